This is an optimization exercise on Yosys and OpenROAD, whose aim is small area, not a production implementation.
The RTL was checked by simulation tests, not by an equivalence proof against the original design.
Runs are listed by start time; runs that overlapped did not see each other's results, and the first one shown may already differ from the original design.
Some runs may be left out. An edit can pass the tests and still lose a function that they never use.

$ cat run.sh
#!/bin/bash
# synth_recipe.tcl (not shown) runs the flow's synth.tcl, then flattens the netlist and writes it again
# the make line also repeats each setting of config.mk as NAME=value (left out here)
make -C /OpenROAD-flow-scripts/flow DESIGN_CONFIG=/design/flow/config.mk WORK_HOME=/design/flow/orfs CLKGATE_MAP_FILE= SYNTH_SCRIPT=/design/flow/synth_recipe.tcl finish
$ cat config.mk
export PLATFORM = sky130hd
export DESIGN_NAME = ov2640_cfg_top
export DESIGN_NICKNAME = ov2640_cfg_top
export VERILOG_FILES = /design/flow/design.v
export SDC_FILE = /design/flow/constraint.sdc
export NUM_CORES = 4
export LEC_CHECK = 0
export CAP_MARGIN = 20
export CORE_MARGIN = 2
export CORE_UTILIZATION = 25
export SLEW_MARGIN = 20
$ cat constraint.sdc
create_clock -name core_clock -period 10.0 [get_ports {clk}]
set_input_delay 2.0000 -clock core_clock [delete_from_list [all_inputs] [get_ports {clk}]]
set_output_delay 2.0000 -clock core_clock [all_outputs]
set_load 0.01 [all_outputs]
$ cat design.v
module OV2640_Registers (
    input clk, 
    input rst_n,
    input resend, 
    input advance, 
    input [7:0] zoom,
    output [15:0] command, 
    output finished
);
    reg [15:0] sreg;
    reg finished_temp;
    reg [8:0] address;
    assign command = sreg; 
    assign finished = finished_temp;
    always @ (sreg) begin
        if(sreg == 16'hFFFF) begin
            finished_temp <= 1;
        end
        else begin
            finished_temp <= 0;
        end
    end
    always @ (posedge clk) begin
        if(rst_n == 0) begin             
            address <= {9{1'b0}};
        end
        else if(resend == 1) begin       
            address <= {8{1'b0}};
        end
        else if(advance == 1) begin      
            address <= address+1;
        end
        if(rst_n == 0) begin
            sreg <= 16'h0000;
        end
        else
        case (address) 
          000 : sreg <= 16'hFF_05;
          001 : sreg <= 16'h12_80;
          002 : sreg <= 16'hFF_00;
          003 : sreg <= 16'h2c_ff;
          004 : sreg <= 16'h2e_df;
          005 : sreg <= 16'hFF_01;
          006 : sreg <= 16'h3c_32;
          007 : sreg <= 16'h11_80; 
          008 : sreg <= 16'h09_02; 
          009 : sreg <= 16'h04_28;
          010 : sreg <= 16'h13_E5;
          011 : sreg <= 16'h14_48;
          012 : sreg <= 16'h15_00; 
          013 : sreg <= 16'h2c_0c;
          014 : sreg <= 16'h33_78;
          015 : sreg <= 16'h3a_33;
          016 : sreg <= 16'h3b_fb;
          017 : sreg <= 16'h3e_00;
          018 : sreg <= 16'h43_11;
          019 : sreg <= 16'h16_10;
          020 : sreg <= 16'h39_02;
          021 : sreg <= 16'h35_88;
          022 : sreg <= 16'h22_0a;
          023 : sreg <= 16'h37_40;
          024 : sreg <= 16'h23_00;
          025 : sreg <= 16'h34_a0;
          026 : sreg <= 16'h06_02;
          027 : sreg <= 16'h06_88;
          028 : sreg <= 16'h07_c0;
          029 : sreg <= 16'h0d_b7;
          030 : sreg <= 16'h0e_01;
          031 : sreg <= 16'h4c_00;
          032 : sreg <= 16'h4a_81;
          033 : sreg <= 16'h21_99;
          034 : sreg <= 16'h24_40;
          035 : sreg <= 16'h25_38;
          036 : sreg <= 16'h26_82; 	
          037 : sreg <= 16'h48_FF; 
          038 : sreg <= {8'h49_,zoom}; 
          039 : sreg <= 16'h5c_00;
          040 : sreg <= 16'h63_00;
          041 : sreg <= 16'h46_00;
          042 : sreg <= 16'h47_00;
          043 : sreg <= 16'h0C_3A; 
          044 : sreg <= 16'h5D_55;
          045 : sreg <= 16'h5E_7d;
          046 : sreg <= 16'h5F_7d;
          047 : sreg <= 16'h60_55;
          048 : sreg <= 16'h61_70;
          049 : sreg <= 16'h62_80;
          050 : sreg <= 16'h7c_05;
          051 : sreg <= 16'h20_80;
          052 : sreg <= 16'h28_30;
          053 : sreg <= 16'h6c_00;
          054 : sreg <= 16'h6d_80;
          055 : sreg <= 16'h6e_00;
          056 : sreg <= 16'h70_02;
          057 : sreg <= 16'h71_94;
          058 : sreg <= 16'h73_c1;
          059 : sreg <= 16'h3d_34;
          060 : sreg <= 16'h5a_57;
          061 : sreg <= 16'h4F_bb;
          062 : sreg <= 16'h50_9c;
          063 : sreg <= 16'hFF_00;
          064 : sreg <= 16'he5_7f;
          065 : sreg <= 16'hF9_C0;
          066 : sreg <= 16'h41_24;
          067 : sreg <= 16'hE0_14;
          068 : sreg <= 16'h76_ff;
          069 : sreg <= 16'h33_a0;
          070 : sreg <= 16'h42_20;
          071 : sreg <= 16'h43_18;
          072 : sreg <= 16'h4c_00;
          073 : sreg <= 16'h87_D0;
          074 : sreg <= 16'h88_3f;
          075 : sreg <= 16'hd7_03;
          076 : sreg <= 16'hd9_10;
          077 : sreg <= 16'hD3_82;
          078 : sreg <= 16'hc8_08;
          079 : sreg <= 16'hc9_80;
          080 : sreg <= 16'h7C_00;
          081 : sreg <= 16'h7D_00;
          082 : sreg <= 16'h7C_03;
          083 : sreg <= 16'h7D_48;
          084 : sreg <= 16'h7D_48;
          085 : sreg <= 16'h7C_08;
          086 : sreg <= 16'h7D_20;
          087 : sreg <= 16'h7D_10;
          088 : sreg <= 16'h7D_0e;
          089 : sreg <= 16'h90_00;
          090 : sreg <= 16'h91_0e;
          091 : sreg <= 16'h91_1a;
          092 : sreg <= 16'h91_31;
          093 : sreg <= 16'h91_5a;
          094 : sreg <= 16'h91_69;
          095 : sreg <= 16'h91_75;
          096 : sreg <= 16'h91_7e;
          097 : sreg <= 16'h91_88;
          098 : sreg <= 16'h91_8f;
          099 : sreg <= 16'h91_96;
          100 : sreg <= 16'h91_a3;
          101 : sreg <= 16'h91_af;
          102 : sreg <= 16'h91_c4;
          103 : sreg <= 16'h91_d7;
          104 : sreg <= 16'h91_e8;
          105 : sreg <= 16'h91_20;
          106 : sreg <= 16'h92_00;
          107 : sreg <= 16'h93_06;
          108 : sreg <= 16'h93_e3;
          109 : sreg <= 16'h93_03;
          110 : sreg <= 16'h93_03;
          111 : sreg <= 16'h93_00;
          112 : sreg <= 16'h93_02;
          113 : sreg <= 16'h93_00;
          114 : sreg <= 16'h93_00;
          115 : sreg <= 16'h93_00;
          116 : sreg <= 16'h93_00;
          117 : sreg <= 16'h93_00;
          118 : sreg <= 16'h93_00;
          119 : sreg <= 16'h93_00;
          120 : sreg <= 16'h96_00;
          121 : sreg <= 16'h97_08;
          122 : sreg <= 16'h97_19;
          123 : sreg <= 16'h97_02;
          124 : sreg <= 16'h97_0c;
          125 : sreg <= 16'h97_24;
          126 : sreg <= 16'h97_30;
          127 : sreg <= 16'h97_28;
          128 : sreg <= 16'h97_26;
          129 : sreg <= 16'h97_02;
          130 : sreg <= 16'h97_98;
          131 : sreg <= 16'h97_80;
          132 : sreg <= 16'h97_00;
          133 : sreg <= 16'h97_00;
          134 : sreg <= 16'ha4_00;
          135 : sreg <= 16'ha8_00;
          136 : sreg <= 16'hc5_11;
          137 : sreg <= 16'hc6_51;
          138 : sreg <= 16'hbf_80;
          139 : sreg <= 16'hc7_10;
          140 : sreg <= 16'hb6_66;
          141 : sreg <= 16'hb8_A5;
          142 : sreg <= 16'hb7_64;
          143 : sreg <= 16'hb9_7C;
          144 : sreg <= 16'hb3_af;
          145 : sreg <= 16'hb4_97;
          146 : sreg <= 16'hb5_FF;
          147 : sreg <= 16'hb0_C5;
          148 : sreg <= 16'hb1_94;
          149 : sreg <= 16'hb2_0f;
          150 : sreg <= 16'hc4_5c;
          151 : sreg <= 16'ha6_00;
          152 : sreg <= 16'ha7_20;
          153 : sreg <= 16'ha7_d8;
          154 : sreg <= 16'ha7_1b;
          155 : sreg <= 16'ha7_31;
          156 : sreg <= 16'ha7_00;
          157 : sreg <= 16'ha7_18;
          158 : sreg <= 16'ha7_20;
          159 : sreg <= 16'ha7_d8;
          160 : sreg <= 16'ha7_19;
          161 : sreg <= 16'ha7_31;
          162 : sreg <= 16'ha7_00;
          163 : sreg <= 16'ha7_18;
          164 : sreg <= 16'ha7_20;
          165 : sreg <= 16'ha7_d8;
          166 : sreg <= 16'ha7_19;
          167 : sreg <= 16'ha7_31;
          168 : sreg <= 16'ha7_00;
          169 : sreg <= 16'ha7_18;
          170 : sreg <= 16'h7f_00;
          171 : sreg <= 16'he5_1f;
          172 : sreg <= 16'he1_77;
          173 : sreg <= 16'hdd_7f;
          174 : sreg <= 16'hC2_0E;
          175 : sreg <= 16'hFF_01;
          176 : sreg <= 16'hFF_00;
          177 : sreg <= 16'hE0_04;
          178 : sreg <= 16'hDA_04; 
          179 : sreg <= 16'hD7_03;
          180 : sreg <= 16'hE1_77;
          181 : sreg <= 16'hE0_00;
          182 : sreg <= 16'hFF_00;
          183 : sreg <= 16'h05_01;
          184 : sreg <= 16'h5A_A0; 
          185 : sreg <= 16'h5B_78; 
          186 : sreg <= 16'h5C_00; 
          187 : sreg <= 16'hFF_01;
          188 : sreg <= 16'h11_80; 
          189 : sreg <= 16'hFF_01;
          190 : sreg <= 16'h12_40; 
          191 : sreg <= 16'h03_0A; 
          192 : sreg <= 16'h32_09; 
          193 : sreg <= 16'h17_11; 
          194 : sreg <= 16'h18_43; 
          195 : sreg <= 16'h19_00; 
          196 : sreg <= 16'h1A_4b; 
          197 : sreg <= 16'h3d_38; 
          198 : sreg <= 16'h35_da;
          199 : sreg <= 16'h22_1a;
          200 : sreg <= 16'h37_c3;
          201 : sreg <= 16'h34_c0;
          202 : sreg <= 16'h06_88;
          203 : sreg <= 16'h0d_87;
          204 : sreg <= 16'h0e_41;
          205 : sreg <= 16'h42_03;
          206 : sreg <= 16'hFF_00; 
          207 : sreg <= 16'h05_01;
          208 : sreg <= 16'hE0_04;
          209 : sreg <= 16'hC0_64;    
          210 : sreg <= 16'hC1_4B;      
          211 : sreg <= 16'h8C_00; 
          212 : sreg <= 16'h53_00; 
          213 : sreg <= 16'h54_00; 
          214 : sreg <= 16'h51_C8;   
          215 : sreg <= 16'h52_96;   
          216 : sreg <= 16'h55_00; 
          217 : sreg <= 16'h57_00; 
          218 : sreg <= 16'h86_3D;
          219 : sreg <= 16'h50_80;         
          220 : sreg <= 16'hD3_80; 
          221 : sreg <= 16'h05_00;
          222 : sreg <= 16'hE0_00;
          223 : sreg <= 16'hFF_00;
          224 : sreg <= 16'h05_00;
          225 : sreg <= 16'hFF_00;
          226 : sreg <= 16'hE0_04;
          227 : sreg <= 16'hDA_04; 
          228 : sreg <= 16'hD7_03;
          229 : sreg <= 16'hE1_77;
          230 : sreg <= 16'hE0_00;            
          default : sreg <= 16'hFF_FF;     
        endcase  
    end 
endmodule               
module I2C_Interface #(parameter SID = 8'h42) ( 
    input clk,                                   
    input rst_n,                                 
    output siod,                                 
    output siod_oe,                              
    output sioc,                                 
    output taken,                                
    input send,                                  
    input [7:0] rega,                            
    input [7:0] value);                          
    reg [7:0] divider;
    reg [31:0] busy_sr;
    reg [31:0] data_sr;
    reg sioc_temp;
    reg taken_temp;
    reg siod_temp;
    reg siod_oe_temp;
    localparam id = SID; 
    assign siod = siod_temp;
    assign siod_oe = siod_oe_temp;
    assign sioc = sioc_temp;
    assign taken = taken_temp;
    always @ (busy_sr or data_sr[31]) begin
        if(busy_sr[11:10] == 2'b10 || busy_sr[20:19] == 2'b10 || busy_sr[29:28] == 2'b10) begin
            siod_temp <= 1'b0;
            siod_oe_temp <= 1'b0;
        end
        else begin
            siod_temp <= data_sr[31];
            siod_oe_temp <= 1'b1;
        end
    end
    always @ (posedge clk) begin
        taken_temp <= 1'b0;
        if(rst_n == 0) begin
            divider <= 8'b00000001;
            busy_sr <= {32{1'b0}};
            data_sr <= {32{1'b1}};
            sioc_temp <= 1'b1;
        end
        else if(busy_sr[31] == 0) begin
            sioc_temp <= 1;
            if(send == 1) begin
                if(divider == 8'b00000000) begin
                    data_sr <= {3'b100, id, 1'b0, rega, 1'b0, value, 1'b0, 2'b01};
                    busy_sr <= {3'b111, 9'b111111111, 9'b111111111, 9'b111111111, 2'b11};
                    taken_temp <= 1'b1;
                end
                else begin
                    divider <= divider + 1;
                end
            end
        end
        else begin
            case ({busy_sr[31:29],busy_sr[2:0]})         
                6'b111_111: begin                        
                    case (divider[7:6])                  
                        2'b00: sioc_temp <= 1;          
                        2'b01: sioc_temp <= 1;          
                        2'b10: sioc_temp <= 1;          
                        default: sioc_temp <= 1;
                    endcase
                end
                6'b111_110: begin                        
                    case (divider[7:6])                  
                        2'b00: sioc_temp <= 1;           
                        2'b01: sioc_temp <= 1;
                        2'b10: sioc_temp <= 1;
                        default: sioc_temp <= 1;
                    endcase
                end
                6'b111_100: begin                        
                    case (divider[7:6])                  
                        2'b00: sioc_temp <= 0;           
                        2'b01: sioc_temp <= 0;           
                        2'b10: sioc_temp <= 0;
                        default: sioc_temp <= 0;
                    endcase
                end
                6'b110_000: begin                        
                    case (divider[7:6])                  
                        2'b00: sioc_temp <= 0;
                        2'b01: sioc_temp <= 1;
                        2'b10: sioc_temp <= 1;
                        default: sioc_temp <= 1;
                    endcase
                end
                6'b100_000: begin                        
                    case (divider[7:6])                  
                        2'b00: sioc_temp <= 1;           
                        2'b01: sioc_temp <= 1;
                        2'b10: sioc_temp <= 1;
                        default: sioc_temp <= 1;
                    endcase
                end
                6'b000_000: begin                        
                    case (divider[7:6])                  
                        2'b00: sioc_temp <= 1;           
                        2'b01: sioc_temp <= 1;           
                        2'b10: sioc_temp <= 1;
                        default: sioc_temp <= 1;
                    endcase
                end
                default: begin                          
                    case (divider[7:6])
                        2'b00: sioc_temp <= 0;          
                        2'b01: sioc_temp <= 1;          
                        2'b10: sioc_temp <= 1;
                        default: sioc_temp <= 0;
                    endcase
                end
            endcase
            if(divider == 8'b11111111) begin
                busy_sr <= {busy_sr[30:0], 1'b0};         
                data_sr <= {data_sr[30:0], 1'b1};         
                divider <= {8{1'b0}};                    
            end
            else begin
                divider <= divider + 1;
            end
        end
    end
endmodule
module OV2640_Controller (
    input clk,                               
    input rst_n,                             
    input resend,                            
    output config_finished,                  
    output sioc,                             
    output siod,                             
    output siod_oe,                          
    output reset,                            
    output pwdn,                             
    input [7:0]zoom
);
    wire [15:0] command;
    wire finished;
    wire taken;
    reg send;
    assign config_finished = finished;
    assign reset = 1;
    assign pwdn = 0;
    always @ (finished) begin
        send = ~finished;
    end
    OV2640_Registers LUT(
        .clk(clk),                           
        .rst_n(rst_n),
        .advance(taken),                     
        .command(command),                   
        .finished(finished),                 
        .resend(resend),                     
        .zoom(zoom)
    );
    I2C_Interface #(
        .SID (8'h60) 
    ) I2C (
        .clk(clk),                           
        .rst_n(rst_n),
        .taken(taken),                       
        .siod(siod),                         
        .siod_oe(siod_oe),
        .sioc(sioc),                         
        .send(send),                         
        .rega(command[15:8]),                
        .value(command[7:0])                 
    );
endmodule
module ov2640_cfg_top (
    input        clk,                
    input        rst_n,              
    input        zoom_in,            
    input        zoom_out,           
    input        resend,             
    output       config_finished,    
    output       sioc,               
    output       siod_o,             
    output       siod_oe,            
    output       cam_reset,          
    output       cam_pwdn            
);
reg [7:0] zoom_counter;
always @(posedge clk) begin
    if (!rst_n) begin
        zoom_counter <= 8'b0;
    end
    else if (zoom_in) begin
        zoom_counter <= zoom_counter + 8'b1;
    end
    else if (zoom_out) begin
        zoom_counter <= zoom_counter - 8'b1;
    end
end
OV2640_Controller u_OV2640_Controller
(
    .clk             (clk),
    .rst_n           (rst_n),
    .resend          (resend),
    .config_finished (config_finished),
    .sioc            (sioc),
    .siod            (siod_o),
    .siod_oe         (siod_oe),
    .reset           (cam_reset),
    .pwdn            (cam_pwdn),
    .zoom            (zoom_counter)
);
endmodule
==> results of run 1 <==
[worst register-to-register path, stage by stage, from the launching register on]
cell and delay, ns:
dfxtp_1 0.43, inv_1 0.10, ha_1 0.21, buf_4 0.27
nand2b_1 0.45, a21oi_1 0.20, a22oi_1 0.77, o221ai_1 0.27
nor4b_1 0.54, nand4_1 0.44, or4_1 0.69, o31a_1 0.27
[metrics by stage]
| step | setup WS, ns | hold slack [ns] | cells |
|---|---|---|---|
| after detailed placement | 5.43 | 0.466 | 1562 |
| after floorplan | 6.21 | 0.447 | 1164 |
| after global placement | 5.41 | 0.463 | 1562 |
| after global routing | 5.29 | 0.502 | 1578 |
| final | 5.25 | 0.476 | 1578 |
| after CTS | 5.59 | 0.478 | 1578 |
[flip-flops by register name, indices dropped and copies added, names as in the netlist]
signal	flops
u_OV2640_Controller.I2C.sioc_temp	1
u_OV2640_Controller.I2C.busy_sr	32
u_OV2640_Controller.LUT.address	9
u_OV2640_Controller.LUT.sreg	16
u_OV2640_Controller.I2C.data_sr	31
u_OV2640_Controller.I2C.taken_temp	1
zoom_counter	8
u_OV2640_Controller.I2C.divider	8
[layout make-up]
class                           instances  area, µm²  area share (%)
Timing Repair Buffer                   52        410            4.51
Clock inverter                          7       80.1           0.880
Sequential cell                       106       2120            23.3
Multi-Input combinational cell        947       5650            62.1
Tap cell                              442        553            6.08
Inverter                               15       56.3           0.619
Clock buffer                            9        225            2.47
[layer usage]
layer | vias to the layer above | track usage (%) | routed length, µm
met2 | 764 | 42.9 | 20500
met1 | 4817 | 36.1 | 19400
met3 | 241 | 8.36 | 5610
li1 | 4277 | - | -
met4 | 2 | 19.9 | 4270
met5 | - | 0 | 13
[Yosys cell counts, types with 18 or more instances]
cell | number | area share, %
nand2_1 | 190 | 8.7
nor2_1 | 113 | 5.2
dfxtp_1 | 106 | 26
a21oi_1 | 71 | 4.3
clkbuf_1 | 69 | 3.2
o21ai_0 | 67 | 4.1
nor3_1 | 43 | 2.6
a31oi_1 | 42 | 3.2
nand3_1 | 34 | 2.1
nand4_1 | 26 | 2.0
o22ai_1 | 21 | 1.6
mux2i_1 | 18 | 2.2
nand2b_1 | 18 | 1.4
nor4_1 | 18 | 1.4
[cells by family after synthesis]
logic type,synth area share (%)
xor gates and xnor gates,2.02
other,0.0914
muxes,2.33
adders and majority gates,2.38
AOI/OAI and AO/OA,27.4
buffers and inverters,5.72
DFF,25.8
and+or+nand+nor,34.3
[placed cells by master (no fill, tap or decap), types with 8 or more instances in the layout]
cell,instances
a21oi_1,71
a2111oi_0,12
xnor2_1,11
buf_4,44
o31a_1,11
clkbuf_16,9
a221o_1,13
a31oi_1,42
nand4_1,26
a211oi_1,8
mux2i_1,18
nand2_1,190
dfxtp_1,105
o22ai_1,21
nor4_1,17
nor2b_1,14
nand3_1,34
or4_1,11
nor2_1,113
ha_1,11
clkdlybuf4s50_1,8
nand3b_1,11
xor2_1,8
nor3_1,42
inv_1,14
and2_1,9
o21ai_0,66
a22oi_1,12
or3_1,10
o211ai_1,10
nand2b_1,18
[worst max-delay path by stage]
stage                                                    startpoint                                         end  slack, ns  cells past startpoint
floorplan                                                   zoom_in                zoom_counter[7]$_SDFFE_PN0P_       6.21                     10
global placement                                            zoom_in                zoom_counter[7]$_SDFFE_PN0P_       5.41                     11
detailed placement                                          zoom_in                zoom_counter[7]$_SDFFE_PN0P_       5.43                     11
CTS                 u_OV2640_Controller.LUT.address[3]$_SDFFE_PP0P_  u_OV2640_Controller.LUT.sreg[8]$_SDFF_PN0_       5.59                      9
global route        u_OV2640_Controller.LUT.address[0]$_SDFFE_PP0P_  u_OV2640_Controller.LUT.sreg[4]$_SDFF_PN0_       5.29                     11
finish              u_OV2640_Controller.LUT.address[0]$_SDFFE_PP0P_  u_OV2640_Controller.LUT.sreg[4]$_SDFF_PN0_       5.25                     11
==> key figures, run 1 <==
Timing
  – Max-slew violations: 0
  – RSZ-0062 raised after global routing: no
  – Fin crit share: 47.5%
  – Worst slew margin: 23.5%
  – Hold Fails Final Rpt: 0
  – Final Setup Violations: 0
  – Actual slew at the worst max-slew pin: 1.14 ns
  – Min Tclk post-route: 4.75 ns
  – Max Fclk: 210 MHz
  – Setup TNS: 0 ns
  – Final Skew: 0.0122 ns

Setup path
  – Crit Path Max Fanout: 34
  – Buf/Inv on CP: 2
  – Crit-path cells: inv_1 > ha_1 > buf_4 > nand2b_1 > a21oi_1 > a22oi_1 > o221ai_1 > nor4b_1 > nand4_1 > or4_1 > o31a_1
  – CP top delay family: simple AND/OR/NAND/NOR gates
  – R2r endpoint: u_OV2640_Controller.LUT.sreg[4]$_SDFF_PN0_
  – R2r setup slk: 5.25 ns
  – Worst R2R Start: u_OV2640_Controller.LUT.address[0]$_SDFFE_PP0P_
  – Nature of the critical path startpoint: register
  – Worst path required time: 10.25 ns
  – CP Class: register to register
  – Max stage delay on crit path: 0.77 ns
  – Reg2reg path depth: 11
  – Crit-path slowest cell: a22oi_1
  – CP Data Arrival Time: 5.00 ns
  – CP Capture Type: register

Place
  – Cell Area, Placed: 8790 µm²
  – Final GP Congestion: 1.11
  – Hpwl dp: 35.9 mm
  – Buffers added on ports: 8

Logic synthesis
  – Syn Area/Cell: 7.06 µm²
  – Main flop type after synthesis: dfxtp_1
  – Synthesized area: 8220 µm²
  – Seq/Total Area, Yosys: 25.8%
  – Unique masters post-synth: 79
  – Post-synth EDFFs: 0
  – Syn Inst Count: 1164
  – Post-synth ARST share: 0%
  – Yosys warns: 4
  – Flops & latches, synth: 106
  – Syn nets: 1184

Global route
  – Initial antenna violation count: 3
  – Global route overflow: 0
  – Pin count of the biggest net entering global routing: 56
  – Vias in the first global route: 9609
  – First-pass GRT wire length: 70.7 mm
  – GRT Util Overall: 29.0%

Layout
  – Filler cell count: 3628
  – # diodes: 0
  – Final Util: 28.0%
  – Share of layout cells above drive strength 1: 7.75%
  – Nets: 1151
  – Syn-to-layout area delta: 10.7%
  – Finished Cell Area: 9100 µm²

Hold path
  – Hold endpoint: u_OV2640_Controller.I2C.busy_sr[24]$_SDFFE_PN0P_
  – Hold Crit Depth: 2
  – Hold Crit Class: register to register
  – HP Start: u_OV2640_Controller.I2C.busy_sr[23]$_SDFFE_PN0P_

Floorplan
  – Die span in y: 185 µm
  – Initial core utilization: 25.3%
  – DIE AREA: 34300 µm²
  – I/O pin count: 11
  – Die Wd: 185 µm
  – Core area: 32500 µm²
  – Num rows: 66

Clocking
  – Clock slew at reported path FFs: 0.08 ns
  – Hold buffer count at CTS: 0
  – # H-tree levels: 3
  – CTS Root Cell: clkbuf_16
  – Post-cts sizing count: 0
  – CTS tree: built
  – Skew-Pair Late Insertion Delay: 0.36 ns
  – Clock Tree Buf Depth: 2
  – # clock sinks: 106
  – Num CTS Buffers: 9
  – Setup bufs post-CTS: 0

Routing
  – Antenna viol nets, final: 0
  – Avg WL per Cell: 31.5 µm
  – DRC: 0
  – Post-Route WL: 49.8 mm
  – DR pass1 iterations: 8
  – Via-to-Cell Ratio: 6.40
  – Initial DRC count: 1711
  – Via count: 10100

Run
  – Max-cap check violation count: 0

Status
  – Status: timing/DRC/antenna clean
Power of run 1 is not shown: the default activity estimate is doubtful for this run.
==> run 2, diff against run 1 <==
==> design.v (replaced) <==
module OV2640_Registers (
    input      [7:0]  idx,
    output reg [15:0] cmd
);
    always @(*) begin
        case (idx)
            8'd1: cmd = 16'hFF_05;
            8'd2: cmd = 16'h12_80;
            8'd3: cmd = 16'hFF_00;
            8'd4: cmd = 16'h2c_ff;
            8'd5: cmd = 16'h2e_df;
            8'd6: cmd = 16'hFF_01;
            8'd7: cmd = 16'h3c_32;
            8'd8: cmd = 16'h11_80;
            8'd9: cmd = 16'h09_02;
            8'd10: cmd = 16'h04_28;
            8'd11: cmd = 16'h13_E5;
            8'd12: cmd = 16'h14_48;
            8'd13: cmd = 16'h15_00;
            8'd14: cmd = 16'h2c_0c;
            8'd15: cmd = 16'h33_78;
            8'd16: cmd = 16'h3a_33;
            8'd17: cmd = 16'h3b_fb;
            8'd18: cmd = 16'h3e_00;
            8'd19: cmd = 16'h43_11;
            8'd20: cmd = 16'h16_10;
            8'd21: cmd = 16'h39_02;
            8'd22: cmd = 16'h35_88;
            8'd23: cmd = 16'h22_0a;
            8'd24: cmd = 16'h37_40;
            8'd25: cmd = 16'h23_00;
            8'd26: cmd = 16'h34_a0;
            8'd27: cmd = 16'h06_02;
            8'd28: cmd = 16'h06_88;
            8'd29: cmd = 16'h07_c0;
            8'd30: cmd = 16'h0d_b7;
            8'd31: cmd = 16'h0e_01;
            8'd32: cmd = 16'h4c_00;
            8'd33: cmd = 16'h4a_81;
            8'd34: cmd = 16'h21_99;
            8'd35: cmd = 16'h24_40;
            8'd36: cmd = 16'h25_38;
            8'd37: cmd = 16'h26_82;
            8'd38: cmd = 16'h48_FF;
            8'd39: cmd = 16'h49_xx;
            8'd40: cmd = 16'h5c_00;
            8'd41: cmd = 16'h63_00;
            8'd42: cmd = 16'h46_00;
            8'd43: cmd = 16'h47_00;
            8'd44: cmd = 16'h0C_3A;
            8'd45: cmd = 16'h5D_55;
            8'd46: cmd = 16'h5E_7d;
            8'd47: cmd = 16'h5F_7d;
            8'd48: cmd = 16'h60_55;
            8'd49: cmd = 16'h61_70;
            8'd50: cmd = 16'h62_80;
            8'd51: cmd = 16'h7c_05;
            8'd52: cmd = 16'h20_80;
            8'd53: cmd = 16'h28_30;
            8'd54: cmd = 16'h6c_00;
            8'd55: cmd = 16'h6d_80;
            8'd56: cmd = 16'h6e_00;
            8'd57: cmd = 16'h70_02;
            8'd58: cmd = 16'h71_94;
            8'd59: cmd = 16'h73_c1;
            8'd60: cmd = 16'h3d_34;
            8'd61: cmd = 16'h5a_57;
            8'd62: cmd = 16'h4F_bb;
            8'd63: cmd = 16'h50_9c;
            8'd64: cmd = 16'hFF_00;
            8'd65: cmd = 16'he5_7f;
            8'd66: cmd = 16'hF9_C0;
            8'd67: cmd = 16'h41_24;
            8'd68: cmd = 16'hE0_14;
            8'd69: cmd = 16'h76_ff;
            8'd70: cmd = 16'h33_a0;
            8'd71: cmd = 16'h42_20;
            8'd72: cmd = 16'h43_18;
            8'd73: cmd = 16'h4c_00;
            8'd74: cmd = 16'h87_D0;
            8'd75: cmd = 16'h88_3f;
            8'd76: cmd = 16'hd7_03;
            8'd77: cmd = 16'hd9_10;
            8'd78: cmd = 16'hD3_82;
            8'd79: cmd = 16'hc8_08;
            8'd80: cmd = 16'hc9_80;
            8'd81: cmd = 16'h7C_00;
            8'd82: cmd = 16'h7D_00;
            8'd83: cmd = 16'h7C_03;
            8'd84: cmd = 16'h7D_48;
            8'd85: cmd = 16'h7D_48;
            8'd86: cmd = 16'h7C_08;
            8'd87: cmd = 16'h7D_20;
            8'd88: cmd = 16'h7D_10;
            8'd89: cmd = 16'h7D_0e;
            8'd90: cmd = 16'h90_00;
            8'd91: cmd = 16'h91_0e;
            8'd92: cmd = 16'h91_1a;
            8'd93: cmd = 16'h91_31;
            8'd94: cmd = 16'h91_5a;
            8'd95: cmd = 16'h91_69;
            8'd96: cmd = 16'h91_75;
            8'd97: cmd = 16'h91_7e;
            8'd98: cmd = 16'h91_88;
            8'd99: cmd = 16'h91_8f;
            8'd100: cmd = 16'h91_96;
            8'd101: cmd = 16'h91_a3;
            8'd102: cmd = 16'h91_af;
            8'd103: cmd = 16'h91_c4;
            8'd104: cmd = 16'h91_d7;
            8'd105: cmd = 16'h91_e8;
            8'd106: cmd = 16'h91_20;
            8'd107: cmd = 16'h92_00;
            8'd108: cmd = 16'h93_06;
            8'd109: cmd = 16'h93_e3;
            8'd110: cmd = 16'h93_03;
            8'd111: cmd = 16'h93_03;
            8'd112: cmd = 16'h93_00;
            8'd113: cmd = 16'h93_02;
            8'd114: cmd = 16'h93_00;
            8'd115: cmd = 16'h93_00;
            8'd116: cmd = 16'h93_00;
            8'd117: cmd = 16'h93_00;
            8'd118: cmd = 16'h93_00;
            8'd119: cmd = 16'h93_00;
            8'd120: cmd = 16'h93_00;
            8'd121: cmd = 16'h96_00;
            8'd122: cmd = 16'h97_08;
            8'd123: cmd = 16'h97_19;
            8'd124: cmd = 16'h97_02;
            8'd125: cmd = 16'h97_0c;
            8'd126: cmd = 16'h97_24;
            8'd127: cmd = 16'h97_30;
            8'd128: cmd = 16'h97_28;
            8'd129: cmd = 16'h97_26;
            8'd130: cmd = 16'h97_02;
            8'd131: cmd = 16'h97_98;
            8'd132: cmd = 16'h97_80;
            8'd133: cmd = 16'h97_00;
            8'd134: cmd = 16'h97_00;
            8'd135: cmd = 16'ha4_00;
            8'd136: cmd = 16'ha8_00;
            8'd137: cmd = 16'hc5_11;
            8'd138: cmd = 16'hc6_51;
            8'd139: cmd = 16'hbf_80;
            8'd140: cmd = 16'hc7_10;
            8'd141: cmd = 16'hb6_66;
            8'd142: cmd = 16'hb8_A5;
            8'd143: cmd = 16'hb7_64;
            8'd144: cmd = 16'hb9_7C;
            8'd145: cmd = 16'hb3_af;
            8'd146: cmd = 16'hb4_97;
            8'd147: cmd = 16'hb5_FF;
            8'd148: cmd = 16'hb0_C5;
            8'd149: cmd = 16'hb1_94;
            8'd150: cmd = 16'hb2_0f;
            8'd151: cmd = 16'hc4_5c;
            8'd152: cmd = 16'ha6_00;
            8'd153: cmd = 16'ha7_20;
            8'd154: cmd = 16'ha7_d8;
            8'd155: cmd = 16'ha7_1b;
            8'd156: cmd = 16'ha7_31;
            8'd157: cmd = 16'ha7_00;
            8'd158: cmd = 16'ha7_18;
            8'd159: cmd = 16'ha7_20;
            8'd160: cmd = 16'ha7_d8;
            8'd161: cmd = 16'ha7_19;
            8'd162: cmd = 16'ha7_31;
            8'd163: cmd = 16'ha7_00;
            8'd164: cmd = 16'ha7_18;
            8'd165: cmd = 16'ha7_20;
            8'd166: cmd = 16'ha7_d8;
            8'd167: cmd = 16'ha7_19;
            8'd168: cmd = 16'ha7_31;
            8'd169: cmd = 16'ha7_00;
            8'd170: cmd = 16'ha7_18;
            8'd171: cmd = 16'h7f_00;
            8'd172: cmd = 16'he5_1f;
            8'd173: cmd = 16'he1_77;
            8'd174: cmd = 16'hdd_7f;
            8'd175: cmd = 16'hC2_0E;
            8'd176: cmd = 16'hFF_01;
            8'd177: cmd = 16'hFF_00;
            8'd178: cmd = 16'hE0_04;
            8'd179: cmd = 16'hDA_04;
            8'd180: cmd = 16'hD7_03;
            8'd181: cmd = 16'hE1_77;
            8'd182: cmd = 16'hE0_00;
            8'd183: cmd = 16'hFF_00;
            8'd184: cmd = 16'h05_01;
            8'd185: cmd = 16'h5A_A0;
            8'd186: cmd = 16'h5B_78;
            8'd187: cmd = 16'h5C_00;
            8'd188: cmd = 16'hFF_01;
            8'd189: cmd = 16'h11_80;
            8'd190: cmd = 16'hFF_01;
            8'd191: cmd = 16'h12_40;
            8'd192: cmd = 16'h03_0A;
            8'd193: cmd = 16'h32_09;
            8'd194: cmd = 16'h17_11;
            8'd195: cmd = 16'h18_43;
            8'd196: cmd = 16'h19_00;
            8'd197: cmd = 16'h1A_4b;
            8'd198: cmd = 16'h3d_38;
            8'd199: cmd = 16'h35_da;
            8'd200: cmd = 16'h22_1a;
            8'd201: cmd = 16'h37_c3;
            8'd202: cmd = 16'h34_c0;
            8'd203: cmd = 16'h06_88;
            8'd204: cmd = 16'h0d_87;
            8'd205: cmd = 16'h0e_41;
            8'd206: cmd = 16'h42_03;
            8'd207: cmd = 16'hFF_00;
            8'd208: cmd = 16'h05_01;
            8'd209: cmd = 16'hE0_04;
            8'd210: cmd = 16'hC0_64;
            8'd211: cmd = 16'hC1_4B;
            8'd212: cmd = 16'h8C_00;
            8'd213: cmd = 16'h53_00;
            8'd214: cmd = 16'h54_00;
            8'd215: cmd = 16'h51_C8;
            8'd216: cmd = 16'h52_96;
            8'd217: cmd = 16'h55_00;
            8'd218: cmd = 16'h57_00;
            8'd219: cmd = 16'h86_3D;
            8'd220: cmd = 16'h50_80;
            8'd221: cmd = 16'hD3_80;
            8'd222: cmd = 16'h05_00;
            8'd223: cmd = 16'hE0_00;
            8'd224: cmd = 16'hFF_00;
            8'd225: cmd = 16'h05_00;
            8'd226: cmd = 16'hFF_00;
            8'd227: cmd = 16'hE0_04;
            8'd228: cmd = 16'hDA_04;
            8'd229: cmd = 16'hD7_03;
            8'd230: cmd = 16'hE1_77;
            8'd231: cmd = 16'hE0_00;
            default: cmd = 16'hxxxx;
        endcase
    end
endmodule
module ov2640_cfg_top (
    input        clk,                
    input        rst_n,              
    input        zoom_in,            
    input        zoom_out,           
    input        resend,             
    output       config_finished,    
    output       sioc,               
    output       siod_o,             
    output       siod_oe,            
    output       cam_reset,          
    output       cam_pwdn            
);
assign cam_reset = 1'b1;
assign cam_pwdn  = 1'b0;
reg [7:0] zoom_counter;
always @(posedge clk) begin
    if (!rst_n)
        zoom_counter <= 8'b0;
    else if (zoom_in)
        zoom_counter <= zoom_counter + 8'b1;
    else if (zoom_out)
        zoom_counter <= zoom_counter - 8'b1;
end
reg  [13:0] c;
reg  [7:0]  cur;
reg         z, o, rs_d;
reg  [7:0]  zsnap;
reg         sioc_r;
wire       idle = c[13];
wire [4:0] k    = c[12:8];
wire [7:0] ptr  = z ? {7'b0, o} : cur;            
wire       fin  = ~z & (cur == 8'd231);           
wire       load = idle & ~fin;
wire       step = (c == 14'd1);                   
always @(posedge clk) begin
    rs_d <= resend;
    if (!rst_n) begin
        c <= 14'd7937;                           
        z <= 1'b1;
        o <= 1'b0;
    end else begin
        if (load) begin
            c   <= 14'd0;
            cur <= ptr;
            z   <= rs_d;
            o   <= 1'b0;
        end else begin
            if (!idle)
                c <= c + 14'd1;
            if (step)
                cur <= cur + 8'd1;
            z <= z | rs_d;
            o <= rs_d ? 1'b0 : (step ? 1'b1 : o);
        end
    end
    if (c == 14'd8191)
        zsnap <= zoom_counter;
end
always @(posedge clk) begin
    if (!rst_n)
        sioc_r <= 1'b1;
    else case (k)
        5'd0, 5'd1, 5'd31: sioc_r <= 1'b1;
        5'd2:              sioc_r <= 1'b0;
        5'd30:             sioc_r <= c[7:6] != 2'b00;
        default:           sioc_r <= c[7] ^ c[6];
    endcase
end
wire [15:0] cmd;
OV2640_Registers u_rom (.idx(cur), .cmd(cmd));
wire [7:0] value = (cur == 8'd39) ? zsnap : cmd[7:0];
reg sd;
always @(*) begin
    case (k)
        5'd0:  sd = 1'b1;                          
        5'd4, 5'd5: sd = 1'b1;                     
        5'd12: sd = cmd[15];
        5'd13: sd = cmd[14];
        5'd14: sd = cmd[13];
        5'd15: sd = cmd[12];
        5'd16: sd = cmd[11];
        5'd17: sd = cmd[10];
        5'd18: sd = cmd[9];
        5'd19: sd = cmd[8];
        5'd21: sd = value[7];
        5'd22: sd = value[6];
        5'd23: sd = value[5];
        5'd24: sd = value[4];
        5'd25: sd = value[3];
        5'd26: sd = value[2];
        5'd27: sd = value[1];
        5'd28: sd = value[0];
        5'd31: sd = 1'b1;                          
        default: sd = 1'b0;
    endcase
end
assign config_finished = fin;
assign sioc    = sioc_r;
assign siod_o  = sd;
assign siod_oe = ~((k == 5'd11) | (k == 5'd20) | (k == 5'd29));
endmodule
==> run 2 against run 1 <==
Critical path depth up 3; global-route usage down 4.4 points; cell area down 15%.
==> key figures, run 2 <==
Status
  – Status: timing/DRC/antenna clean (unchanged)

Clocking
  – Clock slew at reported path FFs: 0.07 ns (was 0.08 ns)
  – CTS tree: built (unchanged)
  – CTS Root Cell: clkbuf_16 (unchanged)
  – Hold buffer count at CTS: 0 (unchanged)
  – Setup bufs post-CTS: 0 (unchanged)
  – Skew-Pair Late Insertion Delay: 0.36 ns (about the same)
  – # clock sinks: 58 (was 106)
  – # H-tree levels: 3 (unchanged)
  – Num CTS Buffers: 9 (unchanged)
  – Clock Tree Buf Depth: 2 (unchanged)
  – Post-cts sizing count: 0 (unchanged)

Logic synthesis
  – Largest family of logic cells by synthesized area: compound AO/OA/AOI/OAI gates (was simple AND/OR/NAND/NOR gates)
  – Post-synthesis mux area share: 3.02% (was 2.33%)
  – Synth Area in XOR/XNOR: 2.25% (was 2.02%)
  – Top-area cell type share of the netlist area: 12.0% (was 25.8%)
  – Unique masters post-synth: 85 (was 79)
  – Main flop type after synthesis: dfxtp_1 (unchanged)
  – Leading cell types by count after synthesis: nand2_1, o21ai_0, nor2_1 (was nand2_1, nor2_1, dfxtp_1)
  – Syn Inst Count: 1011 (was 1164)
  – Seq/Total Area, Yosys: 18.9% (was 25.8%)
  – Synthesized area: 7010 µm² (was 8220 µm²)
  – Yosys warns: 2 (was 4)
  – Post-synth EDFFs: 16 (was 0)
  – Synth Area in Compound Gates: 38.7% (was 27.4%)
  – Count leader, synth: nand2_1 (unchanged)
  – Post-Synth Simple-Gate Area: 23.7% (was 34.3%)
  – Syn Area/Cell: 6.93 µm² (was 7.06 µm²)
  – Post-synth ARST share: 0% (unchanged)
  – Largest cells by area after synthesis: dfxtp_1, o21ai_0, edfxtp_1, nand2_1, a21oi_1 (was dfxtp_1, nand2_1, nor2_1, a21oi_1, o21ai_0)
  – Flops & latches, synth: 58 (was 106)
  – Synth area leader: dfxtp_1 (unchanged)
  – Synth Area in Adders: 5.82% (was 2.38%)
  – Syn nets: 1048 (was 1184)

Timing
  – Hold Fails Final Rpt: 0 (unchanged)
  – RSZ-0062 raised after global routing: no (unchanged)
  – Final Setup Violations: 0 (unchanged)
  – Max-slew violations: 0 (unchanged)
  – Max Fclk: 147 MHz (was 210 MHz)
  – Fin crit share: 67.9% (was 47.5%)
  – Actual slew at the worst max-slew pin: 1.24 ns (was 1.14 ns)
  – Worst slew margin: 16.2% (was 23.5%)
  – Min Tclk post-route: 6.79 ns (was 4.75 ns)
  – Setup TNS: 0 ns (unchanged)
  – Final Skew: 0.0202 ns (was 0.0122 ns)

Layout
  – Finished Cell Area: 7690 µm² (was 9100 µm²)
  – Nets: 1001 (was 1151)
  – Filler cell count: 3069 (was 3628)
  – # diodes: 0 (unchanged)
  – Commonest non-fill, non-tap cell in the layout: nand2_1 (unchanged)
  – Syn-to-layout area delta: 9.73% (was 10.7%)
  – Most frequent cells in the layout: nand2_1, o21ai_0, nor2_1 (was nand2_1, nor2_1, dfxtp_1)
  – Final Util: 27.8% (was 28.0%)
  – Finished Layout Cells: 1347 (was 1578)
  – Number of flip-flops in the largest register: 16 (was 32)
  – Share of layout cells above drive strength 1: 7.22% (was 7.75%)

Setup path
  – CP top delay family: buffers and inverters (was simple AND/OR/NAND/NOR gates)
  – Worst R2R Start: cur[0]$_DFFE_PN_ (was u_OV2640_Controller.LUT.address[0]$_SDFFE_PP0P_)
  – CP Capture Type: register (unchanged)
  – Max stage delay on crit path: 1.02 ns (was 0.77 ns)
  – Crit-path slowest cell: clkdlybuf4s50_1 (was a22oi_1)
  – Crit-path cells: clkdlybuf4s50_1 > o211ai_2 > buf_4 > inv_4 > o21a_1 > ha_1 > buf_4 > clkinv_1 > nand2_1 > a21oi_1 > nor3_1 > nor3_1 > a2111oi_0 > a211oi_1 (was inv_1 > ha_1 > buf_4 > nand2b_1 > a21oi_1 > a22oi_1 > o221ai_1 > nor4b_1 > nand4_1 > or4_1 > o31a_1)
  – Worst path required time: 10.22 ns (was 10.25 ns)
  – Crit Path Max Fanout: 29 (was 34)
  – Nature of the critical path startpoint: primary input (was register)
  – Buf/Inv on CP: 5 (was 2)
  – R2r setup slk: 4.37 ns (was 5.25 ns)
  – CP Data Arrival Time: 7.02 ns (was 5.00 ns)
  – CP Class: primary input to register (was register to register)
  – R2r endpoint: cmd[7]$_DFF_P_ (was u_OV2640_Controller.LUT.sreg[4]$_SDFF_PN0_)
  – Reg2reg path depth: 16 (was 11)

Global route
  – Pin count of the biggest net entering global routing: 74 (was 56)
  – Global route overflow: 0 (unchanged)
  – Initial antenna violation count: 1 (was 3)
  – Vias in the first global route: 8079 (was 9609)
  – First-pass GRT wire length: 53.8 mm (was 70.7 mm)
  – GRT Util Overall: 24.6% (was 29.0%)

Floorplan
  – Core area: 27700 µm² (was 32500 µm²)
  – DIE AREA: 29400 µm² (was 34300 µm²)
  – Num rows: 61 (was 66)
  – Die Wd: 171 µm (was 185 µm)
  – I/O pin count: 11 (unchanged)
  – Die span in y: 171 µm (was 185 µm)
  – Initial core utilization: 25.3% (about the same)

Routing
  – Avg WL per Cell: 27.2 µm (was 31.5 µm)
  – Antenna viol nets, final: 0 (unchanged)
  – Initial DRC count: 1855 (was 1711)
  – DRC: 0 (unchanged)
  – DR pass1 iterations: 7 (was 8)
  – Via-to-Cell Ratio: 6.61 (was 6.40)
  – Via count: 8906 (was 10100)
  – Post-Route WL: 36.6 mm (was 49.8 mm)

Hold path
  – Hold endpoint: o$_SDFFE_PP0N_ (was u_OV2640_Controller.I2C.busy_sr[24]$_SDFFE_PN0P_)
  – Hold Crit Depth: 1 (was 2)
  – HP Start: rs_d$_DFF_P_ (was u_OV2640_Controller.I2C.busy_sr[23]$_SDFFE_PN0P_)
  – Hold Crit Class: register to register (unchanged)

Place
  – Cell Area, Placed: 7380 µm² (was 8790 µm²)
  – Placed cell count: 1331 (was 1562)
  – Hpwl dp: 24.2 mm (was 35.9 mm)
  – Buffers added on ports: 8 (unchanged)
  – Final GP Congestion: 1.06 (was 1.11)

Run
  – Max-cap check violation count: 0 (unchanged)
==> run 2: cell types whose count changed after synthesis, moves of 18 or more <==
cell      before  now
nand4_1       26    5
dfxtp_1      106   42
nand2_1      190  117
buf_2         13   40
o21ai_0       67  102
clkbuf_1      69   39
o211ai_1      10   28
a31oi_1       42   19
==> run 2: kinds of logic after synthesis <==
family | Yosys count
multiplexers | 17
adder cells (fa/ha/maj) | 32
XOR/XNOR | 18
AO/OA/AOI/OAI | 407
other | 2
buffers and inverters | 120
flip-flops | 58
AND/OR/NAND/NOR | 357
==> run 2: worst reg2reg max path: stages, from the launching register on <==
cell,delay [ns]
edfxtp_1,0.54
ha_1,0.31
nand3_1,0.21
o31a_1,0.40
o211ai_2,0.17
buf_4,0.37
inv_4,0.19
o21a_1,0.44
ha_1,0.68
buf_4,0.35
clkinv_1,0.40
nand2_1,0.35
a21oi_1,0.13
nor3_1,0.19
nor3_1,0.08
a2111oi_0,0.62
a211oi_1,0.08
==> run 2: worst max-delay path by stage <==
stage	start	endpoint	cells after the start
after floorplan	cur[0]$_DFFE_PN_	siod_o	9
after global placement	rst_n	cmd[7]$_DFF_P_	14
after detailed placement	rst_n	cmd[7]$_DFF_P_	14
after CTS	rst_n	cmd[7]$_DFF_P_	14
after global routing	rst_n	cmd[7]$_DFF_P_	14
final	rst_n	cmd[7]$_DFF_P_	14
==> run 2: cell type report <==
class | count | area (µm²) | share of cell area, %
clock inverters | 6 | 81.3 | 1.06
flip-flops and latches | 58 | 1320 | 17.2
repair buffers | 36 | 290 | 3.77
inverters | 26 | 100 | 1.30
well taps | 378 | 473 | 6.15
multi-input cells | 833 | 5200 | 67.6
clock buffers | 10 | 229 | 2.98
==> run 2: routing by layer <==
layer / vias to the layer above / track usage, % / share of wire [%]
li1: 3734 / - / -
met1: 4088 / 31.6 / 38
met2: 850 / 33.6 / 39
met3: 234 / 9.71 / 16
met4: 0 / 16.1 / 7.6
met5: - / 0 / 0
==> run 2: metrics by stage <==
| step | hold slack [ns] | setup slack, ns |
|---|---|---|
| final | 0.433 | 3.21 |
| after global routing | 0.453 | 3.08 |
| after CTS | 0.441 | 3.49 |
| after detailed placement | 0.430 | 3.15 |
| after global placement | 0.424 | 3.03 |
| after floorplan | 0.400 | 5.51 |
Power of run 2 is not shown: the default activity estimate is doubtful for this run.
==> run 3, diff against run 2 <==
==> design.v (replaced) <==
module OV2640_Registers (
    input  [7:0]  idx,
    output [15:0] cmd
);
    OV2640_Registers_logic u (.x0(idx[7]), .x1(idx[6]), .x2(idx[5]), .x3(idx[4]), .x4(idx[3]), .x5(idx[2]), .x6(idx[1]), .x7(idx[0]), .z00(cmd[15]), .z01(cmd[14]), .z02(cmd[13]), .z03(cmd[12]), .z04(cmd[11]), .z05(cmd[10]), .z06(cmd[9]), .z07(cmd[8]), .z08(cmd[7]), .z09(cmd[6]), .z10(cmd[5]), .z11(cmd[4]), .z12(cmd[3]), .z13(cmd[2]), .z14(cmd[1]), .z15(cmd[0]));
endmodule
module OV2640_Registers_logic ( 
    x0, x1, x2, x3, x4, x5, x6, x7,
    z00, z01, z02, z03, z04, z05, z06, z07, z08, z09, z10, z11, z12, z13,
    z14, z15  );
  input  x0, x1, x2, x3, x4, x5, x6, x7;
  output z00, z01, z02, z03, z04, z05, z06, z07, z08, z09, z10, z11, z12, z13,
    z14, z15;
  wire new_n25, new_n26, new_n27, new_n28, new_n29, new_n30, new_n31,
    new_n32, new_n33, new_n34, new_n35, new_n36, new_n37, new_n38, new_n39,
    new_n40, new_n41, new_n42, new_n43, new_n44, new_n45, new_n46, new_n47,
    new_n48, new_n49, new_n50, new_n51, new_n52, new_n53, new_n54, new_n55,
    new_n56, new_n57, new_n58, new_n59, new_n60, new_n61, new_n62, new_n63,
    new_n64, new_n65, new_n66, new_n67, new_n68, new_n69, new_n70, new_n71,
    new_n72, new_n73, new_n74, new_n75, new_n76, new_n77, new_n78, new_n79,
    new_n80, new_n81, new_n82, new_n83, new_n84, new_n85, new_n86, new_n87,
    new_n88, new_n89, new_n91, new_n92, new_n93, new_n94, new_n95, new_n96,
    new_n97, new_n98, new_n99, new_n100, new_n101, new_n102, new_n103,
    new_n104, new_n105, new_n106, new_n107, new_n108, new_n109, new_n110,
    new_n111, new_n112, new_n113, new_n114, new_n115, new_n116, new_n117,
    new_n118, new_n119, new_n120, new_n121, new_n122, new_n123, new_n124,
    new_n125, new_n126, new_n127, new_n128, new_n129, new_n130, new_n131,
    new_n132, new_n133, new_n134, new_n135, new_n136, new_n137, new_n138,
    new_n139, new_n140, new_n141, new_n142, new_n143, new_n144, new_n145,
    new_n146, new_n147, new_n148, new_n149, new_n150, new_n151, new_n152,
    new_n153, new_n154, new_n155, new_n156, new_n157, new_n158, new_n159,
    new_n160, new_n161, new_n162, new_n163, new_n164, new_n165, new_n166,
    new_n167, new_n168, new_n169, new_n170, new_n171, new_n172, new_n173,
    new_n174, new_n175, new_n176, new_n177, new_n178, new_n179, new_n180,
    new_n181, new_n182, new_n183, new_n184, new_n185, new_n186, new_n187,
    new_n188, new_n189, new_n190, new_n191, new_n192, new_n193, new_n194,
    new_n195, new_n196, new_n197, new_n198, new_n199, new_n200, new_n201,
    new_n202, new_n203, new_n204, new_n205, new_n206, new_n207, new_n208,
    new_n209, new_n210, new_n211, new_n212, new_n213, new_n214, new_n215,
    new_n216, new_n217, new_n219, new_n220, new_n221, new_n222, new_n223,
    new_n224, new_n225, new_n226, new_n227, new_n228, new_n229, new_n230,
    new_n231, new_n232, new_n233, new_n234, new_n235, new_n236, new_n237,
    new_n238, new_n239, new_n240, new_n241, new_n242, new_n243, new_n244,
    new_n245, new_n246, new_n247, new_n248, new_n249, new_n250, new_n251,
    new_n252, new_n253, new_n254, new_n256, new_n257, new_n258, new_n259,
    new_n260, new_n261, new_n262, new_n263, new_n264, new_n265, new_n266,
    new_n267, new_n268, new_n269, new_n270, new_n271, new_n272, new_n273,
    new_n274, new_n275, new_n276, new_n277, new_n278, new_n279, new_n280,
    new_n281, new_n282, new_n283, new_n284, new_n285, new_n286, new_n287,
    new_n288, new_n289, new_n290, new_n291, new_n292, new_n293, new_n294,
    new_n295, new_n296, new_n297, new_n298, new_n299, new_n300, new_n301,
    new_n302, new_n303, new_n304, new_n305, new_n306, new_n307, new_n308,
    new_n309, new_n310, new_n311, new_n312, new_n313, new_n314, new_n315,
    new_n316, new_n317, new_n318, new_n319, new_n320, new_n321, new_n322,
    new_n323, new_n324, new_n325, new_n326, new_n327, new_n328, new_n329,
    new_n330, new_n331, new_n333, new_n334, new_n335, new_n336, new_n337,
    new_n338, new_n339, new_n340, new_n341, new_n343, new_n344, new_n345,
    new_n346, new_n347, new_n348, new_n349, new_n350, new_n351, new_n352,
    new_n353, new_n354, new_n355, new_n356, new_n357, new_n358, new_n359,
    new_n360, new_n361, new_n362, new_n363, new_n364, new_n365, new_n366,
    new_n367, new_n368, new_n369, new_n370, new_n371, new_n372, new_n373,
    new_n374, new_n375, new_n376, new_n377, new_n378, new_n379, new_n380,
    new_n381, new_n382, new_n383, new_n384, new_n385, new_n386, new_n387,
    new_n388, new_n389, new_n390, new_n391, new_n392, new_n393, new_n394,
    new_n395, new_n396, new_n397, new_n399, new_n400, new_n401, new_n402,
    new_n403, new_n404, new_n405, new_n406, new_n407, new_n408, new_n409,
    new_n410, new_n411, new_n412, new_n413, new_n414, new_n415, new_n416,
    new_n417, new_n418, new_n419, new_n420, new_n421, new_n422, new_n423,
    new_n424, new_n425, new_n426, new_n427, new_n428, new_n429, new_n430,
    new_n431, new_n432, new_n433, new_n434, new_n435, new_n436, new_n437,
    new_n438, new_n439, new_n440, new_n441, new_n442, new_n443, new_n444,
    new_n445, new_n446, new_n447, new_n448, new_n449, new_n450, new_n451,
    new_n452, new_n453, new_n454, new_n455, new_n456, new_n457, new_n458,
    new_n459, new_n460, new_n461, new_n462, new_n463, new_n464, new_n465,
    new_n466, new_n467, new_n468, new_n469, new_n470, new_n471, new_n472,
    new_n473, new_n474, new_n475, new_n476, new_n478, new_n479, new_n480,
    new_n481, new_n482, new_n483, new_n484, new_n485, new_n486, new_n487,
    new_n488, new_n489, new_n490, new_n491, new_n492, new_n493, new_n494,
    new_n495, new_n496, new_n497, new_n498, new_n499, new_n500, new_n501,
    new_n502, new_n503, new_n504, new_n505, new_n506, new_n507, new_n508,
    new_n509, new_n510, new_n511, new_n512, new_n513, new_n514, new_n515,
    new_n516, new_n517, new_n518, new_n519, new_n520, new_n521, new_n522,
    new_n523, new_n524, new_n525, new_n526, new_n527, new_n528, new_n529,
    new_n530, new_n531, new_n532, new_n533, new_n534, new_n535, new_n536,
    new_n537, new_n538, new_n540, new_n541, new_n542, new_n543, new_n544,
    new_n545, new_n546, new_n547, new_n548, new_n549, new_n550, new_n551,
    new_n552, new_n553, new_n554, new_n555, new_n556, new_n557, new_n558,
    new_n559, new_n560, new_n561, new_n562, new_n563, new_n564, new_n565,
    new_n566, new_n567, new_n568, new_n569, new_n570, new_n571, new_n572,
    new_n573, new_n574, new_n575, new_n576, new_n577, new_n578, new_n579,
    new_n580, new_n581, new_n582, new_n583, new_n584, new_n585, new_n586,
    new_n587, new_n588, new_n589, new_n590, new_n591, new_n592, new_n593,
    new_n594, new_n595, new_n596, new_n597, new_n598, new_n600, new_n601,
    new_n602, new_n603, new_n604, new_n605, new_n606, new_n607, new_n608,
    new_n609, new_n610, new_n611, new_n612, new_n613, new_n614, new_n615,
    new_n616, new_n617, new_n618, new_n619, new_n620, new_n621, new_n622,
    new_n623, new_n624, new_n625, new_n626, new_n627, new_n628, new_n629,
    new_n630, new_n631, new_n632, new_n633, new_n634, new_n635, new_n636,
    new_n637, new_n638, new_n639, new_n640, new_n641, new_n642, new_n643,
    new_n644, new_n645, new_n646, new_n647, new_n648, new_n649, new_n650,
    new_n651, new_n652, new_n653, new_n654, new_n655, new_n656, new_n658,
    new_n659, new_n660, new_n661, new_n662, new_n663, new_n664, new_n665,
    new_n666, new_n667, new_n668, new_n669, new_n670, new_n671, new_n672,
    new_n673, new_n674, new_n675, new_n676, new_n677, new_n678, new_n679,
    new_n680, new_n681, new_n682, new_n683, new_n684, new_n685, new_n686,
    new_n687, new_n688, new_n689, new_n690, new_n691, new_n692, new_n693,
    new_n694, new_n695, new_n696, new_n697, new_n698, new_n699, new_n700,
    new_n701, new_n702, new_n703, new_n704, new_n705, new_n706, new_n707,
    new_n708, new_n709, new_n710, new_n711, new_n712, new_n713, new_n714,
    new_n715, new_n716, new_n718, new_n719, new_n720, new_n721, new_n722,
    new_n723, new_n724, new_n725, new_n726, new_n727, new_n728, new_n729,
    new_n730, new_n731, new_n732, new_n733, new_n734, new_n735, new_n736,
    new_n737, new_n738, new_n739, new_n740, new_n741, new_n742, new_n743,
    new_n744, new_n745, new_n746, new_n747, new_n748, new_n749, new_n750,
    new_n751, new_n752, new_n753, new_n754, new_n755, new_n756, new_n757,
    new_n758, new_n759, new_n760, new_n761, new_n762, new_n763, new_n764,
    new_n765, new_n766, new_n767, new_n768, new_n769, new_n770, new_n771,
    new_n772, new_n773, new_n774, new_n775, new_n776, new_n777, new_n778,
    new_n779, new_n780, new_n781, new_n783, new_n784, new_n785, new_n786,
    new_n787, new_n788, new_n789, new_n790, new_n791, new_n792, new_n793,
    new_n794, new_n795, new_n796, new_n797, new_n798, new_n799, new_n800,
    new_n801, new_n802, new_n803, new_n804, new_n805, new_n806, new_n807,
    new_n808, new_n809, new_n810, new_n811, new_n812, new_n813, new_n814,
    new_n815, new_n816, new_n817, new_n818, new_n819, new_n820, new_n821,
    new_n822, new_n823, new_n825, new_n826, new_n827, new_n828, new_n829,
    new_n830, new_n831, new_n832, new_n833, new_n834, new_n835, new_n836,
    new_n837, new_n838, new_n839, new_n840, new_n841, new_n842, new_n843,
    new_n844, new_n845, new_n846, new_n847, new_n848, new_n849, new_n850,
    new_n851, new_n852, new_n853, new_n854, new_n855, new_n856, new_n857,
    new_n858, new_n859, new_n860, new_n861, new_n862, new_n863, new_n864,
    new_n865, new_n866, new_n867, new_n868, new_n869, new_n870, new_n871,
    new_n872, new_n873, new_n874, new_n876, new_n877, new_n878, new_n879,
    new_n880, new_n881, new_n882, new_n883, new_n884, new_n885, new_n886,
    new_n887, new_n888, new_n889, new_n890, new_n891, new_n892, new_n893,
    new_n894, new_n895, new_n896, new_n897, new_n898, new_n899, new_n900,
    new_n901, new_n902, new_n903, new_n904, new_n905, new_n906, new_n907,
    new_n908, new_n909, new_n910, new_n911, new_n912, new_n913, new_n914,
    new_n915, new_n916, new_n917, new_n918, new_n919, new_n920, new_n921,
    new_n922, new_n923, new_n924, new_n925, new_n927, new_n928, new_n929,
    new_n930, new_n931, new_n932, new_n933, new_n934, new_n935, new_n936,
    new_n937, new_n938, new_n939, new_n940, new_n941, new_n942, new_n943,
    new_n944, new_n945, new_n946, new_n947, new_n948, new_n949, new_n950,
    new_n951, new_n952, new_n953, new_n954, new_n955, new_n956, new_n957,
    new_n958, new_n959, new_n960, new_n961, new_n962, new_n963, new_n964,
    new_n965, new_n966;
  assign new_n25 = x5 & ~x7;
  assign new_n26 = x3 & x4;
  assign new_n27 = ~new_n25 & new_n26;
  assign new_n28 = ~x5 & x7;
  assign new_n29 = x4 & x6;
  assign new_n30 = new_n28 & new_n29;
  assign new_n31 = ~new_n27 & ~new_n30;
  assign new_n32 = x2 & ~new_n31;
  assign new_n33 = ~x6 & ~x7;
  assign new_n34 = x3 & new_n33;
  assign new_n35 = x3 & ~x5;
  assign new_n36 = ~new_n34 & ~new_n35;
  assign new_n37 = ~x2 & ~x4;
  assign new_n38 = ~x5 & ~x6;
  assign new_n39 = ~x7 & new_n38;
  assign new_n40 = x3 & new_n39;
  assign new_n41 = new_n37 & ~new_n40;
  assign new_n42 = ~x4 & x6;
  assign new_n43 = x1 & ~x3;
  assign new_n44 = x7 & new_n43;
  assign new_n45 = new_n42 & new_n44;
  assign new_n46 = ~x5 & ~x7;
  assign new_n47 = ~x3 & ~new_n46;
  assign new_n48 = ~x1 & ~new_n47;
  assign new_n49 = ~new_n45 & ~new_n48;
  assign new_n50 = new_n41 & new_n49;
  assign new_n51 = ~new_n36 & new_n50;
  assign new_n52 = ~x2 & x4;
  assign new_n53 = x7 & new_n52;
  assign new_n54 = x5 & x6;
  assign new_n55 = new_n53 & new_n54;
  assign new_n56 = x1 & ~new_n55;
  assign new_n57 = ~new_n51 & new_n56;
  assign new_n58 = ~new_n32 & ~new_n57;
  assign new_n59 = x3 & new_n53;
  assign new_n60 = x0 & ~new_n59;
  assign new_n61 = new_n38 & new_n52;
  assign new_n62 = ~new_n60 & ~new_n61;
  assign new_n63 = ~x3 & ~x4;
  assign new_n64 = x2 & new_n63;
  assign new_n65 = ~x6 & new_n28;
  assign new_n66 = new_n64 & ~new_n65;
  assign new_n67 = ~new_n62 & ~new_n66;
  assign new_n68 = ~new_n58 & new_n67;
  assign new_n69 = ~x2 & ~x3;
  assign new_n70 = ~new_n25 & ~new_n28;
  assign new_n71 = ~x4 & ~new_n70;
  assign new_n72 = ~x2 & ~new_n71;
  assign new_n73 = ~x0 & ~x1;
  assign new_n74 = x4 & x7;
  assign new_n75 = x5 & ~x6;
  assign new_n76 = ~new_n74 & new_n75;
  assign new_n77 = new_n73 & ~new_n76;
  assign new_n78 = ~new_n72 & new_n77;
  assign new_n79 = new_n69 & new_n78;
  assign new_n80 = x3 & x7;
  assign new_n81 = new_n38 & ~new_n80;
  assign new_n82 = new_n37 & ~new_n81;
  assign new_n83 = x1 & ~new_n82;
  assign new_n84 = x1 & ~x7;
  assign new_n85 = ~x3 & ~new_n54;
  assign new_n86 = new_n84 & new_n85;
  assign new_n87 = ~x0 & ~new_n86;
  assign new_n88 = ~new_n83 & new_n87;
  assign new_n89 = ~new_n79 & new_n88;
  assign z00 = ~new_n68 & ~new_n89;
  assign new_n91 = ~x3 & x7;
  assign new_n92 = new_n54 & ~new_n91;
  assign new_n93 = ~x0 & ~x2;
  assign new_n94 = x0 & ~x3;
  assign new_n95 = x5 & new_n94;
  assign new_n96 = ~new_n93 & ~new_n95;
  assign new_n97 = ~new_n92 & ~new_n96;
  assign new_n98 = ~x1 & ~new_n97;
  assign new_n99 = ~x1 & x3;
  assign new_n100 = ~x3 & ~x7;
  assign new_n101 = ~x5 & ~new_n100;
  assign new_n102 = ~new_n99 & new_n101;
  assign new_n103 = ~new_n98 & ~new_n102;
  assign new_n104 = ~x1 & ~new_n65;
  assign new_n105 = x2 & ~new_n104;
  assign new_n106 = ~x5 & x6;
  assign new_n107 = x0 & ~new_n100;
  assign new_n108 = new_n106 & ~new_n107;
  assign new_n109 = x0 & ~x6;
  assign new_n110 = ~x2 & ~x7;
  assign new_n111 = ~new_n25 & ~new_n110;
  assign new_n112 = new_n109 & new_n111;
  assign new_n113 = x0 & x1;
  assign new_n114 = x2 & x6;
  assign new_n115 = new_n80 & new_n114;
  assign new_n116 = ~new_n113 & ~new_n115;
  assign new_n117 = ~new_n112 & new_n116;
  assign new_n118 = ~new_n108 & new_n117;
  assign new_n119 = ~new_n105 & new_n118;
  assign new_n120 = ~new_n103 & new_n119;
  assign new_n121 = x0 & ~x2;
  assign new_n122 = x3 & new_n121;
  assign new_n123 = x4 & ~new_n122;
  assign new_n124 = new_n120 & new_n123;
  assign new_n125 = x0 & ~x5;
  assign new_n126 = ~new_n42 & ~new_n125;
  assign new_n127 = ~x1 & x2;
  assign new_n128 = ~x0 & x5;
  assign new_n129 = ~new_n80 & ~new_n128;
  assign new_n130 = new_n127 & ~new_n129;
  assign new_n131 = ~new_n126 & new_n130;
  assign new_n132 = x6 & x7;
  assign new_n133 = ~x3 & ~new_n132;
  assign new_n134 = ~x5 & new_n132;
  assign new_n135 = x3 & new_n54;
  assign new_n136 = ~new_n134 & ~new_n135;
  assign new_n137 = ~new_n133 & new_n136;
  assign new_n138 = ~new_n33 & ~new_n132;
  assign new_n139 = ~x5 & new_n138;
  assign new_n140 = x1 & ~new_n139;
  assign new_n141 = ~new_n137 & new_n140;
  assign new_n142 = new_n42 & new_n69;
  assign new_n143 = ~new_n75 & ~new_n142;
  assign new_n144 = new_n121 & ~new_n143;
  assign new_n145 = new_n141 & new_n144;
  assign new_n146 = ~new_n131 & ~new_n145;
  assign new_n147 = ~new_n124 & new_n146;
  assign new_n148 = new_n26 & new_n147;
  assign new_n149 = ~x3 & x4;
  assign new_n150 = x1 & x5;
  assign new_n151 = new_n63 & new_n150;
  assign new_n152 = ~new_n149 & ~new_n151;
  assign new_n153 = new_n33 & ~new_n152;
  assign new_n154 = new_n43 & new_n139;
  assign new_n155 = x1 & ~x5;
  assign new_n156 = new_n132 & ~new_n155;
  assign new_n157 = ~new_n99 & ~new_n156;
  assign new_n158 = new_n42 & new_n43;
  assign new_n159 = x4 & x5;
  assign new_n160 = ~x1 & new_n159;
  assign new_n161 = ~new_n158 & ~new_n160;
  assign new_n162 = new_n157 & new_n161;
  assign new_n163 = ~new_n154 & new_n162;
  assign new_n164 = ~new_n153 & new_n163;
  assign new_n165 = ~x3 & x5;
  assign new_n166 = ~new_n35 & ~new_n165;
  assign new_n167 = new_n42 & new_n166;
  assign new_n168 = new_n75 & new_n100;
  assign new_n169 = ~x2 & ~new_n168;
  assign new_n170 = ~new_n167 & new_n169;
  assign new_n171 = ~new_n164 & new_n170;
  assign new_n172 = x2 & x3;
  assign new_n173 = ~new_n69 & ~new_n172;
  assign new_n174 = ~new_n132 & ~new_n165;
  assign new_n175 = new_n173 & new_n174;
  assign new_n176 = x0 & ~x1;
  assign new_n177 = ~new_n63 & new_n176;
  assign new_n178 = ~new_n175 & new_n177;
  assign new_n179 = ~new_n171 & new_n178;
  assign new_n180 = ~new_n148 & new_n179;
  assign new_n181 = ~x2 & x3;
  assign new_n182 = new_n34 & new_n37;
  assign new_n183 = ~new_n29 & ~new_n182;
  assign new_n184 = x6 & new_n46;
  assign new_n185 = ~new_n183 & ~new_n184;
  assign new_n186 = new_n181 & ~new_n185;
  assign new_n187 = ~new_n55 & ~new_n66;
  assign new_n188 = ~new_n186 & new_n187;
  assign new_n189 = x1 & x2;
  assign new_n190 = ~new_n75 & ~new_n106;
  assign new_n191 = x2 & ~new_n190;
  assign new_n192 = new_n26 & ~new_n190;
  assign new_n193 = ~new_n26 & new_n190;
  assign new_n194 = ~new_n192 & ~new_n193;
  assign new_n195 = x1 & ~new_n194;
  assign new_n196 = ~new_n70 & ~new_n190;
  assign new_n197 = ~new_n63 & ~new_n196;
  assign new_n198 = ~new_n195 & new_n197;
  assign new_n199 = ~new_n191 & ~new_n198;
  assign new_n200 = ~new_n189 & ~new_n199;
  assign new_n201 = ~new_n188 & new_n200;
  assign new_n202 = new_n78 & ~new_n201;
  assign new_n203 = new_n113 & ~new_n188;
  assign new_n204 = x6 & ~x7;
  assign new_n205 = x5 & new_n63;
  assign new_n206 = new_n204 & new_n205;
  assign new_n207 = x4 & ~new_n165;
  assign new_n208 = ~new_n38 & new_n207;
  assign new_n209 = x4 & ~x7;
  assign new_n210 = x6 & new_n209;
  assign new_n211 = x0 & ~new_n210;
  assign new_n212 = ~new_n208 & ~new_n211;
  assign new_n213 = ~new_n206 & new_n212;
  assign new_n214 = x1 & ~x2;
  assign new_n215 = new_n213 & new_n214;
  assign new_n216 = ~new_n203 & ~new_n215;
  assign new_n217 = ~new_n202 & new_n216;
  assign z01 = new_n180 | ~new_n217;
  assign new_n219 = ~new_n28 & ~new_n190;
  assign new_n220 = ~x2 & new_n28;
  assign new_n221 = x2 & ~x7;
  assign new_n222 = ~x6 & new_n221;
  assign new_n223 = ~new_n220 & ~new_n222;
  assign new_n224 = ~new_n219 & new_n223;
  assign new_n225 = x3 & x5;
  assign new_n226 = ~x2 & ~x6;
  assign new_n227 = ~new_n114 & ~new_n226;
  assign new_n228 = ~new_n225 & new_n227;
  assign new_n229 = new_n224 & new_n228;
  assign new_n230 = x4 & new_n36;
  assign new_n231 = ~new_n229 & new_n230;
  assign new_n232 = new_n200 & ~new_n231;
  assign new_n233 = ~new_n50 & ~new_n232;
  assign new_n234 = x3 & ~x4;
  assign new_n235 = new_n38 & new_n234;
  assign new_n236 = x0 & ~new_n235;
  assign new_n237 = ~new_n233 & ~new_n236;
  assign new_n238 = new_n85 & new_n127;
  assign new_n239 = x2 & ~x4;
  assign new_n240 = ~new_n225 & ~new_n239;
  assign new_n241 = x1 & x3;
  assign new_n242 = ~new_n240 & ~new_n241;
  assign new_n243 = new_n75 & new_n239;
  assign new_n244 = ~x3 & x6;
  assign new_n245 = x7 & ~new_n244;
  assign new_n246 = ~new_n243 & ~new_n245;
  assign new_n247 = new_n242 & new_n246;
  assign new_n248 = ~new_n238 & ~new_n247;
  assign new_n249 = ~x4 & x7;
  assign new_n250 = new_n127 & new_n249;
  assign new_n251 = x5 & new_n250;
  assign new_n252 = new_n248 & ~new_n251;
  assign new_n253 = ~new_n171 & new_n252;
  assign new_n254 = x0 & ~new_n253;
  assign z02 = new_n237 | new_n254;
  assign new_n256 = x1 & x7;
  assign new_n257 = ~new_n125 & new_n256;
  assign new_n258 = new_n52 & new_n91;
  assign new_n259 = new_n257 & new_n258;
  assign new_n260 = new_n147 & ~new_n259;
  assign new_n261 = x0 & ~new_n86;
  assign new_n262 = ~x1 & new_n34;
  assign new_n263 = new_n75 & new_n181;
  assign new_n264 = ~x7 & new_n263;
  assign new_n265 = ~new_n262 & ~new_n264;
  assign new_n266 = new_n261 & new_n265;
  assign new_n267 = ~x0 & x2;
  assign new_n268 = ~x1 & ~x6;
  assign new_n269 = new_n166 & new_n268;
  assign new_n270 = new_n267 & ~new_n269;
  assign new_n271 = ~x4 & ~new_n270;
  assign new_n272 = ~new_n266 & new_n271;
  assign new_n273 = ~x1 & new_n272;
  assign new_n274 = ~x2 & ~new_n179;
  assign new_n275 = ~new_n272 & new_n274;
  assign new_n276 = ~new_n273 & ~new_n275;
  assign new_n277 = new_n260 & new_n276;
  assign new_n278 = new_n52 & new_n141;
  assign new_n279 = new_n132 & new_n165;
  assign new_n280 = new_n52 & ~new_n165;
  assign new_n281 = ~new_n279 & ~new_n280;
  assign new_n282 = ~x1 & ~new_n281;
  assign new_n283 = new_n155 & new_n281;
  assign new_n284 = x0 & ~new_n283;
  assign new_n285 = ~new_n282 & new_n284;
  assign new_n286 = ~new_n278 & new_n285;
  assign new_n287 = ~new_n277 & new_n286;
  assign new_n288 = ~x7 & new_n149;
  assign new_n289 = new_n268 & new_n288;
  assign new_n290 = ~x2 & ~new_n80;
  assign new_n291 = ~x1 & ~x2;
  assign new_n292 = ~new_n290 & ~new_n291;
  assign new_n293 = new_n75 & new_n234;
  assign new_n294 = ~x1 & x6;
  assign new_n295 = new_n91 & new_n294;
  assign new_n296 = ~new_n293 & ~new_n295;
  assign new_n297 = ~new_n292 & new_n296;
  assign new_n298 = ~x7 & new_n63;
  assign new_n299 = new_n155 & new_n298;
  assign new_n300 = ~x6 & x7;
  assign new_n301 = ~new_n209 & ~new_n300;
  assign new_n302 = new_n150 & ~new_n301;
  assign new_n303 = ~new_n299 & ~new_n302;
  assign new_n304 = new_n297 & new_n303;
  assign new_n305 = ~x4 & new_n28;
  assign new_n306 = ~new_n234 & ~new_n305;
  assign new_n307 = new_n268 & ~new_n306;
  assign new_n308 = ~new_n27 & ~new_n42;
  assign new_n309 = ~x7 & ~new_n308;
  assign new_n310 = ~new_n307 & ~new_n309;
  assign new_n311 = new_n304 & new_n310;
  assign new_n312 = ~new_n289 & new_n311;
  assign new_n313 = new_n190 & new_n288;
  assign new_n314 = x3 & x6;
  assign new_n315 = new_n28 & new_n314;
  assign new_n316 = new_n127 & ~new_n315;
  assign new_n317 = ~new_n192 & new_n316;
  assign new_n318 = ~new_n313 & new_n317;
  assign new_n319 = ~x0 & ~new_n318;
  assign new_n320 = ~new_n312 & new_n319;
  assign new_n321 = x0 & ~x4;
  assign new_n322 = new_n43 & new_n321;
  assign new_n323 = ~new_n224 & new_n322;
  assign new_n324 = ~x1 & new_n74;
  assign new_n325 = ~new_n226 & new_n324;
  assign new_n326 = ~new_n173 & new_n325;
  assign new_n327 = ~new_n323 & ~new_n326;
  assign new_n328 = ~new_n320 & new_n327;
  assign new_n329 = ~new_n287 & new_n328;
  assign new_n330 = new_n73 & new_n91;
  assign new_n331 = new_n159 & new_n330;
  assign z03 = ~new_n329 | new_n331;
  assign new_n333 = new_n99 & ~new_n300;
  assign new_n334 = ~x0 & new_n43;
  assign new_n335 = ~new_n333 & ~new_n334;
  assign new_n336 = ~new_n46 & ~new_n335;
  assign new_n337 = ~x0 & x1;
  assign new_n338 = new_n46 & new_n69;
  assign new_n339 = ~new_n337 & new_n338;
  assign new_n340 = ~new_n336 & ~new_n339;
  assign new_n341 = new_n272 & new_n340;
  assign z04 = ~new_n260 | new_n341;
  assign new_n343 = x1 & x4;
  assign new_n344 = ~new_n39 & new_n172;
  assign new_n345 = ~new_n120 & ~new_n344;
  assign new_n346 = new_n343 & ~new_n345;
  assign new_n347 = ~x2 & ~new_n26;
  assign new_n348 = x4 & ~new_n38;
  assign new_n349 = ~new_n347 & ~new_n348;
  assign new_n350 = ~new_n172 & ~new_n347;
  assign new_n351 = ~new_n25 & ~new_n350;
  assign new_n352 = ~new_n349 & new_n351;
  assign new_n353 = ~x4 & new_n137;
  assign new_n354 = new_n114 & new_n298;
  assign new_n355 = new_n104 & ~new_n354;
  assign new_n356 = ~new_n353 & new_n355;
  assign new_n357 = ~new_n352 & new_n356;
  assign new_n358 = x1 & x6;
  assign new_n359 = ~new_n80 & ~new_n358;
  assign new_n360 = ~new_n241 & ~new_n359;
  assign new_n361 = new_n100 & ~new_n155;
  assign new_n362 = ~new_n360 & ~new_n361;
  assign new_n363 = new_n41 & new_n362;
  assign new_n364 = ~x0 & ~new_n363;
  assign new_n365 = new_n26 & new_n39;
  assign new_n366 = ~new_n364 & ~new_n365;
  assign new_n367 = ~new_n357 & ~new_n366;
  assign new_n368 = ~new_n346 & new_n367;
  assign new_n369 = ~x5 & new_n45;
  assign new_n370 = ~new_n30 & ~new_n64;
  assign new_n371 = ~x2 & new_n26;
  assign new_n372 = new_n54 & new_n249;
  assign new_n373 = ~new_n371 & ~new_n372;
  assign new_n374 = new_n370 & new_n373;
  assign new_n375 = ~x4 & ~x5;
  assign new_n376 = new_n227 & new_n375;
  assign new_n377 = x6 & ~new_n159;
  assign new_n378 = new_n221 & ~new_n377;
  assign new_n379 = ~new_n376 & ~new_n378;
  assign new_n380 = new_n374 & new_n379;
  assign new_n381 = ~new_n150 & ~new_n380;
  assign new_n382 = ~new_n164 & ~new_n381;
  assign new_n383 = new_n37 & new_n225;
  assign new_n384 = ~new_n280 & ~new_n383;
  assign new_n385 = ~new_n75 & ~new_n384;
  assign new_n386 = x1 & ~new_n64;
  assign new_n387 = ~new_n182 & new_n386;
  assign new_n388 = ~new_n385 & new_n387;
  assign new_n389 = ~new_n382 & ~new_n388;
  assign new_n390 = x0 & ~new_n142;
  assign new_n391 = ~new_n258 & new_n390;
  assign new_n392 = ~new_n389 & new_n391;
  assign new_n393 = ~new_n369 & ~new_n392;
  assign new_n394 = ~new_n368 & new_n393;
  assign new_n395 = x1 & ~new_n100;
  assign new_n396 = new_n52 & ~new_n395;
  assign new_n397 = new_n219 & new_n396;
  assign z05 = new_n394 | new_n397;
  assign new_n399 = ~new_n53 & new_n294;
  assign new_n400 = x0 & x3;
  assign new_n401 = new_n209 & new_n400;
  assign new_n402 = x0 & x2;
  assign new_n403 = new_n249 & new_n402;
  assign new_n404 = new_n149 & new_n267;
  assign new_n405 = ~new_n403 & ~new_n404;
  assign new_n406 = ~new_n401 & new_n405;
  assign new_n407 = new_n399 & new_n406;
  assign new_n408 = ~new_n28 & ~new_n125;
  assign new_n409 = ~new_n248 & ~new_n408;
  assign new_n410 = new_n80 & new_n125;
  assign new_n411 = new_n268 & ~new_n371;
  assign new_n412 = ~new_n410 & new_n411;
  assign new_n413 = ~new_n409 & new_n412;
  assign new_n414 = ~new_n407 & ~new_n413;
  assign new_n415 = new_n94 & new_n106;
  assign new_n416 = ~x7 & new_n244;
  assign new_n417 = new_n101 & ~new_n400;
  assign new_n418 = ~new_n416 & ~new_n417;
  assign new_n419 = new_n37 & ~new_n418;
  assign new_n420 = ~new_n415 & ~new_n419;
  assign new_n421 = ~new_n414 & new_n420;
  assign new_n422 = new_n93 & new_n288;
  assign new_n423 = ~x2 & new_n38;
  assign new_n424 = ~x0 & x7;
  assign new_n425 = ~x3 & ~new_n424;
  assign new_n426 = new_n423 & new_n425;
  assign new_n427 = ~new_n422 & ~new_n426;
  assign new_n428 = ~x0 & new_n172;
  assign new_n429 = x1 & ~new_n428;
  assign new_n430 = new_n427 & new_n429;
  assign new_n431 = ~new_n421 & ~new_n430;
  assign new_n432 = x2 & new_n132;
  assign new_n433 = x6 & new_n110;
  assign new_n434 = ~new_n432 & ~new_n433;
  assign new_n435 = x5 & ~new_n434;
  assign new_n436 = new_n176 & new_n435;
  assign new_n437 = x4 & ~x5;
  assign new_n438 = ~new_n138 & new_n437;
  assign new_n439 = new_n42 & new_n46;
  assign new_n440 = new_n138 & new_n159;
  assign new_n441 = ~new_n439 & ~new_n440;
  assign new_n442 = ~new_n438 & new_n441;
  assign new_n443 = new_n267 & ~new_n442;
  assign new_n444 = ~new_n436 & ~new_n443;
  assign new_n445 = ~new_n133 & ~new_n444;
  assign new_n446 = ~new_n93 & ~new_n402;
  assign new_n447 = ~new_n73 & ~new_n113;
  assign new_n448 = x2 & new_n447;
  assign new_n449 = ~new_n114 & ~new_n448;
  assign new_n450 = ~new_n446 & new_n449;
  assign new_n451 = ~x3 & new_n226;
  assign new_n452 = ~new_n402 & ~new_n451;
  assign new_n453 = new_n176 & ~new_n452;
  assign new_n454 = ~new_n109 & new_n149;
  assign new_n455 = x7 & new_n226;
  assign new_n456 = ~new_n454 & ~new_n455;
  assign new_n457 = x1 & ~new_n456;
  assign new_n458 = ~new_n453 & ~new_n457;
  assign new_n459 = ~new_n450 & new_n458;
  assign new_n460 = new_n99 & ~new_n138;
  assign new_n461 = ~new_n64 & ~new_n158;
  assign new_n462 = ~new_n446 & new_n461;
  assign new_n463 = ~new_n460 & new_n462;
  assign new_n464 = x5 & ~new_n463;
  assign new_n465 = ~new_n459 & new_n464;
  assign new_n466 = x5 & ~new_n189;
  assign new_n467 = ~x4 & ~x6;
  assign new_n468 = new_n91 & new_n467;
  assign new_n469 = new_n466 & new_n468;
  assign new_n470 = new_n52 & ~new_n100;
  assign new_n471 = ~new_n298 & ~new_n470;
  assign new_n472 = new_n125 & ~new_n300;
  assign new_n473 = ~new_n471 & new_n472;
  assign new_n474 = ~new_n469 & ~new_n473;
  assign new_n475 = ~new_n465 & new_n474;
  assign new_n476 = ~new_n445 & new_n475;
  assign z06 = new_n431 | ~new_n476;
  assign new_n478 = new_n100 & new_n191;
  assign new_n479 = new_n38 & new_n80;
  assign new_n480 = new_n73 & ~new_n220;
  assign new_n481 = ~new_n479 & new_n480;
  assign new_n482 = ~new_n435 & new_n481;
  assign new_n483 = ~new_n478 & new_n482;
  assign new_n484 = ~x3 & new_n138;
  assign new_n485 = ~new_n122 & ~new_n484;
  assign new_n486 = ~new_n226 & ~new_n485;
  assign new_n487 = ~x5 & ~new_n400;
  assign new_n488 = ~new_n121 & ~new_n487;
  assign new_n489 = x7 & ~new_n267;
  assign new_n490 = ~new_n334 & new_n489;
  assign new_n491 = ~new_n488 & ~new_n490;
  assign new_n492 = x1 & ~new_n491;
  assign new_n493 = ~new_n486 & new_n492;
  assign new_n494 = x0 & x6;
  assign new_n495 = x7 & new_n291;
  assign new_n496 = x3 & ~x7;
  assign new_n497 = ~x1 & new_n35;
  assign new_n498 = ~new_n496 & ~new_n497;
  assign new_n499 = ~new_n495 & new_n498;
  assign new_n500 = new_n494 & ~new_n499;
  assign new_n501 = ~x4 & ~new_n263;
  assign new_n502 = ~new_n500 & new_n501;
  assign new_n503 = ~new_n493 & new_n502;
  assign new_n504 = ~new_n483 & new_n503;
  assign new_n505 = new_n134 & ~new_n291;
  assign new_n506 = ~new_n423 & ~new_n505;
  assign new_n507 = ~new_n334 & ~new_n506;
  assign new_n508 = ~new_n73 & new_n226;
  assign new_n509 = ~new_n101 & new_n508;
  assign new_n510 = ~new_n107 & new_n509;
  assign new_n511 = ~x2 & new_n138;
  assign new_n512 = new_n176 & ~new_n432;
  assign new_n513 = ~new_n511 & new_n512;
  assign new_n514 = x5 & new_n496;
  assign new_n515 = ~x0 & ~new_n226;
  assign new_n516 = new_n514 & new_n515;
  assign new_n517 = ~new_n330 & ~new_n516;
  assign new_n518 = ~new_n513 & new_n517;
  assign new_n519 = ~new_n510 & new_n518;
  assign new_n520 = ~new_n507 & new_n519;
  assign new_n521 = new_n127 & new_n410;
  assign new_n522 = ~new_n127 & new_n472;
  assign new_n523 = x4 & ~new_n522;
  assign new_n524 = ~new_n521 & new_n523;
  assign new_n525 = ~new_n520 & new_n524;
  assign new_n526 = ~new_n91 & ~new_n309;
  assign new_n527 = new_n93 & ~new_n526;
  assign new_n528 = ~new_n337 & ~new_n455;
  assign new_n529 = ~new_n28 & ~new_n528;
  assign new_n530 = new_n44 & new_n190;
  assign new_n531 = new_n28 & new_n176;
  assign new_n532 = new_n209 & new_n314;
  assign new_n533 = ~new_n531 & ~new_n532;
  assign new_n534 = ~new_n530 & new_n533;
  assign new_n535 = ~new_n529 & new_n534;
  assign new_n536 = new_n452 & ~new_n535;
  assign new_n537 = ~new_n527 & new_n536;
  assign new_n538 = ~new_n525 & ~new_n537;
  assign z07 = new_n504 | ~new_n538;
  assign new_n540 = new_n121 & new_n257;
  assign new_n541 = new_n100 & new_n267;
  assign new_n542 = ~new_n540 & ~new_n541;
  assign new_n543 = new_n42 & ~new_n542;
  assign new_n544 = ~x4 & new_n38;
  assign new_n545 = ~new_n348 & ~new_n544;
  assign new_n546 = ~new_n329 & new_n545;
  assign new_n547 = new_n75 & new_n256;
  assign new_n548 = x2 & new_n547;
  assign new_n549 = new_n334 & ~new_n433;
  assign new_n550 = ~new_n548 & new_n549;
  assign new_n551 = ~new_n546 & new_n550;
  assign new_n552 = x3 & new_n435;
  assign new_n553 = ~x2 & new_n234;
  assign new_n554 = new_n439 & ~new_n553;
  assign new_n555 = ~x0 & ~new_n554;
  assign new_n556 = new_n38 & new_n100;
  assign new_n557 = new_n52 & new_n556;
  assign new_n558 = new_n221 & new_n293;
  assign new_n559 = ~new_n557 & ~new_n558;
  assign new_n560 = new_n555 & new_n559;
  assign new_n561 = ~new_n263 & ~new_n468;
  assign new_n562 = ~new_n37 & ~new_n561;
  assign new_n563 = x6 & new_n26;
  assign new_n564 = ~new_n63 & ~new_n563;
  assign new_n565 = new_n63 & ~new_n75;
  assign new_n566 = ~new_n173 & ~new_n565;
  assign new_n567 = ~new_n564 & new_n566;
  assign new_n568 = ~new_n562 & ~new_n567;
  assign new_n569 = new_n560 & new_n568;
  assign new_n570 = ~new_n552 & new_n569;
  assign new_n571 = ~x4 & ~new_n190;
  assign new_n572 = ~new_n484 & new_n571;
  assign new_n573 = new_n121 & ~new_n572;
  assign new_n574 = ~new_n213 & new_n573;
  assign new_n575 = ~new_n570 & ~new_n574;
  assign new_n576 = ~new_n29 & ~new_n467;
  assign new_n577 = new_n220 & ~new_n576;
  assign new_n578 = new_n564 & new_n577;
  assign new_n579 = new_n35 & new_n210;
  assign new_n580 = ~x1 & ~new_n579;
  assign new_n581 = ~new_n578 & new_n580;
  assign new_n582 = ~new_n575 & new_n581;
  assign new_n583 = x3 & new_n337;
  assign new_n584 = ~new_n311 & new_n583;
  assign new_n585 = x7 & ~new_n166;
  assign new_n586 = new_n52 & ~new_n54;
  assign new_n587 = ~new_n314 & new_n586;
  assign new_n588 = ~new_n556 & new_n587;
  assign new_n589 = ~new_n585 & new_n588;
  assign new_n590 = new_n113 & ~new_n589;
  assign new_n591 = new_n190 & new_n298;
  assign new_n592 = new_n402 & ~new_n591;
  assign new_n593 = new_n26 & new_n300;
  assign new_n594 = new_n592 & ~new_n593;
  assign new_n595 = ~new_n590 & ~new_n594;
  assign new_n596 = ~new_n584 & new_n595;
  assign new_n597 = ~new_n582 & new_n596;
  assign new_n598 = ~new_n551 & new_n597;
  assign z08 = new_n543 | new_n598;
  assign new_n600 = x5 & x7;
  assign new_n601 = ~new_n576 & new_n600;
  assign new_n602 = new_n100 & new_n467;
  assign new_n603 = ~new_n579 & ~new_n602;
  assign new_n604 = ~new_n601 & new_n603;
  assign new_n605 = new_n402 & ~new_n604;
  assign new_n606 = new_n64 & new_n134;
  assign new_n607 = new_n159 & new_n300;
  assign new_n608 = ~new_n235 & ~new_n607;
  assign new_n609 = ~new_n606 & new_n608;
  assign new_n610 = ~x0 & ~new_n110;
  assign new_n611 = ~new_n609 & new_n610;
  assign new_n612 = ~x0 & new_n26;
  assign new_n613 = ~new_n227 & new_n612;
  assign new_n614 = new_n438 & new_n613;
  assign new_n615 = ~new_n165 & ~new_n614;
  assign new_n616 = ~new_n611 & new_n615;
  assign new_n617 = ~new_n605 & new_n616;
  assign new_n618 = ~new_n109 & ~new_n446;
  assign new_n619 = new_n74 & ~new_n618;
  assign new_n620 = ~x2 & ~new_n467;
  assign new_n621 = ~new_n93 & ~new_n204;
  assign new_n622 = ~new_n620 & ~new_n621;
  assign new_n623 = new_n33 & new_n93;
  assign new_n624 = new_n165 & ~new_n623;
  assign new_n625 = ~new_n622 & new_n624;
  assign new_n626 = ~new_n619 & new_n625;
  assign new_n627 = ~x1 & ~new_n626;
  assign new_n628 = ~new_n617 & new_n627;
  assign new_n629 = x0 & new_n234;
  assign new_n630 = ~x7 & ~new_n155;
  assign new_n631 = new_n629 & ~new_n630;
  assign new_n632 = x4 & new_n330;
  assign new_n633 = ~new_n631 & ~new_n632;
  assign new_n634 = x6 & ~new_n633;
  assign new_n635 = ~new_n34 & ~new_n184;
  assign new_n636 = new_n176 & ~new_n635;
  assign new_n637 = new_n225 & new_n337;
  assign new_n638 = ~new_n636 & ~new_n637;
  assign new_n639 = ~new_n576 & ~new_n638;
  assign new_n640 = ~new_n634 & ~new_n639;
  assign new_n641 = ~x2 & ~new_n640;
  assign new_n642 = ~x7 & new_n226;
  assign new_n643 = new_n43 & ~new_n642;
  assign new_n644 = new_n25 & ~new_n321;
  assign new_n645 = x7 & new_n29;
  assign new_n646 = ~new_n644 & ~new_n645;
  assign new_n647 = new_n643 & new_n646;
  assign new_n648 = new_n424 & new_n620;
  assign new_n649 = ~new_n38 & ~new_n110;
  assign new_n650 = new_n321 & ~new_n649;
  assign new_n651 = ~new_n648 & ~new_n650;
  assign new_n652 = new_n647 & new_n651;
  assign new_n653 = ~new_n159 & new_n191;
  assign new_n654 = ~new_n592 & ~new_n653;
  assign new_n655 = new_n652 & new_n654;
  assign new_n656 = ~new_n641 & ~new_n655;
  assign z09 = new_n628 | ~new_n656;
  assign new_n658 = new_n91 & ~new_n159;
  assign new_n659 = new_n294 & ~new_n330;
  assign new_n660 = ~new_n658 & ~new_n659;
  assign new_n661 = ~new_n55 & new_n494;
  assign new_n662 = new_n181 & new_n305;
  assign new_n663 = x5 & new_n288;
  assign new_n664 = ~new_n26 & ~new_n63;
  assign new_n665 = x2 & new_n46;
  assign new_n666 = ~new_n664 & new_n665;
  assign new_n667 = ~new_n663 & ~new_n666;
  assign new_n668 = ~new_n662 & new_n667;
  assign new_n669 = new_n661 & new_n668;
  assign new_n670 = ~new_n281 & new_n290;
  assign new_n671 = new_n165 & new_n221;
  assign new_n672 = ~x0 & ~new_n671;
  assign new_n673 = ~new_n670 & new_n672;
  assign new_n674 = ~new_n669 & ~new_n673;
  assign new_n675 = ~new_n660 & ~new_n674;
  assign new_n676 = ~new_n125 & new_n250;
  assign new_n677 = x4 & new_n220;
  assign new_n678 = new_n37 & new_n424;
  assign new_n679 = ~new_n205 & ~new_n678;
  assign new_n680 = ~new_n677 & new_n679;
  assign new_n681 = new_n46 & new_n553;
  assign new_n682 = new_n207 & new_n267;
  assign new_n683 = ~new_n681 & ~new_n682;
  assign new_n684 = new_n680 & new_n683;
  assign new_n685 = x6 & ~new_n684;
  assign new_n686 = x1 & ~new_n685;
  assign new_n687 = ~x2 & new_n401;
  assign new_n688 = new_n74 & new_n94;
  assign new_n689 = ~x0 & new_n63;
  assign new_n690 = new_n75 & ~new_n689;
  assign new_n691 = ~new_n688 & new_n690;
  assign new_n692 = ~new_n687 & new_n691;
  assign new_n693 = new_n35 & new_n337;
  assign new_n694 = new_n37 & ~new_n689;
  assign new_n695 = new_n288 & new_n402;
  assign new_n696 = new_n74 & new_n400;
  assign new_n697 = new_n38 & ~new_n696;
  assign new_n698 = ~new_n695 & new_n697;
  assign new_n699 = ~new_n694 & new_n698;
  assign new_n700 = ~new_n693 & ~new_n699;
  assign new_n701 = ~new_n692 & new_n700;
  assign new_n702 = ~new_n686 & new_n701;
  assign new_n703 = ~new_n676 & ~new_n702;
  assign new_n704 = ~new_n675 & ~new_n703;
  assign new_n705 = ~x2 & new_n249;
  assign new_n706 = x2 & ~x6;
  assign new_n707 = ~x7 & ~new_n375;
  assign new_n708 = new_n706 & ~new_n707;
  assign new_n709 = ~new_n705 & ~new_n708;
  assign new_n710 = new_n334 & ~new_n709;
  assign new_n711 = new_n53 & new_n637;
  assign new_n712 = ~new_n84 & new_n128;
  assign new_n713 = x2 & new_n209;
  assign new_n714 = new_n712 & new_n713;
  assign new_n715 = ~new_n711 & ~new_n714;
  assign new_n716 = ~new_n710 & new_n715;
  assign z10 = new_n704 | ~new_n716;
  assign new_n718 = ~new_n204 & ~new_n514;
  assign new_n719 = new_n176 & ~new_n718;
  assign new_n720 = ~new_n637 & ~new_n719;
  assign new_n721 = new_n496 & ~new_n720;
  assign new_n722 = x1 & new_n39;
  assign new_n723 = ~x0 & new_n547;
  assign new_n724 = x4 & ~new_n723;
  assign new_n725 = ~new_n722 & new_n724;
  assign new_n726 = new_n54 & new_n330;
  assign new_n727 = new_n106 & new_n334;
  assign new_n728 = new_n134 & new_n400;
  assign new_n729 = ~new_n727 & ~new_n728;
  assign new_n730 = ~new_n726 & new_n729;
  assign new_n731 = new_n725 & new_n730;
  assign new_n732 = ~new_n721 & new_n731;
  assign new_n733 = new_n274 & new_n732;
  assign new_n734 = x7 & ~new_n544;
  assign new_n735 = new_n94 & ~new_n734;
  assign new_n736 = ~x3 & ~new_n29;
  assign new_n737 = ~new_n159 & ~new_n204;
  assign new_n738 = new_n736 & ~new_n737;
  assign new_n739 = ~x0 & new_n159;
  assign new_n740 = ~new_n579 & ~new_n739;
  assign new_n741 = ~new_n738 & new_n740;
  assign new_n742 = ~new_n735 & new_n741;
  assign new_n743 = ~x1 & ~new_n742;
  assign new_n744 = new_n205 & new_n494;
  assign new_n745 = ~new_n256 & new_n744;
  assign new_n746 = new_n300 & new_n689;
  assign new_n747 = new_n155 & new_n746;
  assign new_n748 = ~new_n745 & ~new_n747;
  assign new_n749 = ~x1 & ~x4;
  assign new_n750 = new_n75 & new_n749;
  assign new_n751 = new_n29 & new_n337;
  assign new_n752 = ~new_n750 & ~new_n751;
  assign new_n753 = new_n80 & ~new_n752;
  assign new_n754 = new_n337 & new_n556;
  assign new_n755 = x2 & ~new_n754;
  assign new_n756 = ~new_n753 & new_n755;
  assign new_n757 = new_n748 & new_n756;
  assign new_n758 = ~new_n743 & new_n757;
  assign new_n759 = ~new_n25 & new_n177;
  assign new_n760 = new_n43 & new_n494;
  assign new_n761 = ~new_n759 & ~new_n760;
  assign new_n762 = ~new_n28 & ~new_n761;
  assign new_n763 = ~new_n34 & ~new_n585;
  assign new_n764 = new_n73 & ~new_n763;
  assign new_n765 = ~x3 & new_n300;
  assign new_n766 = new_n337 & new_n765;
  assign new_n767 = new_n134 & new_n176;
  assign new_n768 = new_n37 & ~new_n767;
  assign new_n769 = ~new_n766 & new_n768;
  assign new_n770 = ~new_n764 & new_n769;
  assign new_n771 = ~new_n762 & new_n770;
  assign new_n772 = ~new_n758 & ~new_n771;
  assign new_n773 = ~new_n733 & new_n772;
  assign new_n774 = new_n73 & new_n235;
  assign new_n775 = new_n26 & ~new_n268;
  assign new_n776 = ~new_n298 & ~new_n775;
  assign new_n777 = new_n712 & ~new_n776;
  assign new_n778 = ~new_n689 & ~new_n777;
  assign new_n779 = ~x7 & ~new_n565;
  assign new_n780 = ~new_n778 & new_n779;
  assign new_n781 = ~new_n774 & ~new_n780;
  assign z11 = new_n773 | ~new_n781;
  assign new_n783 = x0 & ~new_n556;
  assign new_n784 = ~new_n36 & new_n74;
  assign new_n785 = new_n93 & ~new_n514;
  assign new_n786 = ~new_n601 & new_n785;
  assign new_n787 = ~new_n784 & new_n786;
  assign new_n788 = ~new_n783 & ~new_n787;
  assign new_n789 = new_n438 & ~new_n496;
  assign new_n790 = ~new_n468 & ~new_n744;
  assign new_n791 = ~new_n789 & new_n790;
  assign new_n792 = ~x2 & ~new_n791;
  assign new_n793 = ~new_n788 & ~new_n792;
  assign new_n794 = ~new_n25 & new_n192;
  assign new_n795 = new_n28 & new_n736;
  assign new_n796 = x2 & ~new_n795;
  assign new_n797 = ~new_n794 & new_n796;
  assign new_n798 = ~new_n793 & ~new_n797;
  assign new_n799 = x1 & ~new_n798;
  assign new_n800 = new_n165 & new_n402;
  assign new_n801 = new_n294 & ~new_n383;
  assign new_n802 = ~new_n800 & new_n801;
  assign new_n803 = ~new_n181 & new_n739;
  assign new_n804 = ~new_n687 & ~new_n803;
  assign new_n805 = new_n802 & new_n804;
  assign new_n806 = ~new_n705 & ~new_n713;
  assign new_n807 = new_n125 & ~new_n806;
  assign new_n808 = new_n427 & ~new_n807;
  assign new_n809 = new_n805 & new_n808;
  assign new_n810 = ~new_n799 & ~new_n809;
  assign new_n811 = ~x2 & new_n728;
  assign new_n812 = ~new_n810 & ~new_n811;
  assign new_n813 = ~x5 & new_n321;
  assign new_n814 = ~new_n739 & ~new_n813;
  assign new_n815 = new_n110 & ~new_n814;
  assign new_n816 = ~new_n125 & ~new_n128;
  assign new_n817 = new_n63 & ~new_n446;
  assign new_n818 = ~new_n816 & new_n817;
  assign new_n819 = new_n268 & ~new_n671;
  assign new_n820 = ~new_n662 & new_n819;
  assign new_n821 = ~new_n818 & new_n820;
  assign new_n822 = ~new_n815 & new_n821;
  assign new_n823 = ~new_n812 & ~new_n822;
  assign z12 = new_n543 | new_n823;
  assign new_n825 = new_n496 & new_n544;
  assign new_n826 = ~new_n28 & new_n192;
  assign new_n827 = ~new_n825 & ~new_n826;
  assign new_n828 = ~x0 & ~new_n827;
  assign new_n829 = ~new_n209 & ~new_n293;
  assign new_n830 = new_n109 & ~new_n829;
  assign new_n831 = new_n106 & new_n234;
  assign new_n832 = ~new_n739 & ~new_n831;
  assign new_n833 = ~new_n830 & new_n832;
  assign new_n834 = x7 & ~new_n833;
  assign new_n835 = new_n94 & new_n159;
  assign new_n836 = new_n128 & new_n416;
  assign new_n837 = ~new_n835 & ~new_n836;
  assign new_n838 = ~new_n834 & new_n837;
  assign new_n839 = ~new_n828 & new_n838;
  assign new_n840 = x2 & ~new_n839;
  assign new_n841 = x2 & ~new_n106;
  assign new_n842 = new_n629 & ~new_n841;
  assign new_n843 = new_n190 & new_n511;
  assign new_n844 = ~new_n814 & new_n843;
  assign new_n845 = ~new_n842 & ~new_n844;
  assign new_n846 = ~new_n840 & new_n845;
  assign new_n847 = ~x1 & ~new_n846;
  assign new_n848 = ~new_n223 & new_n350;
  assign new_n849 = new_n64 & new_n190;
  assign new_n850 = new_n172 & new_n440;
  assign new_n851 = ~new_n849 & ~new_n850;
  assign new_n852 = ~new_n848 & new_n851;
  assign new_n853 = new_n337 & ~new_n852;
  assign new_n854 = x1 & new_n221;
  assign new_n855 = ~new_n226 & ~new_n854;
  assign new_n856 = ~x4 & new_n47;
  assign new_n857 = ~new_n855 & new_n856;
  assign new_n858 = new_n30 & new_n69;
  assign new_n859 = ~new_n121 & ~new_n858;
  assign new_n860 = ~new_n369 & new_n859;
  assign new_n861 = ~new_n857 & new_n860;
  assign new_n862 = new_n139 & new_n234;
  assign new_n863 = new_n33 & new_n150;
  assign new_n864 = new_n149 & new_n863;
  assign new_n865 = new_n121 & ~new_n864;
  assign new_n866 = ~new_n862 & new_n865;
  assign new_n867 = ~x3 & new_n159;
  assign new_n868 = ~new_n33 & new_n867;
  assign new_n869 = ~x1 & new_n868;
  assign new_n870 = new_n241 & new_n438;
  assign new_n871 = ~new_n869 & ~new_n870;
  assign new_n872 = new_n866 & new_n871;
  assign new_n873 = ~new_n861 & ~new_n872;
  assign new_n874 = ~new_n853 & ~new_n873;
  assign z13 = new_n847 | ~new_n874;
  assign new_n876 = new_n139 & new_n749;
  assign new_n877 = ~new_n45 & ~new_n876;
  assign new_n878 = ~x3 & new_n722;
  assign new_n879 = new_n314 & ~new_n343;
  assign new_n880 = x0 & ~new_n879;
  assign new_n881 = ~new_n84 & ~new_n209;
  assign new_n882 = ~new_n600 & new_n881;
  assign new_n883 = ~new_n880 & new_n882;
  assign new_n884 = ~new_n878 & ~new_n883;
  assign new_n885 = new_n877 & new_n884;
  assign new_n886 = ~new_n63 & new_n358;
  assign new_n887 = ~x0 & ~new_n775;
  assign new_n888 = ~new_n886 & new_n887;
  assign new_n889 = ~new_n885 & ~new_n888;
  assign new_n890 = ~new_n774 & ~new_n889;
  assign new_n891 = ~x2 & ~new_n890;
  assign new_n892 = new_n100 & ~new_n176;
  assign new_n893 = ~new_n449 & new_n892;
  assign new_n894 = x3 & new_n176;
  assign new_n895 = new_n706 & new_n894;
  assign new_n896 = ~new_n451 & ~new_n495;
  assign new_n897 = ~new_n765 & new_n896;
  assign new_n898 = new_n73 & ~new_n897;
  assign new_n899 = ~new_n895 & ~new_n898;
  assign new_n900 = ~new_n893 & new_n899;
  assign new_n901 = ~new_n375 & ~new_n725;
  assign new_n902 = ~new_n900 & new_n901;
  assign new_n903 = new_n268 & ~new_n424;
  assign new_n904 = ~new_n642 & new_n903;
  assign new_n905 = x1 & new_n110;
  assign new_n906 = ~new_n448 & ~new_n905;
  assign new_n907 = ~new_n904 & new_n906;
  assign new_n908 = new_n867 & ~new_n907;
  assign new_n909 = ~x0 & ~new_n314;
  assign new_n910 = new_n305 & new_n909;
  assign new_n911 = new_n83 & new_n910;
  assign new_n912 = new_n204 & new_n466;
  assign new_n913 = new_n127 & new_n300;
  assign new_n914 = ~new_n863 & ~new_n913;
  assign new_n915 = ~new_n912 & new_n914;
  assign new_n916 = new_n612 & ~new_n915;
  assign new_n917 = new_n63 & new_n547;
  assign new_n918 = ~new_n84 & ~new_n91;
  assign new_n919 = new_n61 & ~new_n447;
  assign new_n920 = ~new_n918 & new_n919;
  assign new_n921 = ~new_n917 & ~new_n920;
  assign new_n922 = ~new_n916 & new_n921;
  assign new_n923 = ~new_n911 & new_n922;
  assign new_n924 = ~new_n908 & new_n923;
  assign new_n925 = ~new_n902 & new_n924;
  assign z14 = new_n891 | ~new_n925;
  assign new_n927 = ~new_n400 & new_n607;
  assign new_n928 = ~new_n825 & ~new_n927;
  assign new_n929 = ~new_n830 & new_n928;
  assign new_n930 = new_n63 & new_n139;
  assign new_n931 = new_n94 & new_n249;
  assign new_n932 = ~new_n209 & ~new_n931;
  assign new_n933 = new_n54 & ~new_n932;
  assign new_n934 = ~new_n930 & ~new_n933;
  assign new_n935 = new_n929 & new_n934;
  assign new_n936 = ~x1 & ~new_n935;
  assign new_n937 = x1 & ~x4;
  assign new_n938 = new_n315 & ~new_n937;
  assign new_n939 = ~new_n206 & ~new_n868;
  assign new_n940 = ~new_n938 & new_n939;
  assign new_n941 = ~new_n369 & new_n940;
  assign new_n942 = ~x0 & ~new_n941;
  assign new_n943 = new_n138 & new_n151;
  assign new_n944 = new_n755 & ~new_n943;
  assign new_n945 = ~new_n942 & new_n944;
  assign new_n946 = ~new_n936 & new_n945;
  assign new_n947 = new_n63 & new_n106;
  assign new_n948 = ~new_n765 & ~new_n947;
  assign new_n949 = ~new_n825 & new_n948;
  assign new_n950 = x1 & ~new_n949;
  assign new_n951 = ~new_n213 & ~new_n950;
  assign new_n952 = x0 & ~new_n951;
  assign new_n953 = ~x0 & new_n134;
  assign new_n954 = ~new_n719 & ~new_n953;
  assign new_n955 = new_n564 & ~new_n954;
  assign new_n956 = new_n234 & new_n531;
  assign new_n957 = new_n65 & new_n688;
  assign new_n958 = ~new_n864 & ~new_n957;
  assign new_n959 = ~new_n956 & new_n958;
  assign new_n960 = ~x2 & ~new_n774;
  assign new_n961 = ~new_n728 & ~new_n746;
  assign new_n962 = new_n960 & new_n961;
  assign new_n963 = ~new_n777 & new_n962;
  assign new_n964 = new_n959 & new_n963;
  assign new_n965 = ~new_n955 & new_n964;
  assign new_n966 = ~new_n952 & new_n965;
  assign z15 = ~new_n946 & ~new_n966;
endmodule
module ov2640_cfg_top (
    input        clk,                
    input        rst_n,              
    input        zoom_in,            
    input        zoom_out,           
    input        resend,             
    output       config_finished,    
    output       sioc,               
    output       siod_o,             
    output       siod_oe,            
    output       cam_reset,          
    output       cam_pwdn            
);
assign cam_reset = 1'b1;
assign cam_pwdn  = 1'b0;
reg [7:0] zoom_counter;
always @(posedge clk) begin
    if (!rst_n)
        zoom_counter <= 8'b0;
    else if (zoom_in)
        zoom_counter <= zoom_counter + 8'b1;
    else if (zoom_out)
        zoom_counter <= zoom_counter - 8'b1;
end
reg  [13:0] c;
reg  [7:0]  cur;
reg         z, o, rs_d;
reg  [7:0]  zsnap;
reg         sioc_r;
wire       idle = c[13];
wire [4:0] k    = c[12:8];
wire [7:0] ptr  = z ? {7'b0, o} : cur;            
wire       fin  = ~z & (cur == 8'd231);           
wire       load = idle & ~fin;
wire       step = (c == 14'd1);                   
always @(posedge clk) begin
    rs_d <= resend;
    if (!rst_n) begin
        c <= 14'd7937;                           
        z <= 1'b1;
        o <= 1'b0;
    end else begin
        if (load) begin
            c   <= 14'd0;
            cur <= ptr;
            z   <= rs_d;
            o   <= 1'b0;
        end else begin
            if (!idle)
                c <= c + 14'd1;
            if (step)
                cur <= cur + 8'd1;
            z <= z | rs_d;
            o <= rs_d ? 1'b0 : (step ? 1'b1 : o);
        end
    end
    if (c == 14'd8191)
        zsnap <= zoom_counter;
end
always @(posedge clk) begin
    if (!rst_n)
        sioc_r <= 1'b1;
    else case (k)
        5'd0, 5'd1, 5'd31: sioc_r <= 1'b1;
        5'd2:              sioc_r <= 1'b0;
        5'd30:             sioc_r <= c[7:6] != 2'b00;
        default:           sioc_r <= c[7] ^ c[6];
    endcase
end
wire [15:0] cmd;
OV2640_Registers u_rom (.idx(cur), .cmd(cmd));
wire [7:0] value = (cur == 8'd39) ? zsnap : cmd[7:0];
reg sd;
always @(*) begin
    case (k)
        5'd0:  sd = 1'b1;                          
        5'd4, 5'd5: sd = 1'b1;                     
        5'd12: sd = cmd[15];
        5'd13: sd = cmd[14];
        5'd14: sd = cmd[13];
        5'd15: sd = cmd[12];
        5'd16: sd = cmd[11];
        5'd17: sd = cmd[10];
        5'd18: sd = cmd[9];
        5'd19: sd = cmd[8];
        5'd21: sd = value[7];
        5'd22: sd = value[6];
        5'd23: sd = value[5];
        5'd24: sd = value[4];
        5'd25: sd = value[3];
        5'd26: sd = value[2];
        5'd27: sd = value[1];
        5'd28: sd = value[0];
        5'd31: sd = 1'b1;                          
        default: sd = 1'b0;
    endcase
end
assign config_finished = fin;
assign sioc    = sioc_r;
assign siod_o  = sd;
assign siod_oe = ~((k == 5'd11) | (k == 5'd20) | (k == 5'd29));
endmodule
--- a/config.mk
+++ b/config.mk
@@ -5,7 +5,8 @@
 export SDC_FILE = /design/flow/constraint.sdc
 export NUM_CORES = 4
 export LEC_CHECK = 0
+export ABC_AREA = 1
 export CAP_MARGIN = 20
 export CORE_MARGIN = 2
-export CORE_UTILIZATION = 25
+export CORE_UTILIZATION = 50
 export SLEW_MARGIN = 20
==> run 3 against run 2 <==
Cell area is 15% lower; via count is 3.2% lower; synthesized cell count is 10% higher; critical path depth is 3 higher; non-clock buffer count is 17 lower; worst setup slack worse by 0.22 ns; cell count is 5.7% lower; first-iteration DRC count is 14% higher; area after synthesis is 11% lower.
==> key figures, run 3 <==
Logic synthesis
  – Largest cells by area after synthesis: nand2_1, ha_1, nor2_1, dfxtp_1, edfxtp_1 (was dfxtp_1, o21ai_0, edfxtp_1, nand2_1, a21oi_1)
  – Syn Inst Count: 1115 (was 1011)
  – Count leader, synth: nand2_1 (unchanged)
  – Synthesized area: 6250 µm² (was 7010 µm²)
  – Unique masters post-synth: 43 (was 85)
  – Top-area cell type share of the netlist area: 20.4% (was 12.0%)
  – Leading cell types by count after synthesis: nand2_1, nor2_1, inv_1 (was nand2_1, o21ai_0, nor2_1)
  – Post-synth ARST share: 0% (unchanged)
  – Flops & latches, synth: 42 (was 58)
  – Seq/Total Area, Yosys: 16.0% (was 18.9%)
  – Post-synth EDFFs: 16 (unchanged)
  – Synth area leader: nand2_1 (was dfxtp_1)
  – Syn nets: 1174 (was 1048)
  – Main flop type after synthesis: dfxtp_1 (unchanged)
  – Yosys warns: 1 (was 2)
  – Syn Area/Cell: 5.60 µm² (was 6.93 µm²)

Run
  – Max-cap check violation count: 0 (unchanged)

Floorplan
  – Num rows: 40 (was 61)
  – Die span in y: 116 µm (was 171 µm)
  – Initial core utilization: 51.6% (was 25.3%)
  – Die Wd: 116 µm (was 171 µm)
  – I/O pin count: 11 (unchanged)
  – DIE AREA: 13400 µm² (was 29400 µm²)
  – Core area: 12100 µm² (was 27700 µm²)

Timing
  – Actual slew at the worst max-slew pin: 1.32 ns (was 1.24 ns)
  – Setup TNS: 0 ns (unchanged)
  – Hold Fails Final Rpt: 0 (unchanged)
  – Worst slew margin: 10.8% (was 16.2%)
  – Max Fclk: 143 MHz (was 147 MHz)
  – RSZ-0062 raised after global routing: no (unchanged)
  – Final Setup Violations: 0 (unchanged)
  – Fin crit share: 70.1% (was 67.9%)
  – Max-slew violations: 0 (unchanged)
  – Min Tclk post-route: 7.01 ns (was 6.79 ns)
  – Final Skew: 0.00948 ns (was 0.0202 ns)

Clocking
  – Clock slew at reported path FFs: 0.06 ns (was 0.07 ns)
  – # H-tree levels: 2 (was 3)
  – Post-cts sizing count: 0 (unchanged)
  – Hold buffer count at CTS: 0 (unchanged)
  – CTS tree: built (unchanged)
  – Skew-Pair Late Insertion Delay: 0.29 ns (was 0.36 ns)
  – CTS Root Cell: clkbuf_16 (unchanged)
  – Setup bufs post-CTS: 0 (unchanged)
  – Num CTS Buffers: 5 (was 9)
  – Clock Tree Buf Depth: 2 (unchanged)
  – # clock sinks: 42 (was 58)

Global route
  – Global route overflow: 0 (unchanged)
  – Vias in the first global route: 8043 (was 8079)
  – Pin count of the biggest net entering global routing: 35 (was 74)
  – First-pass GRT wire length: 50.3 mm (was 53.8 mm)
  – GRT Util Overall: 51.7% (was 24.6%)
  – Initial antenna violation count: 1 (unchanged)

Hold path
  – Hold Crit Class: register to register (unchanged)
  – Hold Crit Depth: 1 (unchanged)

Routing
  – Initial DRC count: 2117 (was 1855)
  – Via count: 8620 (was 8906)
  – Avg WL per Cell: 26.9 µm (was 27.2 µm)
  – DRC: 0 (unchanged)
  – Post-Route WL: 34.2 mm (was 36.6 mm)
  – Antenna viol nets, final: 0 (unchanged)
  – Via-to-Cell Ratio: 6.79 (was 6.61)
  – DR pass1 iterations: 12 (was 7)

Place
  – Final GP Congestion: 1.19 (was 1.06)
  – Hpwl dp: 23.9 mm (was 24.2 mm)
  – Buffers added on ports: 8 (unchanged)

Setup path
  – Nature of the critical path startpoint: register (was primary input)
  – CP Data Arrival Time: 5.01 ns (was 7.02 ns)
  – Reg2reg path depth: 10 (was 16)
  – Crit Path Max Fanout: 26 (was 29)
  – CP Class: register to output port (was primary input to register)
  – CP Capture Type: output port (was register)
  – Worst path required time: 8.00 ns (was 10.22 ns)

Layout
  – Total area of sequential cells: 1000 µm² (was 1320 µm²)
  – Number of flip-flops in the largest register: 14 (was 16)
  – Nets: 1158 (was 1001)
  – Most frequent cells in the layout: nand2_1, nor2_1, inv_1 (was nand2_1, o21ai_0, nor2_1)
  – Commonest non-fill, non-tap cell in the layout: nand2_1 (unchanged)
  – Share of layout cells above drive strength 1: 3.00% (was 7.22%)
  – Area of the multi-input gates: 4510 µm² (was 5200 µm²)
  – Filler cell count: 1264 (was 3069)
  – Syn-to-layout area delta: 4.61% (was 9.73%)

Status
  – Status: timing/DRC/antenna clean (unchanged)
==> run 3: cell type report <==
class / instances / share of cell area, %
flip-flops and latches: 42 / 15.3
inverters: 134 / 7.70
repair buffers: 19 / 2.49
diodes: 2 / 0.0766
clock buffers: 5 / 1.91
multi-input cells: 897 / 69.0
clock inverters: 3 / 0.325
well taps: 168 / 3.22
==> run 3: layer usage <==
layer  GRT usage, %  up-vias  wire, µm
li1               -     3626         -
met1           57.6     3716     11000
met2           74.2      934     13500
met3           28.4      340      6120
met4           36.9        4      3460
met5           5.93        -        54
==> run 3: final timing paths <==
path | start | end | slack (ns)
min reg2reg | rs_d$_DFF_P_ | o$_SDFFE_PP0N_ | 0.44
min | rs_d$_DFF_P_ | o$_SDFFE_PP0N_ | 0.44
max reg2reg | cur[0]$_DFFE_PP_ | cur[6]$_SDFFCE_PP0P_ | 6.57
max | cur[7]$_SDFFCE_PP0P_ | siod_o | 2.99
==> run 3: worst max-delay path, stage by stage (launching register included) <==
cell             delay (ns)
edfxtp_1               0.38
buf_4                  0.27
inv_1                  0.41
buf_4                  0.38
ha_1                   0.41
inv_1                  0.20
o21ai_0                1.07
a31oi_1                0.31
nand3_1                0.18
nand2_1                0.12
nand2_1                0.09
nand2_1                0.05
nand2_1                0.05
nor2_1                 0.04
nand3_1                0.07
nor2_1                 0.05
nand2_1                0.08
clkdlybuf4s50_1        0.54
==> run 3: metrics by stage <==
step | cell area, µm² | worst slack, ns | util, % | hold WS, ns | cells
2_1_floorplan | 6250 | 5.39 | - | 0.400 | 1115
3_3_place_gp | 6380 | 4.23 | 52.7 | 0.420 | 1260
3_5_place_dp | 6380 | 4.33 | 52.7 | 0.434 | 1260
4_1_cts | 6530 | 4.00 | 53.9 | 0.444 | 1268
5_1_grt | 6530 | 3.20 | 53.9 | 0.475 | 1268
6_report | 6540 | 2.99 | 54.0 | 0.439 | 1270
==> run 3: logic make-up (layout without fill, tap and decap cells) <==
family / after synthesis / after routing / synth area share (%)
and+or+nand+nor: 619 / 619 / 40.9
xor gates and xnor gates: 7 / 7 / 0.981
DFF: 42 / 42 / 16.0
buffers and inverters: 176 / 161 / 11.9
AOI/OAI and AO/OA: 215 / 215 / 19.1
adders and majority gates: 54 / 54 / 10.9
other: 2 / 4 / 0.120
Power of run 3 is not shown: the default activity estimate is doubtful for this run.
==> run 4, diff against run 3 <==
==> design.v (replaced) <==
module OV2640_Registers (
    input  [7:0]  idx,
    output [15:0] cmd
);
    OV2640_Registers_logic u (.x0(idx[7]), .x1(idx[6]), .x2(idx[5]), .x3(idx[4]), .x4(idx[3]), .x5(idx[2]), .x6(idx[1]), .x7(idx[0]), .z00(cmd[15]), .z01(cmd[14]), .z02(cmd[13]), .z03(cmd[12]), .z04(cmd[11]), .z05(cmd[10]), .z06(cmd[9]), .z07(cmd[8]), .z08(cmd[7]), .z09(cmd[6]), .z10(cmd[5]), .z11(cmd[4]), .z12(cmd[3]), .z13(cmd[2]), .z14(cmd[1]), .z15(cmd[0]));
endmodule
module OV2640_Registers_logic  ( 
    x0, x1, x2, x3, x4, x5, x6, x7,
    z00, z01, z02, z03, z04, z05, z06, z07, z08, z09, z10, z11, z12, z13,
    z14, z15  );
  input  x0, x1, x2, x3, x4, x5, x6, x7;
  output z00, z01, z02, z03, z04, z05, z06, z07, z08, z09, z10, z11, z12, z13,
    z14, z15;
  wire new_n25, new_n26, new_n27, new_n28, new_n29, new_n30, new_n31,
    new_n32, new_n33, new_n34, new_n35, new_n36, new_n37, new_n38, new_n39,
    new_n40, new_n41, new_n42, new_n43, new_n44, new_n45, new_n46, new_n47,
    new_n48, new_n49, new_n50, new_n51, new_n52, new_n53, new_n54, new_n55,
    new_n56, new_n57, new_n58, new_n59, new_n60, new_n61, new_n62, new_n63,
    new_n64, new_n65, new_n66, new_n67, new_n68, new_n69, new_n70, new_n71,
    new_n72, new_n73, new_n74, new_n75, new_n76, new_n77, new_n78, new_n79,
    new_n80, new_n81, new_n82, new_n83, new_n84, new_n85, new_n86, new_n87,
    new_n88, new_n89, new_n90, new_n91, new_n92, new_n93, new_n94, new_n95,
    new_n96, new_n97, new_n98, new_n99, new_n100, new_n101, new_n102,
    new_n103, new_n104, new_n105, new_n106, new_n107, new_n108, new_n109,
    new_n110, new_n111, new_n112, new_n113, new_n114, new_n115, new_n116,
    new_n117, new_n118, new_n119, new_n120, new_n121, new_n122, new_n123,
    new_n124, new_n125, new_n126, new_n127, new_n128, new_n129, new_n130,
    new_n131, new_n132, new_n133, new_n134, new_n135, new_n136, new_n137,
    new_n138, new_n139, new_n140, new_n141, new_n142, new_n143, new_n144,
    new_n145, new_n146, new_n147, new_n148, new_n149, new_n150, new_n151,
    new_n152, new_n153, new_n154, new_n155, new_n156, new_n157, new_n158,
    new_n159, new_n160, new_n161, new_n162, new_n163, new_n164, new_n165,
    new_n166, new_n167, new_n168, new_n169, new_n170, new_n172, new_n173,
    new_n174, new_n175, new_n176, new_n177, new_n178, new_n179, new_n180,
    new_n181, new_n182, new_n183, new_n184, new_n185, new_n186, new_n187,
    new_n188, new_n189, new_n190, new_n191, new_n192, new_n193, new_n195,
    new_n196, new_n197, new_n198, new_n199, new_n200, new_n201, new_n202,
    new_n203, new_n204, new_n205, new_n206, new_n207, new_n208, new_n209,
    new_n210, new_n211, new_n212, new_n213, new_n214, new_n215, new_n216,
    new_n217, new_n218, new_n219, new_n220, new_n221, new_n222, new_n223,
    new_n224, new_n225, new_n226, new_n227, new_n228, new_n229, new_n230,
    new_n231, new_n232, new_n233, new_n234, new_n235, new_n236, new_n237,
    new_n238, new_n239, new_n240, new_n241, new_n242, new_n243, new_n244,
    new_n245, new_n246, new_n247, new_n248, new_n249, new_n250, new_n251,
    new_n252, new_n253, new_n254, new_n255, new_n256, new_n258, new_n259,
    new_n260, new_n261, new_n262, new_n263, new_n264, new_n265, new_n266,
    new_n267, new_n268, new_n269, new_n270, new_n271, new_n272, new_n273,
    new_n274, new_n275, new_n276, new_n277, new_n278, new_n279, new_n280,
    new_n281, new_n282, new_n283, new_n284, new_n285, new_n286, new_n287,
    new_n288, new_n289, new_n290, new_n291, new_n292, new_n293, new_n294,
    new_n295, new_n296, new_n297, new_n298, new_n299, new_n300, new_n301,
    new_n302, new_n303, new_n304, new_n305, new_n306, new_n307, new_n308,
    new_n309, new_n310, new_n311, new_n312, new_n313, new_n314, new_n315,
    new_n316, new_n317, new_n318, new_n319, new_n320, new_n321, new_n322,
    new_n323, new_n324, new_n325, new_n326, new_n327, new_n328, new_n329,
    new_n330, new_n331, new_n332, new_n333, new_n334, new_n335, new_n336,
    new_n337, new_n339, new_n340, new_n341, new_n342, new_n343, new_n344,
    new_n345, new_n346, new_n347, new_n348, new_n349, new_n350, new_n351,
    new_n352, new_n353, new_n354, new_n355, new_n356, new_n357, new_n358,
    new_n359, new_n360, new_n361, new_n362, new_n363, new_n364, new_n365,
    new_n366, new_n367, new_n368, new_n369, new_n370, new_n371, new_n372,
    new_n373, new_n374, new_n375, new_n376, new_n377, new_n378, new_n379,
    new_n380, new_n381, new_n382, new_n383, new_n384, new_n385, new_n386,
    new_n387, new_n388, new_n389, new_n390, new_n391, new_n392, new_n393,
    new_n394, new_n395, new_n397, new_n398, new_n399, new_n400, new_n401,
    new_n402, new_n403, new_n404, new_n405, new_n406, new_n407, new_n408,
    new_n409, new_n410, new_n411, new_n412, new_n413, new_n414, new_n415,
    new_n416, new_n417, new_n418, new_n419, new_n420, new_n421, new_n422,
    new_n423, new_n424, new_n425, new_n426, new_n427, new_n428, new_n429,
    new_n430, new_n431, new_n432, new_n433, new_n434, new_n435, new_n436,
    new_n437, new_n438, new_n439, new_n440, new_n441, new_n442, new_n443,
    new_n444, new_n445, new_n447, new_n448, new_n449, new_n450, new_n451,
    new_n452, new_n453, new_n454, new_n455, new_n456, new_n457, new_n458,
    new_n459, new_n460, new_n461, new_n462, new_n463, new_n464, new_n465,
    new_n466, new_n467, new_n468, new_n469, new_n470, new_n471, new_n472,
    new_n473, new_n474, new_n475, new_n476, new_n477, new_n478, new_n479,
    new_n480, new_n481, new_n482, new_n483, new_n484, new_n485, new_n486,
    new_n487, new_n488, new_n489, new_n490, new_n491, new_n492, new_n493,
    new_n494, new_n495, new_n496, new_n497, new_n498, new_n499, new_n500,
    new_n501, new_n502, new_n503, new_n504, new_n505, new_n507, new_n508,
    new_n509, new_n510, new_n511, new_n512, new_n513, new_n514, new_n515,
    new_n516, new_n517, new_n518, new_n519, new_n520, new_n521, new_n522,
    new_n523, new_n524, new_n525, new_n526, new_n527, new_n528, new_n529,
    new_n530, new_n531, new_n532, new_n533, new_n534, new_n535, new_n536,
    new_n537, new_n538, new_n539, new_n540, new_n541, new_n542, new_n543,
    new_n544, new_n545, new_n546, new_n547, new_n548, new_n549, new_n550,
    new_n551, new_n552, new_n553, new_n554, new_n555, new_n556, new_n557,
    new_n558, new_n559, new_n560, new_n561, new_n562, new_n563, new_n564,
    new_n565, new_n566, new_n567, new_n568, new_n570, new_n571, new_n572,
    new_n573, new_n574, new_n575, new_n576, new_n577, new_n578, new_n579,
    new_n580, new_n581, new_n582, new_n583, new_n584, new_n585, new_n586,
    new_n587, new_n588, new_n589, new_n590, new_n591, new_n592, new_n593,
    new_n594, new_n595, new_n596, new_n597, new_n598, new_n599, new_n600,
    new_n601, new_n602, new_n603, new_n604, new_n605, new_n606, new_n607,
    new_n608, new_n609, new_n610, new_n611, new_n612, new_n613, new_n614,
    new_n615, new_n616, new_n618, new_n619, new_n620, new_n621, new_n622,
    new_n623, new_n624, new_n625, new_n626, new_n627, new_n628, new_n629,
    new_n630, new_n631, new_n632, new_n633, new_n634, new_n635, new_n636,
    new_n637, new_n638, new_n639, new_n640, new_n641, new_n642, new_n643,
    new_n644, new_n645, new_n646, new_n647, new_n648, new_n649, new_n650,
    new_n651, new_n652, new_n653, new_n654, new_n655, new_n656, new_n657,
    new_n658, new_n659, new_n660, new_n661, new_n662, new_n663, new_n664,
    new_n665, new_n666, new_n667, new_n668, new_n669, new_n670, new_n671,
    new_n672, new_n673, new_n674, new_n675, new_n676, new_n677, new_n679,
    new_n680, new_n681, new_n682, new_n683, new_n684, new_n685, new_n686,
    new_n687, new_n688, new_n689, new_n690, new_n691, new_n692, new_n693,
    new_n694, new_n695, new_n696, new_n697, new_n698, new_n699, new_n700,
    new_n701, new_n702, new_n703, new_n704, new_n705, new_n706, new_n707,
    new_n708, new_n709, new_n710, new_n711, new_n712, new_n713, new_n714,
    new_n715, new_n716, new_n717, new_n718, new_n719, new_n720, new_n721,
    new_n722, new_n723, new_n724, new_n725, new_n726, new_n727, new_n728,
    new_n729, new_n730, new_n731, new_n732, new_n734, new_n735, new_n736,
    new_n737, new_n738, new_n739, new_n740, new_n741, new_n742, new_n743,
    new_n744, new_n745, new_n746, new_n747, new_n748, new_n749, new_n750,
    new_n751, new_n752, new_n753, new_n754, new_n755, new_n756, new_n757,
    new_n758, new_n759, new_n760, new_n761, new_n762, new_n763, new_n764,
    new_n765, new_n766, new_n767, new_n768, new_n769, new_n770, new_n771,
    new_n772, new_n773, new_n774, new_n775, new_n776, new_n777, new_n778,
    new_n779, new_n780, new_n781, new_n782, new_n783, new_n784, new_n785,
    new_n787, new_n788, new_n789, new_n790, new_n791, new_n792, new_n793,
    new_n794, new_n795, new_n796, new_n797, new_n798, new_n799, new_n800,
    new_n801, new_n802, new_n803, new_n804, new_n805, new_n806, new_n807,
    new_n808, new_n809, new_n810, new_n811, new_n812, new_n813, new_n814,
    new_n815, new_n816, new_n817, new_n818, new_n819, new_n820, new_n821,
    new_n822, new_n823, new_n824, new_n825, new_n826, new_n827, new_n828,
    new_n829, new_n830, new_n831, new_n832, new_n833, new_n834, new_n835,
    new_n836, new_n838, new_n839, new_n840, new_n841, new_n842, new_n843,
    new_n844, new_n845, new_n846, new_n847, new_n848, new_n849, new_n850,
    new_n851, new_n852, new_n853, new_n854, new_n855, new_n856, new_n857,
    new_n858, new_n859, new_n860, new_n861, new_n862, new_n863, new_n864,
    new_n865, new_n866, new_n867, new_n868, new_n869, new_n871, new_n872,
    new_n873, new_n874, new_n875, new_n876, new_n877, new_n878, new_n879,
    new_n880, new_n881, new_n882, new_n883, new_n884, new_n885, new_n886,
    new_n887, new_n888, new_n889, new_n890, new_n891, new_n892, new_n893,
    new_n894, new_n895, new_n896, new_n897, new_n898, new_n899, new_n900,
    new_n901, new_n902, new_n903, new_n904, new_n905, new_n906, new_n907,
    new_n908, new_n909, new_n910, new_n911, new_n912, new_n913, new_n914,
    new_n915, new_n916, new_n917, new_n918, new_n919, new_n920, new_n921,
    new_n922, new_n923, new_n924, new_n925, new_n926, new_n927, new_n928,
    new_n929, new_n931, new_n932, new_n933, new_n934, new_n935, new_n936,
    new_n937, new_n938, new_n939, new_n940, new_n941, new_n942, new_n943,
    new_n944, new_n945, new_n946, new_n947, new_n948, new_n949, new_n950,
    new_n951, new_n952, new_n953, new_n954, new_n955, new_n956, new_n957,
    new_n958, new_n959, new_n960, new_n961, new_n962, new_n963, new_n964,
    new_n965, new_n966, new_n967, new_n968, new_n969, new_n970, new_n971,
    new_n972, new_n973, new_n974, new_n975, new_n976, new_n977, new_n978,
    new_n979;
  assign new_n25 = x4 & x5;
  assign new_n26 = x6 & ~x7;
  assign new_n27 = ~x6 & x7;
  assign new_n28 = ~new_n26 & ~new_n27;
  assign new_n29 = ~x0 & x2;
  assign new_n30 = ~x1 & new_n29;
  assign new_n31 = x1 & ~x2;
  assign new_n32 = ~x6 & new_n31;
  assign new_n33 = ~new_n30 & ~new_n32;
  assign new_n34 = ~new_n28 & ~new_n33;
  assign new_n35 = x1 & ~new_n27;
  assign new_n36 = ~x2 & x6;
  assign new_n37 = ~x0 & ~new_n36;
  assign new_n38 = new_n35 & new_n37;
  assign new_n39 = ~new_n34 & ~new_n38;
  assign new_n40 = new_n25 & ~new_n39;
  assign new_n41 = ~x3 & ~x4;
  assign new_n42 = x3 & x5;
  assign new_n43 = ~new_n26 & new_n42;
  assign new_n44 = ~x0 & x1;
  assign new_n45 = x5 & ~x6;
  assign new_n46 = ~x4 & ~x7;
  assign new_n47 = new_n45 & ~new_n46;
  assign new_n48 = new_n44 & ~new_n47;
  assign new_n49 = ~new_n43 & new_n48;
  assign new_n50 = x5 & ~x7;
  assign new_n51 = ~x6 & ~x7;
  assign new_n52 = ~x3 & ~new_n51;
  assign new_n53 = new_n50 & new_n52;
  assign new_n54 = x6 & x7;
  assign new_n55 = ~x4 & ~x5;
  assign new_n56 = ~new_n25 & ~new_n55;
  assign new_n57 = new_n54 & new_n56;
  assign new_n58 = ~x5 & new_n51;
  assign new_n59 = new_n41 & new_n58;
  assign new_n60 = ~new_n57 & ~new_n59;
  assign new_n61 = ~new_n53 & new_n60;
  assign new_n62 = new_n49 & new_n61;
  assign new_n63 = ~x0 & ~new_n62;
  assign new_n64 = new_n41 & ~new_n63;
  assign new_n65 = x0 & ~x3;
  assign new_n66 = x4 & ~x6;
  assign new_n67 = ~x5 & new_n66;
  assign new_n68 = ~new_n51 & ~new_n67;
  assign new_n69 = new_n65 & ~new_n68;
  assign new_n70 = x3 & x4;
  assign new_n71 = x0 & x5;
  assign new_n72 = ~new_n51 & new_n71;
  assign new_n73 = new_n70 & new_n72;
  assign new_n74 = x5 & new_n41;
  assign new_n75 = new_n27 & new_n74;
  assign new_n76 = ~new_n73 & ~new_n75;
  assign new_n77 = ~new_n69 & new_n76;
  assign new_n78 = ~new_n45 & ~new_n77;
  assign new_n79 = x5 & new_n54;
  assign new_n80 = new_n41 & ~new_n58;
  assign new_n81 = ~new_n79 & new_n80;
  assign new_n82 = ~x1 & ~new_n81;
  assign new_n83 = ~x0 & ~x7;
  assign new_n84 = ~x4 & ~new_n83;
  assign new_n85 = x3 & ~new_n84;
  assign new_n86 = new_n45 & new_n85;
  assign new_n87 = ~x5 & new_n54;
  assign new_n88 = new_n44 & new_n87;
  assign new_n89 = x0 & x3;
  assign new_n90 = new_n79 & new_n89;
  assign new_n91 = ~new_n88 & ~new_n90;
  assign new_n92 = ~new_n86 & new_n91;
  assign new_n93 = ~new_n82 & new_n92;
  assign new_n94 = ~new_n78 & new_n93;
  assign new_n95 = ~new_n64 & new_n94;
  assign new_n96 = ~new_n40 & ~new_n95;
  assign new_n97 = ~x2 & ~new_n96;
  assign new_n98 = x2 & ~x3;
  assign new_n99 = ~x5 & new_n46;
  assign new_n100 = ~x1 & x7;
  assign new_n101 = ~x5 & x6;
  assign new_n102 = x4 & ~x7;
  assign new_n103 = new_n101 & new_n102;
  assign new_n104 = ~new_n100 & ~new_n103;
  assign new_n105 = x7 & new_n55;
  assign new_n106 = ~new_n35 & ~new_n105;
  assign new_n107 = new_n104 & ~new_n106;
  assign new_n108 = ~new_n99 & ~new_n107;
  assign new_n109 = ~x0 & ~new_n108;
  assign new_n110 = ~x4 & x7;
  assign new_n111 = ~x6 & new_n110;
  assign new_n112 = ~x0 & x5;
  assign new_n113 = new_n111 & new_n112;
  assign new_n114 = ~x1 & new_n113;
  assign new_n115 = x4 & ~x5;
  assign new_n116 = x0 & ~x1;
  assign new_n117 = new_n115 & new_n116;
  assign new_n118 = ~new_n26 & new_n117;
  assign new_n119 = x1 & x4;
  assign new_n120 = ~new_n28 & new_n119;
  assign new_n121 = x5 & new_n120;
  assign new_n122 = ~new_n118 & ~new_n121;
  assign new_n123 = ~new_n114 & new_n122;
  assign new_n124 = ~new_n109 & new_n123;
  assign new_n125 = new_n98 & ~new_n124;
  assign new_n126 = ~new_n97 & ~new_n125;
  assign new_n127 = x0 & new_n50;
  assign new_n128 = x1 & ~new_n127;
  assign new_n129 = ~new_n126 & ~new_n128;
  assign new_n130 = x3 & ~x4;
  assign new_n131 = x2 & ~new_n58;
  assign new_n132 = ~new_n130 & new_n131;
  assign new_n133 = new_n25 & new_n27;
  assign new_n134 = ~x2 & ~new_n133;
  assign new_n135 = ~new_n57 & new_n134;
  assign new_n136 = ~new_n132 & ~new_n135;
  assign new_n137 = ~x7 & new_n74;
  assign new_n138 = ~x6 & new_n137;
  assign new_n139 = new_n44 & ~new_n138;
  assign new_n140 = ~new_n136 & new_n139;
  assign new_n141 = ~x0 & ~new_n140;
  assign new_n142 = x0 & new_n45;
  assign new_n143 = x0 & ~x5;
  assign new_n144 = new_n54 & new_n143;
  assign new_n145 = ~new_n142 & ~new_n144;
  assign new_n146 = x7 & ~new_n145;
  assign new_n147 = ~new_n65 & ~new_n146;
  assign new_n148 = x2 & ~new_n147;
  assign new_n149 = ~new_n26 & ~new_n147;
  assign new_n150 = ~x6 & new_n143;
  assign new_n151 = x2 & x4;
  assign new_n152 = ~new_n150 & new_n151;
  assign new_n153 = ~x0 & x3;
  assign new_n154 = new_n79 & new_n153;
  assign new_n155 = ~new_n152 & ~new_n154;
  assign new_n156 = ~new_n149 & new_n155;
  assign new_n157 = ~new_n148 & ~new_n156;
  assign new_n158 = x1 & ~new_n157;
  assign new_n159 = ~new_n141 & ~new_n158;
  assign new_n160 = x1 & ~x3;
  assign new_n161 = new_n26 & new_n160;
  assign new_n162 = new_n29 & ~new_n161;
  assign new_n163 = ~new_n56 & new_n160;
  assign new_n164 = new_n162 & new_n163;
  assign new_n165 = x0 & ~x2;
  assign new_n166 = new_n41 & new_n165;
  assign new_n167 = new_n55 & new_n89;
  assign new_n168 = ~new_n166 & ~new_n167;
  assign new_n169 = ~new_n164 & new_n168;
  assign new_n170 = ~new_n159 & new_n169;
  assign z00 = new_n129 | ~new_n170;
  assign new_n172 = x2 & x3;
  assign new_n173 = ~x5 & x7;
  assign new_n174 = x4 & ~new_n58;
  assign new_n175 = ~new_n173 & ~new_n174;
  assign new_n176 = ~new_n127 & ~new_n150;
  assign new_n177 = ~new_n175 & new_n176;
  assign new_n178 = x1 & ~new_n177;
  assign new_n179 = new_n54 & new_n119;
  assign new_n180 = ~x4 & x5;
  assign new_n181 = new_n26 & new_n180;
  assign new_n182 = ~new_n179 & ~new_n181;
  assign new_n183 = x0 & ~new_n182;
  assign new_n184 = new_n25 & new_n100;
  assign new_n185 = x6 & new_n184;
  assign new_n186 = new_n26 & new_n55;
  assign new_n187 = x1 & ~x4;
  assign new_n188 = ~new_n186 & ~new_n187;
  assign new_n189 = ~new_n185 & new_n188;
  assign new_n190 = ~x0 & ~new_n189;
  assign new_n191 = ~new_n183 & ~new_n190;
  assign new_n192 = ~new_n178 & new_n191;
  assign new_n193 = new_n172 & ~new_n192;
  assign z01 = ~new_n126 | new_n193;
  assign new_n195 = ~x3 & new_n28;
  assign new_n196 = ~x1 & x3;
  assign new_n197 = ~new_n160 & ~new_n196;
  assign new_n198 = ~new_n195 & new_n197;
  assign new_n199 = ~new_n62 & ~new_n198;
  assign new_n200 = x3 & ~x5;
  assign new_n201 = ~new_n54 & ~new_n200;
  assign new_n202 = new_n174 & new_n201;
  assign new_n203 = ~x0 & ~x2;
  assign new_n204 = ~new_n202 & new_n203;
  assign new_n205 = ~new_n199 & new_n204;
  assign new_n206 = x5 & x6;
  assign new_n207 = new_n110 & new_n206;
  assign new_n208 = ~new_n115 & ~new_n207;
  assign new_n209 = ~x3 & ~new_n208;
  assign new_n210 = new_n101 & new_n196;
  assign new_n211 = new_n162 & ~new_n210;
  assign new_n212 = ~x1 & ~x3;
  assign new_n213 = ~x6 & new_n173;
  assign new_n214 = new_n212 & new_n213;
  assign new_n215 = new_n25 & ~new_n52;
  assign new_n216 = ~new_n214 & ~new_n215;
  assign new_n217 = new_n211 & new_n216;
  assign new_n218 = ~new_n209 & new_n217;
  assign new_n219 = ~new_n159 & new_n218;
  assign new_n220 = ~new_n205 & ~new_n219;
  assign new_n221 = ~new_n103 & ~new_n133;
  assign new_n222 = ~x4 & ~x6;
  assign new_n223 = ~x3 & ~x5;
  assign new_n224 = ~new_n222 & ~new_n223;
  assign new_n225 = ~x3 & ~new_n224;
  assign new_n226 = new_n221 & new_n225;
  assign new_n227 = new_n26 & new_n130;
  assign new_n228 = x5 & new_n227;
  assign new_n229 = ~x1 & x2;
  assign new_n230 = ~new_n228 & new_n229;
  assign new_n231 = ~new_n226 & new_n230;
  assign new_n232 = x4 & x7;
  assign new_n233 = new_n101 & new_n232;
  assign new_n234 = new_n224 & ~new_n233;
  assign new_n235 = ~new_n195 & new_n234;
  assign new_n236 = ~x2 & ~new_n235;
  assign new_n237 = ~x2 & x7;
  assign new_n238 = new_n42 & new_n237;
  assign new_n239 = new_n25 & new_n26;
  assign new_n240 = ~new_n238 & ~new_n239;
  assign new_n241 = ~new_n36 & ~new_n240;
  assign new_n242 = ~x2 & ~x7;
  assign new_n243 = ~new_n52 & ~new_n242;
  assign new_n244 = new_n180 & ~new_n243;
  assign new_n245 = x6 & new_n25;
  assign new_n246 = new_n172 & new_n245;
  assign new_n247 = new_n66 & new_n223;
  assign new_n248 = new_n51 & new_n55;
  assign new_n249 = ~new_n247 & ~new_n248;
  assign new_n250 = ~new_n246 & new_n249;
  assign new_n251 = ~new_n244 & new_n250;
  assign new_n252 = ~new_n241 & new_n251;
  assign new_n253 = ~new_n236 & new_n252;
  assign new_n254 = x1 & ~new_n253;
  assign new_n255 = ~new_n231 & ~new_n254;
  assign new_n256 = x0 & ~new_n255;
  assign z02 = ~new_n220 | new_n256;
  assign new_n258 = ~x0 & ~x6;
  assign new_n259 = x3 & new_n173;
  assign new_n260 = ~new_n130 & ~new_n259;
  assign new_n261 = new_n258 & ~new_n260;
  assign new_n262 = ~new_n25 & ~new_n105;
  assign new_n263 = ~x6 & ~new_n262;
  assign new_n264 = x6 & new_n232;
  assign new_n265 = ~x0 & ~x3;
  assign new_n266 = ~new_n45 & new_n265;
  assign new_n267 = ~new_n264 & new_n266;
  assign new_n268 = ~new_n263 & new_n267;
  assign new_n269 = x1 & ~new_n268;
  assign new_n270 = ~new_n261 & ~new_n269;
  assign new_n271 = ~x3 & new_n79;
  assign new_n272 = new_n66 & new_n71;
  assign new_n273 = ~new_n271 & ~new_n272;
  assign new_n274 = x6 & new_n143;
  assign new_n275 = new_n102 & new_n274;
  assign new_n276 = new_n65 & new_n264;
  assign new_n277 = ~new_n26 & ~new_n55;
  assign new_n278 = new_n89 & ~new_n277;
  assign new_n279 = ~new_n276 & ~new_n278;
  assign new_n280 = ~new_n275 & new_n279;
  assign new_n281 = new_n273 & new_n280;
  assign new_n282 = ~new_n270 & new_n281;
  assign new_n283 = new_n41 & new_n87;
  assign new_n284 = ~x0 & new_n283;
  assign new_n285 = ~x1 & ~new_n284;
  assign new_n286 = x7 & new_n115;
  assign new_n287 = ~x4 & new_n206;
  assign new_n288 = ~new_n286 & ~new_n287;
  assign new_n289 = x0 & ~new_n288;
  assign new_n290 = new_n50 & new_n222;
  assign new_n291 = ~x0 & new_n290;
  assign new_n292 = new_n232 & new_n258;
  assign new_n293 = ~new_n247 & ~new_n292;
  assign new_n294 = ~new_n85 & new_n293;
  assign new_n295 = ~new_n291 & new_n294;
  assign new_n296 = ~new_n289 & new_n295;
  assign new_n297 = new_n285 & new_n296;
  assign new_n298 = x2 & ~new_n297;
  assign new_n299 = ~new_n282 & new_n298;
  assign new_n300 = ~x3 & x7;
  assign new_n301 = new_n25 & new_n300;
  assign new_n302 = ~new_n110 & new_n200;
  assign new_n303 = x0 & ~new_n302;
  assign new_n304 = ~new_n301 & new_n303;
  assign new_n305 = new_n221 & new_n304;
  assign new_n306 = ~new_n62 & ~new_n305;
  assign new_n307 = ~new_n227 & ~new_n306;
  assign new_n308 = new_n110 & new_n223;
  assign new_n309 = ~x1 & ~new_n308;
  assign new_n310 = ~x2 & ~new_n309;
  assign new_n311 = ~new_n307 & new_n310;
  assign new_n312 = ~x5 & new_n26;
  assign new_n313 = x7 & ~new_n101;
  assign new_n314 = new_n268 & new_n313;
  assign new_n315 = ~new_n312 & ~new_n314;
  assign new_n316 = new_n311 & ~new_n315;
  assign new_n317 = new_n203 & ~new_n308;
  assign new_n318 = ~new_n138 & new_n317;
  assign new_n319 = ~new_n31 & ~new_n318;
  assign new_n320 = new_n54 & ~new_n153;
  assign new_n321 = new_n147 & new_n320;
  assign new_n322 = ~new_n45 & ~new_n173;
  assign new_n323 = ~new_n176 & new_n322;
  assign new_n324 = ~new_n119 & ~new_n274;
  assign new_n325 = ~new_n323 & new_n324;
  assign new_n326 = new_n45 & new_n153;
  assign new_n327 = ~x7 & new_n65;
  assign new_n328 = ~new_n223 & ~new_n327;
  assign new_n329 = ~new_n326 & new_n328;
  assign new_n330 = ~new_n325 & new_n329;
  assign new_n331 = ~new_n321 & new_n330;
  assign new_n332 = ~new_n319 & ~new_n331;
  assign new_n333 = ~new_n316 & new_n332;
  assign new_n334 = ~new_n299 & ~new_n333;
  assign new_n335 = x1 & x3;
  assign new_n336 = new_n50 & new_n335;
  assign new_n337 = new_n255 & new_n336;
  assign z03 = new_n334 | new_n337;
  assign new_n339 = ~new_n54 & ~new_n180;
  assign new_n340 = ~x0 & ~new_n99;
  assign new_n341 = ~new_n277 & new_n340;
  assign new_n342 = new_n339 & new_n341;
  assign new_n343 = ~x0 & x7;
  assign new_n344 = x7 & new_n25;
  assign new_n345 = ~x0 & new_n115;
  assign new_n346 = ~new_n344 & ~new_n345;
  assign new_n347 = ~new_n343 & ~new_n346;
  assign new_n348 = ~new_n79 & new_n98;
  assign new_n349 = ~new_n347 & new_n348;
  assign new_n350 = ~new_n342 & new_n349;
  assign new_n351 = x1 & ~new_n350;
  assign new_n352 = ~new_n220 & new_n351;
  assign new_n353 = ~x4 & new_n212;
  assign new_n354 = new_n101 & new_n353;
  assign new_n355 = ~new_n184 & ~new_n354;
  assign new_n356 = new_n196 & new_n245;
  assign new_n357 = new_n51 & new_n223;
  assign new_n358 = x4 & new_n357;
  assign new_n359 = ~new_n356 & ~new_n358;
  assign new_n360 = new_n355 & new_n359;
  assign new_n361 = ~x4 & new_n51;
  assign new_n362 = ~x5 & new_n222;
  assign new_n363 = ~new_n361 & ~new_n362;
  assign new_n364 = x3 & ~new_n363;
  assign new_n365 = x5 & new_n27;
  assign new_n366 = ~new_n46 & ~new_n365;
  assign new_n367 = new_n212 & ~new_n366;
  assign new_n368 = ~new_n364 & ~new_n367;
  assign new_n369 = new_n360 & new_n368;
  assign new_n370 = ~new_n352 & new_n369;
  assign new_n371 = new_n29 & ~new_n370;
  assign new_n372 = ~new_n102 & ~new_n245;
  assign new_n373 = new_n44 & ~new_n372;
  assign new_n374 = new_n142 & new_n187;
  assign new_n375 = new_n50 & new_n119;
  assign new_n376 = ~new_n374 & ~new_n375;
  assign new_n377 = new_n71 & ~new_n222;
  assign new_n378 = new_n100 & new_n377;
  assign new_n379 = ~x1 & new_n143;
  assign new_n380 = x4 & new_n26;
  assign new_n381 = new_n379 & new_n380;
  assign new_n382 = ~new_n378 & ~new_n381;
  assign new_n383 = new_n376 & new_n382;
  assign new_n384 = ~new_n373 & new_n383;
  assign new_n385 = new_n98 & ~new_n384;
  assign new_n386 = x3 & new_n344;
  assign new_n387 = ~x5 & ~new_n102;
  assign new_n388 = ~new_n302 & new_n387;
  assign new_n389 = ~new_n386 & ~new_n388;
  assign new_n390 = x0 & x2;
  assign new_n391 = x6 & new_n390;
  assign new_n392 = x1 & new_n391;
  assign new_n393 = ~new_n389 & new_n392;
  assign new_n394 = ~new_n385 & ~new_n393;
  assign new_n395 = ~new_n311 & new_n394;
  assign z04 = new_n371 | ~new_n395;
  assign new_n397 = ~new_n36 & ~new_n232;
  assign new_n398 = new_n223 & ~new_n397;
  assign new_n399 = x0 & x1;
  assign new_n400 = ~x2 & new_n115;
  assign new_n401 = ~new_n42 & ~new_n400;
  assign new_n402 = ~x3 & x4;
  assign new_n403 = new_n51 & ~new_n402;
  assign new_n404 = ~new_n401 & new_n403;
  assign new_n405 = x2 & ~new_n55;
  assign new_n406 = new_n27 & ~new_n405;
  assign new_n407 = ~new_n260 & new_n406;
  assign new_n408 = ~x2 & new_n25;
  assign new_n409 = ~new_n172 & ~new_n408;
  assign new_n410 = new_n50 & ~new_n409;
  assign new_n411 = ~new_n407 & ~new_n410;
  assign new_n412 = ~new_n404 & new_n411;
  assign new_n413 = ~new_n57 & ~new_n361;
  assign new_n414 = x2 & ~new_n413;
  assign new_n415 = ~x6 & new_n232;
  assign new_n416 = new_n98 & new_n415;
  assign new_n417 = x6 & new_n55;
  assign new_n418 = ~new_n259 & new_n417;
  assign new_n419 = ~x2 & x5;
  assign new_n420 = x6 & new_n70;
  assign new_n421 = new_n419 & new_n420;
  assign new_n422 = ~new_n418 & ~new_n421;
  assign new_n423 = ~new_n416 & new_n422;
  assign new_n424 = ~new_n414 & new_n423;
  assign new_n425 = new_n412 & new_n424;
  assign new_n426 = new_n399 & ~new_n425;
  assign new_n427 = ~new_n79 & new_n402;
  assign new_n428 = new_n419 & new_n427;
  assign new_n429 = ~new_n227 & ~new_n238;
  assign new_n430 = ~new_n428 & new_n429;
  assign new_n431 = new_n140 & new_n430;
  assign new_n432 = ~new_n426 & ~new_n431;
  assign new_n433 = ~new_n398 & ~new_n432;
  assign new_n434 = ~new_n75 & new_n203;
  assign new_n435 = new_n41 & new_n258;
  assign new_n436 = new_n434 & new_n435;
  assign new_n437 = ~x0 & new_n46;
  assign new_n438 = x3 & ~new_n437;
  assign new_n439 = new_n131 & new_n438;
  assign new_n440 = new_n145 & new_n439;
  assign new_n441 = x0 & new_n70;
  assign new_n442 = ~x1 & ~new_n441;
  assign new_n443 = ~new_n440 & new_n442;
  assign new_n444 = ~new_n436 & new_n443;
  assign new_n445 = ~new_n350 & new_n444;
  assign z05 = ~new_n433 & ~new_n445;
  assign new_n447 = x3 & ~x6;
  assign new_n448 = new_n45 & new_n127;
  assign new_n449 = new_n27 & new_n143;
  assign new_n450 = ~new_n312 & ~new_n449;
  assign new_n451 = ~new_n448 & new_n450;
  assign new_n452 = new_n447 & ~new_n451;
  assign new_n453 = x2 & ~new_n292;
  assign new_n454 = ~new_n358 & new_n453;
  assign new_n455 = ~x3 & new_n133;
  assign new_n456 = new_n25 & new_n54;
  assign new_n457 = ~new_n265 & new_n456;
  assign new_n458 = ~new_n455 & ~new_n457;
  assign new_n459 = new_n454 & new_n458;
  assign new_n460 = new_n45 & new_n130;
  assign new_n461 = ~new_n74 & ~new_n460;
  assign new_n462 = ~new_n142 & ~new_n461;
  assign new_n463 = ~new_n66 & ~new_n87;
  assign new_n464 = new_n265 & ~new_n463;
  assign new_n465 = ~new_n462 & ~new_n464;
  assign new_n466 = new_n459 & new_n465;
  assign new_n467 = ~new_n452 & new_n466;
  assign new_n468 = ~x1 & ~new_n467;
  assign new_n469 = ~x0 & ~new_n221;
  assign new_n470 = ~new_n323 & ~new_n469;
  assign new_n471 = ~x2 & ~new_n166;
  assign new_n472 = ~new_n247 & new_n471;
  assign new_n473 = ~new_n361 & ~new_n380;
  assign new_n474 = ~x3 & ~new_n473;
  assign new_n475 = new_n472 & ~new_n474;
  assign new_n476 = new_n470 & new_n475;
  assign new_n477 = new_n153 & new_n263;
  assign new_n478 = x0 & x6;
  assign new_n479 = ~new_n56 & new_n478;
  assign new_n480 = new_n89 & new_n232;
  assign new_n481 = ~new_n154 & ~new_n480;
  assign new_n482 = ~new_n479 & new_n481;
  assign new_n483 = ~new_n477 & new_n482;
  assign new_n484 = new_n476 & new_n483;
  assign new_n485 = x0 & new_n180;
  assign new_n486 = new_n28 & new_n485;
  assign new_n487 = x2 & ~new_n275;
  assign new_n488 = ~new_n486 & new_n487;
  assign new_n489 = ~new_n83 & ~new_n173;
  assign new_n490 = ~new_n343 & ~new_n489;
  assign new_n491 = new_n427 & ~new_n490;
  assign new_n492 = ~new_n112 & ~new_n150;
  assign new_n493 = new_n41 & ~new_n492;
  assign new_n494 = ~new_n491 & ~new_n493;
  assign new_n495 = new_n488 & new_n494;
  assign new_n496 = ~new_n484 & ~new_n495;
  assign new_n497 = ~new_n468 & new_n496;
  assign new_n498 = new_n130 & new_n391;
  assign new_n499 = ~new_n467 & ~new_n472;
  assign new_n500 = ~new_n498 & ~new_n499;
  assign new_n501 = ~x1 & ~new_n318;
  assign new_n502 = new_n500 & ~new_n501;
  assign new_n503 = ~new_n435 & ~new_n441;
  assign new_n504 = ~new_n500 & new_n503;
  assign new_n505 = ~new_n502 & ~new_n504;
  assign z06 = new_n497 | new_n505;
  assign new_n507 = ~new_n50 & new_n335;
  assign new_n508 = ~new_n54 & new_n507;
  assign new_n509 = ~x5 & ~new_n212;
  assign new_n510 = ~new_n180 & ~new_n509;
  assign new_n511 = x2 & ~new_n510;
  assign new_n512 = x0 & ~new_n66;
  assign new_n513 = new_n212 & new_n400;
  assign new_n514 = new_n512 & ~new_n513;
  assign new_n515 = ~new_n121 & new_n514;
  assign new_n516 = ~new_n511 & new_n515;
  assign new_n517 = x0 & x4;
  assign new_n518 = new_n357 & new_n517;
  assign new_n519 = ~new_n516 & ~new_n518;
  assign new_n520 = ~new_n508 & ~new_n519;
  assign new_n521 = new_n29 & ~new_n283;
  assign new_n522 = ~new_n105 & ~new_n300;
  assign new_n523 = x1 & ~new_n522;
  assign new_n524 = new_n102 & new_n212;
  assign new_n525 = new_n100 & new_n180;
  assign new_n526 = ~new_n524 & ~new_n525;
  assign new_n527 = new_n50 & new_n66;
  assign new_n528 = new_n206 & new_n335;
  assign new_n529 = ~x5 & ~x7;
  assign new_n530 = new_n41 & new_n529;
  assign new_n531 = ~new_n528 & ~new_n530;
  assign new_n532 = ~new_n527 & new_n531;
  assign new_n533 = new_n526 & new_n532;
  assign new_n534 = ~new_n523 & new_n533;
  assign new_n535 = new_n521 & ~new_n534;
  assign new_n536 = ~new_n287 & ~new_n402;
  assign new_n537 = ~x7 & ~new_n536;
  assign new_n538 = ~new_n308 & ~new_n537;
  assign new_n539 = x1 & new_n203;
  assign new_n540 = ~new_n538 & new_n539;
  assign new_n541 = new_n222 & new_n335;
  assign new_n542 = new_n322 & ~new_n541;
  assign new_n543 = ~x2 & ~new_n542;
  assign new_n544 = ~x1 & new_n172;
  assign new_n545 = ~new_n543 & ~new_n544;
  assign new_n546 = ~new_n99 & ~new_n517;
  assign new_n547 = ~new_n545 & ~new_n546;
  assign new_n548 = ~new_n45 & ~new_n51;
  assign new_n549 = ~new_n399 & new_n548;
  assign new_n550 = x2 & ~new_n549;
  assign new_n551 = ~new_n110 & ~new_n362;
  assign new_n552 = ~x3 & ~new_n206;
  assign new_n553 = ~new_n420 & ~new_n552;
  assign new_n554 = new_n551 & new_n553;
  assign new_n555 = new_n550 & new_n554;
  assign new_n556 = ~new_n111 & ~new_n144;
  assign new_n557 = new_n65 & ~new_n556;
  assign new_n558 = ~new_n101 & ~new_n237;
  assign new_n559 = new_n44 & new_n70;
  assign new_n560 = ~new_n558 & new_n559;
  assign new_n561 = ~new_n29 & new_n212;
  assign new_n562 = new_n222 & new_n561;
  assign new_n563 = ~new_n560 & ~new_n562;
  assign new_n564 = ~new_n557 & new_n563;
  assign new_n565 = ~new_n555 & new_n564;
  assign new_n566 = ~new_n547 & new_n565;
  assign new_n567 = ~new_n540 & new_n566;
  assign new_n568 = ~new_n535 & new_n567;
  assign z07 = new_n520 | ~new_n568;
  assign new_n570 = ~z00 & new_n391;
  assign new_n571 = ~new_n47 & new_n288;
  assign new_n572 = x0 & ~new_n102;
  assign new_n573 = new_n571 & new_n572;
  assign new_n574 = new_n286 & ~new_n512;
  assign new_n575 = ~new_n248 & ~new_n574;
  assign new_n576 = ~new_n573 & new_n575;
  assign new_n577 = new_n229 & ~new_n576;
  assign new_n578 = ~new_n292 & ~new_n341;
  assign new_n579 = new_n31 & ~new_n578;
  assign new_n580 = new_n35 & ~new_n46;
  assign new_n581 = new_n51 & new_n165;
  assign new_n582 = ~new_n142 & ~new_n581;
  assign new_n583 = new_n580 & ~new_n582;
  assign new_n584 = new_n30 & new_n47;
  assign new_n585 = x3 & ~new_n584;
  assign new_n586 = ~new_n583 & new_n585;
  assign new_n587 = ~new_n579 & new_n586;
  assign new_n588 = ~new_n577 & new_n587;
  assign new_n589 = ~new_n570 & new_n588;
  assign new_n590 = ~new_n27 & ~new_n344;
  assign new_n591 = new_n29 & ~new_n590;
  assign new_n592 = new_n111 & new_n419;
  assign new_n593 = new_n203 & new_n222;
  assign new_n594 = new_n115 & new_n390;
  assign new_n595 = new_n160 & ~new_n594;
  assign new_n596 = ~new_n593 & new_n595;
  assign new_n597 = ~new_n592 & new_n596;
  assign new_n598 = ~new_n591 & new_n597;
  assign new_n599 = x2 & new_n312;
  assign new_n600 = new_n365 & new_n390;
  assign new_n601 = ~x1 & new_n402;
  assign new_n602 = ~new_n581 & new_n601;
  assign new_n603 = ~new_n600 & new_n602;
  assign new_n604 = ~new_n599 & new_n603;
  assign new_n605 = new_n29 & ~new_n45;
  assign new_n606 = ~new_n165 & ~new_n605;
  assign new_n607 = x7 & ~new_n606;
  assign new_n608 = ~new_n101 & ~new_n419;
  assign new_n609 = x0 & ~new_n608;
  assign new_n610 = new_n353 & ~new_n609;
  assign new_n611 = ~new_n607 & new_n610;
  assign new_n612 = ~new_n604 & ~new_n611;
  assign new_n613 = ~new_n598 & new_n612;
  assign new_n614 = ~new_n589 & new_n613;
  assign new_n615 = new_n137 & ~new_n142;
  assign new_n616 = new_n550 & new_n615;
  assign z08 = new_n614 | new_n616;
  assign new_n618 = new_n51 & ~new_n56;
  assign new_n619 = ~new_n207 & ~new_n618;
  assign new_n620 = x3 & ~new_n619;
  assign new_n621 = ~new_n87 & ~new_n290;
  assign new_n622 = ~new_n380 & new_n621;
  assign new_n623 = ~x3 & ~new_n622;
  assign new_n624 = ~x1 & ~new_n623;
  assign new_n625 = ~new_n620 & new_n624;
  assign new_n626 = ~new_n200 & ~new_n363;
  assign new_n627 = ~new_n25 & ~new_n417;
  assign new_n628 = ~x7 & ~new_n206;
  assign new_n629 = x3 & ~new_n628;
  assign new_n630 = ~new_n627 & new_n629;
  assign new_n631 = x1 & ~new_n630;
  assign new_n632 = ~new_n626 & new_n631;
  assign new_n633 = ~new_n625 & ~new_n632;
  assign new_n634 = x2 & ~new_n633;
  assign new_n635 = ~new_n361 & ~new_n415;
  assign new_n636 = new_n56 & ~new_n635;
  assign new_n637 = x3 & ~new_n239;
  assign new_n638 = ~new_n636 & new_n637;
  assign new_n639 = ~x3 & ~new_n47;
  assign new_n640 = new_n31 & ~new_n639;
  assign new_n641 = ~new_n638 & new_n640;
  assign new_n642 = ~new_n58 & ~new_n287;
  assign new_n643 = new_n212 & ~new_n642;
  assign new_n644 = x0 & ~new_n643;
  assign new_n645 = ~new_n641 & new_n644;
  assign new_n646 = ~x6 & new_n375;
  assign new_n647 = new_n434 & ~new_n646;
  assign new_n648 = ~new_n103 & ~new_n248;
  assign new_n649 = new_n335 & ~new_n648;
  assign new_n650 = ~new_n25 & ~new_n186;
  assign new_n651 = new_n160 & ~new_n650;
  assign new_n652 = ~new_n649 & ~new_n651;
  assign new_n653 = new_n647 & new_n652;
  assign new_n654 = ~new_n645 & ~new_n653;
  assign new_n655 = ~new_n634 & new_n654;
  assign new_n656 = x1 & x2;
  assign new_n657 = new_n213 & new_n656;
  assign new_n658 = ~new_n448 & ~new_n657;
  assign new_n659 = new_n402 & ~new_n658;
  assign new_n660 = ~new_n417 & ~new_n456;
  assign new_n661 = ~x1 & ~new_n660;
  assign new_n662 = ~x5 & ~new_n119;
  assign new_n663 = ~x1 & ~x4;
  assign new_n664 = new_n662 & ~new_n663;
  assign new_n665 = new_n27 & ~new_n160;
  assign new_n666 = new_n664 & new_n665;
  assign new_n667 = ~x3 & new_n51;
  assign new_n668 = ~new_n662 & new_n667;
  assign new_n669 = x6 & new_n46;
  assign new_n670 = new_n50 & new_n212;
  assign new_n671 = ~new_n669 & ~new_n670;
  assign new_n672 = ~new_n668 & new_n671;
  assign new_n673 = ~new_n666 & new_n672;
  assign new_n674 = ~new_n661 & new_n673;
  assign new_n675 = ~new_n353 & new_n390;
  assign new_n676 = ~new_n674 & new_n675;
  assign new_n677 = ~new_n659 & ~new_n676;
  assign z09 = new_n655 | ~new_n677;
  assign new_n679 = ~new_n87 & ~new_n239;
  assign new_n680 = new_n265 & ~new_n679;
  assign new_n681 = x4 & new_n101;
  assign new_n682 = new_n343 & new_n681;
  assign new_n683 = new_n173 & new_n222;
  assign new_n684 = ~new_n207 & ~new_n683;
  assign new_n685 = new_n65 & ~new_n684;
  assign new_n686 = ~new_n682 & ~new_n685;
  assign new_n687 = ~new_n680 & new_n686;
  assign new_n688 = ~new_n133 & ~new_n448;
  assign new_n689 = ~new_n89 & ~new_n688;
  assign new_n690 = ~new_n143 & new_n361;
  assign new_n691 = x0 & new_n67;
  assign new_n692 = ~new_n690 & ~new_n691;
  assign new_n693 = x3 & ~new_n692;
  assign new_n694 = ~new_n689 & ~new_n693;
  assign new_n695 = new_n687 & new_n694;
  assign new_n696 = x1 & ~new_n695;
  assign new_n697 = ~x2 & ~new_n696;
  assign new_n698 = ~new_n99 & ~new_n233;
  assign new_n699 = x0 & ~new_n698;
  assign new_n700 = ~new_n248 & ~new_n292;
  assign new_n701 = ~new_n699 & new_n700;
  assign new_n702 = x3 & ~new_n701;
  assign new_n703 = ~new_n206 & ~new_n222;
  assign new_n704 = new_n265 & new_n703;
  assign new_n705 = x5 & new_n402;
  assign new_n706 = ~new_n704 & new_n705;
  assign new_n707 = new_n127 & new_n245;
  assign new_n708 = new_n67 & new_n343;
  assign new_n709 = new_n143 & new_n403;
  assign new_n710 = ~new_n708 & ~new_n709;
  assign new_n711 = ~new_n707 & new_n710;
  assign new_n712 = ~new_n706 & new_n711;
  assign new_n713 = new_n285 & new_n712;
  assign new_n714 = ~new_n702 & new_n713;
  assign new_n715 = ~new_n103 & ~new_n683;
  assign new_n716 = new_n89 & ~new_n715;
  assign new_n717 = ~new_n110 & new_n206;
  assign new_n718 = ~new_n527 & ~new_n717;
  assign new_n719 = new_n153 & ~new_n718;
  assign new_n720 = ~new_n75 & new_n656;
  assign new_n721 = ~new_n719 & new_n720;
  assign new_n722 = ~new_n716 & new_n721;
  assign new_n723 = ~new_n714 & ~new_n722;
  assign new_n724 = new_n26 & new_n265;
  assign new_n725 = new_n56 & new_n724;
  assign new_n726 = ~new_n723 & ~new_n725;
  assign new_n727 = ~new_n697 & ~new_n726;
  assign new_n728 = ~x2 & ~new_n399;
  assign new_n729 = ~new_n77 & new_n728;
  assign new_n730 = new_n41 & new_n656;
  assign new_n731 = new_n83 & new_n730;
  assign new_n732 = ~new_n729 & ~new_n731;
  assign z10 = new_n727 | ~new_n732;
  assign new_n734 = new_n79 & new_n187;
  assign new_n735 = ~new_n186 & ~new_n247;
  assign new_n736 = ~new_n264 & new_n735;
  assign new_n737 = ~x1 & ~new_n736;
  assign new_n738 = new_n50 & new_n663;
  assign new_n739 = ~new_n213 & ~new_n738;
  assign new_n740 = new_n196 & ~new_n739;
  assign new_n741 = new_n70 & ~new_n104;
  assign new_n742 = ~new_n101 & new_n187;
  assign new_n743 = new_n52 & new_n742;
  assign new_n744 = new_n390 & ~new_n743;
  assign new_n745 = ~new_n741 & new_n744;
  assign new_n746 = ~new_n740 & new_n745;
  assign new_n747 = ~new_n737 & new_n746;
  assign new_n748 = new_n120 & new_n223;
  assign new_n749 = new_n264 & new_n335;
  assign new_n750 = ~new_n646 & ~new_n749;
  assign new_n751 = new_n521 & new_n750;
  assign new_n752 = ~new_n748 & new_n751;
  assign new_n753 = new_n42 & new_n415;
  assign new_n754 = ~new_n27 & new_n200;
  assign new_n755 = new_n663 & new_n754;
  assign new_n756 = ~new_n753 & ~new_n755;
  assign new_n757 = new_n212 & new_n717;
  assign new_n758 = new_n160 & new_n361;
  assign new_n759 = ~new_n757 & ~new_n758;
  assign new_n760 = new_n756 & new_n759;
  assign new_n761 = ~new_n616 & new_n760;
  assign new_n762 = new_n752 & new_n761;
  assign new_n763 = ~new_n747 & ~new_n762;
  assign new_n764 = ~new_n734 & ~new_n763;
  assign new_n765 = ~new_n372 & new_n507;
  assign new_n766 = new_n119 & ~new_n529;
  assign new_n767 = new_n739 & new_n766;
  assign new_n768 = ~new_n765 & new_n767;
  assign new_n769 = new_n335 & ~new_n635;
  assign new_n770 = new_n434 & ~new_n769;
  assign new_n771 = ~new_n768 & new_n770;
  assign new_n772 = new_n160 & ~new_n571;
  assign new_n773 = new_n41 & new_n54;
  assign new_n774 = new_n165 & ~new_n773;
  assign new_n775 = ~new_n59 & new_n774;
  assign new_n776 = new_n290 & new_n335;
  assign new_n777 = new_n196 & new_n380;
  assign new_n778 = new_n119 & new_n213;
  assign new_n779 = ~new_n777 & ~new_n778;
  assign new_n780 = ~new_n776 & new_n779;
  assign new_n781 = new_n775 & new_n780;
  assign new_n782 = ~new_n772 & new_n781;
  assign new_n783 = ~new_n771 & ~new_n782;
  assign new_n784 = ~new_n764 & new_n783;
  assign new_n785 = new_n31 & new_n308;
  assign z11 = new_n784 | new_n785;
  assign new_n787 = ~new_n58 & ~new_n111;
  assign new_n788 = ~x2 & ~new_n787;
  assign new_n789 = ~new_n186 & ~new_n788;
  assign new_n790 = new_n212 & ~new_n789;
  assign new_n791 = new_n28 & new_n196;
  assign new_n792 = new_n408 & new_n791;
  assign new_n793 = ~new_n790 & ~new_n792;
  assign new_n794 = x0 & ~new_n793;
  assign new_n795 = ~new_n474 & ~new_n541;
  assign new_n796 = new_n112 & ~new_n795;
  assign new_n797 = ~new_n89 & ~new_n264;
  assign new_n798 = ~new_n580 & new_n797;
  assign new_n799 = ~new_n26 & ~new_n153;
  assign new_n800 = ~x5 & ~new_n799;
  assign new_n801 = ~new_n798 & new_n800;
  assign new_n802 = ~new_n796 & ~new_n801;
  assign new_n803 = x2 & ~new_n802;
  assign new_n804 = ~new_n79 & ~new_n778;
  assign new_n805 = x0 & ~new_n804;
  assign new_n806 = new_n160 & ~new_n449;
  assign new_n807 = ~new_n708 & new_n806;
  assign new_n808 = ~new_n805 & ~new_n807;
  assign new_n809 = ~new_n437 & ~new_n628;
  assign new_n810 = ~x4 & new_n150;
  assign new_n811 = ~new_n809 & ~new_n810;
  assign new_n812 = ~new_n70 & new_n79;
  assign new_n813 = ~x2 & ~new_n812;
  assign new_n814 = ~new_n811 & new_n813;
  assign new_n815 = ~new_n808 & new_n814;
  assign new_n816 = x7 & new_n229;
  assign new_n817 = ~new_n206 & ~new_n447;
  assign new_n818 = new_n517 & ~new_n817;
  assign new_n819 = ~new_n460 & ~new_n704;
  assign new_n820 = ~new_n818 & new_n819;
  assign new_n821 = new_n816 & ~new_n820;
  assign new_n822 = ~new_n392 & ~new_n544;
  assign new_n823 = new_n46 & ~new_n642;
  assign new_n824 = ~new_n822 & new_n823;
  assign new_n825 = new_n112 & new_n119;
  assign new_n826 = ~new_n117 & ~new_n825;
  assign new_n827 = x3 & ~new_n28;
  assign new_n828 = ~new_n826 & new_n827;
  assign new_n829 = ~new_n51 & ~new_n71;
  assign new_n830 = ~new_n79 & new_n829;
  assign new_n831 = new_n730 & ~new_n830;
  assign new_n832 = ~new_n828 & ~new_n831;
  assign new_n833 = ~new_n824 & new_n832;
  assign new_n834 = ~new_n821 & new_n833;
  assign new_n835 = ~new_n815 & new_n834;
  assign new_n836 = ~new_n803 & new_n835;
  assign z12 = new_n794 | ~new_n836;
  assign new_n838 = new_n41 & new_n363;
  assign new_n839 = new_n42 & new_n66;
  assign new_n840 = ~new_n838 & ~new_n839;
  assign new_n841 = ~x2 & ~new_n840;
  assign new_n842 = ~new_n172 & ~new_n357;
  assign new_n843 = ~x4 & ~new_n79;
  assign new_n844 = ~new_n842 & new_n843;
  assign new_n845 = ~new_n841 & ~new_n844;
  assign new_n846 = ~x1 & ~new_n845;
  assign new_n847 = ~new_n87 & ~new_n229;
  assign new_n848 = ~x5 & new_n229;
  assign new_n849 = new_n402 & ~new_n848;
  assign new_n850 = ~new_n847 & new_n849;
  assign new_n851 = x0 & ~new_n850;
  assign new_n852 = ~new_n846 & new_n851;
  assign new_n853 = new_n389 & new_n766;
  assign new_n854 = ~new_n354 & new_n434;
  assign new_n855 = ~new_n853 & new_n854;
  assign new_n856 = ~new_n852 & ~new_n855;
  assign new_n857 = new_n648 & new_n684;
  assign new_n858 = new_n172 & ~new_n857;
  assign new_n859 = ~new_n428 & ~new_n858;
  assign new_n860 = x1 & ~new_n859;
  assign new_n861 = new_n31 & new_n130;
  assign new_n862 = ~new_n451 & new_n861;
  assign new_n863 = ~new_n860 & ~new_n862;
  assign new_n864 = ~new_n856 & new_n863;
  assign new_n865 = ~new_n161 & ~new_n184;
  assign new_n866 = ~new_n474 & new_n865;
  assign new_n867 = ~new_n206 & ~new_n866;
  assign new_n868 = new_n521 & ~new_n765;
  assign new_n869 = ~new_n867 & new_n868;
  assign z13 = ~new_n864 & ~new_n869;
  assign new_n871 = ~x1 & ~new_n130;
  assign new_n872 = new_n56 & ~new_n871;
  assign new_n873 = ~new_n56 & ~new_n335;
  assign new_n874 = new_n165 & ~new_n873;
  assign new_n875 = ~new_n872 & new_n874;
  assign new_n876 = new_n485 & new_n656;
  assign new_n877 = new_n54 & ~new_n876;
  assign new_n878 = new_n229 & new_n265;
  assign new_n879 = ~new_n56 & new_n878;
  assign new_n880 = x1 & new_n115;
  assign new_n881 = ~x3 & new_n880;
  assign new_n882 = ~new_n879 & ~new_n881;
  assign new_n883 = new_n877 & new_n882;
  assign new_n884 = ~new_n875 & new_n883;
  assign new_n885 = ~new_n167 & ~new_n664;
  assign new_n886 = new_n172 & ~new_n885;
  assign new_n887 = ~new_n408 & ~new_n730;
  assign new_n888 = new_n65 & ~new_n887;
  assign new_n889 = new_n30 & new_n180;
  assign new_n890 = new_n26 & ~new_n889;
  assign new_n891 = ~new_n888 & new_n890;
  assign new_n892 = ~new_n886 & new_n891;
  assign new_n893 = ~new_n884 & ~new_n892;
  assign new_n894 = new_n345 & new_n656;
  assign new_n895 = ~new_n893 & ~new_n894;
  assign new_n896 = x1 & new_n98;
  assign new_n897 = new_n489 & new_n896;
  assign new_n898 = new_n29 & ~new_n300;
  assign new_n899 = ~new_n509 & new_n898;
  assign new_n900 = ~new_n897 & ~new_n899;
  assign new_n901 = ~new_n50 & ~new_n900;
  assign new_n902 = new_n160 & new_n419;
  assign new_n903 = ~new_n670 & ~new_n902;
  assign new_n904 = x0 & ~new_n903;
  assign new_n905 = ~new_n419 & ~new_n529;
  assign new_n906 = x3 & new_n44;
  assign new_n907 = ~new_n905 & new_n906;
  assign new_n908 = new_n66 & ~new_n907;
  assign new_n909 = ~new_n904 & new_n908;
  assign new_n910 = ~new_n901 & new_n909;
  assign new_n911 = ~new_n237 & new_n379;
  assign new_n912 = new_n83 & new_n544;
  assign new_n913 = new_n89 & new_n816;
  assign new_n914 = ~new_n912 & ~new_n913;
  assign new_n915 = ~new_n911 & new_n914;
  assign new_n916 = new_n165 & new_n335;
  assign new_n917 = ~new_n896 & ~new_n916;
  assign new_n918 = new_n50 & ~new_n917;
  assign new_n919 = new_n265 & new_n419;
  assign new_n920 = new_n222 & ~new_n919;
  assign new_n921 = ~new_n731 & new_n920;
  assign new_n922 = ~new_n918 & new_n921;
  assign new_n923 = new_n915 & new_n922;
  assign new_n924 = ~new_n910 & ~new_n923;
  assign new_n925 = ~new_n895 & new_n924;
  assign new_n926 = ~new_n45 & ~new_n417;
  assign new_n927 = new_n165 & ~new_n926;
  assign new_n928 = ~new_n616 & ~new_n927;
  assign new_n929 = new_n212 & ~new_n928;
  assign z14 = new_n925 | new_n929;
  assign new_n931 = new_n45 & new_n663;
  assign new_n932 = x7 & new_n661;
  assign new_n933 = ~new_n29 & ~new_n738;
  assign new_n934 = ~new_n100 & new_n681;
  assign new_n935 = ~new_n361 & ~new_n934;
  assign new_n936 = ~new_n933 & new_n935;
  assign new_n937 = ~new_n932 & new_n936;
  assign new_n938 = ~new_n239 & new_n377;
  assign new_n939 = ~new_n185 & new_n938;
  assign new_n940 = ~x2 & ~new_n825;
  assign new_n941 = ~new_n113 & new_n940;
  assign new_n942 = new_n26 & ~new_n115;
  assign new_n943 = new_n116 & new_n942;
  assign new_n944 = x1 & new_n362;
  assign new_n945 = ~new_n943 & ~new_n944;
  assign new_n946 = new_n941 & new_n945;
  assign new_n947 = ~new_n939 & new_n946;
  assign new_n948 = ~new_n937 & ~new_n947;
  assign new_n949 = ~new_n931 & ~new_n948;
  assign new_n950 = new_n187 & new_n339;
  assign new_n951 = ~new_n179 & new_n390;
  assign new_n952 = ~new_n950 & new_n951;
  assign new_n953 = new_n415 & ~new_n880;
  assign new_n954 = ~x1 & ~new_n115;
  assign new_n955 = new_n51 & ~new_n954;
  assign new_n956 = ~new_n953 & ~new_n955;
  assign new_n957 = new_n952 & new_n956;
  assign new_n958 = ~new_n949 & ~new_n957;
  assign new_n959 = new_n28 & new_n31;
  assign new_n960 = new_n609 & new_n959;
  assign new_n961 = ~new_n958 & new_n960;
  assign new_n962 = ~new_n99 & ~new_n274;
  assign new_n963 = ~x1 & ~new_n962;
  assign new_n964 = new_n111 & new_n116;
  assign new_n965 = ~new_n186 & ~new_n964;
  assign new_n966 = ~new_n963 & new_n965;
  assign new_n967 = x2 & ~new_n966;
  assign new_n968 = ~x4 & new_n960;
  assign new_n969 = ~new_n390 & ~new_n539;
  assign new_n970 = new_n312 & ~new_n969;
  assign new_n971 = ~new_n381 & ~new_n970;
  assign new_n972 = ~new_n968 & new_n971;
  assign new_n973 = ~new_n40 & new_n972;
  assign new_n974 = ~new_n967 & new_n973;
  assign new_n975 = ~new_n961 & new_n974;
  assign new_n976 = x3 & ~new_n975;
  assign new_n977 = new_n960 & new_n974;
  assign new_n978 = ~new_n958 & ~new_n977;
  assign new_n979 = ~x3 & ~new_n978;
  assign z15 = new_n976 | new_n979;
endmodule
module ov2640_cfg_top (
    input        clk,                
    input        rst_n,              
    input        zoom_in,            
    input        zoom_out,           
    input        resend,             
    output       config_finished,    
    output       sioc,               
    output       siod_o,             
    output       siod_oe,            
    output       cam_reset,          
    output       cam_pwdn            
);
assign cam_reset = 1'b1;
assign cam_pwdn  = 1'b0;
reg  [7:0] zoom_counter;
wire       zoom_dn = zoom_out & ~zoom_in;
wire [7:0] zoom_x  = zoom_counter ^ {8{zoom_dn}};
wire [8:0] zoom_t;
assign zoom_t[0] = zoom_in | zoom_out;
genvar gi;
generate for (gi = 0; gi < 8; gi = gi + 1) begin : g_zoom
    assign zoom_t[gi+1] = zoom_t[gi] & zoom_x[gi];
end endgenerate
always @(posedge clk) begin
    if (!rst_n)
        zoom_counter <= 8'b0;
    else
        zoom_counter <= zoom_counter ^ zoom_t[7:0];
end
localparam [7:0] OFF = 8'd31;
reg  [13:0] c;
reg  [7:0]  cur;
reg         z, o, rs_d;
reg  [7:0]  zsnap;
wire       idle = c[13];
wire [4:0] k    = c[12:8];
wire [7:0] ptr  = z ? OFF + {7'b0, o} : cur;      
wire       fin  = ~z & (cur == OFF + 8'd231);     
wire       load = idle & ~fin;
wire       step = (c == 14'd1);                   
always @(posedge clk) begin
    rs_d <= resend;
    if (!rst_n) begin
        c <= 14'd7937;                           
        z <= 1'b1;
        o <= 1'b0;
    end else begin
        if (load) begin
            c   <= 14'd0;
            cur <= ptr;
            z   <= rs_d;
            o   <= 1'b0;
        end else begin
            if (!idle)
                c <= c + 14'd1;
            if (step)
                cur <= cur + 8'd1;
            z <= z | rs_d;
            o <= rs_d ? 1'b0 : (step ? 1'b1 : o);
        end
    end
    if (c == 14'd8191)
        zsnap <= zoom_counter;
end
wire [7:0] d  = c[7:0];
wire       nz = |d[5:0];
reg        sioc_c;
always @(*) begin
    case (k)
        5'd0, 5'd1, 5'd31: sioc_c = 1'b1;
        5'd2:              sioc_c = (d == 8'd0);
        5'd30:             sioc_c = d[7] | (d[6] & nz);
        default:           sioc_c = nz ? (d[7] ^ d[6]) : d[7];
    endcase
end
wire [15:0] cmd;
OV2640_Registers u_rom (.idx(cur), .cmd(cmd));
wire [7:0] value = (cur == OFF + 8'd39) ? zsnap : cmd[7:0];
reg sd;
always @(*) begin
    case (k)
        5'd0:  sd = 1'b1;                          
        5'd4, 5'd5: sd = 1'b1;                     
        5'd12: sd = cmd[15];
        5'd13: sd = cmd[14];
        5'd14: sd = cmd[13];
        5'd15: sd = cmd[12];
        5'd16: sd = cmd[11];
        5'd17: sd = cmd[10];
        5'd18: sd = cmd[9];
        5'd19: sd = cmd[8];
        5'd21: sd = value[7];
        5'd22: sd = value[6];
        5'd23: sd = value[5];
        5'd24: sd = value[4];
        5'd25: sd = value[3];
        5'd26: sd = value[2];
        5'd27: sd = value[1];
        5'd28: sd = value[0];
        5'd31: sd = 1'b1;                          
        default: sd = 1'b0;
    endcase
end
assign config_finished = fin;
assign sioc    = sioc_c;
assign siod_o  = sd;
assign siod_oe = ~((k == 5'd11) | (k == 5'd20) | (k == 5'd29));
endmodule
==> flow/run.sh (new file) <==
#!/bin/bash
# Layout flow: the standard flow (standard.sh), with one change: the
# synthesis maps the logic with an area-oriented ABC script (flow/my_abc.script,
# no gate up-sizing or buffering) instead of ORFS's. flow/my_synth.tcl swaps the
# script into the abc call and otherwise runs synth_recipe.tcl as it is, so the
# registers come out as the standard synthesis makes them.
set -euo pipefail
work=$(pwd)
sed "s#SYNTH_SCRIPT=[^ ]*#SYNTH_SCRIPT=$work/flow/my_synth.tcl#" standard.sh > my_standard.sh
grep -q "SYNTH_SCRIPT=$work/flow/my_synth.tcl" my_standard.sh
bash my_standard.sh > flow_make.log 2>&1 || { tail -50 flow_make.log; exit 1; }
tail -5 flow_make.log
==> flow/my_abc.script (new file) <==
strash
&get -n
&dch
&nf -R 1000
&put
topo
==> flow/my_synth.tcl (new file) <==
# Standard synthesis (synth_recipe.tcl) with two changes to how the logic is
# mapped, none to the registers (they are mapped before either takes effect):
#  - ABC runs flow/my_abc.script, an area-oriented mapping without ORFS's gate
#    up-sizing and buffering, in place of ORFS's script;
#  - Yosys does not pre-map adders to half/full-adder cells (ADDER_MAP_FILE
#    cleared), so ABC maps that logic too.
set my_abc_script [file join [file dirname [file normalize [info script]]] my_abc.script]
set ::env(ADDER_MAP_FILE) ""
proc abc {args} {
  global my_abc_script
  set i [lsearch -exact $args -script]
  if {$i >= 0} { set args [lreplace $args [expr {$i + 1}] [expr {$i + 1}] $my_abc_script] }
  yosys abc {*}$args
}
source [file join [file dirname [file normalize [info script]]] .. synth_recipe.tcl]
==> standard.sh (new file) <==
#!/bin/bash
# synth_recipe.tcl (not shown) runs the flow's synth.tcl, then flattens the netlist and writes it again
# the make line also repeats each setting of config.mk as NAME=value (left out here)
make -C /OpenROAD-flow-scripts/flow DESIGN_CONFIG=/design/flow/config.mk WORK_HOME=/design/flow/orfs CLKGATE_MAP_FILE= SYNTH_SCRIPT=/design/flow/synth_recipe.tcl "${@:-finish}"
--- a/config.mk
+++ b/config.mk
@@ -5,8 +5,7 @@
 export SDC_FILE = /design/flow/constraint.sdc
 export NUM_CORES = 4
 export LEC_CHECK = 0
-export ABC_AREA = 1
 export CAP_MARGIN = 20
 export CORE_MARGIN = 2
-export CORE_UTILIZATION = 50
+export CORE_UTILIZATION = 25
 export SLEW_MARGIN = 20
removed: run.sh
==> run 4 against run 3 <==
Still clean on timing, DRC and antenna; first-iteration DRC count decreased by 13%; area after synthesis decreased by 20%; worst hold slack improved by 0.0024 ns; sequential share of layout area increased by 1.7 points; cell area decreased by 12%; clock skew decreased by 0.0019 ns; die area increased by 58%.
==> key figures, run 4 <==
Logic synthesis
  – Synth area leader: dfxtp_1 (was nand2_1)
  – Synthesized area: 5010 µm² (was 6250 µm²)
  – Flops & latches, synth: 41 (was 42)
  – Top-area cell type share of the netlist area: 9.98% (was 20.4%)
  – Largest cells by area after synthesis: dfxtp_1, edfxtp_1, nor2_1, nand2_1, a21oi_1 (was nand2_1, ha_1, nor2_1, dfxtp_1, edfxtp_1)
  – Syn Inst Count: 778 (was 1115)
  – Yosys warns: 1 (unchanged)
  – Post-synth EDFFs: 16 (unchanged)
  – Unique masters post-synth: 50 (was 43)
  – Syn nets: 783 (was 1174)
  – Main flop type after synthesis: dfxtp_1 (unchanged)
  – Seq/Total Area, Yosys: 19.6% (was 16.0%)
  – Count leader, synth: nor2_1 (was nand2_1)
  – Leading cell types by count after synthesis: nor2_1, nand2_1, a21oi_1 (was nand2_1, nor2_1, inv_1)
  – Syn Area/Cell: 6.45 µm² (was 5.60 µm²)
  – Post-synth ARST share: 0% (unchanged)

Setup path
  – CP Data Arrival Time: 6.00 ns (was 5.01 ns)
  – CP Capture Type: output port (unchanged)
  – Worst R2R Start: cur[2]$_DFFE_PP_ (was cur[0]$_DFFE_PP_)
  – Worst path required time: 8.00 ns (about the same)
  – CP startpoint: cur[1]$_DFFE_PP_ (was cur[7]$_SDFFCE_PP0P_)
  – R2r setup slk: 6.00 ns (was 6.57 ns)
  – R2r endpoint: cur[7]$_SDFFCE_PP0P_ (was cur[6]$_SDFFCE_PP0P_)
  – Crit Path Max Fanout: 26 (unchanged)
  – Nature of the critical path startpoint: register (unchanged)
  – Reg2reg path depth: 7 (was 10)
  – CP Class: register to output port (unchanged)

Routing
  – Avg WL per Cell: 30.6 µm (was 26.9 µm)
  – DR pass1 iterations: 11 (was 12)
  – Antenna viol nets, final: 0 (unchanged)
  – Initial DRC count: 1849 (was 2117)
  – Via-to-Cell Ratio: 6.97 (was 6.79)
  – Via count: 7531 (was 8620)
  – DRC: 0 (unchanged)
  – Post-Route WL: 33.1 mm (was 34.2 mm)

Floorplan
  – Num rows: 51 (was 40)
  – Die Wd: 146 µm (was 116 µm)
  – Die span in y: 146 µm (was 116 µm)
  – Initial core utilization: 25.6% (was 51.6%)
  – DIE AREA: 21200 µm² (was 13400 µm²)
  – I/O pin count: 11 (unchanged)
  – Core area: 19600 µm² (was 12100 µm²)

Timing
  – Max-slew violations: 0 (unchanged)
  – Final Setup Violations: 0 (unchanged)
  – Worst slew margin: 24.5% (was 10.8%)
  – Hold_ws: 0.441 ns (was 0.439 ns)
  – RSZ-0062 raised after global routing: no (unchanged)
  – Hold Fails Final Rpt: 0 (unchanged)
  – Min Tclk post-route: 8.00 ns (was 7.01 ns)
  – Max Fclk: 125 MHz (was 143 MHz)
  – Fin crit share: 80.0% (was 70.1%)
  – Final Skew: 0.00763 ns (was 0.00948 ns)
  – Setup TNS: 0 ns (unchanged)
  – Actual slew at the worst max-slew pin: 1.13 ns (was 1.32 ns)

Global route
  – First-pass GRT wire length: 47.4 mm (was 50.3 mm)
  – Initial antenna violation count: 1 (unchanged)
  – Global route overflow: 0 (unchanged)
  – GRT Util Overall: 29.9% (was 51.7%)
  – Vias in the first global route: 6873 (was 8043)
  – Pin count of the biggest net entering global routing: 54 (was 35)

Clocking
  – Setup bufs post-CTS: 0 (unchanged)
  – # clock sinks: 41 (was 42)
  – Num CTS Buffers: 5 (unchanged)
  – Clock Tree Buf Depth: 2 (unchanged)
  – Hold buffer count at CTS: 0 (unchanged)
  – Skew-Pair Late Insertion Delay: 0.29 ns (about the same)
  – Clock slew at reported path FFs: 0.06 ns (about the same)
  – Post-cts sizing count: 0 (unchanged)
  – # H-tree levels: 2 (unchanged)
  – CTS Root Cell: clkbuf_16 (unchanged)
  – CTS tree: built (unchanged)

Layout
  – Commonest non-fill, non-tap cell in the layout: nor2_1 (was nand2_1)
  – # diodes: 0 (was 2)
  – Share of layout cells above drive strength 1: 3.80% (was 3.00%)
  – Number of flip-flops in the largest register: 14 (unchanged)
  – Syn-to-layout area delta: 14.8% (was 4.61%)
  – Final Util: 29.4% (was 54.0%)
  – Most frequent cells in the layout: nor2_1, nand2_1, a21oi_1 (was nand2_1, nor2_1, inv_1)
  – Nets: 820 (was 1158)

Hold path
  – Hold endpoint: o$_SDFFE_PP0N_ (unchanged)
  – Hold Crit Class: register to register (unchanged)
  – HP Start: rs_d$_DFF_P_ (unchanged)
  – Hold Crit Depth: 1 (unchanged)

Run
  – Max-cap check violation count: 0 (unchanged)

Place
  – Buffers added on ports: 8 (unchanged)
  – Hpwl dp: 22.7 mm (was 23.9 mm)
  – Final GP Congestion: 1.25 (was 1.19)

Status
  – Status: timing/DRC/antenna clean (unchanged)
[run 4: how the worst max path moves through the flow]
stage,slack [ns],end,depth (start not counted)
5_1_grt,1.61,siod_o,15
4_1_cts,2.76,siod_o,15
3_5_place_dp,3.05,siod_o,15
2_1_floorplan,4.38,siod_o,12
6_report,2.00,siod_o,15
3_3_place_gp,2.87,siod_o,15
[run 4: layer usage]
layer,GRT usage (%),wire (µm),vias to the layer above
li1,-,-,3114
met1,37.0,12500,3422
met2,41.1,12500,731
met3,16.2,5280,264
met4,16.8,2830,0
met5,0.227,0,-
[run 4: area by class of cell]
type | count | area (µm²)
Multi-Input combinational cell | 729 | 4000
Tap cell | 265 | 332
Timing Repair Buffer | 32 | 260
Clock buffer | 6 | 129
Inverter | 6 | 22.5
Sequential cell | 41 | 981
Fill cell | 2197 | 13800
Clock inverter | 2 | 35.0
[run 4: metrics by stage]
step,instance area [µm²],worst slack [ns],cells
after global routing,5760,1.61,1081
after global placement,5590,2.87,1073
after CTS,5760,2.76,1081
after detailed placement,5590,3.05,1073
final,5760,2.00,1081
after floorplan,5010,4.38,778
[run 4: logic make-up after synthesis]
family / after synthesis / synth area share (%)
AOI/OAI and AO/OA: 300 / 38.0
xor gates and xnor gates: 19 / 3.32
and+or+nand+nor: 408 / 38.2
other: 2 / 0.150
buffers and inverters: 8 / 0.748
DFF: 41 / 19.6
[run 4: critical path, cell delays in order (launching register included)]
cell and delay, ns:
edfxtp_1 0.78, buf_4 0.40, or2_0 0.43, nor2_1 0.28, o21ai_0 0.83, o211ai_1 0.55
nor3_1 0.35, a21oi_1 0.11, a31oi_1 0.55, nor2_1 0.14, a2111oi_0 0.32, nor3_1 0.12
nand3_1 0.10, nor4_1 0.05, o31ai_1 0.09, clkdlybuf4s50_1 0.60
Power of run 4 is not shown: the default activity estimate is doubtful for this run.
==> run 5, diff against run 4 <==
==> flow/run.sh (replaced) <==
#!/bin/bash
# Layout flow: the standard flow (standard.sh) with these changes:
#  - synthesis maps the logic with an area-oriented ABC script
#    (flow/my_abc.script: &deepsyn for 25 minutes, then &dch/&nf mapping with mfs2
#    resubstitution; no gate up-sizing or buffering) instead of ORFS's.
#    flow/my_synth.tcl swaps that script into the abc call and otherwise runs
#    synth_recipe.tcl as it is, so the registers come out as the standard
#    synthesis makes them;
#  - clock tree: clkbuf_8 buffers, no sink clustering, no dummy loads (CTS_ARGS).
# Each tool's full output is in flow_make.log and in orfs/logs/.
set -euo pipefail
work=$(pwd)
sed "s#SYNTH_SCRIPT=[^ ]*#SYNTH_SCRIPT=$work/flow/my_synth.tcl#" standard.sh > my_standard.sh
grep -q "SYNTH_SCRIPT=$work/flow/my_synth.tcl" my_standard.sh
export CTS_ARGS="-repair_clock_nets -buf_list sky130_fd_sc_hd__clkbuf_8 -dont_use_dummy_load"
bash my_standard.sh > flow_make.log 2>&1 || { tail -50 flow_make.log; exit 1; }
tail -5 flow_make.log
==> flow/my_abc.script (replaced) <==
strash
&get -n
&deepsyn -T 1500
&put
&get -n
&dch -f
&nf -R 1000
&put
mfs2
strash
&get -n
&dch -f
&nf -R 1000
&put
mfs2
strash
&get -n
&dch -f
&nf -R 1000
&put
topo
--- a/config.mk
+++ b/config.mk
@@ -7,5 +7,5 @@
 export LEC_CHECK = 0
 export CAP_MARGIN = 20
 export CORE_MARGIN = 2
-export CORE_UTILIZATION = 25
+export CORE_UTILIZATION = 30
 export SLEW_MARGIN = 20
==> run 5 against run 4 <==
First-iteration DRC count fell by 16%; largest cell class unchanged; critical path depth rose by 7; still clean on timing, DRC and antenna; critical path type unchanged; worst hold slack got worse by 0.0044 ns; worst setup slack got worse by 0.20 ns; highest routed layer unchanged; wire length fell by 15%; via count fell by 9.9%.
==> key figures, run 5 <==
Logic synthesis
  – Post-synth EDFFs: 16 (unchanged)
  – Main flop type after synthesis: dfxtp_1 (unchanged)
  – Flops & latches, synth: 41 (unchanged)
  – Leading cell types by count after synthesis: nand2_1, nor2_1, o21ai_0 (was nor2_1, nand2_1, a21oi_1)
  – Syn Inst Count: 718 (was 778)
  – Unique masters post-synth: 51 (was 50)
  – Top-area cell type share of the netlist area: 10.7% (was 9.98%)
  – Synthesized area: 4660 µm² (was 5010 µm²)
  – Count leader, synth: nand2_1 (was nor2_1)
  – Syn nets: 723 (was 783)
  – Seq/Total Area, Yosys: 21.1% (was 19.6%)
  – Post-synth ARST share: 0% (unchanged)
  – Largest cells by area after synthesis: dfxtp_1, edfxtp_1, o21ai_0, nand2_1, a21oi_1 (was dfxtp_1, edfxtp_1, nor2_1, nand2_1, a21oi_1)
  – Yosys warns: 1 (unchanged)
  – Syn Area/Cell: 6.48 µm² (was 6.45 µm²)
  – Synth area leader: dfxtp_1 (unchanged)

Global route
  – First-pass GRT wire length: 41.2 mm (was 47.4 mm)
  – Vias in the first global route: 6252 (was 6873)
  – Global route overflow: 0 (unchanged)
  – Initial antenna violation count: 0 (was 1)
  – GRT Util Overall: 33.6% (was 29.9%)
  – Pin count of the biggest net entering global routing: 56 (was 54)

Hold path
  – Hold Crit Depth: 1 (unchanged)
  – Hold Crit Class: register to register (unchanged)

Floorplan
  – Num rows: 45 (was 51)
  – Die span in y: 129 µm (was 146 µm)
  – Die Wd: 129 µm (was 146 µm)
  – Core area: 15200 µm² (was 19600 µm²)
  – Initial core utilization: 30.6% (was 25.6%)
  – I/O pin count: 11 (unchanged)
  – DIE AREA: 16500 µm² (was 21200 µm²)

Timing
  – Fin crit share: 82.0% (was 80.0%)
  – Setup TNS: 0 ns (unchanged)
  – Actual slew at the worst max-slew pin: 1.13 ns (about the same)
  – Hold Fails Final Rpt: 0 (unchanged)
  – Final Setup Violations: 0 (unchanged)
  – RSZ-0062 raised after global routing: no (unchanged)
  – Max-slew violations: 0 (unchanged)
  – Final Skew: 0.0257 ns (was 0.00763 ns)
  – Worst slew margin: 23.0% (was 24.5%)
  – Max Fclk: 122 MHz (was 125 MHz)
  – Min Tclk post-route: 8.20 ns (was 8.00 ns)

Place
  – Placed cell count: 944 (was 1073)
  – Cell Area, Placed: 5200 µm² (was 5590 µm²)
  – Hpwl dp: 20.5 mm (was 22.7 mm)
  – Buffers added on ports: 8 (unchanged)
  – Final GP Congestion: 1.15 (was 1.25)

Routing
  – Via-to-Cell Ratio: 7.15 (was 6.97)
  – Post-Route WL: 28.1 mm (was 33.1 mm)
  – Avg WL per Cell: 29.6 µm (was 30.6 µm)
  – Via count: 6788 (was 7531)
  – DR pass1 iterations: 6 (was 11)
  – Initial DRC count: 1551 (was 1849)
  – Antenna viol nets, final: 0 (unchanged)
  – DRC: 0 (unchanged)

Setup path
  – CP Data Arrival Time: 6.20 ns (was 6.00 ns)
  – Worst path required time: 8.00 ns (about the same)
  – CP Capture Type: output port (unchanged)
  – Reg2reg path depth: 10 (was 7)
  – CP Class: register to output port (unchanged)
  – Crit Path Max Fanout: 20 (was 26)
  – Nature of the critical path startpoint: register (unchanged)

Clocking
  – Setup bufs post-CTS: 0 (unchanged)
  – Post-cts sizing count: 0 (unchanged)
  – CTS Root Cell: clkbuf_8 (was clkbuf_16)
  – # H-tree levels: 2 (unchanged)
  – CTS tree: built (unchanged)
  – Num CTS Buffers: 5 (unchanged)
  – Clock Tree Buf Depth: 2 (unchanged)
  – Clock slew at reported path FFs: 0.09 ns (was 0.06 ns)
  – Hold buffer count at CTS: 0 (unchanged)
  – Skew-Pair Late Insertion Delay: 0.30 ns (was 0.29 ns)
  – # clock sinks: 41 (unchanged)

Layout
  – Nets: 768 (was 820)
  – Finished Cell Area: 5270 µm² (was 5760 µm²)
  – Number of flip-flops in the largest register: 14 (unchanged)
  – Share of layout cells above drive strength 1: 4.86% (was 3.80%)
  – Most frequent cells in the layout: nand2_1, nor2_1, o21ai_0 (was nor2_1, nand2_1, a21oi_1)
  – Filler cell count: 1710 (was 2197)
  – Commonest non-fill, non-tap cell in the layout: nand2_1 (was nor2_1)
  – Syn-to-layout area delta: 13.1% (was 14.8%)
  – # diodes: 0 (unchanged)
  – Finished Layout Cells: 949 (was 1081)

Run
  – Max-cap check violation count: 0 (unchanged)

Status
  – Status: timing/DRC/antenna clean (unchanged)
-- run 5: changes by cell type in the layout (fill, tap and decap cells not counted), sizes merged, moves of 5 or more --
cell and delta:
and3 +5, nor4 -6, nor2b +5, xor2 -6
o211ai -8, nor3 -13, o22ai -9, a211oi -6
nor2 -24, buf +8, o21ai +5
-- run 5: routing by layer --
metal  vias up  track usage (%)  share of wire, %
met5         -                0                 0
met4         0             25.1               9.5
met3       192             8.90                13
met2       685             49.1                40
met1      3058             42.4                37
li1       2853                -                 -
-- run 5: cell type report --
type	count	area, µm²	share of cell area, %
Clock buffer	5	68.8	1.31
Sequential cell	41	981	18.6
Multi-Input combinational cell	667	3630	68.9
Timing Repair Buffer	40	320	6.08
Tap cell	188	235	4.47
Inverter	8	30.0	0.570
-- run 5: cell families (layout without fill, tap and decap cells) --
kind of cell           count (synthesis)  in the layout  synth area share, %
AND/OR/NAND/NOR                      366            366                 37.0
AO/OA/AOI/OAI                        287            287                 38.5
flip-flops                            41             41                 21.1
XOR/XNOR                              12             12                 2.26
buffers and inverters                 10             53                0.967
other                                  2              2                0.161
-- run 5: critical path, cell delays in order (launching register included) --
cell	delay, ns
edfxtp_1	0.51
buf_4	0.34
or2_0	0.59
nand2_1	0.47
nand3_1	0.24
o311ai_0	0.22
a21oi_1	0.53
clkinv_1	0.13
o22ai_1	0.38
nand2_1	0.16
nor2_1	0.15
nor3_1	0.13
nand3_1	0.13
nand2_1	0.09
a2111oi_0	0.48
o31ai_1	0.15
a31oi_1	0.18
o21ai_0	0.14
nor2_1	0.12
nor4_1	0.06
nor3_1	0.13
a31oi_1	0.07
clkdlybuf4s50_1	0.49
-- run 5: path summary, 6_finish.rpt --
check                      end             start  slack [ns]
max                     siod_o  cur[2]$_DFFE_PP_        1.80
min reg2reg     o$_SDFFE_PP0N_      rs_d$_DFF_P_        0.44
min             o$_SDFFE_PP0N_      rs_d$_DFF_P_        0.44
max reg2reg  c[2]$_SDFFE_PP0N_  cur[2]$_DFFE_PP_        6.29
-- run 5: stage by stage --
step	setup WS, ns	utilization, %	hold WS (ns)
after floorplan	3.69	-	0.402
after global placement	2.51	34.2	0.422
after detailed placement	2.54	34.2	0.422
after CTS	2.18	34.6	0.436
after global routing	1.66	34.6	0.456
final	1.80	34.6	0.437
Power of run 5 is not shown: the default activity estimate is doubtful for this run.
==> run 6, diff against run 5 <==
==> flow/run.sh (replaced) <==
#!/bin/bash
# Layout flow: the standard flow (standard.sh) with these changes:
#  - synthesis maps the logic with an area-oriented ABC script
#    (flow/my_abc.script: &deepsyn, then &dch/&nf mapping with mfs2
#    resubstitution; no gate up-sizing or buffering) instead of ORFS's.
#    flow/my_synth.tcl swaps that script into the abc call and otherwise runs
#    synth_recipe.tcl as it is, so the registers come out as the standard
#    synthesis makes them.
# Each tool's full output is in flow_make.log and in orfs/logs/.
set -euo pipefail
work=$(pwd)
sed "s#SYNTH_SCRIPT=[^ ]*#SYNTH_SCRIPT=$work/flow/my_synth.tcl#" standard.sh > my_standard.sh
grep -q "SYNTH_SCRIPT=$work/flow/my_synth.tcl" my_standard.sh
bash my_standard.sh > flow_make.log 2>&1 || { tail -50 flow_make.log; exit 1; }
tail -5 flow_make.log
--- a/flow/my_abc.script
+++ b/flow/my_abc.script
@@ -1,6 +1,6 @@
 strash
 &get -n
-&deepsyn -T 1500
+&deepsyn -T 900
 &put
 &get -n
 &dch -f
==> run 6 against run 5 <==
Register-to-register slack got worse by 0.05 ns; maximum frequency grew 0.68%; sequential share of layout area shrank 0.33 points; wire length decreased by 0.31%; via count grew 0.27%; worst setup slack gained 0.056 ns; flip-flop and latch count is the same; critical endpoint unchanged; largest cell class unchanged; highest routed layer unchanged.
==> key figures, run 6 <==
Clocking
  – # clock sinks: 41 (unchanged)
  – Skew-Pair Late Insertion Delay: 0.29 ns (was 0.30 ns)
  – Clock Tree Buf Depth: 2 (unchanged)
  – CTS Root Cell: clkbuf_16 (was clkbuf_8)
  – Hold buffer count at CTS: 0 (unchanged)
  – Setup bufs post-CTS: 0 (unchanged)
  – # H-tree levels: 2 (unchanged)
  – Clock slew at reported path FFs: 0.07 ns (was 0.09 ns)
  – Post-cts sizing count: 0 (unchanged)
  – Num CTS Buffers: 5 (unchanged)
  – CTS tree: built (unchanged)

Run
  – Max-cap check violation count: 0 (unchanged)

Setup path
  – Nature of the critical path startpoint: register (unchanged)
  – Crit-path slowest cell: or2_0 (unchanged)
  – Crit-path cells: buf_4 > or2_0 > nand2_1 > nand3_1 > o311ai_0 > a21oi_1 > clkinv_1 > o22ai_1 > nand2_1 > nor2_1 > nor3_1 > nand3_1 > nand2_1 > a2111oi_0 > o31ai_1 > a31oi_1 > o21ai_0 > nor2_1 > nor4_1 > nor3_1 > a31oi_1 > clkdlybuf4s50_1 (unchanged)
  – CP Data Arrival Time: 6.14 ns (was 6.20 ns)
  – CP top delay family: simple AND/OR/NAND/NOR gates (unchanged)
  – Max stage delay on crit path: 0.61 ns (was 0.59 ns)
  – CP Capture Type: output port (unchanged)
  – Worst path required time: 8.00 ns (about the same)
  – CP dominant cell by count: nand2_1 (unchanged)
  – CP Class: register to output port (unchanged)
  – Crit Path Max Fanout: 20 (unchanged)
  – Buf/Inv on CP: 3 (unchanged)

Timing
  – Final Skew: 0.00681 ns (was 0.0257 ns)
  – Max Fclk: 123 MHz (was 122 MHz)
  – Setup TNS: 0 ns (unchanged)
  – Fin crit share: 81.4% (was 82.0%)
  – Final Setup Violations: 0 (unchanged)
  – Min Tclk post-route: 8.14 ns (was 8.20 ns)
  – Hold Fails Final Rpt: 0 (unchanged)
  – Worst slew margin: 28.9% (was 23.0%)
  – Max-slew violations: 0 (unchanged)
  – Actual slew at the worst max-slew pin: 1.05 ns (was 1.13 ns)
  – RSZ-0062 raised after global routing: no (unchanged)

Logic synthesis
  – Post-synth ARST share: 0% (unchanged)
  – Yosys warns: 1 (unchanged)
  – Synthesized area: 4660 µm² (unchanged)
  – Leading cell types by count after synthesis: nand2_1, nor2_1, o21ai_0 (unchanged)
  – Syn nets: 723 (unchanged)
  – Largest cells by area after synthesis: dfxtp_1, edfxtp_1, o21ai_0, nand2_1, a21oi_1 (unchanged)
  – Seq/Total Area, Yosys: 21.1% (unchanged)
  – Synth area leader: dfxtp_1 (unchanged)
  – Unique masters post-synth: 51 (unchanged)
  – Syn Area/Cell: 6.48 µm² (unchanged)
  – Top-area cell type share of the netlist area: 10.7% (unchanged)
  – Syn Inst Count: 718 (unchanged)
  – Main flop type after synthesis: dfxtp_1 (unchanged)
  – Post-synth EDFFs: 16 (unchanged)
  – Flops & latches, synth: 41 (unchanged)
  – Count leader, synth: nand2_1 (unchanged)

Global route
  – M1 GR Usage: 42.4% (unchanged)
  – Vias in the first global route: 6247 (was 6252)
  – Pin count of the biggest net entering global routing: 56 (unchanged)
  – Global route overflow: 0 (unchanged)
  – Routing usage on met3: 8.98% (was 8.90%)
  – GRT Util Overall: 33.6% (about the same)
  – Global route hottest layer: met2 (unchanged)
  – Met2 Resource Use GR: 49.2% (was 49.1%)
  – Initial antenna violation count: 0 (unchanged)
  – First-pass GRT wire length: 41.2 mm (about the same)

Floorplan
  – DIE AREA: 16500 µm² (unchanged)
  – Die span in y: 129 µm (unchanged)
  – Core area: 15200 µm² (unchanged)
  – Num rows: 45 (unchanged)
  – Initial core utilization: 30.6% (unchanged)
  – I/O pin count: 11 (unchanged)
  – Die Wd: 129 µm (unchanged)

Layout
  – Number of flip-flops in the largest register: 14 (unchanged)
  – Syn-to-layout area delta: 15.2% (was 13.1%)
  – Most frequent cells in the layout: nand2_1, nor2_1, o21ai_0 (unchanged)
  – Total area of sequential cells: 981 µm² (unchanged)
  – Share of layout cells above drive strength 1: 5.24% (was 4.86%)
  – Area of the multi-input gates: 3630 µm² (unchanged)
  – # diodes: 0 (unchanged)
  – Filler cell count: 1697 (was 1710)
  – Finished Layout Cells: 952 (was 949)
  – Nets: 768 (unchanged)
  – Commonest non-fill, non-tap cell in the layout: nand2_1 (unchanged)

Place
  – Placed cell count: 944 (unchanged)
  – Final GP Congestion: 1.15 (unchanged)
  – Buffers added on ports: 8 (unchanged)
  – Hpwl dp: 20.5 mm (unchanged)

Routing
  – Via count: 6806 (was 6788)
  – Via-to-Cell Ratio: 7.15 (about the same)
  – DR pass1 iterations: 9 (was 6)
  – DRC: 0 (unchanged)
  – Initial DRC count: 1728 (was 1551)
  – Antenna viol nets, final: 0 (unchanged)
  – Avg WL per Cell: 29.4 µm (was 29.6 µm)
  – Post-Route WL: 28.0 mm (was 28.1 mm)

Hold path
  – Hold Crit Class: register to register (unchanged)

Status
  – Status: timing/DRC/antenna clean (unchanged)
## run 6: cell counts after synthesis
Identical to the previous run, type by type.
## run 6: metrics by stage
step	instance area [µm²]	setup slack, ns	hold slack [ns]	util, %
3_5_place_dp	5200	2.54	0.422	34.2
3_3_place_gp	5200	2.51	0.422	34.2
4_1_cts	5360	2.21	0.432	35.3
2_1_floorplan	4660	3.69	0.402	-
6_report	5360	1.86	0.433	35.3
5_1_grt	5360	1.70	0.451	35.3
## run 6: logic make-up after synthesis
group / after synthesis / share of synthesized area [%]
AO/OA/AOI/OAI: 287 / 38.5
XOR/XNOR: 12 / 2.26
buffers and inverters: 10 / 0.967
flip-flops: 41 / 21.1
other: 2 / 0.161
AND/OR/NAND/NOR: 366 / 37.0
## run 6: worst reg2reg max path: stages, from the launching register on
cell,delay [ns]
edfxtp_1,0.51
buf_4,0.34
or2_0,0.62
nand2_1,0.48
a31oi_1,0.31
nand2_1,0.18
nor2_1,0.13
nand2_1,0.10
nand2_1,0.44
nand2_1,0.33
nor3_1,0.25
## run 6: worst paths after layout
| path | cells past startpoint | start | slack [ns] | endpoint |
|---|---|---|---|---|
| worst min-delay path | 1 | rs_d$_DFF_P_ | 0.43 | o$_SDFFE_PP0N_ |
| worst max register to register | 10 | cur[2]$_DFFE_PP_ | 6.24 | c[2]$_SDFFE_PP0N_ |
| worst max-delay path | 22 | cur[2]$_DFFE_PP_ | 1.86 | siod_o |
| worst min register to register | 1 | rs_d$_DFF_P_ | 0.43 | o$_SDFFE_PP0N_ |
## run 6: metal layers
layer  share of wire [%]  up-vias
li1                    -     2868
met5                   0        -
met2                  39      700
met1                  36     3016
met4                  10        0
met3                  14      222
## run 6: cell type report
type                       instances  area share (%)
tap                              188            4.39
clock inverter                     2           0.280
inverter                           8           0.560
multi-input combinational        667            67.7
clock buffer                       6            2.80
sequential                        41            18.3
timing repair buffer              40            5.97
Power of run 6 is not shown: the default activity estimate is doubtful for this run.
==> run 7, diff against run 6 <==
==> flow/run.sh (replaced) <==
#!/bin/bash
# Layout flow: the standard flow (standard.sh) with these changes:
#  - synthesis maps the logic with an area-oriented ABC script
#    (flow/my_abc.script: &deepsyn for 15 minutes, then &dch/&nf mapping with mfs2
#    resubstitution; no gate up-sizing or buffering) instead of ORFS's.
#    flow/my_synth.tcl swaps that script into the abc call and otherwise runs
#    synth_recipe.tcl as it is, so the registers come out as the standard
#    synthesis makes them;
#  - clock tree: clkbuf_8 buffers, no sink clustering, no dummy loads (CTS_ARGS).
# Each tool's full output is in flow_make.log and in orfs/logs/.
set -euo pipefail
work=$(pwd)
sed "s#SYNTH_SCRIPT=[^ ]*#SYNTH_SCRIPT=$work/flow/my_synth.tcl#" standard.sh > my_standard.sh
grep -q "SYNTH_SCRIPT=$work/flow/my_synth.tcl" my_standard.sh
export CTS_ARGS="-repair_clock_nets -buf_list sky130_fd_sc_hd__clkbuf_8 -dont_use_dummy_load"
bash my_standard.sh > flow_make.log 2>&1 || { tail -50 flow_make.log; exit 1; }
tail -5 flow_make.log
--- a/config.mk
+++ b/config.mk
@@ -7,5 +7,5 @@
 export LEC_CHECK = 0
 export CAP_MARGIN = 20
 export CORE_MARGIN = 2
-export CORE_UTILIZATION = 30
+export CORE_UTILIZATION = 40
 export SLEW_MARGIN = 20
==> run 7 against run 6 <==
Area after synthesis unchanged; global-route usage up 9.0 points; maximum frequency up 2.0%; clock skew up 0.015 ns; sequential share of layout area up 0.74 points.
==> key figures, run 7 <==
Logic synthesis
  – Synthesized area: 4660 µm² (unchanged)
  – Synth area leader: dfxtp_1 (unchanged)
  – Count leader, synth: nand2_1 (unchanged)
  – Syn Area/Cell: 6.48 µm² (unchanged)
  – Top-area cell type share of the netlist area: 10.7% (unchanged)
  – Syn nets: 723 (unchanged)
  – Post-synth EDFFs: 16 (unchanged)
  – Seq/Total Area, Yosys: 21.1% (unchanged)
  – Unique masters post-synth: 51 (unchanged)
  – Syn Inst Count: 718 (unchanged)
  – Leading cell types by count after synthesis: nand2_1, nor2_1, o21ai_0 (unchanged)
  – Largest cells by area after synthesis: dfxtp_1, edfxtp_1, o21ai_0, nand2_1, a21oi_1 (unchanged)
  – Post-synth ARST share: 0% (unchanged)
  – Yosys warns: 1 (unchanged)
  – Main flop type after synthesis: dfxtp_1 (unchanged)
  – Flops & latches, synth: 41 (unchanged)

Setup path
  – Crit Path Max Fanout: 49 (was 20)
  – R2r endpoint: cur[2]$_DFFE_PP_ (was c[2]$_SDFFE_PP0N_)
  – Crit path depth: 15 (was 22)
  – R2r setup slk: 6.13 ns (was 6.24 ns)
  – Nature of the critical path startpoint: register (unchanged)
  – Crit-path cells: buf_4 > and2_0 > nand2_1 > xor2_1 > a32o_1 > o21ai_0 > nand2_1 > a21oi_1 > nor2_1 > a211oi_1 > a2111oi_0 > nor3_1 > nor3_1 > a31oi_1 > clkdlybuf4s50_1 (was buf_4 > or2_0 > nand2_1 > nand3_1 > o311ai_0 > a21oi_1 > clkinv_1 > o22ai_1 > nand2_1 > nor2_1 > nor3_1 > nand3_1 > nand2_1 > a2111oi_0 > o31ai_1 > a31oi_1 > o21ai_0 > nor2_1 > nor4_1 > nor3_1 > a31oi_1 > clkdlybuf4s50_1)
  – Reg2reg path depth: 8 (was 10)
  – CP Class: register to output port (unchanged)
  – CP top delay family: compound AO/OA/AOI/OAI gates (was simple AND/OR/NAND/NOR gates)
  – CP Data Arrival Time: 5.98 ns (was 6.14 ns)
  – Worst path required time: 8.00 ns (about the same)
  – Max stage delay on crit path: 0.80 ns (was 0.61 ns)
  – Worst R2R Start: cur[4]$_DFFE_PP_ (was cur[2]$_DFFE_PP_)
  – CP Capture Type: output port (unchanged)
  – CP startpoint: cur[1]$_DFFE_PP_ (was cur[2]$_DFFE_PP_)
  – Buf/Inv on CP: 2 (was 3)
  – Crit-path slowest cell: and2_0 (was or2_0)
  – Critical Path Sink: siod_o (unchanged)

Timing
  – Final Setup Violations: 0 (unchanged)
  – RSZ-0062 raised after global routing: no (unchanged)
  – Max Fclk: 125 MHz (was 123 MHz)
  – Hold Fails Final Rpt: 0 (unchanged)
  – Min Tclk post-route: 7.98 ns (was 8.14 ns)
  – Fin crit share: 79.8% (was 81.4%)
  – Actual slew at the worst max-slew pin: 1.17 ns (was 1.05 ns)
  – Setup TNS: 0 ns (unchanged)
  – Worst slew margin: 21.0% (was 28.9%)
  – Final Skew: 0.0214 ns (was 0.00681 ns)
  – Max-slew violations: 0 (unchanged)

Layout
  – Share of layout cells above drive strength 1: 3.99% (was 5.24%)
  – Syn-to-layout area delta: 10.7% (was 15.2%)
  – Nets: 759 (was 768)
  – Most frequent cells in the layout: nand2_1, nor2_1, o21ai_0 (unchanged)
  – Total area of sequential cells: 981 µm² (unchanged)
  – Number of flip-flops in the largest register: 14 (unchanged)
  – Area of the multi-input gates: 3640 µm² (was 3630 µm²)
  – # diodes: 0 (unchanged)
  – Commonest non-fill, non-tap cell in the layout: nand2_1 (unchanged)
  – Filler cell count: 1190 (was 1697)

Floorplan
  – Die span in y: 112 µm (was 129 µm)
  – Die Wd: 112 µm (was 129 µm)
  – Initial core utilization: 40.9% (was 30.6%)
  – Num rows: 39 (was 45)
  – DIE AREA: 12500 µm² (was 16500 µm²)
  – I/O pin count: 11 (unchanged)
  – Core area: 11400 µm² (was 15200 µm²)

Global route
  – GRT Util Overall: 42.6% (was 33.6%)
  – Pin count of the biggest net entering global routing: 57 (was 56)
  – Vias in the first global route: 6358 (was 6247)
  – Initial antenna violation count: 2 (was 0)
  – First-pass GRT wire length: 40.7 mm (was 41.2 mm)
  – Global route overflow: 0 (unchanged)

Place
  – Final GP Congestion: 1.18 (was 1.15)
  – Hpwl dp: 19.2 mm (was 20.5 mm)
  – Buffers added on ports: 8 (unchanged)

Clocking
  – Skew-Pair Late Insertion Delay: 0.30 ns (was 0.29 ns)
  – Clock Tree Buf Depth: 2 (unchanged)
  – Num CTS Buffers: 5 (unchanged)
  – CTS tree: built (unchanged)
  – Clock slew at reported path FFs: 0.08 ns (was 0.07 ns)
  – Setup bufs post-CTS: 0 (unchanged)
  – # clock sinks: 41 (unchanged)
  – Hold buffer count at CTS: 0 (unchanged)
  – CTS Root Cell: clkbuf_8 (was clkbuf_16)
  – Post-cts sizing count: 0 (unchanged)
  – # H-tree levels: 2 (unchanged)

Hold path
  – HP Start: rs_d$_DFF_P_ (unchanged)
  – Hold Crit Class: register to register (unchanged)

Routing
  – Via count: 6974 (was 6806)
  – Avg WL per Cell: 30.7 µm (was 29.4 µm)
  – DRC: 0 (unchanged)
  – Post-Route WL: 27.5 mm (was 28.0 mm)
  – Initial DRC count: 1510 (was 1728)
  – DR pass1 iterations: 9 (unchanged)
  – Via-to-Cell Ratio: 7.79 (was 7.15)
  – Antenna viol nets, final: 0 (unchanged)

Status
  – Status: timing/DRC/antenna clean (unchanged)

Run
  – Max-cap check violation count: 0 (unchanged)
==> run 7: stage by stage <==
stage	hold slack, ns	worst slack (ns)	util [%]	instances	area (µm²)
after detailed placement	0.436	2.72	44.6	890	5070
after global routing	0.461	1.91	45.3	895	5150
after CTS	0.450	2.38	45.2	895	5140
after global placement	0.411	2.71	44.6	890	5070
after floorplan	0.402	3.69	-	718	4660
final	0.458	2.02	45.3	895	5150
==> run 7: cells by family after synthesis <==
kind of cell | share of synthesized area [%]
simple gates | 37.0
other cells | 0.161
compound gates | 38.5
flops | 21.1
buf+inv | 0.967
xor+xnor | 2.26
==> run 7: worst min-delay path by stage <==
stage,end,slack [ns],depth (start not counted)
after floorplan,o$_SDFFE_PP0N_,0.40,1
after global placement,o$_SDFFE_PP0N_,0.41,1
final,o$_SDFFE_PP0N_,0.46,1
after global routing,o$_SDFFE_PP0N_,0.46,1
after detailed placement,o$_SDFFE_PP0N_,0.44,1
after CTS,o$_SDFFE_PP0N_,0.45,1
==> run 7: cell type report <==
class,instances,area share (%)
sequential,41,19.0
timing repair buffer,31,4.90
tap,143,3.47
multi-input combinational,667,70.7
clock buffer,5,1.34
inverter,8,0.583
==> run 7: metal layers <==
metal / up-vias / GRT usage [%] / routed length (µm)
li1: 2832 / - / -
met1: 3109 / 50.1 / 9250
met5: - / 0 / 11
met2: 777 / 61.3 / 10700
met4: 2 / 30.3 / 2890
met3: 254 / 19.5 / 4600
Power of run 7 is not shown: the default activity estimate is doubtful for this run.

## port drivers added, routing unchanged
In the flow no input, the clock included, has a driving cell. The finished layouts below were timed again as built, in two steps. Step 1 sets driving cells, clkbuf_16 on the clock port and buf_2 on the other inputs (assumed; they add their load-dependent delay and slew). Step 2 also shifts input and output timing later by t, the mid clock arrival at the registers, as if the neighbouring blocks saw the same clock. a / b / c = ideal ports / drivers / drivers and shift; a / b = the first two.
run	t, ns	setup WS [ns]	worst hold slack (ns)	cell pins on the clock port's net
run 1	0.408	5.249 / 5.249 / 5.249	0.476 / 0.476 / 0.476	1
run 2	0.392	3.208 / 3.223 / 2.831	0.433 / 0.433 / 0.433	1
run 3	0.319	2.988 / 2.953 / 3.271	0.439 / 0.439 / 0.439	1
run 4	0.317	2.004 / 1.970 / 2.287	0.441 / 0.441 / 0.441	1
run 5	0.321	1.803 / 1.772 / 2.093	0.437 / 0.437 / 0.437	1
run 6	0.322	1.859 / 1.822 / 2.144	0.433 / 0.433 / 0.433	1
run 7	0.315	2.018 / 1.990 / 2.304	0.458 / 0.458 / 0.458	1
After both steps setup and hold are still met in every run listed. The setup slack of run 2, which loses most, moves by +0.015 ns with the drivers and by -0.377 ns with both steps.
